Source: an optimization exercise on an open RTL-to-GDS flow (aim: small area). Production flows keep margins and buffers that such runs may drop. Only simulation tests tie the RTL to the original design; equivalence was not proved. The runs stand in the order in which they began. Some may have run side by side, so a run need not build on the results above it, and the first need not be the original design. Not every run is shown, and edits may drop behaviour that the tests do not exercise. No activity file was given, so power comes from the tool's default toggle rates.

$ cat flow/config.mk
export PLATFORM = sky130hd
export DESIGN_NAME = clock_century
export DESIGN_NICKNAME = clock_century
export VERILOG_FILES = /design/flow/design.v
export SDC_FILE = /design/flow/constraint.sdc
export NUM_CORES = 4
export LEC_CHECK = 0
export CAP_MARGIN = 20
export CORE_MARGIN = 2
export CORE_UTILIZATION = 40
export PLACE_DENSITY = 0.6
export SLEW_MARGIN = 20
$ cat flow/constraint.sdc
create_clock -name core_clock -period 10.0 [get_ports {clk}]
set_input_delay 2.0000 -clock core_clock [delete_from_list [all_inputs] [get_ports {clk}]]
set_output_delay 2.0000 -clock core_clock [all_outputs]
set_load 0.01 [all_outputs]
$ cat flow/design.v
module count#(
    parameter NUM_BIT = 32,
    parameter RESET_VALUE = 0
)(
    input                           clk,
    input                           reset_n,
    input                           inc,
    input                           dec,
    input                           en,
    input        [NUM_BIT - 1 : 0]  max_count,
    output reg   [NUM_BIT - 1 : 0]  count_o,
    output                          done_inc,
    output                          done_dec 
);
always @( posedge clk or negedge reset_n ) begin
    if (~reset_n) begin
        count_o <= RESET_VALUE;
    end
    else begin
        if (~en) begin
            count_o <= count_o;
        end
        else begin
            case ({inc, dec})
                2'b10: begin
                    if (count_o >= max_count) begin
                        count_o <= RESET_VALUE;
                    end
                    else begin
                        count_o <= count_o + 1;
                    end
                end
                2'b01: begin
                    if (count_o > max_count) begin
                        count_o <= max_count - 1;
                    end
                    else begin
                        if (count_o == RESET_VALUE) begin
                            count_o <= max_count;
                        end
                        else begin
                            count_o <= count_o - 1;
                        end
                    end
                end
                2'b00: begin
                    count_o <= count_o;
                end
                2'b11: begin
                    count_o <= count_o;
                end
                default: begin
                    count_o <= count_o;
                end
            endcase 
        end
    end
end
assign done_inc = inc && (count_o == max_count);
assign done_dec = dec && (count_o == RESET_VALUE);
endmodule
module counter_all(
    input clk,
    input reset_n,
    output wire [4:0]    day,
    output wire [3:0]    month,
    output wire [6:0]    year,
    output wire [4:0]    hour,
    output wire [5:0]    minute,
    output wire [5:0]    second,
    input wire [4:0] day_num,
    input wire [4:0] hour_num,
    output wire [4:0] done_inc,
    output wire [4:0] done_dec,
    input wire [5:0] inc,
    input wire [5:0] dec,
    input wire [5:0] en
);
count #(
    .NUM_BIT    (6),
    .RESET_VALUE(0)
) second_inst (
    .clk        (clk),
    .reset_n    (reset_n),
    .inc        (inc[0]),
    .dec        (dec[0]),
    .en         (en[0]),
    .max_count  (59),
    .count_o    (second),
    .done_inc   (done_inc[0]),
    .done_dec   (done_dec[0])
);
count #(
    .NUM_BIT    (6),
    .RESET_VALUE(0)
) minute_inst (
    .clk        (clk),
    .reset_n    (reset_n),
    .inc        (inc[1]),
    .dec        (dec[1]),
    .en         (en[1]),
    .max_count  (59),
    .count_o    (minute),
    .done_inc   (done_inc[1]),
    .done_dec   (done_dec[1])
);
count #(
    .NUM_BIT    (5),
    .RESET_VALUE(0)
) hour_inst (
    .clk        (clk),
    .reset_n    (reset_n),
    .inc        (inc[2]),
    .dec        (dec[2]),
    .en         (en[2]),
    .max_count  (hour_num),
    .count_o    (hour),
    .done_inc   (done_inc[2]),
    .done_dec   (done_dec[2])
);
 count#(
    .NUM_BIT    (5),
    .RESET_VALUE(1)
) day_inst (
    .clk        (clk),
    .reset_n    (reset_n),
    .inc        (inc[3]),
    .dec        (dec[3]),
    .en         (en[3]),
    .max_count  (day_num),
    .count_o    (day),
    .done_inc   (done_inc[3]),
    .done_dec   (done_dec[3])
);
count#(
    .NUM_BIT    (4),
    .RESET_VALUE(1)
) month_inst (
    .clk        (clk),
    .reset_n    (reset_n),
    .inc        (inc[4]),
    .dec        (dec[4]),
    .en         (en[4]),
    .max_count  (12),
    .count_o    (month),
    .done_inc   (done_inc[4]),
    .done_dec   (done_dec[4])
);
count #(
    .NUM_BIT    (7),
    .RESET_VALUE(0)
) year_inst (
    .clk        (clk),
    .reset_n    (reset_n),
    .inc        (inc[5]),
    .dec        (dec[5]),
    .en         (en[5]),
    .max_count  (100),
    .count_o    (year),
    .done_inc(),
    .done_dec()
);
endmodule
module alarm (
    input       clk,
    input       rst_n,
    input [5:0] alarm_min,
    input [4:0] alarm_hour,
    input       alarm_i,
    input [5:0] minute,
    input [4:0] hour,
    output reg  alarm_o
);
reg state_alarm;
always@(posedge clk or negedge rst_n) begin
    if (!rst_n) begin
        state_alarm <= 0;
    end
    else begin
        if (alarm_i) begin
            state_alarm <= !state_alarm;
        end
        else begin
        end
    end
end
always @(posedge clk or negedge rst_n) begin
    if (!rst_n) begin
        alarm_o <= 0;
    end
    else begin
        if (state_alarm) begin
            if (alarm_hour == hour && alarm_min == minute ) begin
                alarm_o <= 1;
            end
            else begin
            end
        end
        else begin
            alarm_o <= 0;
        end
    end
end
endmodule
module decode_input(
    input      [1:0] mode,
    input      [5:0] select,
    input            button_inc,
    input            button_dec,
    input      [4:0] done_inc,
    input      [4:0] done_dec,
    output reg [5:0] inc,
    output reg [5:0] dec,
    output reg [5:0] en
);
always@(mode, select) begin
    case (mode)
        2'b00: begin
            en = 6'b111111;
        end
        2'b01: begin
            en = select;
        end
        2'b10: begin
            en = select;
        end
        2'b11: begin
            en = 6'b111111;
        end
        default: begin
            en = select;
        end
    endcase
end
always@(mode, done_inc, button_inc) begin
    case (mode)
        2'b00: begin
            inc[0] = 1;
            inc[1] = done_inc[0];
            inc[2] = done_inc[1];
            inc[3] = done_inc[2];
            inc[4] = done_inc[3];
            inc[5] = done_inc[4];
        end
        2'b01: begin
            inc[0] = button_inc;
            inc[1] = button_inc;
            inc[2] = button_inc;
            inc[3] = button_inc;
            inc[4] = button_inc;
            inc[5] = button_inc;
        end
        2'b10: begin
            inc[0] = 0;
            inc[1] = 0;
            inc[2] = 0;
            inc[3] = 0;
            inc[4] = 0;
            inc[5] = 0;
        end
        2'b11: begin
            inc[0] = 0;
            inc[1] = 0;
            inc[2] = 0;
            inc[3] = 0;
            inc[4] = 0;
            inc[5] = 0;
        end
        default: begin
            inc[0] = 1;
            inc[1] = done_inc[0];
            inc[2] = done_inc[1];
            inc[3] = done_inc[2];
            inc[4] = done_inc[3];
            inc[5] = done_inc[4];
        end
    endcase    
end
always@(mode, done_dec, button_dec)  begin
    case (mode)
        2'b11: begin
            dec[0] = 1;
            dec[1] = done_dec[0];
            dec[2] = done_dec[1];
            dec[3] = done_dec[2];
            dec[4] = done_dec[3];
            dec[5] = done_dec[4];
        end
        2'b10: begin
            dec[0] = button_dec;
            dec[1] = button_dec;
            dec[2] = button_dec;
            dec[3] = button_dec;
            dec[4] = button_dec;
            dec[5] = button_dec;
        end
        2'b00: begin
            dec[0] = 0;
            dec[1] = 0;
            dec[2] = 0;
            dec[3] = 0;
            dec[4] = 0;
            dec[5] = 0;
        end
        2'b01: begin
            dec[0] = 0;
            dec[1] = 0;
            dec[2] = 0;
            dec[3] = 0;
            dec[4] = 0;
            dec[5] = 0;
        end
        default: begin
            dec[0] = 1;
            dec[1] = done_dec[0];
            dec[2] = done_dec[1];
            dec[3] = done_dec[2];
            dec[4] = done_dec[3];
            dec[5] = done_dec[4];
        end
    endcase    
end
endmodule
module decode_day(
    input                      am_pm,
    input        [6:0]         year,
    input        [3:0]         month,
    output reg   [4:0]         day_num,
    output reg   [4:0]         hour_num
);
always@(*) begin
    if (am_pm) begin
        hour_num = 5'd12;
    end
    else begin
        hour_num = 5'd24;
    end
end
always@(*) begin
    case (month)
         4'd2:begin
            if (year[1:0] == 2'b00) begin
                day_num = 5'd29;
            end
            else begin
                day_num = 5'd28;
            end
        end
        4'd4:begin
            day_num = 5'd30;
        end
        4'd6:begin
            day_num = 5'd30;
        end
        4'd9:begin
            day_num = 5'd30;
        end
        4'd11:begin
            day_num = 5'd30;
        end
        default: begin
            day_num = 5'd31;
        end
    endcase
end
endmodule
module decode_led(
    input      [6:0] a,
    output reg [6:0] led_1,
    output reg [6:0] led_2
);
wire       a_0;
wire [1:0] a_1;
wire [2:0] a_2;
wire [3:0] a_3;
wire [2:0] a_4;
wire [1:0] a_5;
wire [2:0] a_6;
wire [4:0] sum_dvi;
wire [3:0] nho_dvi;
wire [3:0] a_dvi;
wire [3:0] a_ten;
assign a_0 = a[0];
assign a_1 = a[1] ? 2 : 0;
assign a_2 = a[2] ? 4 : 0;
assign a_3 = a[3] ? 8 : 0;
assign a_4 = a[4] ? 6 : 0;
assign a_5 = a[5] ? 2 : 0;
assign a_6 = a[6] ? 4 : 0;
assign sum_dvi = a_0 + a_1 + a_2 + a_3 + a_4 + a_5 + a_6;
assign a_dvi = (sum_dvi >= 20 ) ? (sum_dvi - 20) : ((sum_dvi >= 10) ? (sum_dvi - 10) : sum_dvi);
assign a_ten = ((sum_dvi >= 20 ) ? 2 : ((sum_dvi >= 10) ? 1 : 0)) + (a[5] ? 3 : 0) + (a[4] ? 1 : 0) +(a[6] ? 6 : 0)  ;
always@(a_dvi) begin
    case (a_dvi) 
        4'd1: begin
            led_1 = 7'h79;  
        end
        4'd2: begin
            led_1 = 7'h24;  
        end
        4'd3: begin
            led_1 = 7'h30;  
        end
        4'd4: begin
            led_1 = 7'h19;  
        end
        4'd5: begin
            led_1 = 7'h12;  
        end
        4'd6: begin
            led_1 = 7'h02;  
        end
        4'd7: begin
            led_1 = 7'h78;  
        end
        4'd8: begin
            led_1 = 7'h00;  
        end
        4'd9: begin
            led_1 = 7'h10;  
        end
        default     : begin
            led_1 = 7'h40;  
        end
    endcase
end
always@(a_ten) begin
    case (a_ten) 
        4'd1: begin
            led_2 = 7'h79;  
        end
        4'd2: begin
            led_2 = 7'h24;  
        end
        4'd3: begin
            led_2 = 7'h30;  
        end
        4'd4: begin
            led_2 = 7'h19;  
        end
        4'd5: begin
            led_2 = 7'h12;  
        end
        4'd6: begin
            led_2 = 7'h02;  
        end
        4'd7: begin
            led_2 = 7'h78;  
        end
        4'd8: begin
            led_2 = 7'h00;  
        end
        4'd9: begin
            led_2 = 7'h10;
        end
        default     : begin
            led_2 = 7'h40;  
        end
    endcase
end
endmodule
module decode_all(
    input wire [4:0]    day,
    input wire [3:0]    month,
    input wire [6:0]    year,
    input wire [4:0]    hour,
    input wire [5:0]    minute,
    input wire [5:0]    second,
    output [13:0]   led_day,
    output [13:0]   led_month,
    output [13:0]   led_year,
    output [13:0]   led_hour,
    output [13:0]   led_min,
    output [13:0]   led_sec
);
decode_led decode_led_sec_inst(
    .a          ({1'h0,second}),
    .led_1      (led_sec[6:0]),
    .led_2      (led_sec[13:7])
);      
decode_led decode_led_min_inst(
    .a          ({1'h0,minute}),
    .led_1      (led_min[6:0]),
    .led_2      (led_min[13:7])
);
decode_led decode_led_hour_inst(
    .a          ({2'h0,hour}),
    .led_1      (led_hour[6:0]),
    .led_2      (led_hour[13:7])
);
decode_led decode_led_day_inst(
    .a          ({2'h0,day}),
    .led_1      (led_day[6:0]),
    .led_2      (led_day[13:7])
);
decode_led decode_led_month_inst(
    .a          ({3'h0,month}),
    .led_1      (led_month[6:0]),
    .led_2      (led_month[13:7])
);
decode_led decode_led_year_inst(
    .a          (year),
    .led_1      (led_year[6:0]),
    .led_2      (led_year[13:7])
);
endmodule
module clock_century(
    input           clk,
    input           reset_n,
    input  [1:0]    mode,
    input  [5:0]    select,
    input           button_inc,
    input           button_dec,
    input           am_pm,
    input [5:0]     alarm_min,
    input [4:0]     alarm_hour,
    input           alarm_i,
    output          alarm_o,
    output [13:0]   led_day,
    output [13:0]   led_month,
    output [13:0]   led_year,
    output [13:0]   led_hour,
    output [13:0]   led_min,
    output [13:0]   led_sec
);
wire [4:0]    day;
wire [3:0]    month;
wire [6:0]    year;
wire [4:0]    hour;
wire [5:0]    minute;
wire [5:0]    second;
wire [4:0] day_num;
wire [4:0] hour_num;
wire [4:0] done_inc;
wire [4:0] done_dec;
wire [5:0] inc;
wire [5:0] dec;
wire [5:0] en;
alarm alarm_inst(
    .clk        (clk),
    .rst_n      (reset_n),
    .alarm_min  (alarm_min),
    .alarm_hour (alarm_hour),
    .alarm_i    (alarm_i),
    .minute     (minute),
    .hour       (hour),
    .alarm_o    (alarm_o)
);
decode_input decode_input_inst(
    .mode       (mode),
    .select     (select),
    .button_inc (button_inc),
    .button_dec (button_dec),
    .done_inc   (done_inc),
    .done_dec   (done_dec),
    .inc        (inc),
    .dec        (dec),
    .en         (en)
);
decode_day decode_day_inst(
    .am_pm      (am_pm),
    .year       (year),
    .month      (month),
    .day_num    (day_num),
    .hour_num   (hour_num)
);
counter_all counter_all_inst(
    .clk(clk),
    .reset_n(reset_n),
    .day(day),
    .month(month),
    .year(year),
    .hour(hour),
    .minute(minute),
    .second(second),
    .day_num(day_num),
    .hour_num(hour_num),
    .done_inc(done_inc),
    .done_dec(done_dec),
    .inc(inc),
    .dec(dec),
    .en(en)
);
decode_all decode_all_inst(
    .day(day),
    .month(month),
    .year(year),
    .hour(hour),
    .minute(minute),
    .second(second),
    .led_day(led_day),
    .led_month(led_month),
    .led_year(led_year),
    .led_hour(led_hour),
    .led_min(led_min),
    .led_sec(led_sec)
);
endmodule
$ cat flow/run.sh
#!/bin/bash
# synth_recipe.tcl (not shown) runs the flow's synth.tcl, then flattens the netlist and writes it again
# the make line also repeats each setting of config.mk as NAME=value (left out here)
make -C /OpenROAD-flow-scripts/flow DESIGN_CONFIG=/design/flow/config.mk WORK_HOME=/design/flow/orfs CLKGATE_MAP_FILE= SYNTH_SCRIPT=/design/flow/synth_recipe.tcl finish
==> results_dict.tcl, run 1 <==
set metrics [dict create \
    run_status "no timing/DRC/antenna violations" \
    crit_top_cell "inv_1" \
    grt_pass1_vias 5425 \
    hold_path_class "flop to flop" \
    antenna_found_initial 0 \
    maxSlewHeadroom_pct 38.0 \
    fin_crit_sh_pct 69.1 \
    n_fill_cell 1629 \
    grt_pass1_wl_um 25800 \
    clk_latency_ns 0.28 \
    yosysTopAreaCell "ha_1" \
    critical_path.max_stage_delay_ns 0.55 \
    yosys_warnings 13 \
    grt_max_degree 36 \
    post_cts_buffers 0 \
    die_h_um 133 \
    synth_top_area_share_pct 20.8 \
    gp_congestion 0.849 \
    fmaxAchievable_mhz 145 \
    dpl.hpwl_um 11600 \
    io_pins 110 \
    initialDrtViolationCount 409 \
    netlist_area_mm2 0.00667 \
    die_area_mm2 0.0177 \
    gr-usage-met2_pct 27.8 \
    drc_errors 0 \
    routed_wl_um 14900 \
    clkTransAtPathRegs_ns 0.06 \
    yosys-top-cells-area "ha_1 21%, dfrtp_1 12%, inv_1 5.7%, nand2_1 4.8%, fa_1 4.8%" \
    clock_tree.root_cell "clkbuf_16" \
    rows 47 \
    critical_path.endpoint_type "primary output" \
    critical_path_class "flop to primary output" \
    synthCells 863 \
    required_ns 8.00 \
    track_usage_pct 16.9 \
    multiInputGateArea_mm2 0.00522 \
    die_w_um 133 \
    ant_nets 0 \
    ys_top_cells_by_count "111 x ha_1, 101 x inv_1, 86 x nand2_1" \
    start_util_pct 40.6 \
    synth_area_per_cell_um2 7.72 \
    clock_skew_ns 0.00439 \
    cpMaxStageDelayCell "dfrtp_1" \
    core-area_mm2 0.0164 \
    cts_resized 0 \
    cp_cell_sequence "inv_1 -> fa_1 -> inv_1 -> ha_1 -> inv_1 -> ha_1 -> inv_1 -> o21ai_0 -> a31oi_1 -> inv_1 -> fa_1 -> ha_1 -> inv_1 -> fa_1 -> nand2b_1 -> o21ai_0 -> clkdlybuf4s50_1" \
    fin_nets 1092 \
    synth_cell_types 82 \
    synth-edff-count 0 \
    ctsHoldBuffers 0 \
    hold_viol 0 \
    cts_buffers 5 \
    diodes 0 \
    port-buffer-count 106 \
    cp.arrival_ns 4.91 \
    drtPass1Iterations 5 \
    vias 6029 \
    htree_levels 2 \
    gr-usage-met1_pct 23.8 \
    setup_viol 0 \
    seqCellArea_um2 878 \
    clock_sinks 35 \
    drive_gt1_share_pct 5.84 \
    yosysMostFrequentCell "ha_1" \
    rsz0062_at_grt "false" \
    met3_usage_pct 2.07 \
    ys_ff_latch 35 \
    fin_crit_ns 6.91 \
    final.setup.tns_ns 0 \
    tightest_slew_ns 0.929 \
    cts_tree "yes" \
    top_usage_layer "met2" \
    crit_path_start_kind "flop" \
    worstPathMaxFanout 10 \
    routed_via_density 5.19 \
    synthArstFlopShare_pct 100 \
    cts_max_path_buffers 2 \
    area_growth_pct 19.3 \
    synthFlopType "dfrtp_1" \
    slew_violations 0 \
    grt_overflow_total 0 \
    max-cap-violations 0 \
    post_drt_wl_per_cell_um 12.8 \
    yosysSeqAreaShare_pct 13.2 \
]
worst max-delay path, delay by kind of cell, from the launching register on:
family / cells / cell delay [ns]
AO/OA/AOI/OAI: 3 / 0.56
buffers and inverters: 7 / 1.07
AND/OR/NAND/NOR: 1 / 0.23
flip-flops: 1 / 0.55
adder cells (fa/ha/maj): 6 / 2.21
layout by cell type, fill, tap and decap left out, types with 7 or more instances in the layout:
| master | netlist | routed |
|---|---|---|
| a211oi_1 | 9 | 9 |
| a21o_1 | 14 | 14 |
| a21oi_1 | 56 | 56 |
| a31oi_1 | 11 | 11 |
| and2_1 | 7 | 7 |
| and3_1 | 9 | 9 |
| clkdlybuf4s50_1 | 0 | 105 |
| dfrtp_1 | 33 | 33 |
| fa_1 | 16 | 16 |
| ha_1 | 111 | 111 |
| inv_1 | 101 | 101 |
| mux2_2 | 11 | 11 |
| mux2i_1 | 24 | 24 |
| nand2_1 | 86 | 86 |
| nand2b_1 | 15 | 15 |
| nand3_1 | 23 | 23 |
| nor2_1 | 64 | 64 |
| nor2b_1 | 8 | 8 |
| nor3_1 | 19 | 19 |
| o21ai_0 | 52 | 52 |
| o22ai_1 | 7 | 7 |
| or2_2 | 7 | 7 |
| xnor2_1 | 18 | 18 |
per-layer routing:
layer | vias up | wire length, µm
met1 | 2759 | 7400
met3 | 11 | 535
met4 | 0 | 189
met5 | - | 0
met2 | 107 | 6790
li1 | 3152 | -
path summary, 6_finish.rpt:
path | slack (ns) | from | cells after the start | end
max | 3.09 | counter_all_inst.year_inst.count_o[6]$_DFFE_PN0P_ | 17 | led_year[11]
min | 0.48 | alarm_inst.state_alarm$_DFFE_PN0P_ | 1 | alarm_inst.state_alarm$_DFFE_PN0P_
max reg2reg | 5.57 | counter_all_inst.month_inst.count_o[0]$_DFFE_PN1P_ | 15 | counter_all_inst.year_inst.count_o[0]$_DFFE_PN0P_
min reg2reg | 0.48 | alarm_inst.state_alarm$_DFFE_PN0P_ | 1 | alarm_inst.state_alarm$_DFFE_PN0P_
max in group asynchronous | 7.59 | reset_n | 1 | counter_all_inst.year_inst.count_o[3]$_DFFE_PN0P_
min in group asynchronous | 1.85 | reset_n | 1 | counter_all_inst.hour_inst.count_o[3]$_DFFE_PN0P_
state kept, by name, summed over array words and instances, names as in the netlist:
| signal | flops |
|---|---|
| alarm_inst.alarm_o | 1 |
| alarm_inst.state_alarm | 1 |
| counter_all_inst.day_inst.count_o | 5 |
| counter_all_inst.hour_inst.count_o | 5 |
| counter_all_inst.minute_inst.count_o | 6 |
| counter_all_inst.month_inst.count_o | 4 |
| counter_all_inst.second_inst.count_o | 6 |
| counter_all_inst.year_inst.count_o | 7 |
layout make-up:
class                           instances  area share [%]
Timing Repair Buffer                  106            13.3
Sequential cell                        35            11.0
Multi-Input combinational cell        688            65.6
Tap cell                              220            3.46
Inverter                              104            4.91
Clock buffer                            8            1.71
metrics by stage:
step	utilization, %	area [µm²]	hold WS, ns	setup slack [ns]	cells
2_1_floorplan	-	6670	0.442	3.91	864
3_3_place_gp	47.6	7820	0.462	3.47	1153
3_5_place_dp	47.6	7820	0.466	3.40	1153
4_1_cts	48.5	7950	0.478	3.06	1161
5_1_grt	48.5	7950	0.505	2.74	1161
6_report	48.5	7950	0.477	3.09	1161
cells by family (layout without fill, tap and decap cells):
kind of cell / after synthesis / in the layout / share of synthesized area [%]
flops: 35 / 35 / 13.2
xor+xnor: 25 / 25 / 3.57
buf+inv: 141 / 218 / 8.62
other cells: 2 / 3 / 0.113
mux: 39 / 39 / 6.29
fa+ha+maj: 128 / 128 / 25.8
compound gates: 231 / 231 / 23.8
simple gates: 262 / 262 / 18.6
Power of run 1 is not shown: default switching activity piles up to over one toggle a cycle in this logic, so the estimate is an artifact.
==> run 2: changes to the inputs <==
==> flow/design.v (replaced) <==
module clock_century(
    input           clk,
    input           reset_n,
    input  [1:0]    mode,
    input  [5:0]    select,
    input           button_inc,
    input           button_dec,
    input           am_pm,
    input  [5:0]    alarm_min,
    input  [4:0]    alarm_hour,
    input           alarm_i,
    output reg      alarm_o,
    output [13:0]   led_day,
    output [13:0]   led_month,
    output [13:0]   led_year,
    output [13:0]   led_hour,
    output [13:0]   led_min,
    output [13:0]   led_sec
);
reg [2:0] st; reg [3:0] su;      
reg [2:0] mt; reg [3:0] mu;      
reg [1:0] ht; reg [3:0] hu;      
reg [1:0] dt; reg [3:0] du;      
reg [3:0] mo;                    
reg [3:0] yt; reg [3:0] yu;      
reg       alarm_en;
function [3:0] inc10;            
    input [3:0] d;
    case (d)
        4'd0: inc10 = 4'd1; 4'd1: inc10 = 4'd2; 4'd2: inc10 = 4'd3;
        4'd3: inc10 = 4'd4; 4'd4: inc10 = 4'd5; 4'd5: inc10 = 4'd6;
        4'd6: inc10 = 4'd7; 4'd7: inc10 = 4'd8; 4'd8: inc10 = 4'd9;
        default: inc10 = 4'd0;
    endcase
endfunction
function [3:0] dec10;            
    input [3:0] d;
    case (d)
        4'd1: dec10 = 4'd0; 4'd2: dec10 = 4'd1; 4'd3: dec10 = 4'd2;
        4'd4: dec10 = 4'd3; 4'd5: dec10 = 4'd4; 4'd6: dec10 = 4'd5;
        4'd7: dec10 = 4'd6; 4'd8: dec10 = 4'd7; 4'd9: dec10 = 4'd8;
        default: dec10 = 4'd9;
    endcase
endfunction
function [2:0] inc6;             
    input [2:0] d;
    case (d)
        3'd0: inc6 = 3'd1; 3'd1: inc6 = 3'd2; 3'd2: inc6 = 3'd3;
        3'd3: inc6 = 3'd4; 3'd4: inc6 = 3'd5;
        default: inc6 = 3'd0;
    endcase
endfunction
function [2:0] dec6;             
    input [2:0] d;
    case (d)
        3'd1: dec6 = 3'd0; 3'd2: dec6 = 3'd1; 3'd3: dec6 = 3'd2;
        3'd4: dec6 = 3'd3; 3'd5: dec6 = 3'd4;
        default: dec6 = 3'd5;
    endcase
endfunction
function [6:0] seg;
    input [3:0] d;
    case (d)
        4'd1: seg = 7'h79;
        4'd2: seg = 7'h24;
        4'd3: seg = 7'h30;
        4'd4: seg = 7'h19;
        4'd5: seg = 7'h12;
        4'd6: seg = 7'h02;
        4'd7: seg = 7'h78;
        4'd8: seg = 7'h00;
        4'd9: seg = 7'h10;
        default: seg = 7'h40;
    endcase
endfunction
wire run_fwd = (mode == 2'b00);
wire set_up  = (mode == 2'b01);
wire set_dn  = (mode == 2'b10);
wire run_bwd = (mode == 2'b11);
wire s_u9  = su[3] & su[0];
wire s_u0  = ~su[3] & ~su[2] & ~su[1] & ~su[0];
wire s_max = st[2] & st[0] & s_u9;                   
wire s_min = ~st[2] & ~st[1] & ~st[0] & s_u0;        
wire m_u9  = mu[3] & mu[0];
wire m_u0  = ~mu[3] & ~mu[2] & ~mu[1] & ~mu[0];
wire m_max = mt[2] & mt[0] & m_u9;
wire m_min = ~mt[2] & ~mt[1] & ~mt[0] & m_u0;
wire h_u9  = hu[3] & hu[0];
wire h_u0  = ~hu[3] & ~hu[2] & ~hu[1] & ~hu[0];
wire h_min = ~ht[1] & ~ht[0] & h_u0;
wire h_12  = ht[0] & ~hu[3] & ~hu[2] & hu[1] & ~hu[0];
wire h_24  = ht[1] & hu[2];
wire h_ge12 = ht[1] | (ht[0] & (hu[3] | hu[2] | hu[1]));
wire h_gt12 = ht[1] | (ht[0] & (hu[3] | hu[2] | (hu[1] & hu[0])));
wire h_max = am_pm ? h_12 : h_24;
wire h_ge  = am_pm ? h_ge12 : h_24;
wire h_gt  = am_pm & h_gt12;
wire d_u9  = du[3] & du[0];
wire d_u0  = ~du[3] & ~du[2] & ~du[1] & ~du[0];
wire d_min = ~dt[1] & ~dt[0] & ~du[3] & ~du[2] & ~du[1] & du[0];
wire y_u9  = yu[3] & yu[0];
wire y_u0  = ~yu[3] & ~yu[2] & ~yu[1] & ~yu[0];
wire y_max = yt[3] & yt[1];                          
wire y_min = ~yt[3] & ~yt[2] & ~yt[1] & ~yt[0] & y_u0;
wire mo_max = mo[3] & mo[2];                         
wire mo_min = ~mo[3] & ~mo[2] & ~mo[1] & mo[0];
wire leap = ~yu[0] & ((yu[1] & yt[0]) | (~yu[1] & ~yt[0]));
wire feb  = ~mo[3] & ~mo[2] & mo[1] & ~mo[0];
wire m30  = (~mo[3] & mo[2] & ~mo[0]) | (mo[3] & mo[0]);    
wire c28  = feb & ~leap;
wire c29  = feb & leap;
wire c30  = ~feb & m30;
wire c31  = ~feb & ~m30;
wire d_3x = dt[1] & dt[0];
wire d_2x = dt[1] & ~dt[0];
wire d_max = (c28 & d_2x & du[3] & ~du[0]) | (c29 & d_2x & d_u9) |
             (c30 & d_3x & ~du[0]) | (c31 & d_3x & du[0]);
wire d_ge  = (c28 & (d_3x | (d_2x & du[3]))) | (c29 & (d_3x | (d_2x & d_u9))) |
             (c30 & d_3x) | (c31 & d_3x & du[0]);
wire d_gt  = (c28 & (d_3x | (d_2x & d_u9))) | (c29 & d_3x) | (c30 & d_3x & du[0]);
wire [1:0] dm1_t = c31 ? 2'd3 : 2'd2;
wire [3:0] dm1_u = c28 ? 4'd7 : c29 ? 4'd8 : c30 ? 4'd9 : 4'd0;
wire [1:0] dim_t = (c28 | c29) ? 2'd2 : 2'd3;
wire [3:0] dim_u = c28 ? 4'd8 : c29 ? 4'd9 : c30 ? 4'd0 : 4'd1;
wire [5:0] up, dn;
assign up[0] = run_fwd | (set_up & select[0] & button_inc);
assign up[1] = run_fwd ? s_max : (set_up & select[1] & button_inc);
assign up[2] = run_fwd ? (s_max & m_max) : (set_up & select[2] & button_inc);
assign up[3] = run_fwd ? (s_max & m_max & h_max) : (set_up & select[3] & button_inc);
assign up[4] = run_fwd ? (s_max & m_max & h_max & d_max) : (set_up & select[4] & button_inc);
assign up[5] = run_fwd ? (s_max & m_max & h_max & d_max & mo_max) : (set_up & select[5] & button_inc);
assign dn[0] = run_bwd | (set_dn & select[0] & button_dec);
assign dn[1] = run_bwd ? s_min : (set_dn & select[1] & button_dec);
assign dn[2] = run_bwd ? (s_min & m_min) : (set_dn & select[2] & button_dec);
assign dn[3] = run_bwd ? (s_min & m_min & h_min) : (set_dn & select[3] & button_dec);
assign dn[4] = run_bwd ? (s_min & m_min & h_min & d_min) : (set_dn & select[4] & button_dec);
assign dn[5] = run_bwd ? (s_min & m_min & h_min & d_min & mo_min) : (set_dn & select[5] & button_dec);
always @(posedge clk or negedge reset_n) begin
    if (!reset_n) begin
        st <= 3'd0; su <= 4'd0;
    end else if (up[0]) begin
        su <= inc10(su);
        if (s_u9) st <= inc6(st);
    end else if (dn[0]) begin
        su <= dec10(su);
        if (s_u0) st <= dec6(st);
    end
end
always @(posedge clk or negedge reset_n) begin
    if (!reset_n) begin
        mt <= 3'd0; mu <= 4'd0;
    end else if (up[1]) begin
        mu <= inc10(mu);
        if (m_u9) mt <= inc6(mt);
    end else if (dn[1]) begin
        mu <= dec10(mu);
        if (m_u0) mt <= dec6(mt);
    end
end
always @(posedge clk or negedge reset_n) begin
    if (!reset_n) begin
        ht <= 2'd0; hu <= 4'd0;
    end else if (up[2]) begin
        if (h_ge)      begin ht <= 2'd0; hu <= 4'd0; end
        else begin
            hu <= inc10(hu);
            if (h_u9) ht <= {ht[0], ~ht[0]};
        end
    end else if (dn[2]) begin
        if (h_gt)       begin ht <= 2'd1; hu <= 4'd1; end
        else if (h_min) begin ht <= am_pm ? 2'd1 : 2'd2; hu <= am_pm ? 4'd2 : 4'd4; end
        else begin
            hu <= dec10(hu);
            if (h_u0) ht <= {ht[1] & ht[0], ~ht[0]};
        end
    end
end
always @(posedge clk or negedge reset_n) begin
    if (!reset_n) begin
        dt <= 2'd0; du <= 4'd1;
    end else if (up[3]) begin
        if (d_ge)      begin dt <= 2'd0; du <= 4'd1; end
        else begin
            du <= inc10(du);
            if (d_u9) dt <= {dt[1] | dt[0], ~dt[0]};
        end
    end else if (dn[3]) begin
        if (d_gt)       begin dt <= dm1_t; du <= dm1_u; end
        else if (d_min) begin dt <= dim_t; du <= dim_u; end
        else begin
            du <= dec10(du);
            if (d_u0) dt <= {dt[1] & dt[0], ~dt[0]};
        end
    end
end
always @(posedge clk or negedge reset_n) begin
    if (!reset_n) begin
        mo <= 4'd1;
    end else if (up[4]) begin
        case (mo)
            4'd1: mo <= 4'd2;  4'd2: mo <= 4'd3;  4'd3: mo <= 4'd4;
            4'd4: mo <= 4'd5;  4'd5: mo <= 4'd6;  4'd6: mo <= 4'd7;
            4'd7: mo <= 4'd8;  4'd8: mo <= 4'd9;  4'd9: mo <= 4'd10;
            4'd10: mo <= 4'd11; 4'd11: mo <= 4'd12;
            default: mo <= 4'd1;
        endcase
    end else if (dn[4]) begin
        case (mo)
            4'd2: mo <= 4'd1;  4'd3: mo <= 4'd2;  4'd4: mo <= 4'd3;
            4'd5: mo <= 4'd4;  4'd6: mo <= 4'd5;  4'd7: mo <= 4'd6;
            4'd8: mo <= 4'd7;  4'd9: mo <= 4'd8;  4'd10: mo <= 4'd9;
            4'd11: mo <= 4'd10; 4'd12: mo <= 4'd11;
            default: mo <= 4'd12;
        endcase
    end
end
always @(posedge clk or negedge reset_n) begin
    if (!reset_n) begin
        yt <= 4'd0; yu <= 4'd0;
    end else if (up[5]) begin
        if (y_max)     begin yt <= 4'd0; yu <= 4'd0; end
        else begin
            yu <= inc10(yu);
            if (y_u9) begin
                case (yt)
                    4'd0: yt <= 4'd1; 4'd1: yt <= 4'd2; 4'd2: yt <= 4'd3;
                    4'd3: yt <= 4'd4; 4'd4: yt <= 4'd5; 4'd5: yt <= 4'd6;
                    4'd6: yt <= 4'd7; 4'd7: yt <= 4'd8; 4'd8: yt <= 4'd9;
                    default: yt <= 4'd10;
                endcase
            end
        end
    end else if (dn[5]) begin
        yu <= y_min ? 4'd0 : dec10(yu);
        if (y_u0) begin
            case (yt)
                4'd1: yt <= 4'd0; 4'd2: yt <= 4'd1; 4'd3: yt <= 4'd2;
                4'd4: yt <= 4'd3; 4'd5: yt <= 4'd4; 4'd6: yt <= 4'd5;
                4'd7: yt <= 4'd6; 4'd8: yt <= 4'd7; 4'd9: yt <= 4'd8;
                4'd10: yt <= 4'd9;
                default: yt <= 4'd10;
            endcase
        end
    end
end
reg [4:0] m_half; reg [3:0] h_half;
always @(*) begin
    case ({mt, mu[3:1]})
        6'o00: m_half = 5'd0;  6'o01: m_half = 5'd1;  6'o02: m_half = 5'd2;  6'o03: m_half = 5'd3;  6'o04: m_half = 5'd4;
        6'o10: m_half = 5'd5;  6'o11: m_half = 5'd6;  6'o12: m_half = 5'd7;  6'o13: m_half = 5'd8;  6'o14: m_half = 5'd9;
        6'o20: m_half = 5'd10; 6'o21: m_half = 5'd11; 6'o22: m_half = 5'd12; 6'o23: m_half = 5'd13; 6'o24: m_half = 5'd14;
        6'o30: m_half = 5'd15; 6'o31: m_half = 5'd16; 6'o32: m_half = 5'd17; 6'o33: m_half = 5'd18; 6'o34: m_half = 5'd19;
        6'o40: m_half = 5'd20; 6'o41: m_half = 5'd21; 6'o42: m_half = 5'd22; 6'o43: m_half = 5'd23; 6'o44: m_half = 5'd24;
        6'o50: m_half = 5'd25; 6'o51: m_half = 5'd26; 6'o52: m_half = 5'd27; 6'o53: m_half = 5'd28; 6'o54: m_half = 5'd29;
        default: m_half = 5'd31;
    endcase
    case ({ht, hu[3:1]})
        5'o00: h_half = 4'd0;  5'o01: h_half = 4'd1;  5'o02: h_half = 4'd2;  5'o03: h_half = 4'd3;  5'o04: h_half = 4'd4;
        5'o10: h_half = 4'd5;  5'o11: h_half = 4'd6;  5'o12: h_half = 4'd7;  5'o13: h_half = 4'd8;  5'o14: h_half = 4'd9;
        5'o20: h_half = 4'd10; 5'o21: h_half = 4'd11; 5'o22: h_half = 4'd12; 5'o23: h_half = 4'd13; 5'o24: h_half = 4'd14;
        default: h_half = 4'd15;
    endcase
end
wire alarm_hit = (alarm_min == {m_half, mu[0]}) && (alarm_hour == {h_half, hu[0]});
always @(posedge clk or negedge reset_n) begin
    if (!reset_n) alarm_en <= 1'b0;
    else if (alarm_i) alarm_en <= ~alarm_en;
end
always @(posedge clk or negedge reset_n) begin
    if (!reset_n) alarm_o <= 1'b0;
    else if (!alarm_en) alarm_o <= 1'b0;
    else if (alarm_hit) alarm_o <= 1'b1;
end
wire mo_ten = mo[3] & (mo[2] | mo[1]);
reg [3:0] mo_u;
always @(*) begin
    case (mo)
        4'd10: mo_u = 4'd0;
        4'd11: mo_u = 4'd1;
        4'd12: mo_u = 4'd2;
        default: mo_u = mo;
    endcase
end
assign led_sec   = {seg({1'b0, st}), seg(su)};
assign led_min   = {seg({1'b0, mt}), seg(mu)};
assign led_hour  = {seg({2'b0, ht}), seg(hu)};
assign led_day   = {seg({2'b0, dt}), seg(du)};
assign led_month = {seg({3'b0, mo_ten}), seg(mo_u)};
assign led_year  = {seg(yt), seg(yu)};
endmodule
==> run 2 against run 1 <==
Net effect:
- still clean
- area after synthesis down 15%
- cell count down 12%
- hold slack better by 0.014 ns
- critical endpoint is now led_month[5]
- highest routed layer unchanged
==> results_dict.tcl, run 2 <==
set metrics [dict create \
    routed_via_density 5.71 \
    post_cts_buffers 0 \
    final_common_cell "clkdlybuf4s50_1" \
    cts_tree "yes" \
    synth_fa_ha_area_share_pct 12.3 \
    run_status "no timing/DRC/antenna violations" \
    n_fill_cell 1385 \
    maxSlewHeadroom_pct 34.4 \
    rows 43 \
    post_drt_wl_per_cell_um 15.1 \
    clock_tree.root_cell "clkbuf_16" \
    ant_nets 0 \
    drive_gt1_share_pct 3.19 \
    fin_nets 927 \
    grt_overflow_total 0 \
    drtPass1Iterations 5 \
    dpl.hpwl_um 11300 \
    grt_pass1_vias 5388 \
    core-area_mm2 0.0139 \
    worstPathMaxFanout 28 \
    yosysMostFrequentCell "nand2_1" \
    grt_max_degree 41 \
    die_w_um 123 \
    cts_resized 0 \
    setup_viol 0 \
    critical_path_class "flop to primary output" \
    area_growth_pct 19.2 \
    drc_errors 0 \
    initialDrtViolationCount 366 \
    routed_wl_um 15500 \
    clock_sinks 40 \
    clk_latency_ns 0.29 \
    hold_viol 0 \
    io_pins 110 \
    ys_ff_latch 40 \
    start_util_pct 41.0 \
    ctsHoldBuffers 0 \
    synth_top_family_by_area "compound AO/OA/AOI/OAI gates" \
    yosys-top-cells-area "dfrtp_1 17%, ha_1 12%, nand2_1 6.2%, nor2_1 5.4%, a21oi_1 5.4%" \
    die_area_mm2 0.0152 \
    yosysTopAreaCell "dfrtp_1" \
    fin_crit_ns 5.43 \
    fin_crit_sh_pct 54.3 \
    track_usage_pct 20.3 \
    diodes 0 \
    yosysSeqAreaShare_pct 17.6 \
    synth_top_area_share_pct 16.7 \
    vias 5861 \
    mostFrequentLayoutCells "103 x clkdlybuf4s50_1, 94 x nand2_1, 82 x nor2_1" \
    fin_util_pct 48.9 \
    synth_area_per_cell_um2 7.10 \
    final.setup.tns_ns 0 \
    gp_congestion 0.889 \
    synth_cell_types 82 \
    clock_skew_ns 0.00542 \
    yosys.area_share.xor_xnor_pct 2.93 \
    yosys_warnings 1 \
    irDropWorstVdd_mv 0.146 \
    place_ws_ns 4.96 \
    power.density_mw_per_mm2 324 \
    tightest_slew_ns 0.985 \
    port-buffer-count 104 \
    fin_cells 1027 \
    synth_compound_area_share_pct 29.2 \
    htree_levels 2 \
    cts_buffers 5 \
    fin_total_pwr_mw 2.20 \
    antenna_found_initial 0 \
    synth-edff-count 0 \
    synth_simple_gate_area_share_pct 26.4 \
    netlist_area_mm2 0.00569 \
    required_ns 8.00 \
    placed_cells_incl_taps 1019 \
    clkTransAtPathRegs_ns 0.06 \
    hold_path_class "flop to flop" \
    muxShareOfSynthArea_pct 3.23 \
    synthCells 801 \
    grt_pass1_wl_um 25400 \
    synthArstFlopShare_pct 100 \
    max-cap-violations 0 \
    p_leak_nw 2.79 \
    cts_max_path_buffers 2 \
    cp.arrival_ns 3.43 \
    fmaxAchievable_mhz 184 \
    critical_path.endpoint_type "primary output" \
    worst_slack_ns 4.57 \
    ys_top_cells_by_count "94 x nand2_1, 82 x nor2_1, 61 x a21oi_1" \
    die_h_um 123 \
    rsz0062_at_grt "false" \
    synthFlopType "dfrtp_1" \
    crit_path_start_kind "flop" \
    slew_violations 0 \
]
[run 2: power breakdown]
group | internal [mW] | leakage [nW] | total (mW) | switching (mW)
clock | 0.0924 | 0.0679 | 0.161 | 0.0684
sequential | 0.232 | 0.476 | 0.514 | 0.282
combinational | 0.765 | 2.25 | 1.52 | 0.759
[run 2: cell families (layout without fill, tap and decap cells)]
group | count (synthesis) | after routing
and+or+nand+nor | 305 | 305
AOI/OAI and AO/OA | 253 | 253
buffers and inverters | 108 | 151
adders and majority gates | 56 | 56
DFF | 40 | 40
xor gates and xnor gates | 19 | 19
muxes | 18 | 18
other | 2 | 5
[run 2: layout make-up]
cell class / count / area [µm²] / share of cell area, %
Multi-Input combinational cell: 656 / 4230 / 62.4
Tap cell: 180 / 225 / 3.32
Sequential cell: 40 / 1000 / 14.8
Inverter: 38 / 143 / 2.10
Timing Repair Buffer: 105 / 1040 / 15.4
Clock inverter: 1 / 5.00 / 0.0738
Clock buffer: 7 / 133 / 1.96
[run 2: per-layer routing]
layer / global-route usage (%) / wire length, µm / vias to the layer above
li1: - / - / 2926
met1: 27.5 / 7260 / 2759
met2: 33.2 / 7220 / 155
met3: 3.18 / 723 / 21
met4: 5.97 / 260 / 0
met5: 0 / 0 / -
[run 2: worst paths after layout]
path	from	to	slack (ns)	depth (start not counted)
hold reg to reg	alarm_o$_DFFE_PN0P_	alarm_o$_DFFE_PN0P_	0.49	2
min in group asynchronous	reset_n	su[0]$_DFFE_PN0P_	1.87	1
setup reg to reg	mo[3]$_DFFE_PN0P_	yt[0]$_DFFE_PN0P_	6.92	7
max in group asynchronous	reset_n	yu[1]$_DFFE_PN0P_	7.51	1
hold / removal	alarm_o$_DFFE_PN0P_	alarm_o$_DFFE_PN0P_	0.49	2
setup / recovery	mo[2]$_DFFE_PN0P_	led_month[5]	4.57	9
[run 2: worst max-delay path, stage by stage (launching register included)]
cell	delay (ns)
dfrtp_1	0.88
inv_1	0.30
o211ai_1	0.45
a32o_1	0.26
inv_1	0.08
ha_1	0.22
nor2_1	0.11
a21oi_1	0.06
o22ai_1	0.18
clkdlybuf4s50_1	0.60
[run 2: metrics by stage]
step	instance area, µm²	hold WS [ns]
floorplan	5700	0.462
global placement	6650	0.469
detailed placement	6650	0.485
CTS	6780	0.499
global route	6780	0.544
finish	6780	0.491
==> run 3: changes to the inputs <==
==> flow/flow/run.sh (new file) <==
#!/bin/bash
# Standard ORFS layout with three changes: no adder-cell extraction in
# synthesis, ABC's area script, and the smallest buffer on the ports.
set -euo pipefail
bash standard.sh ADDER_MAP_FILE= ABC_AREA=1 \
    "BUFFER_PORTS_ARGS=-buffer_cell sky130_fd_sc_hd__buf_1" finish > make_finish.log 2>&1
==> flow/standard.sh (new file) <==
#!/bin/bash
# synth_recipe.tcl (not shown) runs the flow's synth.tcl, then flattens the netlist and writes it again
# the make line also repeats each setting of config.mk as NAME=value (left out here)
make -C /OpenROAD-flow-scripts/flow DESIGN_CONFIG=/design/flow/config.mk WORK_HOME=/design/flow/orfs CLKGATE_MAP_FILE= SYNTH_SCRIPT=/design/flow/synth_recipe.tcl "${@:-finish}"
removed: flow/run.sh
==> run 3 against run 2 <==
Net effect:
- maximum frequency rose by 37%
- sequential power shrank 22%
- global-route usage rose by 0.27 points
- utilization fell by 2.9 points
- die area is 16% lower
- non-clock buffer count decreased by 1
- highest routed layer unchanged
- largest cell class unchanged
- critical path depth fell by 2
- via count is 7.2% lower
- flip-flop and latch count is the same
- design area down 22%
==> results_dict.tcl, run 3 <==
set metrics [dict create \
    routed_wl_um 13100 \
    grt_overflow_total 0 \
    fmaxAchievable_mhz 252 \
    hold_path_class "flop to flop" \
    clock_tree.root_cell "clkbuf_16" \
    cts_buffers 5 \
    die_w_um 113 \
    fin_cells 1068 \
    initialDrtViolationCount 385 \
    fin_crit_ns 3.96 \
    dpl.hpwl_um 10300 \
    clock_sinks 40 \
    placed_cell_area_mm2 0.00510 \
    io_pins 110 \
    irDropWorstVdd_mv 0.143 \
    tightest_slew_ns 0.728 \
    crit_path_start_kind "flop" \
    rows 39 \
    final_common_cell "nand2_1" \
    grt_pass1_wl_um 22200 \
    clkTransAtPathRegs_ns 0.06 \
    setup_viol 0 \
    worstPathMaxFanout 10 \
    r2r_cells 10 \
    mostFrequentLayoutCells "240 x nand2_1, 136 x nor2_1, 103 x buf_1" \
    regToRegSetupSlack_ns 7.78 \
    post_cts_buffers 0 \
    hold_viol 0 \
    ys_ff_latch 40 \
    synth_area_per_cell_um2 5.60 \
    ys_top_cells_by_count "240 x nand2_1, 136 x nor2_1, 99 x inv_1" \
    clk_latency_ns 0.29 \
    r2r-end "dt[1]$_DFFE_PN0P_" \
    die_h_um 113 \
    maxSlewHeadroom_pct 51.1 \
    core-area_mm2 0.0115 \
    ctsHoldBuffers 0 \
    ant_nets 0 \
    synth-edff-count 0 \
    placed_cells_incl_taps 1060 \
    synthArstFlopShare_pct 100 \
    synth_cell_types 47 \
    fin_area_mm2 0.00527 \
    die_area_mm2 0.0127 \
    yosysMostFrequentCell "nand2_1" \
    critical_path.endpoint_type "primary output" \
    cts_resized 0 \
    fin_crit_sh_pct 39.6 \
    fin_util_pct 46.0 \
    crit_start "mo[0]$_DFFE_PN1P_" \
    synthCells 844 \
    yosys-top-cells-area "dfrtp_1 20%, nand2_1 19%, nor2_1 11%, inv_1 7.9%, o21ai_0 7.8%" \
    r2r_start "hu[3]$_DFFE_PN0P_" \
    clock_skew_ns 0.0129 \
    grt_pass1_vias 4719 \
    max-cap-violations 0 \
    place_ws_ns 6.25 \
    synth_top_area_share_pct 20.1 \
    critical_path_class "flop to primary output" \
    synthFlopType "dfrtp_1" \
    cts_max_path_buffers 2 \
    yosys_warnings 1 \
    drtPass1Iterations 5 \
    required_ns 8.00 \
    endpoint "led_month[3]" \
    htree_levels 2 \
    fin_nets 949 \
    antenna_found_initial 0 \
    worst_slack_ns 6.04 \
    routed_via_density 5.09 \
    drc_errors 0 \
    diodes 0 \
    power.density_mw_per_mm2 333 \
    gp_congestion 0.897 \
    yosysTopAreaCell "dfrtp_1" \
    fin_total_pwr_mw 1.75 \
    rsz0062_at_grt "false" \
    track_usage_pct 20.6 \
    run_status "no timing/DRC/antenna violations" \
    vias 5438 \
    drive_gt1_share_pct 6.81 \
    cp.arrival_ns 1.96 \
    slew_violations 0 \
    area_growth_pct 11.4 \
    cts_tree "yes" \
    yosysSeqAreaShare_pct 21.2 \
    netlist_area_mm2 0.00473 \
    p_leak_nw 2.64 \
    final.setup.tns_ns 0 \
    grt_max_degree 41 \
    final.hold.worst_slack_ns 0.466 \
    n_fill_cell 1299 \
    post_drt_wl_per_cell_um 12.3 \
    start_util_pct 41.2 \
    port-buffer-count 104 \
]
run 3: cell families after synthesis:
| kind of cell | after synthesis | share of synthesized area, % |
|---|---|---|
| DFF | 40 | 21.2 |
| buffers and inverters | 151 | 13.8 |
| xor gates and xnor gates | 6 | 1.11 |
| other | 2 | 0.159 |
| and+or+nand+nor | 494 | 45.6 |
| AOI/OAI and AO/OA | 151 | 18.1 |
run 3: worst min-delay path by stage:
stage | cells past startpoint | slack (ns) | start | to
global placement | 1 | 0.46 | alarm_en$_DFFE_PN0P_ | alarm_en$_DFFE_PN0P_
CTS | 1 | 0.48 | alarm_en$_DFFE_PN0P_ | alarm_en$_DFFE_PN0P_
floorplan | 1 | 0.44 | alarm_en$_DFFE_PN0P_ | alarm_en$_DFFE_PN0P_
finish | 1 | 0.47 | alarm_en$_DFFE_PN0P_ | alarm_en$_DFFE_PN0P_
detailed placement | 1 | 0.47 | alarm_en$_DFFE_PN0P_ | alarm_en$_DFFE_PN0P_
global route | 1 | 0.49 | alarm_en$_DFFE_PN0P_ | alarm_en$_DFFE_PN0P_
run 3: where the power goes:
group	switching, mW	internal, mW	leakage (nW)	total (mW)
combinational	0.783	0.384	2.07	1.17
clock	0.0678	0.117	0.0798	0.185
sequential	0.165	0.235	0.488	0.401
run 3: worst max-delay path, stage by stage, from the launching register on:
cell and delay (ns):
dfstp_2 0.65, nor2_1 0.11, nor2_1 0.22, inv_1 0.13, nand3_1 0.11, o21ai_0 0.11
a211oi_1 0.17, buf_1 0.17
run 3: cell type report:
type	count	area [µm²]	share of cell area, %
repair buffers	104	394	7.48
clock buffers	5	125	2.37
well taps	143	179	3.40
multi-input cells	656	3080	58.5
clock inverters	3	42.5	0.807
flip-flops and latches	40	1000	19.0
inverters	117	443	8.40
run 3: metal layers:
layer | part of all wire (%) | routed length [µm] | GRT usage, % | vias to the layer above
met4 | 0.96 | 126 | 3.90 | 0
met3 | 5.4 | 706 | 3.32 | 13
met5 | 0 | 0 | 0 | -
met1 | 49 | 6410 | 29.8 | 2404
met2 | 45 | 5850 | 32.7 | 164
li1 | - | - | - | 2857
==> run 4: changes to the inputs <==
==> flow/flow/run.sh (replaced) <==
#!/bin/bash
# The standard ORFS layout (standard.sh), with these changes:
#  - synthesis maps no half/full-adder cells and uses ABC with an
#    area-oriented script (flow/abc_area.script, in a copy of ORFS's scripts);
#  - the ports are buffered with the smallest buffer;
#  - the clock tree uses one buffer size and no dummy loads.
# Each step's full log is in orfs/logs/; make's output is in make_*.log.
set -euo pipefail
cp -r "$FLOW_HOME/scripts" scripts_local
cp flow/abc_area.script scripts_local/abc_area.script
bash standard.sh SCRIPTS_DIR="$PWD/scripts_local" ADDER_MAP_FILE= ABC_AREA=1 \
    "BUFFER_PORTS_ARGS=-buffer_cell sky130_fd_sc_hd__buf_1" \
    "CTS_ARGS=-sink_clustering_enable -repair_clock_nets -dont_use_dummy_load -root_buf sky130_fd_sc_hd__clkbuf_8 -buf_list sky130_fd_sc_hd__clkbuf_8 -sink_clustering_size 50 -sink_clustering_max_diameter 500" \
    finish > make_finish.log 2>&1
==> flow/flow/abc_area.script (new file) <==
strash
dc2
dch -f
map -a
topo
strash
dch -f
map -a
topo
==> run 4 against run 3 <==
Net effect:
- still clean on timing, DRC and antenna
- worst setup slack worse by 0.78 ns
- clock skew up 0.0029 ns
- global-route usage up 0.95 points
- sequential power down 8.0%
- combinational power down 6%
- sequential share of layout area up 3.2 points
- critical path type is now input port to flop
- routed wire length down 12%
- non-clock buffer count up 1
- die area down 16%
- largest cell class unchanged
==> results_dict.tcl, run 4 <==
set metrics [dict create \
    run_status "no timing/DRC/antenna violations" \
    regToRegSetupSlack_ns 5.90 \
    die_area_mm2 0.0107 \
    clk_latency_ns 0.29 \
    start_util_pct 40.9 \
    dpl.hpwl_um 9300 \
    clkTransAtPathRegs_ns 0.08 \
    netlist_area_mm2 0.00396 \
    mostFrequentLayoutCells "158 x nor2_1, 114 x clkinv_1, 103 x buf_1" \
    track_usage_pct 21.5 \
    clock_sinks 40 \
    p_leak_nw 1.67 \
    r2r_cells 17 \
    cts_max_path_buffers 2 \
    ant_nets 0 \
    drc_errors 0 \
    grt_overflow_total 0 \
    setup_viol 0 \
    rsz0062_at_grt "false" \
    grt_pass1_vias 4081 \
    tightest_slew_ns 0.860 \
    die_h_um 103 \
    fin_crit_sh_pct 47.5 \
    irDropWorstVdd_mv 0.152 \
    critical_path_class "input port to flop" \
    routed_wl_um 11600 \
    vias 4865 \
    critical_path.endpoint_type "flop" \
    routed_via_density 5.38 \
    fmaxAchievable_mhz 211 \
    area_growth_pct 14.0 \
    clock_tree.root_cell "clkbuf_8" \
    post_cts_buffers 0 \
    cp.arrival_ns 4.94 \
    final_common_cell "nor2_1" \
    diodes 0 \
    ys_top_cells_by_count "158 x nor2_1, 114 x clkinv_1, 76 x o21ai_0" \
    port-buffer-count 104 \
    yosysMostFrequentCell "nor2_1" \
    cts_buffers 5 \
    post_drt_wl_per_cell_um 12.8 \
    slew_violations 0 \
    yosys-top-cells-area "dfrtp_1 24%, nor2_1 15%, clkinv_1 11%, o21ai_0 9.6%, a21oi_1 8.1%" \
    hold_path_depth 1 \
    synth_top_area_share_pct 24.0 \
    synthArstFlopShare_pct 100 \
    fin_crit_ns 4.75 \
    worstHoldStart "alarm_en$_DFFE_PN0P_" \
    hold_path_class "flop to flop" \
    gp_congestion 0.919 \
    cts_resized 0 \
    yosysSeqAreaShare_pct 25.3 \
    synth-edff-count 0 \
    ctsHoldBuffers 0 \
    r2r-end "yt[1]$_DFFE_PN0P_" \
    initialDrtViolationCount 231 \
    fin_total_pwr_mw 1.56 \
    core-area_mm2 0.00968 \
    grt_max_degree 41 \
    die_w_um 103 \
    final.setup.tns_ns 0 \
    power.density_mw_per_mm2 346 \
    antenna_found_initial 0 \
    maxSlewHeadroom_pct 42.3 \
    worstPathMaxFanout 9 \
    htree_levels 2 \
    fin_nets 799 \
    whs_endpoint "alarm_en$_DFFE_PN0P_" \
    hold_viol 0 \
    ys_ff_latch 40 \
    crit_path_start_kind "input port" \
    clock_skew_ns 0.0158 \
    yosysTopAreaCell "dfrtp_1" \
    synth_area_per_cell_um2 5.89 \
    synthFlopType "dfrtp_1" \
    drive_gt1_share_pct 1.17 \
    grt_pass1_wl_um 18900 \
    synth_cell_types 31 \
    drtPass1Iterations 5 \
    r2r_start "mo[3]$_DFFE_PN0P_" \
    rows 36 \
    yosys_warnings 1 \
    max-cap-violations 0 \
    synthCells 672 \
    cts_tree "yes" \
    required_ns 10.20 \
    io_pins 110 \
]
-- run 4: cell count changes in the layout (fill, tap and decap cells not counted), moves of 6 or more --
cell | before | now
a21oi_1 | 39 | 64
a22oi_1 | 4 | 10
clkinv_1 | 3 | 114
inv_1 | 99 | 0
inv_2 | 13 | 0
nand2_1 | 240 | 70
nand2_2 | 8 | 0
nand3_1 | 50 | 21
nand3b_1 | 10 | 0
nand4_1 | 9 | 3
nor2_1 | 136 | 158
nor2_2 | 8 | 0
nor3_1 | 16 | 31
o22ai_1 | 2 | 10
-- run 4: metal layers --
metal / global-route usage [%] / share of wire (%) / vias up
met5: 0 / 0 / -
met1: 31.6 / 48 / 2191
met3: 2.89 / 6.2 / 13
met4: 4.25 / 1.1 / 0
li1: - / - / 2494
met2: 34.0 / 45 / 167
-- run 4: kinds of logic (layout without fill, tap and decap cells) --
family / count (synthesis) / in the layout / share of synthesized area (%)
AOI/OAI and AO/OA: 208 / 208 / 30.2
xor gates and xnor gates: 9 / 9 / 1.99
buffers and inverters: 127 / 224 / 13.1
DFF: 40 / 40 / 25.3
other: 2 / 5 / 0.190
and+or+nand+nor: 286 / 286 / 29.1
-- run 4: metrics by stage --
stage          instances  hold WS (ns)  worst slack (ns)  cell area (µm²)  util [%]
6_report             905         0.472              5.25             4510      46.6
5_1_grt              905         0.484              4.88             4510      46.6
4_1_cts              905         0.474              5.29             4510      46.6
3_5_place_dp         900         0.457              5.02             4450      45.9
3_3_place_gp         900         0.455              5.22             4450      45.9
2_1_floorplan        675         0.442              5.76             3970         -
-- run 4: cell type report --
type / instances / area [µm²]
well taps: 133 / 166
multi-input cells: 508 / 2450
clock buffers: 5 / 68.8
fillers: 1067 / 5170
inverters: 114 / 428
flip-flops and latches: 40 / 1000
repair buffers: 105 / 399
-- run 4: worst max path at each step --
stage | from | to | slack, ns | cells after the start
CTS | mode[1] | yt[1]$_DFFE_PN0P_ | 5.29 | 14
floorplan | mode[1] | yt[1]$_DFFE_PN0P_ | 5.76 | 13
finish | mode[1] | yt[1]$_DFFE_PN0P_ | 5.25 | 14
detailed placement | mode[1] | yt[1]$_DFFE_PN0P_ | 5.02 | 14
global placement | mode[1] | yt[1]$_DFFE_PN0P_ | 5.22 | 14
global route | mode[1] | yt[0]$_DFFE_PN0P_ | 4.88 | 14
-- run 4: where the power goes --
| group | internal [mW] | switching (mW) | leakage (nW) | total, mW |
|---|---|---|---|---|
| Combinational | 0.353 | 0.743 | 1.17 | 1.10 |
| Clock | 0.0450 | 0.0530 | 0.0359 | 0.0981 |
| Sequential | 0.237 | 0.132 | 0.462 | 0.369 |
-- run 4: worst max-delay path, stage by stage --
cell,delay (ns)
buf_1,0.10
nor2_1,0.15
nand3_1,0.11
clkinv_1,0.08
nand2_1,0.09
nor3_1,0.32
nand3_1,0.11
o21ai_0,0.32
clkinv_1,0.24
o221ai_1,0.32
o21ai_0,0.26
nor3_1,0.56
o21ai_0,0.18
o21ai_0,0.12
==> run 5: changes to the inputs <==
==> flow/design.v (replaced) <==
module clock_century(
    input           clk,
    input           reset_n,
    input  [1:0]    mode,
    input  [5:0]    select,
    input           button_inc,
    input           button_dec,
    input           am_pm,
    input  [5:0]    alarm_min,
    input  [4:0]    alarm_hour,
    input           alarm_i,
    output reg      alarm_o,
    output [13:0]   led_day,
    output [13:0]   led_month,
    output [13:0]   led_year,
    output [13:0]   led_hour,
    output [13:0]   led_min,
    output [13:0]   led_sec
);
reg [6:0] sec;
reg [6:0] mnt;
reg [4:0] hr;
reg [5:0] dy;
reg [3:0] mon;
reg [7:0] yr;
reg alarm_en;
wire leap;
assign leap = (~yr[4] & ~yr[1] & ~yr[0]) | (yr[4] & yr[1] & ~yr[0]);
wire [1:0] dcls;
assign dcls[0] = (~mon[3] & mon[0]) | (mon[3] & ~mon[0]) | (leap & ~mon[2] & ~mon[0]);
assign dcls[1] = (mon[0]) | (mon[2]) | (mon[3]);
wire run_fwd = ~mode[1] & ~mode[0];
wire set_up  = ~mode[1] &  mode[0];
wire set_dn  =  mode[1] & ~mode[0];
wire run_bwd =  mode[1] &  mode[0];
wire [5:0] up, dn;
wire dir = mode[1];                        
wire run = ~(mode[1] ^ mode[0]);           
wire btn = mode[1] ? button_dec : button_inc;
wire [5:0] step;
wire sec_max;
assign sec_max = (sec[6] & sec[4] & sec[3] & sec[0]);
wire sec_min;
assign sec_min = (~sec[6] & ~sec[5] & ~sec[4] & ~sec[3] & ~sec[2] & ~sec[1] & ~sec[0]);
wire sec_wrap;
assign sec_wrap = (dir & ~sec[6] & ~sec[5] & ~sec[4] & ~sec[3] & ~sec[2] & ~sec[1] & ~sec[0]) | (~dir & sec[6] & sec[4] & sec[3] & sec[0]);
wire [6:0] sec_inc;
assign sec_inc[0] = (~sec[0]);
assign sec_inc[1] = (~sec[3] & ~sec[1] & sec[0]) | (sec[1] & ~sec[0]);
assign sec_inc[2] = (~sec[2] & sec[1] & sec[0]) | (sec[2] & ~sec[1]) | (sec[2] & ~sec[0]);
assign sec_inc[3] = (sec[2] & sec[1] & sec[0]) | (sec[3] & ~sec[0]);
assign sec_inc[4] = (~sec[4] & sec[3] & sec[0]) | (sec[4] & ~sec[3]) | (sec[4] & ~sec[0]);
assign sec_inc[5] = (~sec[6] & ~sec[5] & sec[4] & sec[3] & sec[0]) | (sec[5] & ~sec[4]) | (sec[5] & ~sec[3]) | (sec[5] & ~sec[0]);
assign sec_inc[6] = (sec[6] & ~sec[4]) | (sec[6] & ~sec[3]) | (sec[6] & ~sec[0]) | (sec[5] & sec[4] & sec[3] & sec[0]);
wire [6:0] sec_dec;
assign sec_dec[0] = (~sec[0]);
assign sec_dec[1] = (sec[1] & sec[0]) | (sec[2] & ~sec[1] & ~sec[0]) | (sec[3] & ~sec[0]);
assign sec_dec[2] = (sec[2] & sec[0]) | (sec[2] & sec[1]) | (sec[3] & ~sec[0]);
assign sec_dec[3] = (~sec[3] & ~sec[2] & ~sec[1] & ~sec[0]) | (sec[3] & sec[0]);
assign sec_dec[4] = (~sec[4] & ~sec[3] & ~sec[2] & ~sec[1] & ~sec[0]) | (sec[4] & sec[0]) | (sec[4] & sec[1]) | (sec[4] & sec[2]) | (sec[4] & sec[3]);
assign sec_dec[5] = (sec[6] & ~sec[4] & ~sec[3] & ~sec[2] & ~sec[1] & ~sec[0]) | (sec[5] & sec[0]) | (sec[5] & sec[1]) | (sec[5] & sec[2]) | (sec[5] & sec[3]) | (sec[5] & sec[4]);
assign sec_dec[6] = (~sec[6] & ~sec[5] & ~sec[4] & ~sec[3] & ~sec[2] & ~sec[1] & ~sec[0]) | (sec[6] & sec[0]) | (sec[6] & sec[1]) | (sec[6] & sec[2]) | (sec[6] & sec[3]) | (sec[6] & sec[4]);
always @(posedge clk or negedge reset_n)
    if (!reset_n) sec <= 7'd0;
    else if (step[0]) sec <= dir ? sec_dec : sec_inc;
wire mnt_max;
assign mnt_max = (mnt[6] & mnt[4] & mnt[3] & mnt[0]);
wire mnt_min;
assign mnt_min = (~mnt[6] & ~mnt[5] & ~mnt[4] & ~mnt[3] & ~mnt[2] & ~mnt[1] & ~mnt[0]);
wire mnt_wrap;
assign mnt_wrap = (dir & ~mnt[6] & ~mnt[5] & ~mnt[4] & ~mnt[3] & ~mnt[2] & ~mnt[1] & ~mnt[0]) | (~dir & mnt[6] & mnt[4] & mnt[3] & mnt[0]);
wire [6:0] mnt_inc;
assign mnt_inc[0] = (~mnt[0]);
assign mnt_inc[1] = (~mnt[3] & ~mnt[1] & mnt[0]) | (mnt[1] & ~mnt[0]);
assign mnt_inc[2] = (~mnt[2] & mnt[1] & mnt[0]) | (mnt[2] & ~mnt[1]) | (mnt[2] & ~mnt[0]);
assign mnt_inc[3] = (mnt[2] & mnt[1] & mnt[0]) | (mnt[3] & ~mnt[0]);
assign mnt_inc[4] = (~mnt[4] & mnt[3] & mnt[0]) | (mnt[4] & ~mnt[3]) | (mnt[4] & ~mnt[0]);
assign mnt_inc[5] = (~mnt[6] & ~mnt[5] & mnt[4] & mnt[3] & mnt[0]) | (mnt[5] & ~mnt[4]) | (mnt[5] & ~mnt[3]) | (mnt[5] & ~mnt[0]);
assign mnt_inc[6] = (mnt[6] & ~mnt[4]) | (mnt[6] & ~mnt[3]) | (mnt[6] & ~mnt[0]) | (mnt[5] & mnt[4] & mnt[3] & mnt[0]);
wire [6:0] mnt_dec;
assign mnt_dec[0] = (~mnt[0]);
assign mnt_dec[1] = (mnt[1] & mnt[0]) | (mnt[2] & ~mnt[1] & ~mnt[0]) | (mnt[3] & ~mnt[0]);
assign mnt_dec[2] = (mnt[2] & mnt[0]) | (mnt[2] & mnt[1]) | (mnt[3] & ~mnt[0]);
assign mnt_dec[3] = (~mnt[3] & ~mnt[2] & ~mnt[1] & ~mnt[0]) | (mnt[3] & mnt[0]);
assign mnt_dec[4] = (~mnt[4] & ~mnt[3] & ~mnt[2] & ~mnt[1] & ~mnt[0]) | (mnt[4] & mnt[0]) | (mnt[4] & mnt[1]) | (mnt[4] & mnt[2]) | (mnt[4] & mnt[3]);
assign mnt_dec[5] = (mnt[6] & ~mnt[4] & ~mnt[3] & ~mnt[2] & ~mnt[1] & ~mnt[0]) | (mnt[5] & mnt[0]) | (mnt[5] & mnt[1]) | (mnt[5] & mnt[2]) | (mnt[5] & mnt[3]) | (mnt[5] & mnt[4]);
assign mnt_dec[6] = (~mnt[6] & ~mnt[5] & ~mnt[4] & ~mnt[3] & ~mnt[2] & ~mnt[1] & ~mnt[0]) | (mnt[6] & mnt[0]) | (mnt[6] & mnt[1]) | (mnt[6] & mnt[2]) | (mnt[6] & mnt[3]) | (mnt[6] & mnt[4]);
always @(posedge clk or negedge reset_n)
    if (!reset_n) mnt <= 7'd0;
    else if (step[1]) mnt <= dir ? mnt_dec : mnt_inc;
wire hr_max;
assign hr_max = (~am_pm & hr[4] & hr[3]) | (am_pm & hr[3] & hr[2] & ~hr[1] & ~hr[0]);
wire hr_min;
assign hr_min = (~hr[4] & ~hr[3] & ~hr[2] & ~hr[1] & ~hr[0]);
wire hr_wrap;
assign hr_wrap = (dir & ~hr[4] & ~hr[3] & ~hr[2] & ~hr[1] & ~hr[0]) | (~dir & ~am_pm & hr[4] & hr[3]) | (~dir & am_pm & hr[3] & hr[2] & ~hr[1] & ~hr[0]);
wire [4:0] hr_inc;
assign hr_inc[0] = (~am_pm & ~hr[3] & ~hr[0]) | (~hr[4] & ~hr[3] & ~hr[0]) | (~hr[4] & ~hr[2] & ~hr[0]) | (~am_pm & hr[2] & ~hr[0]);
assign hr_inc[1] = (~am_pm & ~hr[1] & hr[0]) | (~am_pm & hr[1] & ~hr[0]) | (~hr[4] & ~hr[3] & ~hr[1] & hr[0]) | (~hr[4] & ~hr[3] & hr[1] & ~hr[0]) | (hr[3] & ~hr[2] & ~hr[1] & hr[0]) | (hr[3] & ~hr[2] & hr[1] & ~hr[0]);
assign hr_inc[2] = (~am_pm & hr[2] & ~hr[1]) | (~am_pm & hr[2] & ~hr[0]) | (~am_pm & ~hr[2] & hr[1] & hr[0]) | (~hr[4] & ~hr[2] & hr[1] & hr[0]) | (~hr[4] & ~hr[3] & hr[2] & ~hr[1]) | (~hr[4] & ~hr[3] & hr[2] & ~hr[0]);
assign hr_inc[3] = (~hr[4] & ~hr[3] & hr[2] & hr[1] & hr[0]) | (~hr[4] & hr[3] & ~hr[2]) | (~am_pm & hr[3] & hr[2] & ~hr[1]) | (~am_pm & hr[3] & hr[1] & ~hr[0]) | (~am_pm & ~hr[3] & hr[2] & hr[1] & hr[0]);
assign hr_inc[4] = (~am_pm & hr[3] & hr[2] & hr[1] & hr[0]) | (~am_pm & hr[4] & ~hr[3]);
wire [4:0] hr_dec;
assign hr_dec[0] = (hr[1] & ~hr[0]) | (hr[2] & ~hr[0]) | (hr[3] & ~hr[0]) | (hr[4] & ~hr[0]) | (am_pm & hr[3] & hr[2]) | (am_pm & hr[4]);
assign hr_dec[1] = (hr[1] & hr[0]) | (hr[2] & ~hr[1] & ~hr[0]) | (hr[3] & ~hr[1] & ~hr[0]) | (hr[4] & ~hr[1] & ~hr[0]) | (am_pm & hr[3] & hr[2]) | (am_pm & hr[4]);
assign hr_dec[2] = (~am_pm & hr[2] & hr[0]) | (~am_pm & hr[2] & hr[1]) | (~am_pm & hr[4] & ~hr[2] & ~hr[1] & ~hr[0]) | (am_pm & ~hr[4] & ~hr[2] & ~hr[1] & ~hr[0]) | (~hr[4] & ~hr[3] & hr[2] & hr[0]) | (~hr[4] & ~hr[3] & hr[2] & hr[1]) | (~am_pm & hr[3] & ~hr[2] & ~hr[1] & ~hr[0]);
assign hr_dec[3] = (~hr[3] & ~hr[2] & ~hr[1] & ~hr[0]) | (hr[3] & hr[0]) | (hr[3] & hr[1]) | (hr[3] & hr[2]) | (am_pm & hr[4]);
assign hr_dec[4] = (~am_pm & ~hr[4] & ~hr[3] & ~hr[2] & ~hr[1] & ~hr[0]) | (~am_pm & hr[4] & hr[0]) | (~am_pm & hr[4] & hr[1]) | (~am_pm & hr[4] & hr[2]) | (~am_pm & hr[4] & hr[3]);
always @(posedge clk or negedge reset_n)
    if (!reset_n) hr <= 5'd0;
    else if (step[2]) hr <= dir ? hr_dec : hr_inc;
wire dy_max;
assign dy_max = (~dcls[1] & ~dcls[0] & dy[5] & dy[3] & ~dy[0]) | (~dcls[1] & dcls[0] & dy[5] & dy[3] & dy[0]) | (dcls[1] & dcls[0] & dy[5] & dy[4] & dy[0]) | (dcls[1] & ~dcls[0] & dy[5] & dy[4] & ~dy[0]);
wire dy_min;
assign dy_min = (~dy[5] & ~dy[4] & ~dy[3] & ~dy[2] & ~dy[1]);
wire dy_wrap;
assign dy_wrap = (dir & ~dy[5] & ~dy[4] & ~dy[3] & ~dy[2] & ~dy[1]) | (~dir & ~dcls[1] & ~dcls[0] & dy[5] & dy[3] & ~dy[0]) | (~dir & ~dcls[1] & dcls[0] & dy[5] & dy[3] & dy[0]) | (~dir & dcls[1] & ~dcls[0] & dy[5] & dy[4] & ~dy[0]) | (~dir & dcls[1] & dcls[0] & dy[5] & dy[4] & dy[0]);
wire [5:0] dy_inc;
assign dy_inc[0] = (~dy[0]) | (~dcls[1] & dy[5] & dy[3]) | (dy[5] & dy[4]);
assign dy_inc[1] = (dy[1] & ~dy[0]) | (~dy[5] & ~dy[3] & ~dy[1] & dy[0]) | (~dy[4] & ~dy[3] & ~dy[1] & dy[0]);
assign dy_inc[2] = (~dy[2] & dy[1] & dy[0]) | (dy[2] & ~dy[1]) | (dy[2] & ~dy[0]);
assign dy_inc[3] = (dy[2] & dy[1] & dy[0]) | (dcls[1] & dy[3] & ~dy[0]) | (dcls[0] & dy[3] & ~dy[0]) | (~dy[5] & dy[3] & ~dy[0]);
assign dy_inc[4] = (~dy[5] & ~dy[4] & dy[3] & dy[0]) | (~dy[5] & dy[4] & ~dy[3]) | (dcls[1] & dcls[0] & dy[4] & ~dy[0]) | (~dy[5] & dy[4] & ~dy[0]) | (dcls[1] & ~dy[4] & dy[3] & dy[0]);
assign dy_inc[5] = (dy[4] & dy[3] & dy[0]) | (dy[5] & ~dy[4] & ~dy[3]) | (dcls[1] & dcls[0] & dy[5] & ~dy[0]) | (dcls[1] & dy[5] & dy[3]) | (dcls[0] & dy[5] & ~dy[4] & ~dy[0]);
wire [5:0] dy_dec;
assign dy_dec[0] = (~dcls[1] & ~dcls[0] & dy[5] & dy[3]) | (~dcls[0] & dy[5] & dy[4]) | (dcls[0] & ~dy[5] & ~dy[4] & ~dy[3] & ~dy[2] & ~dy[1]) | (~dy[5] & ~dy[0]) | (~dy[4] & ~dy[0]) | (dcls[1] & ~dy[0]);
assign dy_dec[1] = (dy[1] & dy[0]) | (dy[2] & ~dy[1] & ~dy[0]) | (dy[3] & ~dy[0]) | (~dcls[1] & ~dcls[0] & dy[5] & dy[3]) | (~dcls[1] & ~dcls[0] & dy[5] & dy[4]);
assign dy_dec[2] = (dy[2] & dy[0]) | (dy[2] & dy[1]) | (dy[3] & ~dy[0]) | (~dcls[1] & ~dcls[0] & dy[5] & dy[3]) | (~dcls[1] & ~dcls[0] & dy[5] & dy[4]);
assign dy_dec[3] = (~dy[5] & ~dy[3] & ~dy[2] & ~dy[1] & ~dy[0]) | (~dy[4] & ~dy[3] & ~dy[2] & ~dy[1] & ~dy[0]) | (dcls[1] & dy[3] & dy[0]) | (dcls[0] & dy[3] & dy[0]) | (dcls[1] & ~dcls[0] & dy[5] & dy[4]) | (~dcls[1] & dcls[0] & dy[5] & dy[4]) | (~dcls[1] & ~dy[5] & ~dy[4] & ~dy[2] & ~dy[1] & dy[0]) | (dy[4] & dy[3] & dy[0]) | (dcls[1] & dy[5] & dy[4] & ~dy[0]);
assign dy_dec[4] = (~dy[5] & dy[4] & dy[0]) | (dy[4] & dy[1]) | (dy[4] & dy[2]) | (dy[4] & dy[3]) | (~dy[4] & ~dy[3] & ~dy[2] & ~dy[1] & ~dy[0]) | (dcls[1] & dcls[0] & dy[4] & dy[0]) | (dcls[1] & ~dy[5] & ~dy[4] & ~dy[3] & ~dy[2] & ~dy[1]);
assign dy_dec[5] = (dy[5] & dy[1]) | (dy[5] & dy[2]) | (dy[5] & dy[3]) | (dy[5] & dy[4]) | (~dy[4] & ~dy[3] & ~dy[2] & ~dy[1] & dy[0]);
always @(posedge clk or negedge reset_n)
    if (!reset_n) dy <= 6'd1;
    else if (step[3]) dy <= dir ? dy_dec : dy_inc;
wire mon_max;
assign mon_max = (mon[3] & mon[2]);
wire mon_min;
assign mon_min = (~mon[3] & ~mon[2] & ~mon[1]);
wire mon_wrap;
assign mon_wrap = (dir & ~mon[3] & ~mon[2] & ~mon[1]) | (~dir & mon[3] & mon[2]);
wire [3:0] mon_inc;
assign mon_inc[0] = (~mon[0]);
assign mon_inc[1] = (~mon[1] & mon[0]) | (mon[1] & ~mon[0]);
assign mon_inc[2] = (~mon[2] & mon[1] & mon[0]) | (~mon[3] & mon[2] & ~mon[0]) | (mon[2] & ~mon[1] & mon[0]);
assign mon_inc[3] = (mon[2] & mon[1] & mon[0]) | (mon[3] & ~mon[2]);
wire [3:0] mon_dec;
assign mon_dec[0] = (~mon[0]);
assign mon_dec[1] = (mon[1] & mon[0]) | (~mon[1] & ~mon[0]);
assign mon_dec[2] = (mon[2] & mon[1]) | (~mon[2] & ~mon[1] & ~mon[0]) | (~mon[3] & ~mon[1] & mon[0]);
assign mon_dec[3] = (mon[3] & mon[1]) | (mon[3] & mon[2]) | (~mon[2] & ~mon[1] & mon[0]);
always @(posedge clk or negedge reset_n)
    if (!reset_n) mon <= 4'd1;
    else if (step[4]) mon <= dir ? mon_dec : mon_inc;
wire yr_max;
assign yr_max = (yr[7] & yr[5]);
wire yr_min;
assign yr_min = (~yr[7] & ~yr[6] & ~yr[5] & ~yr[4] & ~yr[3] & ~yr[2] & ~yr[1] & ~yr[0]);
wire yr_wrap;
assign yr_wrap = (dir & ~yr[7] & ~yr[6] & ~yr[5] & ~yr[4] & ~yr[3] & ~yr[2] & ~yr[1] & ~yr[0]) | (~dir & yr[7] & yr[5]);
wire [7:0] yr_inc;
assign yr_inc[0] = (~yr[5] & ~yr[0]) | (~yr[7] & ~yr[0]);
assign yr_inc[1] = (~yr[3] & ~yr[1] & yr[0]) | (yr[1] & ~yr[0]);
assign yr_inc[2] = (~yr[2] & yr[1] & yr[0]) | (yr[2] & ~yr[1]) | (yr[2] & ~yr[0]);
assign yr_inc[3] = (yr[2] & yr[1] & yr[0]) | (yr[3] & ~yr[0]);
assign yr_inc[4] = (~yr[4] & yr[3] & yr[0]) | (yr[4] & ~yr[3]) | (yr[4] & ~yr[0]);
assign yr_inc[5] = (~yr[5] & yr[4] & yr[3] & yr[0]) | (~yr[7] & yr[5] & ~yr[3]) | (~yr[7] & yr[5] & ~yr[4]) | (~yr[7] & yr[5] & ~yr[0]);
assign yr_inc[6] = (~yr[6] & yr[5] & yr[4] & yr[3] & yr[0]) | (yr[6] & ~yr[5]) | (yr[6] & ~yr[4]) | (yr[6] & ~yr[3]) | (yr[6] & ~yr[0]);
assign yr_inc[7] = (yr[7] & ~yr[5]) | (yr[6] & yr[5] & yr[4] & yr[3] & yr[0]);
wire [7:0] yr_dec;
assign yr_dec[0] = (yr[7] & ~yr[0]) | (yr[1] & ~yr[0]) | (yr[2] & ~yr[0]) | (yr[3] & ~yr[0]) | (yr[4] & ~yr[0]) | (yr[5] & ~yr[0]) | (yr[6] & ~yr[0]);
assign yr_dec[1] = (yr[1] & yr[0]) | (yr[2] & ~yr[1] & ~yr[0]) | (yr[3] & ~yr[0]);
assign yr_dec[2] = (yr[2] & yr[0]) | (yr[2] & yr[1]) | (yr[3] & ~yr[0]);
assign yr_dec[3] = (yr[7] & ~yr[3] & ~yr[2] & ~yr[1] & ~yr[0]) | (yr[6] & ~yr[3] & ~yr[2] & ~yr[1] & ~yr[0]) | (yr[3] & yr[0]) | (yr[4] & ~yr[3] & ~yr[2] & ~yr[1] & ~yr[0]) | (yr[5] & ~yr[3] & ~yr[2] & ~yr[1] & ~yr[0]);
assign yr_dec[4] = (yr[7] & ~yr[4] & ~yr[3] & ~yr[2] & ~yr[1] & ~yr[0]) | (yr[4] & yr[0]) | (yr[4] & yr[1]) | (yr[4] & yr[2]) | (yr[4] & yr[3]) | (yr[5] & ~yr[4] & ~yr[3] & ~yr[2] & ~yr[1] & ~yr[0]) | (yr[6] & ~yr[4] & ~yr[3] & ~yr[2] & ~yr[1] & ~yr[0]);
assign yr_dec[5] = (~yr[5] & ~yr[4] & ~yr[3] & ~yr[2] & ~yr[1] & ~yr[0]) | (yr[5] & yr[0]) | (yr[5] & yr[1]) | (yr[5] & yr[2]) | (yr[5] & yr[3]) | (yr[5] & yr[4]);
assign yr_dec[6] = (yr[7] & ~yr[5] & ~yr[4] & ~yr[3] & ~yr[2] & ~yr[1] & ~yr[0]) | (yr[6] & yr[0]) | (yr[6] & yr[1]) | (yr[6] & yr[2]) | (yr[6] & yr[3]) | (yr[6] & yr[4]) | (yr[6] & yr[5]);
assign yr_dec[7] = (~yr[7] & ~yr[6] & ~yr[5] & ~yr[4] & ~yr[3] & ~yr[2] & ~yr[1] & ~yr[0]) | (yr[7] & yr[0]) | (yr[7] & yr[1]) | (yr[7] & yr[2]) | (yr[7] & yr[3]) | (yr[7] & yr[4]) | (yr[7] & yr[5]);
always @(posedge clk or negedge reset_n)
    if (!reset_n) yr <= 8'd0;
    else if (step[5]) yr <= dir ? yr_dec : yr_inc;
assign step[0] = run | (select[0] & btn);
assign step[1] = run ? (sec_wrap) : (select[1] & btn);
assign step[2] = run ? (sec_wrap & mnt_wrap) : (select[2] & btn);
assign step[3] = run ? (sec_wrap & mnt_wrap & hr_wrap) : (select[3] & btn);
assign step[4] = run ? (sec_wrap & mnt_wrap & hr_wrap & dy_wrap) : (select[4] & btn);
assign step[5] = run ? (sec_wrap & mnt_wrap & hr_wrap & dy_wrap & mon_wrap) : (select[5] & btn);
assign led_sec[0] = (~sec[3] & ~sec[2] & ~sec[1] & sec[0]) | (sec[2] & ~sec[1] & ~sec[0]);
assign led_sec[1] = (sec[2] & ~sec[1] & sec[0]) | (sec[2] & sec[1] & ~sec[0]);
assign led_sec[2] = (~sec[2] & sec[1] & ~sec[0]);
assign led_sec[3] = (~sec[3] & ~sec[2] & ~sec[1] & sec[0]) | (sec[2] & ~sec[1] & ~sec[0]) | (sec[2] & sec[1] & sec[0]);
assign led_sec[4] = (sec[0]) | (sec[2] & ~sec[1]);
assign led_sec[5] = (~sec[3] & ~sec[2] & sec[0]) | (~sec[2] & sec[1]) | (sec[1] & sec[0]);
assign led_sec[6] = (~sec[3] & ~sec[2] & ~sec[1]) | (sec[2] & sec[1] & sec[0]);
assign led_sec[7] = (sec[6] & ~sec[4]) | (~sec[6] & ~sec[5] & sec[4]);
assign led_sec[8] = (sec[6] & sec[4]);
assign led_sec[9] = (sec[5] & ~sec[4]);
assign led_sec[10] = (sec[6] & ~sec[4]) | (~sec[6] & ~sec[5] & sec[4]);
assign led_sec[11] = (sec[4]) | (sec[6]);
assign led_sec[12] = (~sec[6] & sec[4]) | (sec[5]);
assign led_sec[13] = (~sec[6] & ~sec[5]);
assign led_min[0] = (~mnt[3] & ~mnt[2] & ~mnt[1] & mnt[0]) | (mnt[2] & ~mnt[1] & ~mnt[0]);
assign led_min[1] = (mnt[2] & ~mnt[1] & mnt[0]) | (mnt[2] & mnt[1] & ~mnt[0]);
assign led_min[2] = (~mnt[2] & mnt[1] & ~mnt[0]);
assign led_min[3] = (~mnt[3] & ~mnt[2] & ~mnt[1] & mnt[0]) | (mnt[2] & ~mnt[1] & ~mnt[0]) | (mnt[2] & mnt[1] & mnt[0]);
assign led_min[4] = (mnt[0]) | (mnt[2] & ~mnt[1]);
assign led_min[5] = (~mnt[3] & ~mnt[2] & mnt[0]) | (~mnt[2] & mnt[1]) | (mnt[1] & mnt[0]);
assign led_min[6] = (~mnt[3] & ~mnt[2] & ~mnt[1]) | (mnt[2] & mnt[1] & mnt[0]);
assign led_min[7] = (mnt[6] & ~mnt[4]) | (~mnt[6] & ~mnt[5] & mnt[4]);
assign led_min[8] = (mnt[6] & mnt[4]);
assign led_min[9] = (mnt[5] & ~mnt[4]);
assign led_min[10] = (mnt[6] & ~mnt[4]) | (~mnt[6] & ~mnt[5] & mnt[4]);
assign led_min[11] = (mnt[4]) | (mnt[6]);
assign led_min[12] = (~mnt[6] & mnt[4]) | (mnt[5]);
assign led_min[13] = (~mnt[6] & ~mnt[5]);
assign led_hour[0] = (~hr[4] & ~hr[3] & ~hr[2] & ~hr[1] & hr[0]) | (~hr[4] & ~hr[3] & hr[2] & ~hr[1] & ~hr[0]) | (hr[4] & hr[2] & ~hr[1] & hr[0]) | (hr[4] & hr[3]) | (hr[3] & ~hr[2] & hr[1] & hr[0]) | (hr[3] & hr[2] & hr[1] & ~hr[0]);
assign led_hour[1] = (hr[4] & ~hr[3] & ~hr[2] & ~hr[1] & ~hr[0]) | (~hr[4] & ~hr[3] & hr[2] & ~hr[1] & hr[0]) | (~hr[4] & ~hr[3] & hr[2] & hr[1] & ~hr[0]) | (hr[3] & hr[2] & hr[1] & hr[0]);
assign led_hour[2] = (~hr[4] & ~hr[3] & ~hr[2] & hr[1] & ~hr[0]) | (hr[3] & hr[2] & ~hr[1] & ~hr[0]) | (hr[4] & hr[2] & hr[1] & ~hr[0]);
assign led_hour[3] = (~hr[3] & ~hr[2] & ~hr[1] & hr[0]) | (~hr[4] & ~hr[3] & hr[2] & ~hr[1] & ~hr[0]) | (~hr[4] & ~hr[3] & hr[2] & hr[1] & hr[0]) | (hr[3] & ~hr[2] & hr[1] & hr[0]) | (hr[3] & hr[2] & hr[1] & ~hr[0]) | (hr[4] & ~hr[1] & hr[0]) | (hr[4] & hr[3]);
assign led_hour[4] = (hr[0]) | (~hr[4] & ~hr[3] & hr[2] & ~hr[1]) | (hr[3] & hr[2] & hr[1]) | (hr[4] & hr[3]);
assign led_hour[5] = (~hr[4] & ~hr[3] & ~hr[2] & hr[1]) | (hr[3] & hr[2] & ~hr[1]) | (hr[4] & hr[2] & hr[1]) | (hr[4] & ~hr[1] & hr[0]) | (~hr[4] & ~hr[2] & hr[1] & hr[0]) | (~hr[4] & ~hr[3] & ~hr[2] & hr[0]) | (~hr[4] & ~hr[3] & hr[1] & hr[0]);
assign led_hour[6] = (~hr[4] & ~hr[3] & ~hr[2] & ~hr[1]) | (~hr[4] & ~hr[3] & hr[2] & hr[1] & hr[0]) | (hr[3] & ~hr[2] & hr[1]) | (hr[4] & hr[2] & ~hr[1]) | (hr[4] & ~hr[1] & hr[0]);
assign led_hour[7] = (hr[3] & hr[1]) | (hr[3] & hr[2]) | (hr[4] & ~hr[3] & ~hr[2]);
assign led_hour[8] = 1'b0;
assign led_hour[9] = (hr[4] & hr[2]) | (hr[4] & hr[3]);
assign led_hour[10] = (hr[3] & hr[1]) | (hr[3] & hr[2]) | (hr[4] & ~hr[3] & ~hr[2]);
assign led_hour[11] = (hr[3] & hr[1]) | (hr[3] & hr[2]) | (hr[4] & ~hr[3] & ~hr[2]);
assign led_hour[12] = (hr[3] & hr[1]) | (hr[3] & hr[2]) | (hr[4]);
assign led_hour[13] = (~hr[4]) | (~hr[3] & ~hr[2]);
assign led_day[0] = (~dy[3] & ~dy[2] & ~dy[1] & dy[0]) | (dy[2] & ~dy[1] & ~dy[0]);
assign led_day[1] = (dy[2] & ~dy[1] & dy[0]) | (dy[2] & dy[1] & ~dy[0]);
assign led_day[2] = (~dy[2] & dy[1] & ~dy[0]);
assign led_day[3] = (~dy[3] & ~dy[2] & ~dy[1] & dy[0]) | (dy[2] & ~dy[1] & ~dy[0]) | (dy[2] & dy[1] & dy[0]);
assign led_day[4] = (dy[0]) | (dy[2] & ~dy[1]);
assign led_day[5] = (~dy[3] & ~dy[2] & dy[0]) | (~dy[2] & dy[1]) | (dy[1] & dy[0]);
assign led_day[6] = (~dy[3] & ~dy[2] & ~dy[1]) | (dy[2] & dy[1] & dy[0]);
assign led_day[7] = (~dy[5] & dy[4]);
assign led_day[8] = 1'b0;
assign led_day[9] = (dy[5] & ~dy[4]);
assign led_day[10] = (~dy[5] & dy[4]);
assign led_day[11] = (dy[4]);
assign led_day[12] = (dy[4]) | (dy[5]);
assign led_day[13] = (~dy[5]);
assign led_year[0] = (~yr[3] & ~yr[2] & ~yr[1] & yr[0]) | (yr[2] & ~yr[1] & ~yr[0]);
assign led_year[1] = (yr[2] & ~yr[1] & yr[0]) | (yr[2] & yr[1] & ~yr[0]);
assign led_year[2] = (~yr[2] & yr[1] & ~yr[0]);
assign led_year[3] = (~yr[3] & ~yr[2] & ~yr[1] & yr[0]) | (yr[2] & ~yr[1] & ~yr[0]) | (yr[2] & yr[1] & yr[0]);
assign led_year[4] = (yr[0]) | (yr[2] & ~yr[1]);
assign led_year[5] = (~yr[3] & ~yr[2] & yr[0]) | (~yr[2] & yr[1]) | (yr[1] & yr[0]);
assign led_year[6] = (~yr[3] & ~yr[2] & ~yr[1]) | (yr[2] & yr[1] & yr[0]);
assign led_year[7] = (yr[6] & ~yr[5] & ~yr[4]) | (~yr[7] & ~yr[6] & ~yr[5] & yr[4]);
assign led_year[8] = (yr[6] & ~yr[5] & yr[4]) | (yr[6] & yr[5] & ~yr[4]);
assign led_year[9] = (~yr[7] & ~yr[6] & yr[5] & ~yr[4]);
assign led_year[10] = (yr[6] & ~yr[5] & ~yr[4]) | (~yr[7] & ~yr[6] & ~yr[5] & yr[4]) | (yr[6] & yr[5] & yr[4]);
assign led_year[11] = (yr[4]) | (yr[6] & ~yr[5]);
assign led_year[12] = (~yr[7] & ~yr[6] & yr[4]) | (~yr[7] & ~yr[6] & yr[5]) | (yr[5] & yr[4]);
assign led_year[13] = (~yr[7] & ~yr[6] & ~yr[5]) | (yr[7] & yr[5]) | (yr[6] & yr[5] & yr[4]);
assign led_month[0] = (~mon[3] & ~mon[2] & ~mon[1]) | (mon[3] & mon[1] & mon[0]) | (~mon[3] & ~mon[1] & ~mon[0]);
assign led_month[1] = (mon[2] & ~mon[1] & mon[0]) | (mon[2] & mon[1] & ~mon[0]);
assign led_month[2] = (~mon[3] & ~mon[2] & ~mon[0]) | (mon[3] & mon[2]);
assign led_month[3] = (~mon[3] & ~mon[2] & ~mon[1]) | (mon[3] & mon[1] & mon[0]) | (~mon[3] & ~mon[1] & ~mon[0]) | (mon[2] & mon[1] & mon[0]);
assign led_month[4] = (mon[0]) | (~mon[3] & ~mon[1]);
assign led_month[5] = (~mon[3] & ~mon[2]) | (mon[1] & mon[0]) | (mon[3] & mon[2]);
assign led_month[6] = (~mon[3] & ~mon[2] & ~mon[1]) | (mon[3] & mon[1]) | (mon[2] & mon[1] & mon[0]);
assign led_month[7] = (mon[3] & mon[1]) | (mon[3] & mon[2]);
assign led_month[8] = 1'b0;
assign led_month[9] = 1'b0;
assign led_month[10] = (mon[3] & mon[1]) | (mon[3] & mon[2]);
assign led_month[11] = (mon[3] & mon[1]) | (mon[3] & mon[2]);
assign led_month[12] = (mon[3] & mon[1]) | (mon[3] & mon[2]);
assign led_month[13] = 1'b1;
wire [5:0] mnt_bin;
assign mnt_bin[0] = (mnt[0]);
assign mnt_bin[1] = (~mnt[4] & mnt[1]) | (mnt[4] & ~mnt[1]);
assign mnt_bin[2] = (~mnt[5] & ~mnt[4] & mnt[2]) | (~mnt[5] & mnt[4] & ~mnt[2] & mnt[1]) | (~mnt[5] & mnt[2] & ~mnt[1]) | (mnt[5] & ~mnt[4] & ~mnt[2]) | (mnt[5] & ~mnt[2] & ~mnt[1]) | (mnt[5] & mnt[4] & mnt[2] & mnt[1]);
assign mnt_bin[3] = (mnt[6] & ~mnt[4] & ~mnt[3]) | (~mnt[6] & ~mnt[4] & mnt[3]) | (mnt[6] & mnt[2] & mnt[1]) | (mnt[6] & mnt[4] & mnt[3]) | (mnt[5] & ~mnt[4] & mnt[2]) | (~mnt[6] & ~mnt[5] & mnt[4] & ~mnt[3] & ~mnt[2]) | (mnt[5] & mnt[4] & ~mnt[3] & ~mnt[2] & ~mnt[1]) | (~mnt[6] & ~mnt[5] & mnt[4] & ~mnt[3] & ~mnt[1]);
assign mnt_bin[4] = (mnt[6] & mnt[3]) | (mnt[6] & mnt[4]) | (~mnt[5] & mnt[4] & mnt[2] & mnt[1]) | (~mnt[5] & mnt[4] & mnt[3]) | (mnt[5] & ~mnt[4]) | (mnt[5] & ~mnt[3] & ~mnt[2] & ~mnt[1]);
assign mnt_bin[5] = (mnt[6]) | (mnt[5] & mnt[4] & mnt[1]) | (mnt[5] & mnt[4] & mnt[2]) | (mnt[5] & mnt[4] & mnt[3]);
wire [4:0] hr_bin;
assign hr_bin[0] = (hr[0]);
assign hr_bin[1] = (hr[1]);
assign hr_bin[2] = (hr[2]);
assign hr_bin[3] = (hr[3]);
assign hr_bin[4] = (hr[4]);
wire alarm_hit = (alarm_min == mnt_bin) & (alarm_hour == hr_bin);
always @(posedge clk or negedge reset_n)
    if (!reset_n) alarm_en <= 1'b0;
    else if (alarm_i) alarm_en <= ~alarm_en;
always @(posedge clk or negedge reset_n)
    if (!reset_n) alarm_o <= 1'b0;
    else if (!alarm_en) alarm_o <= 1'b0;
    else if (alarm_hit) alarm_o <= 1'b1;
endmodule
==> flow/flow/run.sh (replaced) <==
#!/bin/bash
# The standard layout (standard.sh), with these changes:
#  - after the standard synthesis, its combinational logic is mapped again
#    by ABC with an area script (flow/reopt.tcl, flow/abc_area.script); every
#    flip-flop instance is kept as the standard synthesis made it;
#  - the ports are buffered with the smallest buffer;
#  - the clock tree uses clkbuf_8 and no dummy loads.
# Logs: make_synth.log, reopt.log, make_finish.log here, and each ORFS
# step's own log under orfs/logs/.
set -euo pipefail
R="$PWD/orfs/results/$FLOW_PLATFORM/clock_century/base"
bash standard.sh synth > make_synth.log 2>&1
cp "$R/1_2_yosys.v" "$R/1_2_yosys_standard.v"
REOPT_LIB="$FLOW_HOME/platforms/$FLOW_PLATFORM/lib/sky130_fd_sc_hd__tt_025C_1v80.lib" \
REOPT_IN="$R/1_2_yosys_standard.v" REOPT_OUT="$R/1_2_yosys.v" \
REOPT_ABC="$PWD/flow/abc_area.script" REOPT_STAT="$PWD/reopt_stat.txt" \
    yosys -c flow/reopt.tcl > reopt.log 2>&1
rm -f "$R/1_synth.odb" "$R/1_synth.sdc"
bash standard.sh \
    "BUFFER_PORTS_ARGS=-buffer_cell sky130_fd_sc_hd__buf_1" \
    "CTS_ARGS=-sink_clustering_enable -repair_clock_nets -dont_use_dummy_load -root_buf sky130_fd_sc_hd__clkbuf_8 -buf_list sky130_fd_sc_hd__clkbuf_8 -sink_clustering_size 50 -sink_clustering_max_diameter 500" \
    finish > make_finish.log 2>&1
==> flow/flow/abc_area.script (replaced) <==
strash
&get -n
&deepsyn -T 60
&put
dch -f
amap
topo
==> flow/flow/reopt.tcl (new file) <==
# Re-maps the combinational logic of the standard synthesis's netlist with
# ABC (script abc_area.script beside this file), keeping every flip-flop and
# tie-cell instance, and so every register's name and cell type, unchanged.
yosys -import
set lib $::env(REOPT_LIB)
read_liberty -overwrite -ignore_miss_func -ignore_miss_dir $lib
read_verilog -overwrite $::env(REOPT_IN)
hierarchy -top $::env(FLOW_TOP)
blackbox {sky130_fd_sc_hd__df*} {sky130_fd_sc_hd__conb*}
flatten
opt_clean -purge
abc -script $::env(REOPT_ABC) -liberty $lib -dont_use *lpflow* -dont_use *probe*
opt_clean -purge
hilomap -singleton -hicell sky130_fd_sc_hd__conb_1 HI -locell sky130_fd_sc_hd__conb_1 LO
splitnets
opt_clean -purge
insbuf -buf sky130_fd_sc_hd__buf_4 A X
yosys rename -hide w:*.*
opt_clean -purge
tee -o $::env(REOPT_STAT) stat -liberty $lib
write_verilog -noattr -nohex -nodec $::env(REOPT_OUT)
==> run 5 against run 4 <==
Net effect:
- critical path type unchanged
- flip-flop and latch count fell by 1
- clock power is essentially flat
- count of clock-buffer cells in the layout unchanged
- via count decreased by 19%
- die area down 15%
- utilization up 0.53 points
- global-route usage is 0.22 points lower
==> results_dict.tcl, run 5 <==
set metrics [dict create \
    clock_sinks 39 \
    die_h_um 95.2 \
    ctsHoldBuffers 0 \
    slew_violations 0 \
    placed_cell_area_mm2 0.00377 \
    max-cap-violations 0 \
    cp.arrival_ns 5.39 \
    hold_path_class "flop to flop" \
    cts_resized 0 \
    ant_nets 0 \
    worstPathMaxFanout 32 \
    regToRegSetupSlack_ns 6.48 \
    final_common_cell "nor2_1" \
    port-buffer-count 104 \
    htree_levels 2 \
    fmaxAchievable_mhz 192 \
    area_growth_pct 15.2 \
    critical_path.endpoint_type "flop" \
    diodes 0 \
    required_ns 10.18 \
    cts_buffers 5 \
    maxSlewHeadroom_pct 37.1 \
    vias 3920 \
    drtPass1Iterations 5 \
    start_util_pct 40.9 \
    drive_gt1_share_pct 1.48 \
    irDropWorstVdd_mv 0.157 \
    routed_wl_um 9560 \
    gp_congestion 0.908 \
    dpl.hpwl_um 7260 \
    cts_max_path_buffers 2 \
    fin_area_mm2 0.00383 \
    power.density_mw_per_mm2 336 \
    clock_tree.root_cell "clkbuf_8" \
    rows 33 \
    mostFrequentLayoutCells "131 x nor2_1, 103 x buf_1, 68 x clkinv_1" \
    tightest_slew_ns 0.943 \
    setup_viol 0 \
    p_leak_nw 1.39 \
    initialDrtViolationCount 268 \
    crit_path_start_kind "input port" \
    clkTransAtPathRegs_ns 0.08 \
    die_w_um 95.2 \
    post_cts_buffers 0 \
    drc_errors 0 \
    hold_viol 0 \
    grt_max_degree 40 \
    final.setup.tns_ns 0 \
    critical_path_class "input port to flop" \
    netlist_area_mm2 0.00333 \
    io_pins 110 \
    core-area_mm2 0.00813 \
    routed_via_density 5.48 \
    grt_pass1_vias 3482 \
    die_area_mm2 0.00907 \
    synthCells 511 \
    fin_nets 637 \
    yosys_warnings 1 \
    grt_pass1_wl_um 15700 \
    fin_crit_ns 5.21 \
    rsz0062_at_grt "false" \
    cts_tree "yes" \
    synth_area_per_cell_um2 6.52 \
    clock_skew_ns 0.0127 \
    clk_latency_ns 0.29 \
    track_usage_pct 21.3 \
    post_drt_wl_per_cell_um 13.4 \
    antenna_found_initial 0 \
    grt_overflow_total 0 \
    fin_crit_sh_pct 52.1 \
    run_status "no timing/DRC/antenna violations" \
]
run 5: cell type report:
class                   instances  area [µm²]
repair buffers                105         399
flip-flops and latches         39         978
inverters                      68         255
well taps                     105         131
multi-input cells             393        2000
clock buffers                   5        68.8
fillers                       860        4300
run 5: report_power, final:
group,total [mW],leakage (nW),internal [mW],switching [mW]
registers,0.333,0.455,0.225,0.107
logic,0.858,0.899,0.291,0.566
clock network,0.100,0.0359,0.0451,0.0551
run 5: worst max-delay path, cell delays in order:
cell      delay (ns)
buf_1           0.07
buf_4           0.33
clkinv_1        0.58
nor3_1          0.47
nand2_1         0.15
nor2_1          0.11
o21ai_0         0.10
o211ai_1        0.12
nor3b_1         0.22
o21ai_0         0.16
nand2_1         0.18
clkinv_1        0.22
or2_0           0.33
a221o_1         0.36
run 5: path summary, 6_finish.rpt:
check                                           from                    to  cells after the start
worst max-delay path                         mode[1]     dy[1]$_DFFE_PN0P_                     14
worst min-delay path            alarm_en$_DFFE_PN0P_  alarm_en$_DFFE_PN0P_                      1
worst max register to register     hr[2]$_DFFE_PN0P_                  flop                     13
worst min register to register  alarm_en$_DFFE_PN0P_  alarm_en$_DFFE_PN0P_                      1
max in group asynchronous                    reset_n    mon[1]$_DFFE_PN0P_                      1
min in group asynchronous                    reset_n    sec[4]$_DFFE_PN0P_                      1
run 5: per-layer routing:
| metal | GRT usage (%) | vias up | part of all wire (%) |
|---|---|---|---|
| met3 | 3.72 | 23 | 6.6 |
| met1 | 27.8 | 1774 | 45 |
| met4 | 6.40 | 0 | 2.0 |
| li1 | - | 1973 | - |
| met2 | 35.9 | 150 | 46 |
| met5 | 0 | - | 0 |
run 5: stage by stage:
step	setup WS [ns]	total power, mW	instances	util, %	hold WS [ns]
global placement	4.71	1.19	710	46.3	0.466
global route	4.35	1.43	715	47.1	0.505
floorplan	5.65	0.943	514	-	0.440
detailed placement	4.54	1.19	710	46.3	0.473
CTS	4.84	1.29	715	47.1	0.489
finish	4.79	1.29	715	47.1	0.489
==> run 6: changes to the inputs <==
==> flow/flow/run.sh (replaced) <==
#!/bin/bash
# The standard layout (standard.sh), with these changes:
#  - after the standard synthesis, its combinational logic is mapped again
#    by ABC with an area script (flow/reopt.tcl, flow/abc_area.script), from
#    four random seeds, keeping the smallest result; every flip-flop instance
#    is kept as the standard synthesis made it;
#  - the ports are buffered with the smallest buffer;
#  - the clock tree uses clkbuf_8 and no dummy loads.
# Logs: make_synth.log, reopt_<seed>.log, make_finish.log here, and each
# ORFS step's own log under orfs/logs/.
set -euo pipefail
R="$PWD/orfs/results/$FLOW_PLATFORM/clock_century/base"
bash standard.sh synth > make_synth.log 2>&1
cp "$R/1_2_yosys.v" "$R/1_2_yosys_standard.v"
best=""; bestarea=""
for s in 1 2 3 4; do
  sed "s/SEED/$s/g" flow/abc_area.script > "abc_area_$s.script"
  REOPT_LIB="$FLOW_HOME/platforms/$FLOW_PLATFORM/lib/sky130_fd_sc_hd__tt_025C_1v80.lib" \
  REOPT_IN="$R/1_2_yosys_standard.v" REOPT_OUT="$PWD/reopt_$s.v" \
  REOPT_ABC="$PWD/abc_area_$s.script" REOPT_STAT="$PWD/reopt_stat_$s.txt" \
      yosys -c flow/reopt.tcl > "reopt_$s.log" 2>&1 &
done
wait
for s in 1 2 3 4; do
  a=$(awk '/Chip area/ {print $NF}' "reopt_stat_$s.txt")
  echo "seed $s: area $a" >> reopt_summary.log
  if [[ -z "$best" ]] || awk -v a="$a" -v b="$bestarea" 'BEGIN{exit !(a < b)}'; then
    best=$s; bestarea=$a
  fi
done
echo "kept seed $best" >> reopt_summary.log
cp "reopt_$best.v" "$R/1_2_yosys.v"
rm -f "$R/1_synth.odb" "$R/1_synth.sdc"
bash standard.sh \
    "BUFFER_PORTS_ARGS=-buffer_cell sky130_fd_sc_hd__buf_1" \
    "CTS_ARGS=-sink_clustering_enable -repair_clock_nets -dont_use_dummy_load -root_buf sky130_fd_sc_hd__clkbuf_8 -buf_list sky130_fd_sc_hd__clkbuf_8 -sink_clustering_size 50 -sink_clustering_max_diameter 500" \
    finish > make_finish.log 2>&1
==> flow/flow/abc_area.script (replaced) <==
strash
dc2
&get -n
&deepsyn -T 60 -S SEED
&put
dch -f
amap
topo
strash
&get -n
&deepsyn -T 30 -S SEED
&put
dch -f
amap
topo
==> run 6 against run 5 <==
Net effect:
- still clean
- non-clock buffer count stayed put
- first-iteration DRC count fell by 16%
- total power is 1.7% lower
- hold slack worse by 0.012 ns
- clock skew is 0.0025 ns higher
- clock power barely moved
- highest routed layer unchanged
==> results_dict.tcl, run 6 <==
set metrics [dict create \
    hold_viol 0 \
    rows 32 \
    die_h_um 94.0 \
    ant_nets 0 \
    core-area_mm2 0.00777 \
    ctsHoldBuffers 0 \
    cts_max_path_buffers 2 \
    n_fill_cell 819 \
    clock_sinks 39 \
    drc_errors 0 \
    irDropWorstVdd_mv 0.170 \
    critical_path_class "input port to flop" \
    clock_tree.root_cell "clkbuf_8" \
    dr_wl_met2_um 4350 \
    antenna_found_initial 0 \
    cts_tree "yes" \
    power.density_mw_per_mm2 339 \
    synth_area_per_cell_um2 6.62 \
    cts_resized 0 \
    fmaxAchievable_mhz 162 \
    top_layer "met4" \
    cts_buffers 5 \
    final_common_cell "nor2_1" \
    synthCells 489 \
    grt_pass1_wl_um 15100 \
    worst_slack_ns 3.83 \
    start_util_pct 41.7 \
    slew_violations 0 \
    setup_viol 0 \
    htree_levels 2 \
    grt_pass1_vias 3358 \
    vias 3870 \
    clock_skew_ns 0.0152 \
    required_ns 10.18 \
    rsz0062_at_grt "false" \
    routed_wl_um 9210 \
    post_cts_buffers 0 \
    p_leak_nw 1.36 \
    fin_nets 615 \
    final.setup.tns_ns 0 \
    wl_met1_um 4070 \
    run_status "no timing/DRC/antenna violations" \
    initialDrtViolationCount 224 \
    yosys_warnings 1 \
    routed_via_density 5.61 \
    mostFrequentLayoutCells "107 x nor2_1, 103 x buf_1, 70 x clkinv_1" \
    max-cap-violations 0 \
    critical_path.endpoint_type "flop" \
    place_ws_ns 3.59 \
    drive_gt1_share_pct 1.53 \
    drtPass1Iterations 7 \
    io_pins 110 \
    worstPathMaxFanout 21 \
    tightest_slew_ns 0.878 \
    die_area_mm2 0.00883 \
    fin_crit_ns 6.17 \
    clk_latency_ns 0.29 \
    area_growth_pct 15.5 \
    fin_crit_sh_pct 61.7 \
    clkTransAtPathRegs_ns 0.08 \
    diodes 0 \
    crit_path_start_kind "input port" \
    track_usage_pct 21.0 \
    port-buffer-count 104 \
    grt_max_degree 40 \
    cp.arrival_ns 6.35 \
    maxSlewHeadroom_pct 41.5 \
    post_drt_wl_per_cell_um 13.3 \
    hold_path_class "flop to flop" \
    grt_overflow_total 0 \
    die_w_um 94.0 \
    route.met3.wl_um 648 \
    dpl.hpwl_um 7080 \
    netlist_area_mm2 0.00324 \
    gp_congestion 0.914 \
]
run 6: worst paths after layout:
kind / to / cells after the start / slack [ns] / start
setup / recovery: yr[4]$_DFFE_PN0P_ / 21 / 3.83 / mode[1]
hold / removal: alarm_en$_DFFE_PN0P_ / 1 / 0.48 / alarm_en$_DFFE_PN0P_
setup reg to reg: yr[4]$_DFFE_PN0P_ / 23 / 5.04 / mnt[0]$_DFFE_PN0P_
hold reg to reg: alarm_en$_DFFE_PN0P_ / 1 / 0.48 / alarm_en$_DFFE_PN0P_
max in group asynchronous: hr[4]$_DFFE_PN0P_ / 1 / 7.61 / reset_n
min in group asynchronous: yr[4]$_DFFE_PN0P_ / 1 / 1.82 / reset_n
run 6: metrics by stage:
step	cell area (µm²)	hold WS, ns	util [%]	cells	total power, mW
CTS	3740	0.480	48.2	690	1.27
floorplan	3250	0.440	-	492	0.928
detailed placement	3670	0.468	47.3	685	1.17
global placement	3670	0.453	47.3	685	1.16
global route	3740	0.519	48.2	690	1.40
finish	3740	0.477	48.2	690	1.27
run 6: cell type report:
type,count,area (µm²),share of cell area (%)
tap,102,128,3.41
clock buffer,5,68.8,1.84
timing repair buffer,105,399,10.7
sequential,39,978,26.2
inverter,70,263,7.02
multi-input combinational,369,1900,50.9
run 6: power by group:
group / total (mW) / switching [mW] / leakage [nW] / internal (mW)
clock: 0.0973 / 0.0523 / 0.0359 / 0.0450
combinational: 0.842 / 0.561 / 0.866 / 0.281
sequential: 0.329 / 0.101 / 0.461 / 0.228
total: 1.27 / 0.715 / 1.36 / 0.554
run 6: routing by layer:
layer  vias to the layer above  track usage, %
li1                       1930               -
met1                      1758            27.9
met2                       169            33.9
met3                        13            3.77
met4                         0            8.21
met5                         -               0
run 6: critical path: stages:
cell,delay (ns)
buf_1,0.07
buf_4,0.24
clkinv_1,0.51
nor3_1,0.45
a32oi_1,0.18
nor2_1,0.14
o21ai_0,0.14
o21bai_1,0.20
o31ai_1,0.42
nand2_1,0.14
nor2_1,0.32
clkinv_1,0.20
o31ai_1,0.38
clkinv_1,0.18
nor2_1,0.17
a21oi_1,0.10
nand2_1,0.11
and3_1,0.19
a21oi_1,0.06
nor2_1,0.10
a21oi_1,0.05
==> run 7: changes to the inputs <==
--- a/flow/design.v
+++ b/flow/design.v
@@ -20,7 +20,7 @@
 reg [6:0] sec;
 reg [6:0] mnt;
 reg [4:0] hr;
-reg [5:0] dy;
+reg [4:0] dy;
 reg [3:0] mon;
 reg [7:0] yr;
 reg alarm_en;
@@ -110,27 +110,25 @@
     if (!reset_n) hr <= 5'd0;
     else if (step[2]) hr <= dir ? hr_dec : hr_inc;
 wire dy_max;
-assign dy_max = (~dcls[1] & ~dcls[0] & dy[5] & dy[3] & ~dy[0]) | (~dcls[1] & dcls[0] & dy[5] & dy[3] & dy[0]) | (dcls[1] & dcls[0] & dy[5] & dy[4] & dy[0]) | (dcls[1] & ~dcls[0] & dy[5] & dy[4] & ~dy[0]);
+assign dy_max = (~dcls[1] & ~dcls[0] & dy[4] & dy[3] & dy[2] & ~dy[1] & ~dy[0]) | (~dcls[1] & dcls[0] & dy[4] & dy[3] & dy[2] & ~dy[1] & dy[0]) | (dcls[1] & ~dcls[0] & dy[4] & dy[3] & dy[2] & dy[1] & ~dy[0]) | (dcls[1] & dcls[0] & dy[4] & dy[3] & dy[2] & dy[1] & dy[0]);
 wire dy_min;
-assign dy_min = (~dy[5] & ~dy[4] & ~dy[3] & ~dy[2] & ~dy[1]);
+assign dy_min = (~dy[4] & ~dy[3] & ~dy[2] & ~dy[1]);
 wire dy_wrap;
-assign dy_wrap = (dir & ~dy[5] & ~dy[4] & ~dy[3] & ~dy[2] & ~dy[1]) | (~dir & ~dcls[1] & ~dcls[0] & dy[5] & dy[3] & ~dy[0]) | (~dir & ~dcls[1] & dcls[0] & dy[5] & dy[3] & dy[0]) | (~dir & dcls[1] & ~dcls[0] & dy[5] & dy[4] & ~dy[0]) | (~dir & dcls[1] & dcls[0] & dy[5] & dy[4] & dy[0]);
-wire [5:0] dy_inc;
-assign dy_inc[0] = (~dy[0]) | (~dcls[1] & dy[5] & dy[3]) | (dy[5] & dy[4]);
-assign dy_inc[1] = (dy[1] & ~dy[0]) | (~dy[5] & ~dy[3] & ~dy[1] & dy[0]) | (~dy[4] & ~dy[3] & ~dy[1] & dy[0]);
-assign dy_inc[2] = (~dy[2] & dy[1] & dy[0]) | (dy[2] & ~dy[1]) | (dy[2] & ~dy[0]);
-assign dy_inc[3] = (dy[2] & dy[1] & dy[0]) | (dcls[1] & dy[3] & ~dy[0]) | (dcls[0] & dy[3] & ~dy[0]) | (~dy[5] & dy[3] & ~dy[0]);
-assign dy_inc[4] = (~dy[5] & ~dy[4] & dy[3] & dy[0]) | (~dy[5] & dy[4] & ~dy[3]) | (dcls[1] & dcls[0] & dy[4] & ~dy[0]) | (~dy[5] & dy[4] & ~dy[0]) | (dcls[1] & ~dy[4] & dy[3] & dy[0]);
-assign dy_inc[5] = (dy[4] & dy[3] & dy[0]) | (dy[5] & ~dy[4] & ~dy[3]) | (dcls[1] & dcls[0] & dy[5] & ~dy[0]) | (dcls[1] & dy[5] & dy[3]) | (dcls[0] & dy[5] & ~dy[4] & ~dy[0]);
-wire [5:0] dy_dec;
-assign dy_dec[0] = (~dcls[1] & ~dcls[0] & dy[5] & dy[3]) | (~dcls[0] & dy[5] & dy[4]) | (dcls[0] & ~dy[5] & ~dy[4] & ~dy[3] & ~dy[2] & ~dy[1]) | (~dy[5] & ~dy[0]) | (~dy[4] & ~dy[0]) | (dcls[1] & ~dy[0]);
-assign dy_dec[1] = (dy[1] & dy[0]) | (dy[2] & ~dy[1] & ~dy[0]) | (dy[3] & ~dy[0]) | (~dcls[1] & ~dcls[0] & dy[5] & dy[3]) | (~dcls[1] & ~dcls[0] & dy[5] & dy[4]);
-assign dy_dec[2] = (dy[2] & dy[0]) | (dy[2] & dy[1]) | (dy[3] & ~dy[0]) | (~dcls[1] & ~dcls[0] & dy[5] & dy[3]) | (~dcls[1] & ~dcls[0] & dy[5] & dy[4]);
-assign dy_dec[3] = (~dy[5] & ~dy[3] & ~dy[2] & ~dy[1] & ~dy[0]) | (~dy[4] & ~dy[3] & ~dy[2] & ~dy[1] & ~dy[0]) | (dcls[1] & dy[3] & dy[0]) | (dcls[0] & dy[3] & dy[0]) | (dcls[1] & ~dcls[0] & dy[5] & dy[4]) | (~dcls[1] & dcls[0] & dy[5] & dy[4]) | (~dcls[1] & ~dy[5] & ~dy[4] & ~dy[2] & ~dy[1] & dy[0]) | (dy[4] & dy[3] & dy[0]) | (dcls[1] & dy[5] & dy[4] & ~dy[0]);
-assign dy_dec[4] = (~dy[5] & dy[4] & dy[0]) | (dy[4] & dy[1]) | (dy[4] & dy[2]) | (dy[4] & dy[3]) | (~dy[4] & ~dy[3] & ~dy[2] & ~dy[1] & ~dy[0]) | (dcls[1] & dcls[0] & dy[4] & dy[0]) | (dcls[1] & ~dy[5] & ~dy[4] & ~dy[3] & ~dy[2] & ~dy[1]);
-assign dy_dec[5] = (dy[5] & dy[1]) | (dy[5] & dy[2]) | (dy[5] & dy[3]) | (dy[5] & dy[4]) | (~dy[4] & ~dy[3] & ~dy[2] & ~dy[1] & dy[0]);
-always @(posedge clk or negedge reset_n)
-    if (!reset_n) dy <= 6'd1;
+assign dy_wrap = (dir & ~dy[4] & ~dy[3] & ~dy[2] & ~dy[1]) | (~dir & ~dcls[1] & ~dcls[0] & dy[4] & dy[3] & dy[2] & ~dy[1] & ~dy[0]) | (~dir & ~dcls[1] & dcls[0] & dy[4] & dy[3] & dy[2] & ~dy[1] & dy[0]) | (~dir & dcls[1] & ~dcls[0] & dy[4] & dy[3] & dy[2] & dy[1] & ~dy[0]) | (~dir & dcls[1] & dcls[0] & dy[4] & dy[3] & dy[2] & dy[1] & dy[0]);
+wire [4:0] dy_inc;
+assign dy_inc[0] = (~dy[0]) | (~dcls[1] & dy[4] & dy[3] & dy[2]) | (dy[4] & dy[3] & dy[2] & dy[1]);
+assign dy_inc[1] = (~dy[4] & ~dy[1] & dy[0]) | (~dy[4] & dy[1] & ~dy[0]) | (~dy[3] & ~dy[1] & dy[0]) | (~dy[3] & dy[1] & ~dy[0]) | (~dy[2] & ~dy[1] & dy[0]) | (~dy[2] & dy[1] & ~dy[0]) | (dcls[1] & ~dy[1] & dy[0]) | (dcls[1] & dcls[0] & dy[1] & ~dy[0]);
+assign dy_inc[2] = (~dy[2] & dy[1] & dy[0]) | (~dy[4] & dy[2] & ~dy[1]) | (~dy[4] & dy[2] & ~dy[0]) | (~dy[3] & dy[2] & ~dy[1]) | (~dy[3] & dy[2] & ~dy[0]) | (dcls[0] & dy[2] & ~dy[1] & ~dy[0]) | (dcls[1] & dy[2] & ~dy[1]) | (dcls[1] & dcls[0] & dy[2] & ~dy[0]);
+assign dy_inc[3] = (~dy[3] & dy[2] & dy[1] & dy[0]) | (dy[3] & ~dy[2]) | (~dy[4] & dy[3] & ~dy[1]) | (~dy[4] & dy[3] & ~dy[0]) | (dcls[0] & dy[3] & ~dy[1] & ~dy[0]) | (dcls[1] & dy[3] & ~dy[1]) | (dcls[1] & dcls[0] & dy[3] & ~dy[0]);
+assign dy_inc[4] = (~dy[4] & dy[3] & dy[2] & dy[1] & dy[0]) | (dy[4] & ~dy[3]) | (dy[4] & ~dy[2]) | (dcls[0] & dy[4] & ~dy[1] & ~dy[0]) | (dcls[1] & dy[4] & ~dy[1]) | (dcls[1] & dcls[0] & dy[4] & ~dy[0]);
+wire [4:0] dy_dec;
+assign dy_dec[0] = (~dcls[1] & ~dcls[0] & dy[4] & dy[3] & dy[2]) | (dcls[0] & ~dy[4] & ~dy[3] & ~dy[2] & ~dy[1]) | (~dy[4] & ~dy[0]) | (~dy[3] & ~dy[0]) | (~dy[2] & ~dy[0]) | (~dy[1] & ~dy[0]) | (~dcls[0] & dy[4] & dy[3] & dy[2] & dy[1]) | (dcls[1] & ~dy[0]);
+assign dy_dec[1] = (~dy[1] & ~dy[0]) | (~dcls[1] & ~dcls[0] & dy[4] & dy[3] & dy[2]) | (~dy[4] & dy[1] & dy[0]) | (~dy[3] & dy[1] & dy[0]) | (~dy[2] & dy[1] & dy[0]) | (dcls[1] & dcls[0] & dy[1] & dy[0]) | (dcls[1] & ~dy[4] & ~dy[3] & ~dy[2] & ~dy[1]);
+assign dy_dec[2] = (~dy[2] & ~dy[1] & ~dy[0]) | (~dy[4] & dy[2] & dy[0]) | (~dy[4] & dy[2] & dy[1]) | (~dy[3] & dy[2] & dy[0]) | (~dy[3] & dy[2] & dy[1]) | (dcls[0] & dy[2] & dy[0]) | (dcls[0] & dy[2] & dy[1]) | (dcls[1] & dy[2] & dy[0]) | (dcls[1] & dy[2] & dy[1]) | (~dy[4] & ~dy[3] & ~dy[2] & ~dy[1]);
+assign dy_dec[3] = (dy[3] & dy[1]) | (dy[3] & dy[2]) | (~dy[3] & ~dy[2] & ~dy[1] & ~dy[0]) | (dy[3] & dy[0]) | (~dy[4] & ~dy[3] & ~dy[2] & ~dy[1]);
+assign dy_dec[4] = (dy[4] & dy[1]) | (dy[4] & dy[2]) | (dy[4] & dy[3]) | (~dy[3] & ~dy[2] & ~dy[1] & dy[0]);
+always @(posedge clk or negedge reset_n)
+    if (!reset_n) dy <= 5'd1;
     else if (step[3]) dy <= dir ? dy_dec : dy_inc;
 wire mon_max;
 assign mon_max = (mon[3] & mon[2]);
@@ -226,20 +224,20 @@
 assign led_hour[11] = (hr[3] & hr[1]) | (hr[3] & hr[2]) | (hr[4] & ~hr[3] & ~hr[2]);
 assign led_hour[12] = (hr[3] & hr[1]) | (hr[3] & hr[2]) | (hr[4]);
 assign led_hour[13] = (~hr[4]) | (~hr[3] & ~hr[2]);
-assign led_day[0] = (~dy[3] & ~dy[2] & ~dy[1] & dy[0]) | (dy[2] & ~dy[1] & ~dy[0]);
-assign led_day[1] = (dy[2] & ~dy[1] & dy[0]) | (dy[2] & dy[1] & ~dy[0]);
-assign led_day[2] = (~dy[2] & dy[1] & ~dy[0]);
-assign led_day[3] = (~dy[3] & ~dy[2] & ~dy[1] & dy[0]) | (dy[2] & ~dy[1] & ~dy[0]) | (dy[2] & dy[1] & dy[0]);
-assign led_day[4] = (dy[0]) | (dy[2] & ~dy[1]);
-assign led_day[5] = (~dy[3] & ~dy[2] & dy[0]) | (~dy[2] & dy[1]) | (dy[1] & dy[0]);
-assign led_day[6] = (~dy[3] & ~dy[2] & ~dy[1]) | (dy[2] & dy[1] & dy[0]);
-assign led_day[7] = (~dy[5] & dy[4]);
+assign led_day[0] = (~dy[4] & ~dy[3] & ~dy[2] & ~dy[1]) | (~dy[4] & ~dy[3] & ~dy[1] & ~dy[0]) | (dy[4] & ~dy[3] & dy[2] & ~dy[1] & dy[0]) | (dy[4] & dy[3] & ~dy[2] & ~dy[1] & ~dy[0]) | (~dy[4] & dy[3] & ~dy[2] & dy[1] & dy[0]) | (~dy[4] & dy[3] & dy[2] & dy[1] & ~dy[0]) | (dy[4] & dy[3] & dy[2] & dy[1] & dy[0]);
+assign led_day[1] = (~dy[3] & ~dy[2] & ~dy[1] & ~dy[0]) | (~dy[4] & ~dy[3] & dy[2] & ~dy[1] & dy[0]) | (~dy[4] & ~dy[3] & dy[2] & dy[1] & ~dy[0]) | (dy[4] & dy[3] & ~dy[2] & ~dy[1] & dy[0]) | (dy[4] & dy[3] & ~dy[2] & dy[1] & ~dy[0]) | (~dy[4] & dy[3] & dy[2] & dy[1] & dy[0]);
+assign led_day[2] = (~dy[4] & ~dy[3] & ~dy[2] & ~dy[0]) | (~dy[4] & dy[3] & dy[2] & ~dy[1] & ~dy[0]) | (dy[4] & ~dy[3] & dy[2] & dy[1] & ~dy[0]);
+assign led_day[3] = (~dy[4] & ~dy[3] & ~dy[1] & ~dy[0]) | (~dy[4] & ~dy[3] & dy[2] & dy[1] & dy[0]) | (dy[3] & ~dy[2] & dy[1] & dy[0]) | (~dy[4] & dy[3] & dy[2] & dy[1] & ~dy[0]) | (dy[4] & ~dy[3] & ~dy[1] & dy[0]) | (dy[4] & dy[3] & ~dy[2] & ~dy[1] & ~dy[0]) | (dy[4] & dy[3] & dy[1] & dy[0]) | (~dy[4] & ~dy[3] & ~dy[2] & ~dy[1]);
+assign led_day[4] = (dy[0]) | (~dy[4] & ~dy[3] & ~dy[1]) | (~dy[4] & dy[3] & dy[2] & dy[1]) | (dy[4] & dy[3] & ~dy[2] & ~dy[1]);
+assign led_day[5] = (~dy[4] & ~dy[3] & ~dy[2]) | (~dy[4] & dy[3] & dy[2] & ~dy[1]) | (dy[4] & ~dy[3] & dy[2] & dy[1]) | (dy[3] & ~dy[2] & dy[1] & dy[0]) | (dy[4] & ~dy[3] & ~dy[1] & dy[0]) | (~dy[4] & ~dy[3] & dy[1] & dy[0]) | (dy[4] & dy[3] & dy[1] & dy[0]);
+assign led_day[6] = (~dy[4] & ~dy[3] & dy[2] & dy[1] & dy[0]) | (~dy[4] & dy[3] & ~dy[2] & dy[1]) | (dy[4] & ~dy[3] & dy[2] & ~dy[1]) | (dy[4] & dy[3] & dy[2] & dy[1]) | (~dy[3] & ~dy[2] & ~dy[1] & dy[0]) | (dy[3] & ~dy[2] & dy[1] & dy[0]);
+assign led_day[7] = (~dy[4] & dy[3] & dy[1]) | (~dy[4] & dy[3] & dy[2]) | (dy[4] & ~dy[3] & ~dy[2]);
 assign led_day[8] = 1'b0;
-assign led_day[9] = (dy[5] & ~dy[4]);
-assign led_day[10] = (~dy[5] & dy[4]);
-assign led_day[11] = (dy[4]);
-assign led_day[12] = (dy[4]) | (dy[5]);
-assign led_day[13] = (~dy[5]);
+assign led_day[9] = (dy[4] & ~dy[3] & dy[2]) | (dy[4] & dy[3] & ~dy[2]) | (dy[4] & dy[2] & ~dy[1]);
+assign led_day[10] = (~dy[4] & dy[3] & dy[1]) | (~dy[4] & dy[3] & dy[2]) | (dy[4] & ~dy[3] & ~dy[2]);
+assign led_day[11] = (~dy[4] & dy[3] & dy[1]) | (~dy[4] & dy[3] & dy[2]) | (dy[4] & ~dy[3] & ~dy[2]) | (dy[3] & dy[2] & dy[1]);
+assign led_day[12] = (dy[3] & dy[1]) | (dy[3] & dy[2]) | (dy[4]);
+assign led_day[13] = (~dy[4]) | (~dy[3] & ~dy[2]);
 assign led_year[0] = (~yr[3] & ~yr[2] & ~yr[1] & yr[0]) | (yr[2] & ~yr[1] & ~yr[0]);
 assign led_year[1] = (yr[2] & ~yr[1] & yr[0]) | (yr[2] & yr[1] & ~yr[0]);
 assign led_year[2] = (~yr[2] & yr[1] & ~yr[0]);
==> run 7 against run 6 <==
Net effect:
- still clean
- global-route usage shrank 0.72 points
- count of clock-buffer cells in the layout is the same
- total power grew 6.1%
- cell count grew 2.2%
- synthesized cell count grew 2.9%
==> results_dict.tcl, run 7 <==
set metrics [dict create \
    core-area_mm2 0.00777 \
    fin_crit_sh_pct 57.7 \
    placed_cell_area_mm2 0.00365 \
    grt_pass1_wl_um 14800 \
    grt_pass1_vias 3441 \
    netlist_area_mm2 0.00321 \
    track_usage_pct 20.3 \
    final.setup.tns_ns 0 \
    critical_path.endpoint_type "flop" \
    cp.arrival_ns 5.96 \
    crit_path_start_kind "input port" \
    irDropWorstVdd_mv 0.156 \
    cts_resized 0 \
    clockPowerShare_pct 7.1 \
    dpl.hpwl_um 7020 \
    initialDrtViolationCount 154 \
    fin_total_pwr_mw 1.35 \
    power_frac_seq_pct 24.9 \
    clock_sinks 38 \
    path_buf_inv 4 \
    die_area_mm2 0.00876 \
    start_util_pct 41.3 \
    post_drt_wl_per_cell_um 12.8 \
    slew_violations 0 \
    rsz0062_at_grt "false" \
    worstPathMaxFanout 19 \
    grt_overflow_total 0 \
    regToRegSetupSlack_ns 5.55 \
    drive_gt1_share_pct 1.49 \
    antenna_found_initial 0 \
    fin_crit_ns 5.77 \
    fin_nets 630 \
    power.density_mw_per_mm2 362 \
    final_common_cell "nor2_1" \
    cp_cell_sequence "buf_1 -> buf_4 -> clkinv_1 -> nor2_1 -> a32oi_1 -> nor3_1 -> o21ai_0 -> o21bai_1 -> nor3_1 -> a21oi_1 -> or2_0 -> nor2_1 -> clkinv_1 -> o21ai_0 -> o21ai_0 -> o21ai_0 -> o21ai_0 -> a31o_1" \
    htree_levels 2 \
    io_pins 110 \
    p_sw_share_pct 57.3 \
    run_status "no timing/DRC/antenna violations" \
    post_cts_buffers 0 \
    yosys_warnings 1 \
    ctsHoldBuffers 0 \
    vias 3777 \
    maxSlewHeadroom_pct 41.1 \
    final.hold.worst_slack_ns 0.470 \
    gp_congestion 0.907 \
    mostFrequentLayoutCells "118 x nor2_1, 103 x buf_1, 73 x clkinv_1" \
    required_ns 10.19 \
    critical_path.max_stage_delay_ns 0.46 \
    fin_area_mm2 0.00372 \
    drc_errors 0 \
    cts_tree "yes" \
    port-buffer-count 104 \
    cpMaxStageDelayCell "clkinv_1" \
    max-cap-violations 0 \
    clock_tree.root_cell "clkbuf_8" \
    ant_nets 0 \
    cts_max_path_buffers 2 \
    p_int_uw 575 \
    path_delay_family "compound AO/OA/AOI/OAI gates" \
    critical_path_class "input port to flop" \
    synth_area_per_cell_um2 6.38 \
    clk_latency_ns 0.29 \
    p_sw_uw 770 \
    pwr-share-comb_pct 68.0 \
    rows 32 \
    die_w_um 93.6 \
    clock_skew_ns 0.0158 \
    diodes 0 \
    cts_buffers 5 \
    routed_via_density 5.36 \
    drtPass1Iterations 5 \
    tightest_slew_ns 0.884 \
    die_h_um 93.6 \
    fmaxAchievable_mhz 173 \
    hold_path_class "flop to flop" \
    synthCells 503 \
    routed_wl_um 8990 \
    p_leak_nw 1.37 \
    crit_top_cell "o21ai_0" \
    grt_max_degree 39 \
    clkTransAtPathRegs_ns 0.08 \
    area_growth_pct 15.9 \
    hold_viol 0 \
    setup_viol 0 \
]
==> run 7: per-stage QoR <==
| stage | setup WS, ns | std cells | utilization, % |
|---|---|---|---|
| after floorplan | 5.12 | 506 | - |
| after global placement | 4.20 | 700 | 47.0 |
| after detailed placement | 3.98 | 700 | 47.0 |
| after CTS | 4.26 | 705 | 47.9 |
| after global routing | 3.70 | 705 | 47.9 |
| final | 4.23 | 705 | 47.9 |
==> run 7: per-layer routing <==
metal	vias to the layer above	track usage, %	routed length [µm]
met5	-	0	0
met4	0	3.74	38
met3	2	5.08	550
met2	97	35.7	4270
met1	1734	25.4	4130
li1	1944	-	-
==> run 7: power groups by stage <==
stage	logic (mW)	registers (mW)	clock network [mW]
final	0.916	0.334	0.0956
after global routing	1.04	0.349	0.106
after CTS	0.918	0.332	0.0996
after detailed placement	0.914	0.334	0
after global placement	0.911	0.335	0
after floorplan	0.682	0.304	0
==> run 7: final timing paths <==
check                                        to                 start  depth (start not counted)
max                                        flop               mode[1]                         18
min                        alarm_en$_DFFE_PN0P_  alarm_en$_DFFE_PN0P_                          1
max reg2reg                                flop    sec[0]$_DFFE_PN0P_                         20
min reg2reg                alarm_en$_DFFE_PN0P_  alarm_en$_DFFE_PN0P_                          1
max in group asynchronous    mnt[4]$_DFFE_PN0P_               reset_n                          1
min in group asynchronous     hr[0]$_DFFE_PN0P_               reset_n                          1
==> run 7: cell type report <==
cell class	instances	area, µm²
well taps	102	128
clock buffers	5	68.8
flip-flops and latches	38	953
multi-input cells	382	1900
inverters	73	274
fillers	820	4050
repair buffers	105	399
==> run 8: changes to the inputs <==
--- a/flow/flow/run.sh
+++ b/flow/flow/run.sh
@@ -2,7 +2,7 @@
 # The standard layout (standard.sh), with these changes:
 #  - after the standard synthesis, its combinational logic is mapped again
 #    by ABC with an area script (flow/reopt.tcl, flow/abc_area.script), from
-#    four random seeds, keeping the smallest result; every flip-flop instance
+#    eight random seeds, keeping the smallest result; every flip-flop instance
 #    is kept as the standard synthesis made it;
 #  - the ports are buffered with the smallest buffer;
 #  - the clock tree uses clkbuf_8 and no dummy loads.
@@ -13,15 +13,17 @@
 bash standard.sh synth > make_synth.log 2>&1
 cp "$R/1_2_yosys.v" "$R/1_2_yosys_standard.v"
 best=""; bestarea=""
-for s in 1 2 3 4; do
-  sed "s/SEED/$s/g" flow/abc_area.script > "abc_area_$s.script"
-  REOPT_LIB="$FLOW_HOME/platforms/$FLOW_PLATFORM/lib/sky130_fd_sc_hd__tt_025C_1v80.lib" \
-  REOPT_IN="$R/1_2_yosys_standard.v" REOPT_OUT="$PWD/reopt_$s.v" \
-  REOPT_ABC="$PWD/abc_area_$s.script" REOPT_STAT="$PWD/reopt_stat_$s.txt" \
-      yosys -c flow/reopt.tcl > "reopt_$s.log" 2>&1 &
+for wave in "1 2 3 4" "5 6 7 8"; do
+  for s in $wave; do
+    sed "s/SEED/$s/g" flow/abc_area.script > "abc_area_$s.script"
+    REOPT_LIB="$FLOW_HOME/platforms/$FLOW_PLATFORM/lib/sky130_fd_sc_hd__tt_025C_1v80.lib" \
+    REOPT_IN="$R/1_2_yosys_standard.v" REOPT_OUT="$PWD/reopt_$s.v" \
+    REOPT_ABC="$PWD/abc_area_$s.script" REOPT_STAT="$PWD/reopt_stat_$s.txt" \
+        yosys -c flow/reopt.tcl > "reopt_$s.log" 2>&1 &
+  done
+  wait
 done
-wait
-for s in 1 2 3 4; do
+for s in 1 2 3 4 5 6 7 8; do
   a=$(awk '/Chip area/ {print $NF}' "reopt_stat_$s.txt")
   echo "seed $s: area $a" >> reopt_summary.log
   if [[ -z "$best" ]] || awk -v a="$a" -v b="$bestarea" 'BEGIN{exit !(a < b)}'; then
--- a/flow/flow/abc_area.script
+++ b/flow/flow/abc_area.script
@@ -13,3 +13,10 @@
 dch -f
 amap
 topo
+strash
+&get -n
+&deepsyn -T 30 -S SEED
+&put
+dch -f
+amap
+topo
==> run 8 against run 7 <==
Net effect:
- hold slack improved by 0.0035 ns
- still clean
- clock power rose by 3.0%
- non-clock buffer count did not move
- cell count fell by 0.57%
- clock skew fell by 0.0042 ns
- via count rose by 0.50%
==> results_dict.tcl, run 8 <==
set metrics [dict create \
    post_cts_buffers 0 \
    crit_cells 18 \
    start_util_pct 41.4 \
    fin_total_pwr_mw 1.36 \
    clock_skew_ns 0.0116 \
    drive_gt1_share_pct 1.50 \
    tightest_slew_ns 0.888 \
    maxSlewHeadroom_pct 40.8 \
    required_ns 10.17 \
    dpl.hpwl_um 7070 \
    post_drt_wl_per_cell_um 13.0 \
    worstPathMaxFanout 20 \
    grt_overflow_total 0 \
    fin_crit_sh_pct 57.4 \
    rows 32 \
    critical_path.endpoint_type "flop" \
    netlist_area_mm2 0.00320 \
    ctsHoldBuffers 0 \
    gp_congestion 0.911 \
    max-cap-violations 0 \
    port-buffer-count 104 \
    diodes 0 \
    fin_util_pct 48.0 \
    whs_endpoint "alarm_en$_DFFE_PN0P_" \
    hold_viol 0 \
    setup_viol 0 \
    worstHoldStart "alarm_en$_DFFE_PN0P_" \
    regToRegSetupSlack_ns 5.80 \
    vias 3796 \
    grt_pass1_vias 3418 \
    path_buf_inv 4 \
    fin_cells 701 \
    irDropWorstVdd_mv 0.162 \
    crit_top_cell "o21ai_0" \
    drc_errors 0 \
    r2r_cells 19 \
    clock_sinks 38 \
    die_h_um 93.4 \
    run_status "no timing/DRC/antenna violations" \
    routed_via_density 5.42 \
    antenna_found_initial 0 \
    crit_path_start_kind "input port" \
    r2r_start "dy[2]$_DFFE_PN0P_" \
    die_area_mm2 0.00873 \
    routed_wl_um 9090 \
    p_leak_nw 1.38 \
    mostFrequentLayoutCells "122 x nor2_1, 103 x buf_1, 69 x clkinv_1" \
    clkTransAtPathRegs_ns 0.08 \
    rsz0062_at_grt "false" \
    initialDrtViolationCount 158 \
    slew_violations 0 \
    cpMaxStageDelayCell "clkinv_1" \
    clock_tree.root_cell "clkbuf_8" \
    critical_path.max_stage_delay_ns 0.43 \
    cp.arrival_ns 5.91 \
    htree_levels 2 \
    synth_area_per_cell_um2 6.41 \
    area_growth_pct 15.9 \
    critical_path_class "input port to flop" \
    fmaxAchievable_mhz 174 \
    die_w_um 93.4 \
    placed_cells_incl_taps 696 \
    yosys_warnings 1 \
    ant_nets 0 \
    cts_tree "yes" \
    core-area_mm2 0.00773 \
    grt_max_degree 39 \
    hold_path_depth 1 \
    cts_max_path_buffers 2 \
    synthCells 499 \
    final_common_cell "nor2_1" \
    hold_path_class "flop to flop" \
    cts_resized 0 \
    power.density_mw_per_mm2 365 \
    grt_pass1_wl_um 15200 \
    cp_cell_sequence "buf_1 -> buf_4 -> clkinv_1 -> nor2_1 -> a32oi_1 -> nor3_1 -> o21ai_0 -> o21bai_1 -> nor3_1 -> a21oi_1 -> or2_0 -> nor2_1 -> clkinv_1 -> o21ai_0 -> o21ai_0 -> o21ai_0 -> o21ai_0 -> a31o_1" \
    path_delay_family "compound AO/OA/AOI/OAI gates" \
    track_usage_pct 20.9 \
    drtPass1Iterations 4 \
    cts_buffers 5 \
    final.setup.tns_ns 0 \
    clk_latency_ns 0.29 \
    io_pins 110 \
    fin_nets 626 \
    fin_crit_ns 5.74 \
]
-- run 8: area by class of cell --
cell class / instances / area, µm²
Tap cell: 102 / 128
Timing Repair Buffer: 105 / 399
Clock buffer: 5 / 68.8
Inverter: 69 / 259
Multi-Input combinational cell: 382 / 1900
Fill cell: 832 / 4020
Sequential cell: 38 / 953
-- run 8: worst register-to-register path, delay by kind of cell, from the launching register on --
family / cells / cell delay (ns)
simple gates: 7 / 1.47
buf+inv: 3 / 0.51
flops: 1 / 0.44
compound gates: 9 / 1.68
-- run 8: routing by layer --
layer / track usage (%) / vias to the layer above / part of all wire [%]
met5: 0 / - / 0
met1: 28.6 / 1752 / 46
met2: 34.5 / 93 / 47
li1: - / 1941 / -
met3: 3.30 / 10 / 5.0
met4: 5.15 / 0 / 1.1
-- run 8: worst max path at each step --
stage	start	to	slack, ns
2_1_floorplan	mode[1]	flop	5.13
3_3_place_gp	mode[1]	flop	4.27
3_5_place_dp	mode[1]	flop	4.04
4_1_cts	mode[1]	flop	4.32
5_1_grt	mode[1]	flop	3.70
6_report	mode[1]	flop	4.26
-- run 8: through the flow --
step	setup WS, ns	cell area, µm²	hold WS (ns)
6_report	4.26	3710	0.473
4_1_cts	4.32	3710	0.476
5_1_grt	3.70	3710	0.502
3_3_place_gp	4.27	3640	0.459
3_5_place_dp	4.04	3640	0.464
2_1_floorplan	5.13	3210	0.440
-- run 8: power by group --
| part | leakage, nW | total [mW] | internal, mW | switching, mW |
|---|---|---|---|---|
| Combinational | 0.892 | 0.913 | 0.308 | 0.605 |
| Sequential | 0.451 | 0.344 | 0.223 | 0.121 |
| Clock | 0.0359 | 0.0985 | 0.0451 | 0.0534 |
==> run 9: changes to the inputs <==
==> flow/flow/run.sh (replaced) <==
#!/bin/bash
# The standard layout (standard.sh), with these changes:
#  - the standard synthesis runs unchanged; then the logic is mapped again
#    for area, several ways: ABC on the standard netlist's combinational
#    logic (flow/reopt.tcl), and a fresh Yosys synthesis of the design
#    (flow/own_synth.tcl) whose registers are then given the standard
#    synthesis's instance names (flow/rename_regs.py); each from several ABC
#    seeds (flow/abc_area.script). The smallest netlist is kept; every
#    register keeps the standard synthesis's name and cell type;
#  - the ports are buffered with the smallest buffer;
#  - the clock tree uses clkbuf_8 and no dummy loads.
# Logs: make_synth.log, cand_*.log, pick.log, make_finish.log here, and each
# ORFS step's own log under orfs/logs/.
set -euo pipefail
R="$PWD/orfs/results/$FLOW_PLATFORM/clock_century/base"
LIB="$FLOW_HOME/platforms/$FLOW_PLATFORM/lib/sky130_fd_sc_hd__tt_025C_1v80.lib"
bash standard.sh synth > make_synth.log 2>&1
cp "$R/1_2_yosys.v" "$R/1_2_yosys_standard.v"
mkdir -p cand
run_cand() {   # kind seed
  local k=$1 s=$2
  sed "s/SEED/$s/g" flow/abc_area.script > "cand/abc_$k$s.script"
  if [[ $k == own ]]; then
    OWN_LIB="$LIB" OWN_DESIGN="$FLOW_DESIGN" OWN_ABC="$PWD/cand/abc_$k$s.script" \
    OWN_STAT="$PWD/cand/stat_$k$s.txt" OWN_OUT="$PWD/cand/raw_$k$s.v" \
        yosys -c flow/own_synth.tcl > "cand_$k$s.log" 2>&1 &&
    python3 flow/rename_regs.py "$R/1_2_yosys_standard.v" "cand/raw_$k$s.v" "cand/net_$k$s.v" \
        >> "cand_$k$s.log" 2>&1 || rm -f "cand/stat_$k$s.txt"
  else
    REOPT_LIB="$LIB" REOPT_IN="$R/1_2_yosys_standard.v" REOPT_OUT="$PWD/cand/net_$k$s.v" \
    REOPT_ABC="$PWD/cand/abc_$k$s.script" REOPT_STAT="$PWD/cand/stat_$k$s.txt" \
        yosys -c flow/reopt.tcl > "cand_$k$s.log" 2>&1 || rm -f "cand/stat_$k$s.txt"
  fi
}
for wave in "own 1;own 2;own 3;own 4" "own 5;own 6;own 7;own 8" "re 1;re 2;re 3;re 4"; do
  IFS=';' read -ra jobs <<< "$wave"
  for j in "${jobs[@]}"; do run_cand $j & done
  wait || true
done
python3 flow/pick.py cand/stat_*.txt > pick.log || true
best=$(head -1 pick.log | awk '{print $2}' | sed 's|cand/stat_\(.*\)\.txt|\1|')
if [[ -n "$best" && -f "cand/net_$best.v" ]]; then
  echo "kept $best" >> pick.log
  cp "cand/net_$best.v" "$R/1_2_yosys.v"
else
  echo "kept the standard synthesis" >> pick.log
fi
rm -f "$R/1_synth.odb" "$R/1_synth.sdc"
bash standard.sh \
    "BUFFER_PORTS_ARGS=-buffer_cell sky130_fd_sc_hd__buf_1" \
    "CTS_ARGS=-sink_clustering_enable -repair_clock_nets -dont_use_dummy_load -root_buf sky130_fd_sc_hd__clkbuf_8 -buf_list sky130_fd_sc_hd__clkbuf_8 -sink_clustering_size 50 -sink_clustering_max_diameter 500" \
    finish > make_finish.log 2>&1
==> flow/flow/own_synth.tcl (new file) <==
# Synthesizes the design again for area: Yosys's generic synthesis (without
# the fsm and share passes, flattened, as the standard synthesis), the same
# flip-flop mapping, then ABC with an area script (abc_area.script). Register
# instances are renamed to the standard synthesis's names afterwards
# (rename_regs.py).
yosys -import
set lib $::env(OWN_LIB)
read_verilog -sv $::env(OWN_DESIGN)
hierarchy -check -top $::env(FLOW_TOP)
synth -nofsm -noshare -flatten -top $::env(FLOW_TOP)
dfflibmap -liberty $lib -dont_use *lpflow* -dont_use *probe*
opt
abc -script $::env(OWN_ABC) -liberty $lib -dont_use *lpflow* -dont_use *probe*
opt_clean -purge
hilomap -singleton -hicell sky130_fd_sc_hd__conb_1 HI -locell sky130_fd_sc_hd__conb_1 LO
splitnets
opt_clean -purge
insbuf -buf sky130_fd_sc_hd__buf_4 A X
# left out here: hide names made inside functions, clean up
tee -o $::env(OWN_STAT) stat -liberty $lib
write_verilog -noattr -nohex -nodec $::env(OWN_OUT)
==> flow/flow/pick.py (new file) <==
#!/usr/bin/env python3
"""pick.py STAT... : prints the stat files ordered by cell area, leaving out
the buf_4 cells that insbuf adds (placement removes them before it buffers
the ports), smallest first. Missing or unreadable files are skipped."""
import re, sys
rows = []
for f in sys.argv[1:]:
    try:
        t = open(f).read()
    except OSError:
        continue
    m = re.search(r'Chip area for module .*: ([0-9.]+)', t)
    if not m:
        continue
    b = re.search(r'^\s*(\d+)\s+([0-9.]+)\s+sky130_fd_sc_hd__buf_4\s*$', t, re.M)
    rows.append((float(m.group(1)) - (float(b.group(2)) if b else 0.0), f))
for a, f in sorted(rows):
    print(f"{a:.3f} {f}")
==> flow/flow/rename_regs.py (new file) <==
#!/usr/bin/env python3
"""rename_regs.py STANDARD.v OWN.v OUT.v
Gives each flip-flop of OWN.v the instance name of the standard synthesis's
flip-flop that drives the same register net (its Q net), after prefixing
OWN.v's automatic _N_ names so that no name can clash. Fails unless both
netlists hold the same registers in the same cell types."""
import re, sys
INST = re.compile(r'^\s*(sky130_fd_sc_hd__\w+)\s+(\\\S+|[A-Za-z_][\w$]*)\s*\((.*?)\);', re.S | re.M)
def flops(text):
    out = {}
    for m in INST.finditer(text):
        cell, name, body = m.groups()
        if not cell.startswith('sky130_fd_sc_hd__df'):
            continue
        q = re.search(r'\.Q\((.*?)\)', body, re.S).group(1).strip()
        out[q] = (cell, name)
    return out
std = open(sys.argv[1]).read()
own = open(sys.argv[2]).read()
own = re.sub(r'(?<![\w\\$])_(\d+)_(?![\w$])', r'n_\1_', own)
fs, fo = flops(std), flops(own)
if set(fs) != set(fo):
    sys.exit(f"register nets differ: {sorted(set(fs) ^ set(fo))}")
ren = {}
for q, (cell, name) in fs.items():
    ocell, oname = fo[q]
    if ocell != cell:
        sys.exit(f"register on {q}: {ocell} here, {cell} in the standard synthesis")
    ren[oname] = name
def sub(m):
    cell, name, body = m.groups()
    if name in ren:
        return m.group(0).replace(name, ren[name] + ' ', 1) if name.startswith('\\') else \
               re.sub(r'^(\s*' + re.escape(cell) + r'\s+)' + re.escape(name), lambda k: k.group(1) + ren[name] + ' ', m.group(0), count=1)
    return m.group(0)
out = INST.sub(sub, own)
chk = flops(out)
for q, (cell, name) in fs.items():
    if chk[q] != (cell, name):
        sys.exit(f"renaming failed for {q}: {chk[q]} vs {(cell, name)}")
open(sys.argv[3], 'w').write(out)
print(f"renamed {len(ren)} registers")
==> run 9 against run 8 <==
Net effect:
- still clean on timing, DRC and antenna
- clock power decreased by 4.0%
- first-iteration DRC count grew 22%
- cell count down 1.9%
- sequential share of layout area about the same
- clock skew down 0.0022 ns
- routed wire length decreased by 2.8%
- count of clock-buffer cells in the layout stayed put
- largest cell class unchanged
- largest power group unchanged
==> results_dict.tcl, run 9 <==
set metrics [dict create \
    critical_path.max_stage_delay_ns 0.65 \
    fin_nets 613 \
    clk_latency_ns 0.29 \
    cp_cell_sequence "buf_1 -> buf_4 -> clkinv_1 -> nor4_1 -> clkinv_1 -> nor2_1 -> o21ai_0 -> nor2_1 -> a21oi_1 -> or2_0 -> nor2_1 -> clkinv_1 -> nor2_1 -> a21oi_1 -> nor2b_1 -> clkinv_1 -> nor3_1 -> nor2_1 -> nor2_1 -> nand2_1 -> o21ai_0" \
    port-buffer-count 104 \
    hold_viol 0 \
    io_pins 110 \
    yosys_warnings 1 \
    ctsHoldBuffers 0 \
    fin_total_pwr_mw 1.34 \
    crit_top_cell "nor2_1" \
    post_drt_wl_per_cell_um 12.8 \
    start_util_pct 41.1 \
    fin_cells 688 \
    worst_slack_ns 4.26 \
    final_common_cell "buf_1" \
    synth_area_per_cell_um2 6.55 \
    synthCells 483 \
    critical_path.endpoint_type "flop" \
    power.density_mw_per_mm2 360 \
    crit_path_start_kind "input port" \
    diodes 0 \
    drive_gt1_share_pct 1.71 \
    hold_path_class "flop to flop" \
    cts_resized 0 \
    grt_max_degree 39 \
    area_growth_pct 17.4 \
    track_usage_pct 20.7 \
    fin_crit_ns 5.74 \
    initialDrtViolationCount 192 \
    tightest_slew_ns 0.625 \
    dpl.hpwl_um 6770 \
    max-cap-violations 0 \
    routed_wl_um 8840 \
    cts_buffers 5 \
    slew_violations 0 \
    routed_via_density 5.45 \
    clkTransAtPathRegs_ns 0.07 \
    clock_tree.root_cell "clkbuf_8" \
    fin_area_mm2 0.00371 \
    maxSlewHeadroom_pct 58.0 \
    setup_viol 0 \
    rows 32 \
    regToRegSetupSlack_ns 5.72 \
    cp.arrival_ns 5.94 \
    clock_skew_ns 0.00950 \
    netlist_area_mm2 0.00316 \
    ant_nets 0 \
    fin_crit_sh_pct 57.4 \
    fmaxAchievable_mhz 174 \
    cts_tree "yes" \
    cts_max_path_buffers 2 \
    place_ws_ns 4.03 \
    drtPass1Iterations 5 \
    placed_cell_area_mm2 0.00362 \
    antenna_found_initial 0 \
    final.hold.worst_slack_ns 0.476 \
    gp_congestion 0.890 \
    required_ns 10.20 \
    clock_sinks 38 \
    critical_path_class "input port to flop" \
    post_cts_buffers 0 \
    cpMaxStageDelayCell "nor4_1" \
    run_status "no timing/DRC/antenna violations" \
    worstPathMaxFanout 20 \
    rsz0062_at_grt "false" \
    fin_util_pct 48.3 \
    grt_pass1_wl_um 14900 \
    mostFrequentLayoutCells "103 x buf_1, 102 x nor2_1, 78 x clkinv_1" \
    placed_cells_incl_taps 682 \
    core-area_mm2 0.00769 \
    vias 3748 \
    grt_overflow_total 0 \
    irDropWorstVdd_mv 0.152 \
    p_leak_nw 1.34 \
    drc_errors 0 \
    final.setup.tns_ns 0 \
    htree_levels 2 \
    die_h_um 92.9 \
    grt_pass1_vias 3235 \
    die_w_um 92.9 \
    die_area_mm2 0.00864 \
]
## run 9: cell type report
type | count | area, µm²
sequential | 38 | 953
timing repair buffer | 106 | 427
clock buffer | 5 | 68.8
tap | 102 | 128
fill | 842 | 3970
inverter | 78 | 293
multi-input combinational | 359 | 1850
## run 9: worst paths after layout
path / startpoint / cells past startpoint / end
max in group asynchronous: reset_n / 2 / mon[0]$_DFFE_PN1P_
max reg2reg: hr[1]$_DFFE_PN0P_ / 21 / yr[4]$_DFFE_PN0P_
max: mode[1] / 21 / yr[4]$_DFFE_PN0P_
min: alarm_en$_DFFE_PN0P_ / 1 / alarm_en$_DFFE_PN0P_
min in group asynchronous: reset_n / 1 / sec[5]$_DFFE_PN0P_
min reg2reg: alarm_en$_DFFE_PN0P_ / 1 / alarm_en$_DFFE_PN0P_
## run 9: where the power goes
group	leakage (nW)	switching [mW]	internal, mW
combinational	0.846	0.597	0.308
clock	0.0359	0.0497	0.0449
sequential	0.453	0.112	0.225
total	1.34	0.759	0.578
## run 9: critical path, delay by kind of cell
family	cells	cell delay, ns
compound gates	4	0.38
simple gates	11	2.23
buf+inv	6	1.32
## run 9: per-layer routing
metal | part of all wire [%] | vias up | global-route usage [%] | routed length, µm
met5 | 0 | - | 0 | 0
met4 | 0.83 | 0 | 4.17 | 73
li1 | - | 1897 | - | -
met1 | 48 | 1693 | 30.2 | 4220
met2 | 44 | 151 | 32.5 | 3930
met3 | 6.9 | 7 | 3.01 | 607
==> run 10: changes to the inputs <==
--- a/flow/config.mk
+++ b/flow/config.mk
@@ -5,8 +5,8 @@
 export SDC_FILE = /design/flow/constraint.sdc
 export NUM_CORES = 4
 export LEC_CHECK = 0
-export CAP_MARGIN = 20
+export CAP_MARGIN = 5
 export CORE_MARGIN = 2
 export CORE_UTILIZATION = 40
 export PLACE_DENSITY = 0.6
-export SLEW_MARGIN = 20
+export SLEW_MARGIN = 5
==> run 10 against run 9 <==
Net effect:
- still clean
- critical path depth did not move
- routed wire length barely moved
- total power fell by 0.14%
- combinational power barely moved
- global-route usage did not move
- worst setup slack got worse by 0.020 ns
- non-clock buffer count fell by 1
- first-iteration DRC count fell by 16%
- clock power barely moved
- register-to-register slack barely moved
- critical path type unchanged
- critical endpoint unchanged
==> results_dict.tcl, run 10 <==
set metrics [dict create \
    netlist_area_mm2 0.00316 \
    cts_max_path_buffers 2 \
    ctsHoldBuffers 0 \
    irDropWorstVdd_mv 0.152 \
    hold_viol 0 \
    die_area_mm2 0.00864 \
    die_h_um 92.9 \
    critical_path.endpoint_type "flop" \
    rsz0062_at_grt "false" \
    fin_area_mm2 0.00369 \
    routed_wl_um 8830 \
    crit_top_cell "nor2_1" \
    ant_nets 0 \
    clock_skew_ns 0.00991 \
    routed_via_density 5.44 \
    cts_tree "yes" \
    r2r-end "yr[4]$_DFFE_PN0P_" \
    synthCells 483 \
    maxSlewHeadroom_pct 34.8 \
    mostFrequentLayoutCells "103 x buf_1, 102 x nor2_1, 78 x clkinv_1" \
    path_delay_family "simple AND/OR/NAND/NOR gates" \
    fmaxAchievable_mhz 174 \
    htree_levels 2 \
    crit_path_start_kind "input port" \
    grt_pass1_wl_um 14900 \
    path_buf_inv 6 \
    vias 3736 \
    grt_pass1_vias 3235 \
    synth_area_per_cell_um2 6.55 \
    required_ns 10.20 \
    p_leak_nw 1.32 \
    final.hold.worst_slack_ns 0.476 \
    fin_nets 612 \
    initialDrtViolationCount 162 \
    io_pins 110 \
    max-cap-violations 0 \
    fin_crit_sh_pct 57.6 \
    gp_congestion 0.890 \
    clkTransAtPathRegs_ns 0.07 \
    r2r_start "hr[1]$_DFFE_PN0P_" \
    drc_errors 0 \
    grt_max_degree 39 \
    power.density_mw_per_mm2 362 \
    clock_tree.root_cell "clkbuf_8" \
    whs_endpoint "alarm_en$_DFFE_PN0P_" \
    track_usage_pct 20.7 \
    clk_latency_ns 0.29 \
    cp.arrival_ns 5.96 \
    diodes 0 \
    yosys_warnings 1 \
    critical_path_class "input port to flop" \
    drtPass1Iterations 4 \
    port-buffer-count 104 \
    grt_overflow_total 0 \
    clock_sinks 38 \
    hold_path_class "flop to flop" \
    worstPathMaxFanout 20 \
    final_common_cell "buf_1" \
    run_status "no timing/DRC/antenna violations" \
    drive_gt1_share_pct 1.54 \
    cts_buffers 5 \
    cp_cell_sequence "buf_1 -> buf_4 -> clkinv_1 -> nor4_1 -> clkinv_1 -> nor2_1 -> o21ai_0 -> nor2_1 -> a21oi_1 -> or2_0 -> nor2_1 -> clkinv_1 -> nor2_1 -> a21oi_1 -> nor2b_1 -> clkinv_1 -> nor3_1 -> nor2_1 -> nor2_1 -> nand2_1 -> o21ai_0" \
    fin_crit_ns 5.76 \
    fin_total_pwr_mw 1.34 \
    post_drt_wl_per_cell_um 12.9 \
    dpl.hpwl_um 6770 \
    n_fill_cell 850 \
    core-area_mm2 0.00769 \
    area_growth_pct 16.6 \
    rows 32 \
    critical_path.max_stage_delay_ns 0.64 \
    post_cts_buffers 0 \
    placed_cells_incl_taps 682 \
    final.setup.tns_ns 0 \
    antenna_found_initial 0 \
    fin_cells 687 \
    placed_cell_area_mm2 0.00362 \
    die_w_um 92.9 \
    slew_violations 0 \
    setup_viol 0 \
    worstHoldStart "alarm_en$_DFFE_PN0P_" \
    start_util_pct 41.1 \
    cpMaxStageDelayCell "nor4_1" \
    hold_path_depth 1 \
    cts_resized 0 \
    regToRegSetupSlack_ns 5.73 \
    r2r_cells 21 \
    tightest_slew_ns 0.979 \
]
run 10: metal layers:
metal	track usage (%)	part of all wire, %	vias up	routed length, µm
li1	-	-	1897	-
met5	0	0	-	0
met1	30.2	48	1693	4230
met4	4.17	0.83	0	73
met3	3.01	6.7	7	588
met2	32.5	45	139	3940
run 10: area by class of cell:
class,count,area [µm²],share of cell area [%]
clock buffers,5,68.8,1.87
inverters,78,293,7.94
multi-input cells,359,1850,50.1
flip-flops and latches,38,953,25.9
well taps,102,128,3.46
repair buffers,105,399,10.8
run 10: how the worst max path moves through the flow:
stage | start | end | slack, ns | cells past startpoint
finish | mode[1] | yr[4]$_DFFE_PN0P_ | 4.24 | 21
detailed placement | mode[1] | yr[4]$_DFFE_PN0P_ | 4.03 | 20
floorplan | mode[1] | yr[4]$_DFFE_PN0P_ | 5.17 | 18
global route | mode[1] | yr[4]$_DFFE_PN0P_ | 3.73 | 21
CTS | mode[1] | yr[4]$_DFFE_PN0P_ | 4.28 | 21
global placement | mode[1] | yr[4]$_DFFE_PN0P_ | 4.23 | 20
run 10: metrics by stage:
step / util (%) / worst slack (ns)
2_1_floorplan: - / 5.17
3_3_place_gp: 47.1 / 4.23
3_5_place_dp: 47.1 / 4.03
4_1_cts: 48.0 / 4.28
5_1_grt: 48.0 / 3.73
6_report: 48.0 / 4.24
run 10: worst register-to-register path, stage by stage (launching register included):
cell	delay [ns]
dfrtp_1	0.49
clkinv_1	0.26
nor2_1	0.34
o21ai_0	0.18
nor4_1	0.42
clkinv_1	0.18
nor2_1	0.11
o21ai_0	0.11
nor2_1	0.12
a21oi_1	0.08
or2_0	0.25
nor2_1	0.19
clkinv_1	0.19
nor2_1	0.16
a21oi_1	0.12
nor2b_1	0.22
clkinv_1	0.15
nor3_1	0.25
nor2_1	0.09
nor2_1	0.13
nand2_1	0.06
o21ai_0	0.08
run 10: power breakdown:
| group | switching, mW | leakage [nW] | internal [mW] |
|---|---|---|---|
| clock network | 0.0498 | 0.0359 | 0.0449 |
| registers | 0.112 | 0.453 | 0.225 |
| logic | 0.597 | 0.834 | 0.307 |
==> run 11: changes to the inputs <==
--- a/flow/config.mk
+++ b/flow/config.mk
@@ -7,6 +7,6 @@
 export LEC_CHECK = 0
 export CAP_MARGIN = 5
 export CORE_MARGIN = 2
-export CORE_UTILIZATION = 40
-export PLACE_DENSITY = 0.6
+export CORE_UTILIZATION = 65
+export PLACE_DENSITY = 0.8
 export SLEW_MARGIN = 5
==> run 11 against run 10 <==
Net effect:
- area after synthesis stayed put
- still clean
- first-iteration DRC count grew 130%
- maximum frequency down 2.0%
- clock skew grew 0.0059 ns
- largest power group unchanged
- global-route usage up 11 points
- utilization up 29 points
- critical endpoint unchanged
==> results_dict.tcl, run 11 <==
set metrics [dict create \
    grt_pass1_vias 3230 \
    mostFrequentLayoutCells "103 x buf_1, 102 x nor2_1, 78 x clkinv_1" \
    drc_errors 0 \
    synth_area_per_cell_um2 6.55 \
    hold_viol 0 \
    netlist_area_mm2 0.00316 \
    die_area_mm2 0.00544 \
    fin_nets 612 \
    multiInputGateArea_mm2 0.00185 \
    dpl.hpwl_um 6510 \
    htree_levels 2 \
    cp.arrival_ns 6.09 \
    required_ns 10.22 \
    core-area_mm2 0.00472 \
    final.setup.tns_ns 0 \
    cts_max_path_buffers 2 \
    clkTransAtPathRegs_ns 0.08 \
    power.density_mw_per_mm2 368 \
    routed_wl_um 8650 \
    cts_buffers 5 \
    gr-usage-met2_pct 53.1 \
    post_cts_buffers 0 \
    path_delay_family "simple AND/OR/NAND/NOR gates" \
    post_drt_wl_per_cell_um 13.3 \
    fin_crit_sh_pct 58.7 \
    top_usage_layer "met2" \
    drtPass1Iterations 5 \
    gp_congestion 0.913 \
    track_usage_pct 31.8 \
    slew_violations 0 \
    clock_sinks 38 \
    cpMaxStageDelayCell "nor4_1" \
    synthCells 483 \
    cts_resized 0 \
    rsz0062_at_grt "false" \
    vias 3849 \
    crit_path_start_kind "input port" \
    hold_path_class "flop to flop" \
    grt_overflow_total 0 \
    met3_usage_pct 5.90 \
    critical_path.endpoint_type "flop" \
    crit_start "mode[1]" \
    worstPathMaxFanout 20 \
    fin_total_pwr_mw 1.34 \
    r2r-end "yr[4]$_DFFE_PN0P_" \
    r2r_start "hr[1]$_DFFE_PN0P_" \
    p_leak_nw 1.32 \
    critical_path.max_stage_delay_ns 0.65 \
    fmaxAchievable_mhz 170 \
    gr-usage-met1_pct 40.7 \
    ant_nets 0 \
    clock_tree.root_cell "clkbuf_8" \
    clock_skew_ns 0.0158 \
    max-cap-violations 0 \
    r2r_cells 21 \
    irDropWorstVdd_mv 0.210 \
    clk_latency_ns 0.30 \
    fin_area_mm2 0.00364 \
    initialDrtViolationCount 374 \
    die_w_um 73.8 \
    regToRegSetupSlack_ns 5.62 \
    routed_via_density 5.90 \
    antenna_found_initial 0 \
    maxSlewHeadroom_pct 36.1 \
    start_util_pct 67.0 \
    critical_path_class "input port to flop" \
    port-buffer-count 104 \
    path_buf_inv 6 \
    cts_tree "yes" \
    die_h_um 73.8 \
    crit_cells 21 \
    fin_crit_ns 5.87 \
    n_fill_cell 359 \
    grt_max_degree 39 \
    yosys_warnings 1 \
    diodes 0 \
    rows 25 \
    cp_cell_sequence "buf_1 -> buf_4 -> clkinv_1 -> nor4_1 -> clkinv_1 -> nor2_1 -> o21ai_0 -> nor2_1 -> a21oi_1 -> or2_0 -> nor2_1 -> clkinv_1 -> nor2_1 -> a21oi_1 -> nor2b_1 -> clkinv_1 -> nor3_1 -> nor2_1 -> nor2_1 -> nand2_1 -> o21ai_0" \
    final.hold.worst_slack_ns 0.462 \
    endpoint "yr[4]$_DFFE_PN0P_" \
    drive_gt1_share_pct 1.54 \
    run_status "no timing/DRC/antenna violations" \
    grt_pass1_wl_um 13800 \
    tightest_slew_ns 0.959 \
    area_growth_pct 15.2 \
    setup_viol 0 \
    placed_cell_area_mm2 0.00357 \
    final_common_cell "buf_1" \
    io_pins 110 \
    crit_top_cell "nor2_1" \
    ctsHoldBuffers 0 \
    seqCellArea_um2 953 \
]
## run 11: worst register-to-register path: stages (launching register included)
cell and delay [ns]:
dfrtp_1 0.47, clkinv_1 0.25, nor2_1 0.35, o21ai_0 0.20, nor4_1 0.43, clkinv_1 0.22, nor2_1 0.12, o21ai_0 0.13
nor2_1 0.15, a21oi_1 0.07, or2_0 0.24, nor2_1 0.18, clkinv_1 0.18, nor2_1 0.18, a21oi_1 0.13, nor2b_1 0.23
clkinv_1 0.14, nor3_1 0.25, nor2_1 0.10, nor2_1 0.14, nand2_1 0.07, o21ai_0 0.08
## run 11: worst min-delay path by stage
| stage | startpoint | end | slack, ns | cells after the start |
|---|---|---|---|---|
| 2_1_floorplan | alarm_en$_DFFE_PN0P_ | alarm_en$_DFFE_PN0P_ | 0.44 | 1 |
| 3_5_place_dp | alarm_en$_DFFE_PN0P_ | alarm_en$_DFFE_PN0P_ | 0.46 | 1 |
| 5_1_grt | alarm_en$_DFFE_PN0P_ | alarm_en$_DFFE_PN0P_ | 0.51 | 1 |
| 6_report | alarm_en$_DFFE_PN0P_ | alarm_en$_DFFE_PN0P_ | 0.46 | 1 |
| 4_1_cts | alarm_en$_DFFE_PN0P_ | alarm_en$_DFFE_PN0P_ | 0.47 | 1 |
| 3_3_place_gp | alarm_en$_DFFE_PN0P_ | alarm_en$_DFFE_PN0P_ | 0.45 | 1 |
## run 11: report_power, final
part           internal (mW)  switching (mW)  total, mW
Sequential             0.225           0.113      0.338
Clock                 0.0450          0.0513     0.0963
Combinational          0.307           0.601      0.909
Total                  0.577           0.765       1.34
## run 11: layer usage
layer,wire [µm],vias up,share of wire (%)
met5,0,-,0
met4,209,0,2.4
met2,4050,222,47
met3,766,33,8.9
li1,-,1891,-
met1,3630,1703,42
## run 11: cell type report
class / instances / area share [%]
timing repair buffer: 105 / 11.0
inverter: 78 / 8.04
tap: 67 / 2.30
clock buffer: 5 / 1.89
multi-input combinational: 359 / 50.7
sequential: 38 / 26.2
## run 11: per-stage QoR
step                setup slack [ns]  cells  utilization, %
global route                    3.73    652            77.1
floorplan                       5.17    486               -
detailed placement              4.06    647            75.7
CTS                             4.31    652            77.1
global placement                4.30    647            75.7
finish                          4.13    652            77.1
==> run 12: changes to the inputs <==
--- a/flow/flow/run.sh
+++ b/flow/flow/run.sh
@@ -32,7 +32,7 @@
         yosys -c flow/reopt.tcl > "cand_$k$s.log" 2>&1 || rm -f "cand/stat_$k$s.txt"
   fi
 }
-for wave in "own 1;own 2;own 3;own 4" "own 5;own 6;own 7;own 8" "re 1;re 2;re 3;re 4"; do
+for wave in "own 1;own 2;own 3;own 4" "own 5;own 6;own 7;own 8" "own 9;own 10;own 11;own 12" "own 13;own 14;own 15;own 16" "re 1;re 2;re 3;re 4"; do
   IFS=';' read -ra jobs <<< "$wave"
   for j in "${jobs[@]}"; do run_cand $j & done
   wait || true
--- a/flow/config.mk
+++ b/flow/config.mk
@@ -7,6 +7,6 @@
 export LEC_CHECK = 0
 export CAP_MARGIN = 5
 export CORE_MARGIN = 2
-export CORE_UTILIZATION = 65
-export PLACE_DENSITY = 0.8
+export CORE_UTILIZATION = 40
+export PLACE_DENSITY = 0.6
 export SLEW_MARGIN = 5
==> run 12 against run 11 <==
Net effect:
- die area rose by 59%
- area after synthesis is the same
- maximum frequency grew 2.0%
- still clean
- flip-flop and latch count stayed put
- sequential power about the same
- design area increased by 1.2%
- combinational power fell by 0.7%
- clock power decreased by 2%
- worst setup slack better by 0.11 ns
- critical path depth is the same
- utilization down 29 points
- highest routed layer unchanged
==> results_dict.tcl, run 12 <==
set metrics [dict create \
    io_pins 110 \
    routed_via_density 5.44 \
    whs_endpoint "alarm_en$_DFFE_PN0P_" \
    r2r_cells 21 \
    seqCellArea_um2 953 \
    max-cap-violations 0 \
    cts_buffers 5 \
    synthCells 483 \
    grt_overflow_total 0 \
    ctsHoldBuffers 0 \
    hold_path_depth 1 \
    r2r-end "yr[4]$_DFFE_PN0P_" \
    clock_tree.root_cell "clkbuf_8" \
    worstPathMaxFanout 20 \
    rows 32 \
    irDropWorstVdd_mv 0.152 \
    clkTransAtPathRegs_ns 0.07 \
    cts_resized 0 \
    gp_congestion 0.890 \
    synth_area_per_cell_um2 6.55 \
    multiInputGateArea_mm2 0.00185 \
    start_util_pct 41.1 \
    post_drt_wl_per_cell_um 12.9 \
    crit_path_start_kind "input port" \
    placed_cells_incl_taps 682 \
    fin_nets 612 \
    yosys_warnings 1 \
    cts_max_path_buffers 2 \
    n_fill_cell 850 \
    grt_pass1_vias 3235 \
    final.setup.tns_ns 0 \
    cpMaxStageDelayCell "nor4_1" \
    clockPowerShare_pct 7.1 \
    p_sw_share_pct 56.8 \
    power.density_mw_per_mm2 362 \
    hold_viol 0 \
    r2r_start "hr[1]$_DFFE_PN0P_" \
    required_ns 10.20 \
    port-buffer-count 104 \
    setup_viol 0 \
    mostFrequentLayoutCells "103 x buf_1, 102 x nor2_1, 78 x clkinv_1" \
    final_common_cell "buf_1" \
    p_int_uw 577 \
    routed_wl_um 8830 \
    htree_levels 2 \
    cp_cell_sequence "buf_1 -> buf_4 -> clkinv_1 -> nor4_1 -> clkinv_1 -> nor2_1 -> o21ai_0 -> nor2_1 -> a21oi_1 -> or2_0 -> nor2_1 -> clkinv_1 -> nor2_1 -> a21oi_1 -> nor2b_1 -> clkinv_1 -> nor3_1 -> nor2_1 -> nor2_1 -> nand2_1 -> o21ai_0" \
    regToRegSetupSlack_ns 5.73 \
    drtPass1Iterations 4 \
    tightest_slew_ns 0.979 \
    clock_sinks 38 \
    critical_path_class "input port to flop" \
    hold_path_class "flop to flop" \
    core-area_mm2 0.00769 \
    fin_cells 687 \
    critical_path.max_stage_delay_ns 0.64 \
    path_buf_inv 6 \
    diodes 0 \
    p_sw_uw 758 \
    die_w_um 92.9 \
    worstHoldStart "alarm_en$_DFFE_PN0P_" \
    cp.arrival_ns 5.96 \
    die_area_mm2 0.00864 \
    fin_crit_sh_pct 57.6 \
    grt_pass1_wl_um 14900 \
    fin_crit_ns 5.76 \
    maxSlewHeadroom_pct 34.8 \
    area_growth_pct 16.6 \
    p_leak_nw 1.32 \
    final.hold.worst_slack_ns 0.476 \
    power_frac_seq_pct 25.2 \
    post_cts_buffers 0 \
    clk_latency_ns 0.29 \
    track_usage_pct 20.7 \
    crit_top_cell "nor2_1" \
    antenna_found_initial 0 \
    rsz0062_at_grt "false" \
    slew_violations 0 \
    ant_nets 0 \
    drive_gt1_share_pct 1.54 \
    grt_max_degree 39 \
    die_h_um 92.9 \
    dpl.hpwl_um 6770 \
    critical_path.endpoint_type "flop" \
    fmaxAchievable_mhz 174 \
    vias 3736 \
    drc_errors 0 \
    path_delay_family "simple AND/OR/NAND/NOR gates" \
    cts_tree "yes" \
    netlist_area_mm2 0.00316 \
    initialDrtViolationCount 162 \
    pwr-share-comb_pct 67.7 \
    clock_skew_ns 0.00991 \
    run_status "no timing/DRC/antenna violations" \
]
## run 12: cell type report
cell class	count	area share, %
multi-input cells	359	50.1
flip-flops and latches	38	25.9
inverters	78	7.94
clock buffers	5	1.87
well taps	102	3.46
repair buffers	105	10.8
## run 12: worst reg2reg max path, delay by kind of cell (launching register included)
| family | cells | cell delay, ns |
|---|---|---|
| buffers and inverters | 4 | 0.78 |
| flip-flops | 1 | 0.49 |
| AO/OA/AOI/OAI | 5 | 0.57 |
| AND/OR/NAND/NOR | 12 | 2.34 |
## run 12: power by group through the flow
stage          Combinational [mW]  Clock [mW]  Sequential (mW)
6_report                    0.903      0.0947            0.337
5_1_grt                      1.03       0.104            0.354
4_1_cts                     0.903      0.0989            0.335
3_5_place_dp                0.898           0            0.337
3_3_place_gp                0.893           0            0.339
2_1_floorplan               0.667           0            0.308
## run 12: per-layer routing
| layer | routed length, µm | part of all wire, % | up-vias | global-route usage, % |
|---|---|---|---|---|
| li1 | - | - | 1897 | - |
| met1 | 4230 | 48 | 1693 | 30.2 |
| met2 | 3940 | 45 | 139 | 32.5 |
| met3 | 588 | 6.7 | 7 | 3.01 |
| met4 | 73 | 0.83 | 0 | 4.17 |
| met5 | 0 | 0 | - | 0 |
## run 12: worst max path at each step
stage / from / endpoint / slack (ns) / cells after the start
after global routing: mode[1] / yr[4]$_DFFE_PN0P_ / 3.73 / 21
final: mode[1] / yr[4]$_DFFE_PN0P_ / 4.24 / 21
after floorplan: mode[1] / yr[4]$_DFFE_PN0P_ / 5.17 / 18
after detailed placement: mode[1] / yr[4]$_DFFE_PN0P_ / 4.03 / 20
after CTS: mode[1] / yr[4]$_DFFE_PN0P_ / 4.28 / 21
after global placement: mode[1] / yr[4]$_DFFE_PN0P_ / 4.23 / 20
## run 12: per-stage QoR
stage | worst slack [ns] | instance area (µm²) | power, mW | utilization, %
CTS | 4.28 | 3690 | 1.34 | 48.0
global placement | 4.23 | 3620 | 1.23 | 47.1
floorplan | 5.17 | 3170 | 0.975 | -
global route | 3.73 | 3690 | 1.49 | 48.0
finish | 4.24 | 3690 | 1.34 | 48.0
detailed placement | 4.03 | 3620 | 1.24 | 47.1

-- static timing again, ports no longer ideal --
How much do the figures lean on ideal ports? The routed layouts below were timed once more, with nothing changed but the port constraints. Step 1 sets driving cells, clkbuf_16 on the clock port and buf_2 on the other inputs (assumed; they add their load-dependent delay and slew). Step 2 times the ports against the registers' clock, not the clock port: input delays grow and output delays shrink by t, the midpoint of the rising clock arrivals with the driver on. Slacks: ideal / step 1 / step 2; pairs: ideal / step 1.
run	t (ns)	slack for setup (ns)	clock arrival spread, ns	slew at the worst register clock pin (ns)	worst data-port slew with drivers (ns)
run 1	0.320	3.087 / 3.050 / 3.369	0.004 / 0.005	0.06 / 0.06	0.04
run 2	0.327	4.570 / 4.533 / 4.859	0.005 / 0.005	0.06 / 0.06	0.07
run 3	0.320	6.036 / 5.999 / 6.218	0.013 / 0.012	0.07 / 0.07	0.05
run 4	0.316	5.253 / 5.260 / 4.944	0.016 / 0.016	0.08 / 0.08	0.05
run 5	0.320	4.791 / 4.801 / 4.482	0.013 / 0.013	0.08 / 0.08	0.03
run 6	0.318	3.831 / 3.841 / 3.524	0.015 / 0.015	0.08 / 0.08	0.04
run 7	0.313	4.227 / 4.234 / 3.921	0.015 / 0.016	0.08 / 0.08	0.05
run 8	0.309	4.263 / 4.261 / 3.952	0.011 / 0.012	0.08 / 0.08	0.05
run 9	0.314	4.261 / 4.268 / 3.955	0.009 / 0.009	0.07 / 0.07	0.05
run 10	0.314	4.241 / 4.249 / 3.935	0.010 / 0.010	0.07 / 0.07	0.05
run 11	0.317	4.126 / 4.128 / 3.812	0.016 / 0.015	0.08 / 0.08	0.05
run 12	0.314	4.241 / 4.249 / 3.935	0.010 / 0.010	0.07 / 0.07	0.05
After both steps setup and hold are still met in every run listed. The setup slack of run 11, which loses most, moves by +0.002 ns with the drivers and by -0.314 ns with both steps.
